This is an optimization exercise on Yosys and OpenROAD, whose aim is small area, not a production implementation. At most, simulation tests tie the RTL to the original design; equivalence was not proved. Runs are listed by start time; runs that overlapped did not see each other's results, and the first one shown may already differ from the original design. The series may have gaps, and a smaller design here may also do less where the tests do not look. No functional check of the RTL was part of runs 5 to 9. Power figures rest on the tool's default switching activity, not on a simulated workload. The clock port is modelled as an ideal driver; clocking choices that lean on that would not hold on a real chip.

### design/flow/run.sh
#!/bin/bash
# synth_recipe.tcl (not shown) runs the flow's synth.tcl, then flattens the netlist and writes it again
# the make line also repeats each setting of config.mk as NAME=value (left out here)
make -C /OpenROAD-flow-scripts/flow DESIGN_CONFIG=/design/flow/config.mk WORK_HOME=/design/flow/orfs CLKGATE_MAP_FILE= SYNTH_SCRIPT=/design/flow/synth_recipe.tcl finish
### design/flow/config.mk
export PLATFORM = sky130hd
export DESIGN_NAME = max_pooling2x2
export DESIGN_NICKNAME = max_pooling2x2
export VERILOG_FILES = /design/flow/design.v
export SDC_FILE = /design/flow/constraint.sdc
export NUM_CORES = 8
export LEC_CHECK = 0
export CAP_MARGIN = 20
export CORE_MARGIN = 2
export CORE_UTILIZATION = 40
export SLEW_MARGIN = 20
### design/flow/constraint.sdc
create_clock -name core_clock -period 30.0 [get_ports {clk}]
set_input_delay 6.0000 -clock core_clock [delete_from_list [all_inputs] [get_ports {clk}]]
set_output_delay 6.0000 -clock core_clock [all_outputs]
set_load 0.01 [all_outputs]
### design/flow/design.v
module max_fp_2input #(parameter DATA_WIDTH = 32)(o_sel, i_data_0, i_data_1);
input 	[DATA_WIDTH-1:0] 	i_data_0;    
input 	[DATA_WIDTH-1:0] 	i_data_1;    
output 							o_sel;       
wire lt = (i_data_0[DATA_WIDTH-2:0] < i_data_1[DATA_WIDTH-2:0]);
assign o_sel = lt ? ~i_data_1[DATA_WIDTH-1] : i_data_0[DATA_WIDTH-1];
endmodule
module lines_buffer_maxpool
	#(	parameter IMAGE_WIDTH = 28)
	(	input      clk,
		input      rst_n,
		input      i_valid,
		output reg col_odd,
		output reg row_odd,
		output reg o_valid
	);
localparam NB = IMAGE_WIDTH/2;
reg [3:0] blk;       
always @(posedge clk or negedge rst_n) begin
	if (!rst_n) begin
		col_odd <= 1'b0;
		row_odd <= 1'b0;
		blk     <= 0;
		o_valid <= 1'b0;
	end else begin
		o_valid <= i_valid & col_odd & row_odd;
		if (i_valid) begin
			col_odd <= ~col_odd;
			if (col_odd) begin
				if (blk == NB-1) begin
					blk     <= 0;
					row_odd <= ~row_odd;
				end else
					blk <= blk + 1'b1;
			end
		end
	end
end
endmodule
module max_pooling2x2 
	#(	parameter DATA_WIDTH = 32,
		parameter IMAGE_WIDTH = 28)
	(	clk,
		rst_n,
		i_valid,
		i_data,
		o_data,
		o_valid
	);
input 							clk;
input 							rst_n;
input 							i_valid;
input 	[DATA_WIDTH-1:0] 	i_data;
output 	[DATA_WIDTH-1:0] 	o_data;
output 							o_valid;
localparam NB = IMAGE_WIDTH/2;
wire col_odd, row_odd;
lines_buffer_maxpool #(.IMAGE_WIDTH(IMAGE_WIDTH)) Position (
	.clk(clk), .rst_n(rst_n), .i_valid(i_valid),
	.col_odd(col_odd), .row_odd(row_odd), .o_valid(o_valid));
reg [DATA_WIDTH-1:0] R [0:NB-1];
wire sel_head, sel_tail;
max_fp_2input #(.DATA_WIDTH(DATA_WIDTH)) MaxHead (sel_head, R[0],    i_data);
max_fp_2input #(.DATA_WIDTH(DATA_WIDTH)) MaxTail (sel_tail, R[NB-1], i_data);
wire take_new = col_odd ? sel_head : (~row_odd | sel_tail);
always @(posedge clk) begin
	if (i_valid) begin
		if (col_odd) begin
			if (take_new) R[0] <= i_data;
		end else begin
			R[0] <= take_new ? i_data : R[NB-1];
		end
	end
end
genvar k;
generate
	for (k = 1; k < NB; k = k + 1) begin : chain
		always @(posedge clk)
			if (i_valid & ~col_odd) R[k] <= R[k-1];
	end
endgenerate
assign o_data = R[0];
endmodule
==> results of run 1 <==
## Yosys cell counts, drive strengths merged (2+ instances only)
cell type	instances
a211o	3
a211oi	2
a21o	12
a21oi	19
a221oi	2
and2	2
and4	3
buf	3
dfrtp	7
edfxtp	448
ha	60
inv	32
mux2	31
mux2i	2
nand2	11
nand2b	2
nand3	2
nand4	9
nor2	8
nor2b	2
o2111ai	2
o211ai	2
o21ai	11
or3	2
xnor2	2
## metrics by stage
| stage | worst slack, ps | hold WS [ps] |
|---|---|---|
| 3_5_place_dp | 18340 | 405 |
| 2_1_floorplan | 4910 | 400 |
| 5_1_grt | 18520 | 420 |
| 6_report | 19050 | 412 |
| 3_3_place_gp | 18580 | 400 |
| 4_1_cts | 18990 | 414 |
## cell type report
type                    instances  area [µm²]
clock buffers                  54        1200
clock inverters                27         210
fillers                      3229       20300
inverters                      32         120
multi-input cells             199        1940
flip-flops and latches        455       13600
well taps                     518         648
repair buffers                 74         723
## registers in the layout (all words and copies together) (netlist names)
signal	count
R	448
Position.o_valid	1
Position.col_odd	1
Position.row_odd	1
Position.blk	4
## worst max-delay path by stage
stage	end	cells past startpoint	slack, ps
finish	R[8][25]	6	19050
global route	R[11][28]	6	18520
CTS	R[10][25]	6	18990
detailed placement	R[7][24]	6	18340
global placement	R[7][24]	6	18580
floorplan	R[10][0]	1	4910
## power by group
group	leakage (nW)	internal, mW	switching, mW
registers	4.29	0.899	0.0540
logic	1.46	0.0742	0.118
clock network	0.687	0.311	0.226
## cell families after synthesis
family	count (synthesis)	synth area share, %
flip-flops	455	86.8
adder cells (fa/ha/maj)	60	4.78
AO/OA/AOI/OAI	59	2.49
AND/OR/NAND/NOR	44	1.66
buffers and inverters	36	1.00
multiplexers	33	3.09
XOR/XNOR	3	0.167
## metal layers
layer | global-route usage (%) | up-vias | wire [µm]
met4 | 3.91 | 0 | 606
met1 | 17.9 | 3223 | 11900
met2 | 16.3 | 132 | 10000
met3 | 2.97 | 47 | 1270
met5 | 0 | - | 0
li1 | - | 2980 | -
==> flow_metrics.env, run 1 <==
export IMPL_syn_cell_area_mm2=0.0157
export IMPL_viasPerCell=4.70
export IMPL_final_cell_mix="edfxtp_1 (448), clkdlybuf4s50_1 (67), ha_1 (60)"
export IMPL_nNetsFinal=902
export IMPL_slew_headroom_pct=29.0
export IMPL_fin_util_pct=47.7
export IMPL_final_common_cell="edfxtp_1"
export IMPL_synth_nets=785
export IMPL_period_needed_ps=10950
export IMPL_cts_htree_levels=2
export IMPL_clk_pin_slew_ps=60
export IMPL_worst_pin_slew_ps=1060
export IMPL_synth_edf_count=448
export IMPL_setup_viol=0
export IMPL_cts_num_sinks=455
export IMPL_maxCapViolCount=0
export IMPL_clock_root_buffer="clkbuf_16"
export IMPL_port_buffers=67
export IMPL_first_global_vias=6384
export IMPL_syn_mean_instance_area_um2=22.8
export IMPL_grt_pass1_wl_um=36300
export IMPL_cp_startpoint="i_valid"
export IMPL_period_share_pct=36.5
export IMPL_pin_count=68
export IMPL_crit_path_end_kind="flip-flop"
export IMPL_reg2reg_to="R[8][25]"
export IMPL_crit_buf_inv=5
export IMPL_cts_buffer_depth=3
export IMPL_max_clock_freq_mhz=91.3
export IMPL_cp_required_ps=30170
export IMPL_worst_hold_path_type="reg -> reg"
export IMPL_areaGrowthSynthToFinish_pct=17.7
export IMPL_drt_pass1_iterations=6
export IMPL_yosys_top_cells_area="edfxtp_1 (86%), ha_1 (4.8%), mux2_4 (2.9%)"
export IMPL_crit_family="buffers and inverters"
export IMPL_path_cells="clkdlybuf4s50_1, nor2b_4, buf_4, buf_4, buf_4, buf_4"
export IMPL_num_antenna_cells=0
export IMPL_cpMaxStageDelayCell="buf_4"
export IMPL_track_usage_pct=11.7
export IMPL_dpl_cell_area_mm2=0.0171
export IMPL_ir_drop_v=0.0000718
export IMPL_synth_seq_cells=455
export IMPL_reg2reg_depth=5
export IMPL_final_hold_viol_count=0
export IMPL_crit_path_max_incr_delay_ps=950
export IMPL_post_dp_hpwl_um=14000
export IMPL_grt_max_degree=88
export IMPL_antenna_found_initial=0
export IMPL_core_area_mm2=0.0387
export IMPL_drcViolationCount=0
export IMPL_slew_violations=0
export IMPL_finalPower_mw=1.68
export IMPL_dieArea_mm2=0.0408
export IMPL_worst_skew_pair_late_latency_ps=540
export IMPL_postCtsHoldBufs=0
export IMPL_start_kind="primary input"
export IMPL_worst_r2r_setup_slack_ps=24620
export IMPL_vias=6382
export IMPL_final_area_mm2=0.0185
export IMPL_cts_buffers=45
export IMPL_synth_largest_area_cell="edfxtp_1"
export IMPL_overflow=0
export IMPL_drive_gt1_share_pct=13.0
export IMPL_cts_tree="built"
export IMPL_ys_types=41
export IMPL_drtIter0Drc=434
export IMPL_globalplace_congestion=0.724
export IMPL_syn_inst=690
export IMPL_fin_skew_ps=17.5
export IMPL_wire_per_inst_um=17.5
export IMPL_postRouteAntennaNets=0
export IMPL_placed_cells=1278
export IMPL_fin_tns_setup_ps=0
export IMPL_post_cts_setup_buffer_count=0
export IMPL_core_rowCount=72
export IMPL_ys_flop_type="edfxtp_1"
export IMPL_wirelength_um=23800
export IMPL_status="timing/DRC/antenna clean"
export IMPL_start_util_pct=40.5
export IMPL_final_cells=1359
export IMPL_min_delay_path_depth=0
export IMPL_ctsResizeCount=0
export IMPL_rr_startpoint="Position.col_odd"
export IMPL_ys_warnings_count=4
export IMPL_fp_dieH_um=202
export IMPL_critPathKind="in -> reg"
export IMPL_rsz0062_at_grt="no"
export IMPL_power_leakage_nw=6.45
export IMPL_path_max_fanout=87
export IMPL_whs_endpoint="R[5][24]"
export IMPL_cp_data_arrival_time_ps=11120
export IMPL_die_x_um=202
export IMPL_crit_top_cell="buf_4"
export IMPL_synth_top_area_share_pct=85.7
export IMPL_power_density_mw_per_mm2=91.1
export IMPL_ys_async_sr_fraction_pct=1.54
export IMPL_ys_seq_area_share_pct=86.8
export IMPL_hp_start="R[4][24]"
==> run 2, diff against run 1 <==
--- a/design/flow/design.v
+++ b/design/flow/design.v
@@ -1,9 +1,23 @@
-module max_fp_2input #(parameter DATA_WIDTH = 32)(o_sel, i_data_0, i_data_1);
+module max_fp_2input #(parameter DATA_WIDTH = 32)(o_sel, i_data_0, i_sign_1, i_nmag_1);
 input 	[DATA_WIDTH-1:0] 	i_data_0;    
-input 	[DATA_WIDTH-1:0] 	i_data_1;    
-output 							o_sel;       
-wire lt = (i_data_0[DATA_WIDTH-2:0] < i_data_1[DATA_WIDTH-2:0]);
-assign o_sel = lt ? ~i_data_1[DATA_WIDTH-1] : i_data_0[DATA_WIDTH-1];
+input 							i_sign_1;    
+input 	[DATA_WIDTH-2:0] 	i_nmag_1;    
+output 							o_sel;
+wire [DATA_WIDTH-1:0] ge;
+assign ge[1] = i_data_0[0] | i_nmag_1[0];
+genvar i;
+generate
+	for (i = 1; i < DATA_WIDTH-1; i = i + 1) begin : chain
+		maj3_cell Carry (.a(i_data_0[i]), .b(i_nmag_1[i]), .c(ge[i]), .y(ge[i+1]));
+	end
+endgenerate
+assign o_sel = ge[DATA_WIDTH-1] ? i_data_0[DATA_WIDTH-1] : ~i_sign_1;
+endmodule
+module maj3_cell (input a, input b, input c, output y);
+assign y = (a & b) | (c & (a | b));
+endmodule
+module mux2_cell (input a0, input a1, input s, output y);
+assign y = s ? a1 : a0;
 endmodule
 module lines_buffer_maxpool
 	#(	parameter IMAGE_WIDTH = 28)
@@ -59,24 +73,26 @@
 	.clk(clk), .rst_n(rst_n), .i_valid(i_valid),
 	.col_odd(col_odd), .row_odd(row_odd), .o_valid(o_valid));
 reg [DATA_WIDTH-1:0] R [0:NB-1];
+wire [DATA_WIDTH-2:0] nmag = ~i_data[DATA_WIDTH-2:0];
 wire sel_head, sel_tail;
-max_fp_2input #(.DATA_WIDTH(DATA_WIDTH)) MaxHead (sel_head, R[0],    i_data);
-max_fp_2input #(.DATA_WIDTH(DATA_WIDTH)) MaxTail (sel_tail, R[NB-1], i_data);
-wire take_new = col_odd ? sel_head : (~row_odd | sel_tail);
-always @(posedge clk) begin
-	if (i_valid) begin
-		if (col_odd) begin
-			if (take_new) R[0] <= i_data;
-		end else begin
-			R[0] <= take_new ? i_data : R[NB-1];
-		end
+max_fp_2input #(.DATA_WIDTH(DATA_WIDTH)) MaxHead (sel_head, R[0],    i_data[DATA_WIDTH-1], nmag);
+max_fp_2input #(.DATA_WIDTH(DATA_WIDTH)) MaxTail (sel_tail, R[NB-1], i_data[DATA_WIDTH-1], nmag);
+wire pick_new = col_odd | ~row_odd | sel_tail;
+wire load0 = i_valid & (~col_odd | sel_head);
+wire shift = i_valid & ~col_odd;
+wire [DATA_WIDTH-1:0] next0;
+genvar k;
+generate
+	for (k = 0; k < DATA_WIDTH; k = k + 1) begin : in_mux
+		mux2_cell Sel (.a0(R[NB-1][k]), .a1(i_data[k]), .s(pick_new), .y(next0[k]));
 	end
-end
-genvar k;
+endgenerate
+always @(posedge clk)
+	if (load0) R[0] <= next0;
 generate
 	for (k = 1; k < NB; k = k + 1) begin : chain
 		always @(posedge clk)
-			if (i_valid & ~col_odd) R[k] <= R[k-1];
+			if (shift) R[k] <= R[k-1];
 	end
 endgenerate
 assign o_data = R[0];
--- a/design/flow/config.mk
+++ b/design/flow/config.mk
@@ -7,5 +7,10 @@
 export LEC_CHECK = 0
 export CAP_MARGIN = 20
 export CORE_MARGIN = 2
-export CORE_UTILIZATION = 40
+export CORE_UTILIZATION = 70
+export CTS_BUF_LIST = sky130_fd_sc_hd__clkbuf_8
+export CTS_CLUSTER_DIAMETER = 60
+export CTS_CLUSTER_SIZE = 16
 export SLEW_MARGIN = 20
+export SYNTH_HIERARCHICAL = 1
+export SYNTH_MINIMUM_KEEP_SIZE = 0
==> run 2 against run 1 <==
Against the previous run: still clean on timing, DRC and antenna; final cell count fell by 26%; sequential share of layout area is 7.4 points higher; clock skew increased by 5.6 ps; cell area decreased by 9.1%; fmax is 37% lower; clock power shrank 42%; highest routed layer is now met5.
==> flow_metrics.env, run 2 <==
export IMPL_power_density_mw_per_mm2=82.5
export IMPL_antenna_found_initial=1
export IMPL_worst_pin_slew_ps=1020
export IMPL_place_ws_ps=12170
export IMPL_die_x_um=151
export IMPL_rr_startpoint="R[13][0]"
export IMPL_syn_inst=605
export IMPL_cp_required_ps=30320
export IMPL_ir_drop_v=0.0000590
export IMPL_top_register="R"
export IMPL_yosysMostFrequentCell="edfxtp_1"
export IMPL_wire_per_inst_um=21.3
export IMPL_top_regs="R: 448 flops, Position.blk: 4 flops"
export IMPL_port_buffers=67
export IMPL_vias=5686
export IMPL_grt_pass1_wl_um=32400
export IMPL_nNetsFinal=751
export IMPL_path_max_fanout=32
export IMPL_postRouteAntennaNets=0
export IMPL_fin_tns_setup_ps=0
export IMPL_num_antenna_cells=0
export IMPL_viasPerCell=5.67
export IMPL_maxCapViolCount=0
export IMPL_ys_types=23
export IMPL_synth_top_area_share_pct=89.2
export IMPL_post_cts_setup_buffer_count=0
export IMPL_yosys_top_cells_area="edfxtp_1 (89%), maj3_2 (4.5%), mux2_4 (3.2%)"
export IMPL_synth_largest_area_cell="edfxtp_1"
export IMPL_dieArea_mm2=0.0227
export IMPL_min_delay_path_depth=0
export IMPL_final_common_cell="edfxtp_1"
export IMPL_core_area_mm2=0.0211
export IMPL_drtIter0Drc=441
export IMPL_slew_violations=0
export IMPL_drive_gt1_share_pct=20.2
export IMPL_ctsResizeCount=0
export IMPL_clock_root_buffer="clkbuf_8"
export IMPL_ys_async_sr_fraction_pct=1.54
export IMPL_power_leakage_nw=5.69
export IMPL_postCtsHoldBufs=0
export IMPL_cp_data_arrival_time_ps=17600
export IMPL_pin_count=68
export IMPL_cts_buffer_depth=3
export IMPL_rsz0062_at_grt="no"
export IMPL_syn_mean_instance_area_um2=24.9
export IMPL_core_rowCount=53
export IMPL_grt_max_degree=97
export IMPL_cts_tree="built"
export IMPL_post_dp_hpwl_um=12000
export IMPL_drt_pass1_iterations=5
export IMPL_ys_flop_type="edfxtp_1"
export IMPL_areaGrowthSynthToFinish_pct=11.3
export IMPL_cp_endpoint="R[0][1]"
export IMPL_ys_seq_area_share_pct=90.3
export IMPL_reg2reg_to="R[0][1]"
export IMPL_drcViolationCount=0
export IMPL_max_clock_freq_mhz=57.8
export IMPL_start_util_pct=71.5
export IMPL_final_hold_viol_count=0
export IMPL_synth_edf_count=448
export IMPL_overflow=0
export IMPL_syn_cell_area_mm2=0.0151
export IMPL_fp_dieH_um=151
export IMPL_setup_ws_ps=12710
export IMPL_ys_warnings_count=10
export IMPL_cts_buffers=35
export IMPL_crit_path_max_incr_delay_ps=480
export IMPL_synth_nets=640
export IMPL_clk_pin_slew_ps=100
export IMPL_first_global_vias=5824
export IMPL_worst_r2r_setup_slack_ps=18240
export IMPL_period_needed_ps=17290
export IMPL_globalplace_congestion=0.770
export IMPL_worst_skew_pair_late_latency_ps=560
export IMPL_fin_skew_ps=23.1
export IMPL_slew_headroom_pct=31.8
export IMPL_track_usage_pct=19.7
export IMPL_wirelength_um=21400
export IMPL_status="timing/DRC/antenna clean"
export IMPL_start_kind="primary input"
export IMPL_cts_num_sinks=455
export IMPL_cp_startpoint="i_data[0]"
export IMPL_worst_hold_path_type="reg -> reg"
export IMPL_setup_viol=0
export IMPL_cpMaxStageDelayCell="clkdlybuf4s50_1"
export IMPL_crit_path_end_kind="flip-flop"
export IMPL_largest_reg_flops=448
export IMPL_ys_top_cells_by_count="edfxtp_1 (448), maj3_2 (60), inv_1 (34)"
export IMPL_period_share_pct=57.6
export IMPL_critPathKind="in -> reg"
export IMPL_reg2reg_depth=35
export IMPL_crit_top_cell="maj3_2"
export IMPL_cts_htree_levels=2
export IMPL_final_cell_mix="edfxtp_1 (448), clkdlybuf4s50_1 (67), maj3_2 (60)"
export IMPL_synth_seq_cells=455
[run 2: worst min path at each step]
stage | startpoint | end
after global routing | R[12][10] | R[13][10]
after global placement | R[12][2] | R[13][2]
after detailed placement | R[11][13] | R[12][13]
final | R[12][10] | R[13][10]
after floorplan | R[9][0] | R[10][0]
after CTS | R[11][9] | R[12][9]
[run 2: per-stage QoR]
| stage | hold WS, ps | cell area, µm² | util, % | cells | total power [mW] |
|---|---|---|---|---|---|
| floorplan | 400 | 15100 | - | 605 | 1.04 |
| global placement | 401 | 16200 | 76.6 | 953 | 1.07 |
| detailed placement | 405 | 16200 | 76.6 | 953 | 1.09 |
| CTS | 419 | 16800 | 79.5 | 1002 | 1.40 |
| global route | 425 | 16800 | 79.7 | 1003 | 1.44 |
| finish | 415 | 16800 | 79.7 | 1003 | 1.39 |
[run 2: layer usage]
metal | wire length (µm) | GRT usage, % | vias to the layer above
met1 | 9330 | 28.4 | 2921
met3 | 1170 | 4.46 | 33
met5 | 7 | 0 | -
li1 | - | - | 2582
met4 | 363 | 6.26 | 2
met2 | 10500 | 31.0 | 148
[run 2: worst max-delay path, delay by kind of cell]
kind | cells | cell delay [ps]
fa+ha+maj | 30 | 9510
buf+inv | 3 | 870
simple gates | 2 | 670
mux | 2 | 500
[run 2: kinds of logic (layout without fill, tap and decap cells)]
logic type / after synthesis / after routing / share of synthesized area, %
mux: 34 / 34 / 3.32
fa+ha+maj: 60 / 60 / 4.48
flops: 455 / 455 / 90.3
simple gates: 13 / 13 / 0.605
xor+xnor: 3 / 3 / 0.174
compound gates: 6 / 6 / 0.249
buf+inv: 34 / 157 / 0.846
[run 2: report_power, final]
part	total, mW	switching [mW]	leakage (nW)	internal (mW)
Sequential	0.939	0.0518	4.30	0.887
Clock	0.312	0.183	0.327	0.129
Combinational	0.134	0.0862	1.06	0.0479
Total	1.39	0.321	5.69	1.06
[run 2: per-module statistics from Yosys (local to each module, per instance), a selection]
module	flops+latches	area, µm²	times used	cells
mux2_cell	0	15.0	32	1
maj3_cell	0	11.3	60	1
max_pooling2x2	448	13600	1	483
[run 2: area by class of cell]
| class | instances | area (µm²) |
|---|---|---|
| clock buffer | 36 | 495 |
| inverter | 34 | 128 |
| multi-input combinational | 116 | 1340 |
| tap | 275 | 344 |
| clock inverter | 13 | 120 |
| sequential | 455 | 13600 |
| fill | 988 | 4290 |
| timing repair buffer | 74 | 739 |
==> run 3, diff against run 2 <==
--- a/design/flow/config.mk
+++ b/design/flow/config.mk
@@ -8,9 +8,9 @@
 export CAP_MARGIN = 20
 export CORE_MARGIN = 2
 export CORE_UTILIZATION = 70
-export CTS_BUF_LIST = sky130_fd_sc_hd__clkbuf_8
-export CTS_CLUSTER_DIAMETER = 60
-export CTS_CLUSTER_SIZE = 16
+export CTS_BUF_LIST = sky130_fd_sc_hd__clkbuf_16
+export CTS_CLUSTER_DIAMETER = 100
+export CTS_CLUSTER_SIZE = 30
 export SLEW_MARGIN = 20
 export SYNTH_HIERARCHICAL = 1
 export SYNTH_MINIMUM_KEEP_SIZE = 0
==> run 3 against run 2 <==
Against the previous run: still clean on timing, DRC and antenna; flip-flop and latch count unchanged; non-clock buffer count unchanged; clock skew up 3.1 ps; fmax up 0.12%; die area unchanged; global-route usage down 1.1 points; wire length down 3.5%; critical path type unchanged; critical endpoint unchanged.
==> flow_metrics.env, run 3 <==
export IMPL_cts_htree_levels=1
export IMPL_post_dp_hpwl_um=12000
export IMPL_setup_viol=0
export IMPL_start_kind="primary input"
export IMPL_slew_headroom_pct=32.0
export IMPL_ys_async_sr_fraction_pct=1.54
export IMPL_crit_top_cell="maj3_2"
export IMPL_finalPower_mw=1.36
export IMPL_num_antenna_cells=0
export IMPL_post_cts_setup_buffer_count=0
export IMPL_dieArea_mm2=0.0227
export IMPL_drtIter0Drc=381
export IMPL_cp_required_ps=30290
export IMPL_ys_warnings_count=10
export IMPL_clock_root_buffer="clkbuf_16"
export IMPL_grt_max_degree=97
export IMPL_cts_buffers=19
export IMPL_maxCapViolCount=0
export IMPL_die_x_um=151
export IMPL_overflow=0
export IMPL_fin_tns_setup_ps=0
export IMPL_power_density_mw_per_mm2=81.5
export IMPL_postRouteAntennaNets=0
export IMPL_synth_edf_count=448
export IMPL_areaGrowthSynthToFinish_pct=10.8
export IMPL_globalplace_congestion=0.770
export IMPL_start_util_pct=71.5
export IMPL_grt_pass1_wl_um=31200
export IMPL_clk_pin_slew_ps=100
export IMPL_whs_ps=402
export IMPL_period_needed_ps=17270
export IMPL_slew_violations=0
export IMPL_final_cell_mix="edfxtp_1 (448), clkdlybuf4s50_1 (67), maj3_2 (60)"
export IMPL_ctsResizeCount=0
export IMPL_ys_seq_area_share_pct=90.3
export IMPL_final_common_cell="edfxtp_1"
export IMPL_largest_reg_flops=448
export IMPL_period_share_pct=57.6
export IMPL_hp_start="R[5][2]"
export IMPL_fin_skew_ps=26.2
export IMPL_power_leakage_nw=5.64
export IMPL_port_buffers=67
export IMPL_core_area_mm2=0.0211
export IMPL_nNetsFinal=735
export IMPL_rr_startpoint="R[13][0]"
export IMPL_top_register="R"
export IMPL_seq_area_mm2=0.0136
export IMPL_drcViolationCount=0
export IMPL_antenna_found_initial=0
export IMPL_synth_largest_area_cell="edfxtp_1"
export IMPL_vias=5561
export IMPL_cp_data_arrival_time_ps=17560
export IMPL_ys_types=23
export IMPL_synth_nets=640
export IMPL_yosys_top_cells_area="edfxtp_1 (89%), maj3_2 (4.5%), mux2_4 (3.2%)"
export IMPL_core_rowCount=53
export IMPL_top_regs="R: 448 flops, Position.blk: 4 flops"
export IMPL_status="timing/DRC/antenna clean"
export IMPL_synth_seq_cells=455
export IMPL_track_usage_pct=18.6
export IMPL_yosysMostFrequentCell="edfxtp_1"
export IMPL_fp_dieH_um=151
export IMPL_wirelength_um=20600
export IMPL_postCtsHoldBufs=0
export IMPL_synth_top_area_share_pct=89.2
export IMPL_cts_tree="built"
export IMPL_drive_gt1_share_pct=17.8
export IMPL_ys_top_cells_by_count="edfxtp_1 (448), maj3_2 (60), inv_1 (34)"
export IMPL_path_max_fanout=32
export IMPL_drt_pass1_iterations=4
export IMPL_final_hold_viol_count=0
export IMPL_cts_num_sinks=455
export IMPL_wire_per_inst_um=21.0
export IMPL_first_global_vias=5623
export IMPL_cpMaxStageDelayCell="clkdlybuf4s50_1"
export IMPL_ys_flop_type="edfxtp_1"
export IMPL_worst_pin_slew_ps=1020
export IMPL_syn_inst=605
export IMPL_rsz0062_at_grt="no"
export IMPL_ir_drop_v=0.0000576
export IMPL_worst_skew_pair_late_latency_ps=530
export IMPL_viasPerCell=5.67
export IMPL_crit_path_max_incr_delay_ps=480
export IMPL_cts_buffer_depth=3
export IMPL_crit_path_end_kind="flip-flop"
export IMPL_pin_count=68
export IMPL_worst_hold_path_type="reg -> reg"
export IMPL_critPathKind="in -> reg"
export IMPL_syn_cell_area_mm2=0.0151
export IMPL_multiInputGateArea_mm2=0.00134
export IMPL_fillerInstances=1007
export IMPL_syn_mean_instance_area_um2=24.9
export IMPL_max_clock_freq_mhz=57.9
export IMPL_cp_startpoint="i_data[0]"
-- run 3: path summary, 6_finish.rpt --
kind | slack [ps] | cells after the start | end
max | 12730 | 37 | R[0][1]
min | 400 | 0 | R[6][2]
max reg2reg | 18280 | 35 | R[0][1]
min reg2reg | 400 | 0 | R[6][2]
max in group asynchronous | 24070 | 1 | Position.col_odd
min in group asynchronous | 5710 | 1 | Position.blk[1]
-- run 3: critical path, delay by kind of cell --
family / cells / cell delay, ps
mux: 2 / 510
buf+inv: 3 / 870
fa+ha+maj: 30 / 9450
simple gates: 2 / 670
-- run 3: cell type report --
type,instances,share of cell area (%)
clock inverters,8,0.367
inverters,34,0.763
well taps,275,2.06
flip-flops and latches,455,81.5
repair buffers,74,4.42
clock buffers,19,2.84
multi-input cells,116,8.04
-- run 3: cell families after synthesis --
group           share of synthesized area (%)
buf+inv                                 0.846
fa+ha+maj                                4.48
simple gates                            0.605
compound gates                          0.249
mux                                      3.32
xor+xnor                                0.174
flops                                    90.3
-- run 3: metal layers --
metal | part of all wire [%] | global-route usage, % | wire, µm
met1 | 46 | 27.7 | 9460
met2 | 49 | 29.9 | 10100
met3 | 3.4 | 3.22 | 708
met4 | 1.9 | 4.30 | 393
met5 | 0 | 0 | 0
-- run 3: Yosys stat by module, one instance, submodules excluded, a selection --
module / area (µm²) / cells inside
maj3_cell: 11.3 / 1
max_pooling2x2: 13600 / 483
mux2_cell: 15.0 / 1
-- run 3: where the power goes --
group / internal (mW) / switching [mW] / leakage, nW
clock network: 0.119 / 0.173 / 0.282
logic: 0.0478 / 0.0856 / 1.06
registers: 0.887 / 0.0511 / 4.30
-- run 3: through the flow --
stage          area [µm²]  worst slack, ps  instances  util, %
2_1_floorplan       15100            11580        605        -
3_3_place_gp        16200            12290        953     76.6
3_5_place_dp        16200            12170        953     76.6
4_1_cts             16700            12710        980     79.2
5_1_grt             16700            12570        981     79.3
6_report            16700            12730        981     79.3
==> run 4, diff against run 3 <==
==> design/flow/flow/run.sh (new file) <==
#!/bin/bash
# Own layout flow: the standard synthesis, then every combinational cell
# set to its smallest drive strength (placement repair sizes up what needs
# it), then the standard layout with minimum-size port buffers and a
# clock tree built from fewer, larger clusters.
set -euo pipefail
LIB=$FLOW_HOME/platforms/$FLOW_PLATFORM/lib/sky130_fd_sc_hd__tt_025C_1v80.lib
RES=orfs/results/$FLOW_PLATFORM/max_pooling2x2/base

bash standard.sh synth > synth.log 2>&1
python3 flow/downsize.py "$LIB" $RES/1_2_yosys.v > downsize.log 2>&1

export BUFFER_PORTS_ARGS="-buffer_cell sky130_fd_sc_hd__buf_1"
export CTS_ARGS="-sink_clustering_enable -repair_clock_nets -sink_clustering_size 30 -sink_clustering_max_diameter 100 -buf_list sky130_fd_sc_hd__clkbuf_16"
bash standard.sh finish > layout.log 2>&1
==> design/flow/flow/downsize.py (new file) <==
#!/usr/bin/env python3
"""Set every combinational cell of a synthesised netlist to the smallest drive
strength of its kind (same function and pins); flip-flops are left as they
are. Placement's repair then sizes up what needs more drive.
usage: downsize.py LIBERTY NETLIST"""
import re, sys, collections

lib, net = sys.argv[1], sys.argv[2]
txt = open(lib).read()
area = {}
seq = set()
for m in re.finditer(r'\n\s*cell\s*\(\s*"?(\w+)"?\s*\)\s*\{', txt):
    name = m.group(1)
    end = txt.find('\n    cell (', m.end())
    body = txt[m.end(): end if end > 0 else len(txt)]
    a = re.search(r'area\s*:\s*([\d.]+)', body)
    if a:
        area[name] = float(a.group(1))
    if re.search(r'\b(ff|latch|statetable)\s*\(', body) or 'dont_use : true' in body:
        seq.add(name)
dont = ('lpflow', 'probe', 'clk', 'dly', 'buf', 'conb', 'tap', 'fill', 'decap', 'diode')
groups = collections.defaultdict(list)
for n in area:
    m = re.match(r'(sky130_fd_sc_hd__\w+?)_(\d+)$', n)
    if m and n not in seq and not any(d in n for d in dont):
        groups[m.group(1)].append(n)
best = {}
for base, ns in groups.items():
    small = min(ns, key=lambda n: (area[n], n))
    for n in ns:
        if n != small and area[n] > area[small]:
            best[n] = small

src = open(net).read()
count = collections.Counter()
def sub(m):
    c = m.group(1)
    if c in best:
        count[c + ' -> ' + best[c]] += 1
        return m.group(0).replace(c, best[c], 1)
    return m.group(0)
out = re.sub(r'^(\s*)(sky130_fd_sc_hd__\w+)(\s)', lambda m: m.group(1) + best.get(m.group(2), m.group(2)) + m.group(3), src, flags=re.M)
for m in re.finditer(r'^\s*(sky130_fd_sc_hd__\w+)\s', src, flags=re.M):
    if m.group(1) in best:
        count[m.group(1) + ' -> ' + best[m.group(1)]] += 1
open(net, 'w').write(out)
for k, v in sorted(count.items()):
    print(f'{v:5d} {k}')
==> design/flow/standard.sh (new file) <==
#!/bin/bash
# synth_recipe.tcl (not shown) runs the flow's synth.tcl, then flattens the netlist and writes it again
# the make line also repeats each setting of config.mk as NAME=value (left out here)
make -C /OpenROAD-flow-scripts/flow DESIGN_CONFIG=/design/flow/config.mk WORK_HOME=/design/flow/orfs CLKGATE_MAP_FILE= SYNTH_SCRIPT=/design/flow/synth_recipe.tcl "${@:-finish}"
--- a/design/flow/config.mk
+++ b/design/flow/config.mk
@@ -8,9 +8,6 @@
 export CAP_MARGIN = 20
 export CORE_MARGIN = 2
 export CORE_UTILIZATION = 70
-export CTS_BUF_LIST = sky130_fd_sc_hd__clkbuf_16
-export CTS_CLUSTER_DIAMETER = 100
-export CTS_CLUSTER_SIZE = 30
 export SLEW_MARGIN = 20
 export SYNTH_HIERARCHICAL = 1
 export SYNTH_MINIMUM_KEEP_SIZE = 0
removed: design/flow/run.sh
==> run 4 against run 3 <==
Against the previous run: still clean on timing, DRC and antenna; area after synthesis shrank 1.4%; combinational power is 19% lower; final cell count fell by 0.20%; total power shrank 1.8%; non-clock buffer count down 2; sequential power is essentially flat.
==> flow_metrics.env, run 4 <==
export IMPL_status="timing/DRC/antenna clean"
export IMPL_port_buffers=67
export IMPL_clk_pin_slew_ps=110
export IMPL_top_register="R"
export IMPL_finalPower_mw=1.34
export IMPL_postRouteAntennaNets=0
export IMPL_final_cells=979
export IMPL_cp_data_arrival_time_ps=19000
export IMPL_viasPerCell=5.62
export IMPL_syn_mean_instance_area_um2=24.6
export IMPL_final_area_mm2=0.0161
export IMPL_whs_ps=405
export IMPL_path_max_fanout=32
export IMPL_fp_dieH_um=150
export IMPL_dieArea_mm2=0.0224
export IMPL_max_clock_freq_mhz=53.4
export IMPL_wire_per_inst_um=20.5
export IMPL_ir_drop_v=0.0000567
export IMPL_clock_root_buffer="clkbuf_16"
export IMPL_top_regs="R: 448 flops, Position.blk: 4 flops"
export IMPL_core_rowCount=53
export IMPL_first_global_vias=5505
export IMPL_setup_viol=0
export IMPL_cts_htree_levels=1
export IMPL_largest_reg_flops=448
export IMPL_track_usage_pct=18.2
export IMPL_core_area_mm2=0.0210
export IMPL_crit_path_end_kind="flip-flop"
export IMPL_crit_top_cell="maj3_1"
export IMPL_worst_skew_pair_late_latency_ps=530
export IMPL_fillerInstances=1117
export IMPL_globalplace_congestion=0.808
export IMPL_start_kind="primary input"
export IMPL_cpMaxStageDelayCell="or3b_2"
export IMPL_start_util_pct=71.0
export IMPL_power_leakage_nw=5.20
export IMPL_worst_pin_slew_ps=1040
export IMPL_fin_tns_setup_ps=0
export IMPL_cts_tree="built"
export IMPL_overflow=0
export IMPL_period_needed_ps=18720
export IMPL_power_density_mw_per_mm2=83.3
export IMPL_slew_headroom_pct=30.9
export IMPL_nNetsFinal=733
export IMPL_grt_pass1_wl_um=30400
export IMPL_final_cell_mix="edfxtp_1 (448), buf_1 (67), maj3_1 (60)"
export IMPL_period_share_pct=62.4
export IMPL_rsz0062_at_grt="no"
export IMPL_vias=5505
export IMPL_cp_required_ps=30280
export IMPL_wirelength_um=20100
export IMPL_ctsResizeCount=0
export IMPL_antenna_found_initial=0
export IMPL_drcViolationCount=0
export IMPL_syn_inst=605
export IMPL_fin_util_pct=76.6
export IMPL_critPathKind="in -> reg"
export IMPL_postCtsHoldBufs=0
export IMPL_post_dp_hpwl_um=11600
export IMPL_final_hold_viol_count=0
export IMPL_fin_skew_ps=28.9
export IMPL_ys_warnings_count=10
export IMPL_drt_pass1_iterations=7
export IMPL_die_x_um=150
export IMPL_cts_buffer_depth=3
export IMPL_slew_violations=0
export IMPL_cts_buffers=19
export IMPL_num_antenna_cells=0
export IMPL_place_ws_ps=10740
export IMPL_setup_ws_ps=11280
export IMPL_final_common_cell="edfxtp_1"
export IMPL_cts_num_sinks=455
export IMPL_worst_hold_path_type="reg -> reg"
export IMPL_post_cts_setup_buffer_count=0
export IMPL_dpl_cell_area_mm2=0.0155
export IMPL_drtIter0Drc=385
export IMPL_placed_cells=952
export IMPL_crit_path_max_incr_delay_ps=810
export IMPL_grt_max_degree=96
export IMPL_areaGrowthSynthToFinish_pct=7.95
export IMPL_synth_nets=640
export IMPL_maxCapViolCount=0
export IMPL_drive_gt1_share_pct=3.98
export IMPL_syn_cell_area_mm2=0.0149
export IMPL_pin_count=68
## run 4: layout make-up
type	instances	area, µm²	area share (%)
well taps	275	344	2.14
inverters	34	128	0.795
multi-input cells	116	1140	7.07
repair buffers	72	293	1.82
clock inverters	8	56.3	0.351
flip-flops and latches	455	13600	84.9
clock buffers	19	475	2.96
## run 4: metal layers
metal  part of all wire [%]  routed length [µm]  global-route usage [%]  vias to the layer above
met2                     47                9390                    27.9                       83
met1                     47                9520                    28.5                     2849
met3                    3.8                 759                    2.84                       29
met5                      0                   0                       0                        -
met4                    2.0                 408                    4.91                        0
li1                       -                   -                       -                     2544
## run 4: final timing paths
check / startpoint / end / slack, ps / depth (start not counted)
min in group asynchronous: rst_n / Position.blk[1] / 5340 / 1
max: i_data[0] / R[0][4] / 11280 / 36
min: R[4][9] / R[5][9] / 400 / 0
max in group asynchronous: rst_n / Position.row_odd / 24390 / 1
min reg2reg: R[4][9] / R[5][9] / 400 / 0
max reg2reg: R[13][0] / R[0][4] / 16470 / 34
## run 4: critical path: cells and delay by family
kind	cells	cell delay [ps]
adders and majority gates	30	11200
buffers and inverters	2	160
muxes	2	580
and+or+nand+nor	2	1040
## run 4: report_power, final
group	switching, mW	leakage, nW	internal [mW]	total (mW)
Clock	0.174	0.283	0.118	0.292
Sequential	0.0504	4.30	0.887	0.938
Combinational	0.0823	0.620	0.0260	0.108
Total	0.307	5.20	1.03	1.34
==> run 5, diff against run 4 <==
--- a/design/flow/design.v
+++ b/design/flow/design.v
@@ -16,8 +16,8 @@
 module maj3_cell (input a, input b, input c, output y);
 assign y = (a & b) | (c & (a | b));
 endmodule
-module mux2_cell (input a0, input a1, input s, output y);
-assign y = s ? a1 : a0;
+module mux2_cell (input a0, input a1, input s0, input s1, output y);
+assign y = (s1 & a1) | (s0 & a0);
 endmodule
 module lines_buffer_maxpool
 	#(	parameter IMAGE_WIDTH = 28)
@@ -84,7 +84,7 @@
 genvar k;
 generate
 	for (k = 0; k < DATA_WIDTH; k = k + 1) begin : in_mux
-		mux2_cell Sel (.a0(R[NB-1][k]), .a1(i_data[k]), .s(pick_new), .y(next0[k]));
+		mux2_cell Sel (.a0(R[NB-1][k]), .a1(i_data[k]), .s0(~pick_new), .s1(pick_new), .y(next0[k]));
 	end
 endgenerate
 always @(posedge clk)
--- a/design/flow/flow/run.sh
+++ b/design/flow/flow/run.sh
@@ -11,5 +11,5 @@
 python3 flow/downsize.py "$LIB" $RES/1_2_yosys.v > downsize.log 2>&1
 
 export BUFFER_PORTS_ARGS="-buffer_cell sky130_fd_sc_hd__buf_1"
-export CTS_ARGS="-sink_clustering_enable -repair_clock_nets -sink_clustering_size 30 -sink_clustering_max_diameter 100 -buf_list sky130_fd_sc_hd__clkbuf_16"
+export CTS_ARGS="-sink_clustering_enable -repair_clock_nets -sink_clustering_size 30 -sink_clustering_max_diameter 100 -buf_list sky130_fd_sc_hd__clkbuf_16 -dont_use_dummy_load"
 bash standard.sh finish > layout.log 2>&1
==> run 5 against run 4 <==
Against the previous run: first-iteration DRC count shrank 12%; fmax decreased by 0.54%; cell area decreased by 0.41%; synthesized cell count is 0.17% higher; wire length down 1.8%; critical path depth is 2 higher; die area fell by 0.51%; area after synthesis is 0.52% lower; sequential power about the same; flip-flop and latch count unchanged; largest power group unchanged.
==> flow_metrics.env, run 5 <==
export IMPL_largest_reg_flops=448
export IMPL_antenna_found_initial=4
export IMPL_worst_pin_slew_ps=1060
export IMPL_viasPerCell=5.63
export IMPL_yosysMostFrequentCell="edfxtp_1"
export IMPL_path_max_fanout=33
export IMPL_overflow=0
export IMPL_ys_area_mm2=0.0149
export IMPL_rr_startpoint="R[13][0]"
export IMPL_ys_flop_type="edfxtp_1"
export IMPL_cts_buffers=19
export IMPL_synth_edf_count=448
export IMPL_slew_headroom_pct=29.5
export IMPL_whs_endpoint="R[7][9]"
export IMPL_final_hold_viol_count=0
export IMPL_drtIter0Drc=337
export IMPL_wirelength_um=19700
export IMPL_period_share_pct=62.8
export IMPL_postCtsHoldBufs=0
export IMPL_vias=5495
export IMPL_crit_top_cell="maj3_1"
export IMPL_cp_data_arrival_time_ps=19100
export IMPL_reg2reg_to="R[0][30]"
export IMPL_ys_warnings_count=10
export IMPL_post_cts_setup_buffer_count=0
export IMPL_track_usage_pct=18.0
export IMPL_worst_r2r_setup_slack_ps=16410
export IMPL_fin_skew_ps=59.7
export IMPL_worst_skew_pair_late_latency_ps=520
export IMPL_period_needed_ps=18830
export IMPL_drcViolationCount=0
export IMPL_die_x_um=149
export IMPL_critPathKind="in -> reg"
export IMPL_cts_htree_levels=1
export IMPL_dieArea_mm2=0.0223
export IMPL_nNetsFinal=736
export IMPL_cts_num_sinks=455
export IMPL_ys_seq_area_share_pct=91.5
export IMPL_top_register="R"
export IMPL_synth_seq_cells=455
export IMPL_drt_pass1_iterations=4
export IMPL_dpl_cell_area_mm2=0.0155
export IMPL_final_common_cell="edfxtp_1"
export IMPL_fin_tns_setup_ps=0
export IMPL_syn_inst=606
export IMPL_cts_buffer_depth=3
export IMPL_top_regs="R: 448 flops, Position.blk: 4 flops"
export IMPL_final_area_mm2=0.0160
export IMPL_start_kind="primary input"
export IMPL_worst_hold_path_type="reg -> reg"
export IMPL_power_density_mw_per_mm2=83.2
export IMPL_wire_per_inst_um=20.2
export IMPL_maxCapViolCount=0
export IMPL_fp_dieH_um=149
export IMPL_min_delay_path_depth=0
export IMPL_hp_start="R[6][9]"
export IMPL_areaGrowthSynthToFinish_pct=8.07
export IMPL_drive_gt1_share_pct=4.15
export IMPL_grt_pass1_wl_um=29700
export IMPL_crit_buf_inv=4
export IMPL_final_cell_mix="edfxtp_1 (448), buf_1 (67), maj3_1 (60)"
export IMPL_post_dp_hpwl_um=11800
export IMPL_postRouteAntennaNets=0
export IMPL_ys_top_cells_by_count="edfxtp_1 (448), maj3_2 (60), inv_1 (35)"
export IMPL_rsz0062_at_grt="no"
export IMPL_reg2reg_depth=36
export IMPL_setup_viol=0
export IMPL_clk_pin_slew_ps=100
export IMPL_yosys_top_cells_area="edfxtp_1 (90%), maj3_2 (4.5%), a22o_1 (1.9%)"
export IMPL_crit_path_max_incr_delay_ps=530
export IMPL_ir_drop_v=0.0000669
export IMPL_max_clock_freq_mhz=53.1
export IMPL_synth_largest_area_cell="edfxtp_1"
export IMPL_clock_root_buffer="clkbuf_16"
export IMPL_synth_top_area_share_pct=90.3
export IMPL_power_leakage_nw=5.15
export IMPL_globalplace_congestion=0.759
export IMPL_cts_tree="built"
export IMPL_crit_family="adder cells"
export IMPL_syn_mean_instance_area_um2=24.4
export IMPL_port_buffers=67
export IMPL_ys_async_sr_fraction_pct=1.54
export IMPL_core_area_mm2=0.0209
export IMPL_slew_violations=0
export IMPL_cp_required_ps=30270
export IMPL_syn_cell_area_mm2=0.0148
export IMPL_ys_types=22
export IMPL_crit_path_end_kind="flip-flop"
export IMPL_ctsResizeCount=0
export IMPL_grt_max_degree=98
export IMPL_pin_count=68
export IMPL_core_rowCount=53
export IMPL_cpMaxStageDelayCell="inv_1"
export IMPL_start_util_pct=70.9
export IMPL_synth_nets=641
export IMPL_first_global_vias=5387
export IMPL_status="timing/DRC/antenna clean"
-- run 5: cell types whose count changed in the layout (fill, tap and decap cells not counted) --
cell | previous run | this run
nor3b_2 | 0 | 1
or3b_2 | 1 | 0
clkinv_16 | 1 | 0
mux2_1 | 32 | 0
buf_4 | 4 | 3
buf_16 | 0 | 2
diode_2 | 0 | 2
inv_1 | 41 | 35
buf_6 | 1 | 2
a22o_1 | 0 | 32
-- run 5: Yosys stat by module, one instance, submodules excluded, excerpt --
module          cells  flip-flops and latches  copies in the design
max_pooling2x2    484                     448                     1
mux2_cell           1                       0                    32
maj3_cell           1                       0                    60
-- run 5: per-stage QoR --
stage          total power, mW  worst slack (ps)  hold slack [ps]  cells  util [%]
2_1_floorplan             1.06              9510              400    606         -
3_3_place_gp              1.05             10850              401    953      74.0
3_5_place_dp              1.07             10670              405    953      74.0
4_1_cts                   1.34             11200              365    972      76.3
5_1_grt                   1.38             10790              375    974      76.5
6_report                  1.33             11170              356    976      76.6
-- run 5: routing by layer --
| layer | share of wire, % | global-route usage (%) |
|---|---|---|
| met5 | 0.14 | 0 |
| met4 | 1.5 | 4.29 |
| met3 | 6.2 | 4.42 |
| met2 | 46 | 26.3 |
| met1 | 46 | 28.5 |
-- run 5: worst reg2reg max path: cells and delay by family (launching register included) --
| family | cells | cell delay (ps) |
|---|---|---|
| DFF | 1 | 400 |
| buffers and inverters | 2 | 880 |
| AOI/OAI and AO/OA | 1 | 440 |
| and+or+nand+nor | 2 | 370 |
| adders and majority gates | 30 | 11100 |
| muxes | 1 | 150 |
-- run 5: logic make-up (layout without fill, tap and decap cells) --
group / count (synthesis) / count (layout) / share of synthesized area, %
xor gates and xnor gates: 3 / 3 / 0.176
other: 0 / 2 / 0
and+or+nand+nor: 13 / 13 / 0.638
buffers and inverters: 35 / 128 / 0.882
AOI/OAI and AO/OA: 38 / 38 / 2.13
adders and majority gates: 60 / 60 / 4.54
muxes: 2 / 2 / 0.134
DFF: 455 / 455 / 91.5
-- run 5: how the worst max path moves through the flow --
stage / from / endpoint / slack, ps / depth (start not counted)
2_1_floorplan: i_data[0] / R[0][0] / 9510 / 36
3_3_place_gp: i_data[0] / R[0][26] / 10850 / 38
3_5_place_dp: i_data[0] / R[0][11] / 10670 / 38
4_1_cts: i_data[0] / R[0][29] / 11200 / 38
5_1_grt: i_data[0] / R[0][30] / 10790 / 38
6_report: i_data[0] / R[0][30] / 11170 / 38
-- run 5: cell type report --
| type | count | area [µm²] |
|---|---|---|
| fill | 1080 | 4890 |
| clock buffer | 19 | 475 |
| inverter | 35 | 131 |
| tap | 275 | 344 |
| antenna | 2 | 5.00 |
| sequential | 455 | 13600 |
| timing repair buffer | 74 | 352 |
| multi-input combinational | 116 | 1060 |
-- run 5: power by group --
group | leakage, nW | internal, mW | switching (mW)
Clock | 0.234 | 0.114 | 0.161
Sequential | 4.30 | 0.888 | 0.0509
Combinational | 0.618 | 0.0316 | 0.0846
==> run 6, diff against run 5 <==
--- a/design/flow/flow/run.sh
+++ b/design/flow/flow/run.sh
@@ -11,5 +11,5 @@
 python3 flow/downsize.py "$LIB" $RES/1_2_yosys.v > downsize.log 2>&1
 
 export BUFFER_PORTS_ARGS="-buffer_cell sky130_fd_sc_hd__buf_1"
-export CTS_ARGS="-sink_clustering_enable -repair_clock_nets -sink_clustering_size 30 -sink_clustering_max_diameter 100 -buf_list sky130_fd_sc_hd__clkbuf_16 -dont_use_dummy_load"
+export CTS_ARGS="-sink_clustering_enable -repair_clock_nets -sink_clustering_size 33 -sink_clustering_max_diameter 100 -buf_list sky130_fd_sc_hd__clkbuf_16 -sink_clustering_buffer sky130_fd_sc_hd__clkbuf_16 -tree_buf sky130_fd_sc_hd__clkbuf_4 -root_buf sky130_fd_sc_hd__clkbuf_4 -dont_use_dummy_load"
 bash standard.sh finish > layout.log 2>&1
==> run 6 against run 5 <==
Against the previous run: critical endpoint is now R[0][26]; largest power group unchanged; fmax rose by 0.89%; worst hold slack better by 1.2 ps; global-route usage grew 0.34 points; clock power decreased by 9.8%; count of clock-buffer cells in the layout is 2 lower; highest routed layer unchanged; critical path type unchanged; sequential share of layout area up 0.65 points; synthesized cell count did not move; still clean.
==> flow_metrics.env, run 6 <==
export IMPL_top_regs="R: 448 flops, Position.blk: 4 flops"
export IMPL_syn_mean_instance_area_um2=24.4
export IMPL_seq_area_mm2=0.0136
export IMPL_slew_violations=0
export IMPL_ys_area_mm2=0.0149
export IMPL_syn_inst=606
export IMPL_synth_largest_area_cell="edfxtp_1"
export IMPL_fin_tns_setup_ps=0
export IMPL_period_share_pct=62.2
export IMPL_ys_async_sr_fraction_pct=1.54
export IMPL_yosys_top_cells_area="edfxtp_1 (90%), maj3_2 (4.5%), a22o_1 (1.9%)"
export IMPL_areaGrowthSynthToFinish_pct=7.25
export IMPL_path_max_fanout=33
export IMPL_fillerInstances=1105
export IMPL_grt_use_met3_pct=4.05
export IMPL_start_util_pct=70.9
export IMPL_ys_seq_area_share_pct=91.5
export IMPL_dieArea_mm2=0.0223
export IMPL_viasPerCell=5.66
export IMPL_drive_gt1_share_pct=3.74
export IMPL_synth_nets=641
export IMPL_slew_headroom_pct=30.1
export IMPL_crit_buf_inv=4
export IMPL_synth_seq_cells=455
export IMPL_drt_pass1_iterations=5
export IMPL_worst_pin_slew_ps=1050
export IMPL_whs_ps=357
export IMPL_p_sw_share_pct=22.7
export IMPL_yosysMostFrequentCell="edfxtp_1"
export IMPL_cts_num_sinks=455
export IMPL_overflow=0
export IMPL_drcViolationCount=0
export IMPL_grt_busiest_layer="met1"
export IMPL_syn_cell_area_mm2=0.0148
export IMPL_synth_top_area_share_pct=90.3
export IMPL_cts_buffers=17
export IMPL_max_clock_freq_mhz=53.6
export IMPL_synth_edf_count=448
export IMPL_ir_drop_v=0.0000691
export IMPL_fin_skew_ps=99.1
export IMPL_met2_usage_pct=26.7
export IMPL_start_kind="primary input"
export IMPL_cts_htree_levels=1
export IMPL_power_leakage_nw=5.09
export IMPL_cts_tree="built"
export IMPL_worst_skew_pair_late_latency_ps=730
export IMPL_worst_hold_path_type="reg -> reg"
export IMPL_placed_cells=953
export IMPL_setup_viol=0
export IMPL_crit_family="adder cells"
export IMPL_cts_buffer_depth=3
export IMPL_period_needed_ps=18660
export IMPL_cp_data_arrival_time_ps=19060
export IMPL_vias=5522
export IMPL_track_usage_pct=18.3
export IMPL_first_global_vias=5373
export IMPL_cpMaxStageDelayCell="inv_1"
export IMPL_final_cell_mix="edfxtp_1 (448), buf_1 (67), maj3_1 (60)"
export IMPL_final_common_cell="edfxtp_1"
export IMPL_crit_top_cell="maj3_1"
export IMPL_final_hold_viol_count=0
export IMPL_ys_types=22
export IMPL_wire_per_inst_um=20.7
export IMPL_rsz0062_at_grt="no"
export IMPL_port_buffers=67
export IMPL_seq_power_share_pct=72.2
export IMPL_ys_warnings_count=10
export IMPL_status="timing/DRC/antenna clean"
export IMPL_cp_required_ps=30400
export IMPL_clkPwrFrac_pct=19.0
export IMPL_top_register="R"
export IMPL_critPathKind="in -> reg"
export IMPL_power_density_mw_per_mm2=82.0
export IMPL_multiInputGateArea_mm2=0.00106
export IMPL_ys_flop_type="edfxtp_1"
export IMPL_core_area_mm2=0.0209
export IMPL_crit_path_max_incr_delay_ps=530
export IMPL_crit_path_end_kind="flip-flop"
export IMPL_grt_max_degree=98
export IMPL_ys_top_cells_by_count="edfxtp_1 (448), maj3_2 (60), inv_1 (35)"
export IMPL_clk_pin_slew_ps=120
export IMPL_fp_dieH_um=149
export IMPL_grtUsageMet1_pct=29.9
export IMPL_ctsResizeCount=0
export IMPL_drtIter0Drc=406
export IMPL_post_dp_hpwl_um=11800
export IMPL_power_switching_uw=296
export IMPL_wirelength_um=20200
export IMPL_nNetsFinal=733
export IMPL_postCtsHoldBufs=0
export IMPL_pin_count=68
export IMPL_power_internal_mw=1.01
export IMPL_grt_pass1_wl_um=30100
export IMPL_clock_root_buffer="clkbuf_4"
export IMPL_final_cells=975
export IMPL_post_cts_setup_buffer_count=0
export IMPL_core_rowCount=53
export IMPL_largest_reg_flops=448
export IMPL_comb_power_share_pct=8.8
export IMPL_antenna_found_initial=5
export IMPL_maxCapViolCount=0
export IMPL_globalplace_congestion=0.759
export IMPL_die_x_um=149
export IMPL_postRouteAntennaNets=0
## run 6: cell count changes in the layout (fill, tap and decap cells not counted)
cell | previous run | this run
clkbuf_16 | 19 | 14
clkbuf_4 | 0 | 3
diode_2 | 2 | 4
buf_16 | 2 | 1
buf_4 | 3 | 2
buf_6 | 2 | 3
## run 6: stage by stage
| step | power [mW] | util, % | cell area (µm²) | setup slack, ps |
|---|---|---|---|---|
| final | 1.30 | 76.0 | 15900 | 11340 |
| after global placement | 1.05 | 74.0 | 15500 | 10850 |
| after floorplan | 1.06 | - | 14800 | 9510 |
| after detailed placement | 1.07 | 74.0 | 15500 | 10670 |
| after CTS | 1.31 | 75.8 | 15800 | 11370 |
| after global routing | 1.35 | 76.0 | 15900 | 10980 |
## run 6: Yosys stat by module, one instance, submodules excluded, excerpt
module          flops+latches  times used  cells  cell area, µm²
maj3_cell                   0          60      1            11.3
max_pooling2x2            448           1    484           13600
mux2_cell                   0          32      1            8.76
## run 6: layout make-up
type                    instances  area share, %
diodes                          4         0.0631
multi-input cells             116           6.68
flip-flops and latches        455           85.9
well taps                     275           2.17
clock buffers                  17           2.35
repair buffers                 73           2.07
inverters                      35          0.828
## run 6: worst paths after layout
path / startpoint / end / slack (ps) / cells after the start
min reg2reg: R[2][27] / R[3][27] / 360 / 0
max reg2reg: R[13][0] / R[0][26] / 16360 / 36
max in group asynchronous: rst_n / Position.row_odd / 24570 / 1
max: i_data[0] / R[0][26] / 11340 / 38
min in group asynchronous: rst_n / Position.o_valid / 5140 / 1
min: R[2][27] / R[3][27] / 360 / 0
## run 6: cells by family after synthesis
| group | share of synthesized area, % |
|---|---|
| flip-flops | 91.5 |
| AND/OR/NAND/NOR | 0.638 |
| buffers and inverters | 0.882 |
| AO/OA/AOI/OAI | 2.13 |
| multiplexers | 0.134 |
| XOR/XNOR | 0.176 |
| adder cells (fa/ha/maj) | 4.54 |
## run 6: layer usage
layer / wire, µm / share of wire [%]
met2: 9380 / 46
met4: 252 / 1.2
met3: 1160 / 5.8
met5: 27 / 0.13
met1: 9390 / 46
## run 6: worst reg2reg max path, delay by kind of cell (launching register included)
family | cells | cell delay, ps
flip-flops | 1 | 400
buffers and inverters | 2 | 900
multiplexers | 1 | 140
AND/OR/NAND/NOR | 2 | 370
adder cells (fa/ha/maj) | 30 | 11100
AO/OA/AOI/OAI | 1 | 430
## run 6: power by group through the flow
stage	clock (mW)	sequential, mW	combinational [mW]
finish	0.248	0.940	0.114
global route	0.272	0.955	0.127
CTS	0.255	0.945	0.113
detailed placement	0	0.954	0.113
global placement	0	0.947	0.108
floorplan	0	0.987	0.0752
==> run 7, diff against run 6 <==
--- a/design/flow/flow/run.sh
+++ b/design/flow/flow/run.sh
@@ -11,5 +11,5 @@
 python3 flow/downsize.py "$LIB" $RES/1_2_yosys.v > downsize.log 2>&1
 
 export BUFFER_PORTS_ARGS="-buffer_cell sky130_fd_sc_hd__buf_1"
-export CTS_ARGS="-sink_clustering_enable -repair_clock_nets -sink_clustering_size 33 -sink_clustering_max_diameter 100 -buf_list sky130_fd_sc_hd__clkbuf_16 -sink_clustering_buffer sky130_fd_sc_hd__clkbuf_16 -tree_buf sky130_fd_sc_hd__clkbuf_4 -root_buf sky130_fd_sc_hd__clkbuf_4 -dont_use_dummy_load"
+export CTS_ARGS="-sink_clustering_enable -repair_clock_nets -sink_clustering_size 30 -sink_clustering_max_diameter 100 -buf_list sky130_fd_sc_hd__clkbuf_16 -dont_use_dummy_load"
 bash standard.sh finish > layout.log 2>&1
--- a/design/flow/config.mk
+++ b/design/flow/config.mk
@@ -5,9 +5,9 @@
 export SDC_FILE = /design/flow/constraint.sdc
 export NUM_CORES = 8
 export LEC_CHECK = 0
-export CAP_MARGIN = 20
+export CAP_MARGIN = 0
 export CORE_MARGIN = 2
 export CORE_UTILIZATION = 70
-export SLEW_MARGIN = 20
+export SLEW_MARGIN = 0
 export SYNTH_HIERARCHICAL = 1
 export SYNTH_MINIMUM_KEEP_SIZE = 0
==> run 7 against run 6 <==
Against the previous run: critical endpoint is now R[0][30]; largest cell class unchanged; die area did not move; first-iteration DRC count fell by 22%; still clean; count of clock-buffer cells in the layout rose by 2; highest routed layer unchanged; sequential power barely moved; synthesized cell count did not move.
==> flow_metrics.env, run 7 <==
export IMPL_status="timing/DRC/antenna clean"
export IMPL_finalPower_mw=1.33
export IMPL_worst_pin_slew_ps=1160
export IMPL_setup_ws_ps=11230
export IMPL_synth_largest_area_cell="edfxtp_1"
export IMPL_areaGrowthSynthToFinish_pct=7.65
export IMPL_grt_pass1_wl_um=29700
export IMPL_port_buffers=67
export IMPL_final_area_mm2=0.0159
export IMPL_place_ws_ps=10670
export IMPL_postRouteAntennaNets=0
export IMPL_drtIter0Drc=317
export IMPL_met2_usage_pct=26.3
export IMPL_crit_path_end_kind="flip-flop"
export IMPL_slew_headroom_pct=22.4
export IMPL_crit_top_cell="maj3_1"
export IMPL_whs_ps=356
export IMPL_globalplace_congestion=0.759
export IMPL_cpMaxStageDelayCell="inv_1"
export IMPL_fin_util_pct=76.3
export IMPL_setup_viol=0
export IMPL_power_density_mw_per_mm2=83.3
export IMPL_ys_flop_type="edfxtp_1"
export IMPL_slew_violations=0
export IMPL_fillerInstances=1094
export IMPL_ys_types=22
export IMPL_crit_path_max_incr_delay_ps=520
export IMPL_drt_pass1_iterations=4
export IMPL_dieArea_mm2=0.0223
export IMPL_synthXorXnorAreaFrac_pct=0.176
export IMPL_core_area_mm2=0.0209
export IMPL_fin_tns_setup_ps=0
export IMPL_placed_cells=953
export IMPL_core_rowCount=53
export IMPL_first_global_vias=5387
export IMPL_track_usage_pct=18.0
export IMPL_dpl_cell_area_mm2=0.0155
export IMPL_yosys_top_cells_area="edfxtp_1 (90%), maj3_2 (4.5%), a22o_1 (1.9%)"
export IMPL_period_needed_ps=18770
export IMPL_worst_skew_pair_late_latency_ps=520
export IMPL_nNetsFinal=734
export IMPL_synth_top_area_share_pct=90.3
export IMPL_wirelength_um=19700
export IMPL_ctsResizeCount=0
export IMPL_post_cts_setup_buffer_count=0
export IMPL_clock_root_buffer="clkbuf_16"
export IMPL_final_cells=974
export IMPL_max_clock_freq_mhz=53.3
export IMPL_yosysMostFrequentCell="edfxtp_1"
export IMPL_fin_skew_ps=59.3
export IMPL_synth_compound_area_share_pct=2.13
export IMPL_crit_buf_inv=4
export IMPL_synthSimpleGateAreaFrac_pct=0.638
export IMPL_synth_nets=641
export IMPL_wire_per_inst_um=20.2
export IMPL_cts_tree="built"
export IMPL_syn_mean_instance_area_um2=24.4
export IMPL_power_leakage_nw=5.13
export IMPL_die_x_um=149
export IMPL_grt_max_degree=98
export IMPL_largest_reg_flops=448
export IMPL_final_hold_viol_count=0
export IMPL_ys_async_sr_fraction_pct=1.54
export IMPL_synth_seq_cells=455
export IMPL_grt_busiest_layer="met1"
export IMPL_vias=5479
export IMPL_start_kind="primary input"
export IMPL_rsz0062_at_grt="no"
export IMPL_synth_edf_count=448
export IMPL_fp_dieH_um=149
export IMPL_ys_seq_area_share_pct=91.5
export IMPL_drive_gt1_share_pct=3.87
export IMPL_synth_mux_area_share_pct=0.134
export IMPL_cts_buffers=19
export IMPL_syn_inst=606
export IMPL_grt_use_met3_pct=4.42
export IMPL_top_register="R"
export IMPL_post_dp_hpwl_um=11800
export IMPL_cts_num_sinks=455
export IMPL_drcViolationCount=0
export IMPL_period_share_pct=62.6
export IMPL_grtUsageMet1_pct=28.5
export IMPL_maxCapViolCount=0
export IMPL_cts_buffer_depth=3
export IMPL_overflow=0
export IMPL_antenna_found_initial=4
export IMPL_ir_drop_v=0.0000669
export IMPL_critPathKind="in -> reg"
export IMPL_syn_cell_area_mm2=0.0148
export IMPL_ys_warnings_count=10
export IMPL_cp_required_ps=30270
export IMPL_path_max_fanout=33
export IMPL_crit_family="adder cells"
export IMPL_start_util_pct=70.9
export IMPL_top_regs="R: 448 flops, Position.blk: 4 flops"
export IMPL_synth_top_family_by_area="adder cells"
export IMPL_viasPerCell=5.63
export IMPL_ys_area_mm2=0.0149
export IMPL_cts_htree_levels=1
export IMPL_synth_fa_ha_area_share_pct=4.54
export IMPL_pin_count=68
export IMPL_worst_hold_path_type="reg -> reg"
export IMPL_final_cell_mix="edfxtp_1 (448), buf_1 (67), maj3_1 (60)"
export IMPL_final_common_cell="edfxtp_1"
export IMPL_ys_top_cells_by_count="edfxtp_1 (448), maj3_2 (60), inv_1 (35)"
export IMPL_clk_pin_slew_ps=110
export IMPL_postCtsHoldBufs=0
export IMPL_cp_data_arrival_time_ps=19040
[run 7: where the power goes]
part	internal (mW)	switching, mW
combinational	0.0275	0.0836
sequential	0.890	0.0507
clock	0.114	0.161
total	1.03	0.295
[run 7: worst register-to-register path: cells and delay by family, from the launching register on]
| family | cells | cell delay, ps |
|---|---|---|
| fa+ha+maj | 30 | 11080 |
| simple gates | 2 | 370 |
| flops | 1 | 400 |
| mux | 1 | 140 |
| compound gates | 1 | 430 |
| buf+inv | 2 | 880 |
[run 7: final timing paths]
path                       depth (start not counted)                to  slack [ps]  startpoint
max                                               38          R[0][30]       11230   i_data[0]
min                                                0           R[7][9]         360     R[6][9]
max reg2reg                                       36          R[0][30]       16470    R[13][0]
min reg2reg                                        0           R[7][9]         360     R[6][9]
max in group asynchronous                          1  Position.row_odd       24350       rst_n
min in group asynchronous                          1  Position.o_valid        5370       rst_n
[run 7: cells by family (layout without fill, tap and decap cells)]
group                      Yosys count  after routing
other                                0              2
adders and majority gates           60             60
and+or+nand+nor                     13             13
DFF                                455            455
muxes                                2              2
buffers and inverters               35            126
xor gates and xnor gates             3              3
AOI/OAI and AO/OA                   38             38
[run 7: final cells by class]
cell class                 instances  area, µm²  area share (%)
sequential                       455      13600            85.5
multi-input combinational        116       1060            6.65
clock buffer                      19        475            2.98
tap                              275        344            2.16
timing repair buffer              72        289            1.81
inverter                          35        131           0.825
antenna                            2       5.00          0.0314
[run 7: Yosys stat by module (local to each module, per instance), excerpt]
module | area, µm² | flops+latches | cells inside | times used
max_pooling2x2 | 13600 | 448 | 484 | 1
mux2_cell | 8.76 | 0 | 1 | 32
maj3_cell | 11.3 | 0 | 1 | 60
[run 7: metal layers]
metal | up-vias | routed length [µm] | part of all wire (%)
met4 | 4 | 292 | 1.5
met5 | - | 27 | 0.14
li1 | 2573 | - | -
met2 | 108 | 9020 | 46
met1 | 2765 | 9210 | 47
met3 | 29 | 1140 | 5.8
==> run 8, diff against run 7 <==
--- a/design/flow/flow/run.sh
+++ b/design/flow/flow/run.sh
@@ -11,5 +11,5 @@
 python3 flow/downsize.py "$LIB" $RES/1_2_yosys.v > downsize.log 2>&1
 
 export BUFFER_PORTS_ARGS="-buffer_cell sky130_fd_sc_hd__buf_1"
-export CTS_ARGS="-sink_clustering_enable -repair_clock_nets -sink_clustering_size 30 -sink_clustering_max_diameter 100 -buf_list sky130_fd_sc_hd__clkbuf_16 -dont_use_dummy_load"
+export CTS_ARGS="-sink_clustering_enable -repair_clock_nets -sink_clustering_size 30 -sink_clustering_max_diameter 100 -buf_list sky130_fd_sc_hd__buf_12 -sink_clustering_buffer sky130_fd_sc_hd__buf_12 -tree_buf sky130_fd_sc_hd__clkbuf_4 -root_buf sky130_fd_sc_hd__clkbuf_4 -dont_use_dummy_load"
 bash standard.sh finish > layout.log 2>&1
==> run 8 against run 7 <==
Against the previous run: final cell count up 0.21%; non-clock buffer count is the same; count of clock-buffer cells in the layout stayed put; synthesized cell count unchanged; fmax increased by 0.97%; critical endpoint unchanged.
==> flow_metrics.env, run 8 <==
export IMPL_top_layer_used="met5"
export IMPL_worst_pin_slew_ps=1150
export IMPL_syn_inst=606
export IMPL_synth_nets=641
export IMPL_die_x_um=149
export IMPL_core_area_mm2=0.0209
export IMPL_slew_violations=0
export IMPL_ys_flop_type="edfxtp_1"
export IMPL_yosys_top_cells_area="edfxtp_1 (90%), maj3_2 (4.5%), a22o_1 (1.9%)"
export IMPL_wl_met1_um=9290
export IMPL_ys_warnings_count=10
export IMPL_cts_num_sinks=455
export IMPL_drt_pass1_iterations=4
export IMPL_top_register="R"
export IMPL_setup_ws_ps=11410
export IMPL_final_hold_viol_count=0
export IMPL_max_clock_freq_mhz=53.8
export IMPL_ys_area_mm2=0.0149
export IMPL_ys_top_cells_by_count="edfxtp_1 (448), maj3_2 (60), inv_1 (35)"
export IMPL_period_needed_ps=18590
export IMPL_final_common_cell="edfxtp_1"
export IMPL_finalPower_mw=1.30
export IMPL_place_ws_ps=10670
export IMPL_critPathKind="in -> reg"
export IMPL_grt_pass1_wl_um=29800
export IMPL_fillerInstances=1115
export IMPL_synth_top_area_share_pct=90.3
export IMPL_start_util_pct=70.9
export IMPL_synth_largest_area_cell="edfxtp_1"
export IMPL_wirelength_um=19700
export IMPL_clk_pin_slew_ps=110
export IMPL_seq_area_mm2=0.0136
export IMPL_ctsResizeCount=0
export IMPL_routed_wl_met2_um=9000
export IMPL_globalplace_congestion=0.759
export IMPL_nNetsFinal=734
export IMPL_maxCapViolCount=0
export IMPL_cts_buffer_depth=3
export IMPL_antenna_found_initial=5
export IMPL_worst_r2r_setup_slack_ps=16460
export IMPL_power_density_mw_per_mm2=82.4
export IMPL_ys_seq_area_share_pct=91.5
export IMPL_areaGrowthSynthToFinish_pct=6.79
export IMPL_pin_count=68
export IMPL_crit_path_max_incr_delay_ps=520
export IMPL_multiInputGateArea_mm2=0.00106
export IMPL_viasPerCell=5.64
export IMPL_slew_headroom_pct=23.0
export IMPL_first_global_vias=5372
export IMPL_core_rowCount=53
export IMPL_syn_cell_area_mm2=0.0148
export IMPL_wire_per_inst_um=20.2
export IMPL_dieArea_mm2=0.0223
export IMPL_overflow=0
export IMPL_drcViolationCount=0
export IMPL_cts_htree_levels=1
export IMPL_path_max_fanout=33
export IMPL_worst_skew_pair_late_latency_ps=720
export IMPL_cts_tree="built"
export IMPL_cts_buffers=19
export IMPL_grt_max_degree=98
export IMPL_postCtsHoldBufs=0
export IMPL_post_dp_hpwl_um=11800
export IMPL_drtIter0Drc=322
export IMPL_syn_mean_instance_area_um2=24.4
export IMPL_top_regs="R: 448 flops, Position.blk: 4 flops"
export IMPL_final_area_mm2=0.0158
export IMPL_ys_async_sr_fraction_pct=1.54
export IMPL_port_buffers=67
export IMPL_cpMaxStageDelayCell="inv_1"
export IMPL_start_kind="primary input"
export IMPL_vias=5500
export IMPL_fp_dieH_um=149
export IMPL_post_cts_setup_buffer_count=0
export IMPL_power_leakage_nw=5.06
export IMPL_whs_ps=356
export IMPL_final_cell_mix="edfxtp_1 (448), buf_1 (67), maj3_1 (60)"
export IMPL_largest_reg_flops=448
export IMPL_track_usage_pct=18.0
export IMPL_met3WireLength_um=1130
export IMPL_ys_types=22
export IMPL_rsz0062_at_grt="no"
export IMPL_clock_root_buffer="clkbuf_4"
export IMPL_final_cells=976
export IMPL_synth_seq_cells=455
export IMPL_cp_required_ps=30460
export IMPL_placed_cells=953
export IMPL_postRouteAntennaNets=0
export IMPL_ir_drop_v=0.0000645
export IMPL_drive_gt1_share_pct=3.87
export IMPL_dpl_cell_area_mm2=0.0155
export IMPL_yosysMostFrequentCell="edfxtp_1"
export IMPL_status="timing/DRC/antenna clean"
export IMPL_crit_top_cell="maj3_1"
export IMPL_period_share_pct=62.0
export IMPL_fin_tns_setup_ps=0
export IMPL_worst_hold_path_type="reg -> reg"
export IMPL_synth_edf_count=448
export IMPL_cp_data_arrival_time_ps=19050
export IMPL_setup_viol=0
export IMPL_fin_util_pct=75.7
export IMPL_fin_skew_ps=65.3
export IMPL_crit_path_end_kind="flip-flop"
run 8: kinds of logic (layout without fill, tap and decap cells):
family | Yosys count | count (layout) | synth area share (%)
flip-flops | 455 | 455 | 91.5
adder cells (fa/ha/maj) | 60 | 60 | 4.54
AO/OA/AOI/OAI | 38 | 38 | 2.13
buffers and inverters | 35 | 126 | 0.882
AND/OR/NAND/NOR | 13 | 13 | 0.638
XOR/XNOR | 3 | 3 | 0.176
multiplexers | 2 | 2 | 0.134
other | 0 | 4 | 0
run 8: power breakdown:
group,switching [mW],internal (mW)
Sequential,0.0508,0.890
Combinational,0.0835,0.0275
Clock,0.164,0.0864
run 8: final cells by class:
type	count	area share [%]
inverter	35	0.831
sequential	455	86.2
multi-input combinational	116	6.71
tap	275	2.18
timing repair buffer	72	1.83
clock buffer	19	2.17
antenna	4	0.0633
run 8: final timing paths:
kind                            startpoint                to  cells past startpoint
min in group asynchronous            rst_n  Position.o_valid                      1
worst max register to register    R[13][0]          R[0][30]                     36
worst max-delay path             i_data[0]          R[0][30]                     38
max in group asynchronous            rst_n  Position.row_odd                      1
worst min-delay path               R[6][9]           R[7][9]                      0
worst min register to register     R[6][9]           R[7][9]                      0
run 8: Yosys stat by module (local to each module, per instance), excerpt:
module | cells inside | flops+latches
maj3_cell | 1 | 0
max_pooling2x2 | 484 | 448
mux2_cell | 1 | 0
run 8: worst max-delay path, delay by kind of cell:
| kind | cells | cell delay (ps) |
|---|---|---|
| compound gates | 1 | 420 |
| fa+ha+maj | 30 | 11050 |
| buf+inv | 4 | 1010 |
| mux | 1 | 140 |
| simple gates | 2 | 370 |
run 8: routing by layer:
metal  track usage (%)  up-vias
met5                 0        -
met4              4.19        2
met3              4.51       28
met2              25.9       97
met1              28.9     2800
li1                  -     2573
==> run 9, diff against run 8 <==
--- a/design/flow/flow/run.sh
+++ b/design/flow/flow/run.sh
@@ -11,5 +11,5 @@
 python3 flow/downsize.py "$LIB" $RES/1_2_yosys.v > downsize.log 2>&1
 
 export BUFFER_PORTS_ARGS="-buffer_cell sky130_fd_sc_hd__buf_1"
-export CTS_ARGS="-sink_clustering_enable -repair_clock_nets -sink_clustering_size 30 -sink_clustering_max_diameter 100 -buf_list sky130_fd_sc_hd__buf_12 -sink_clustering_buffer sky130_fd_sc_hd__buf_12 -tree_buf sky130_fd_sc_hd__clkbuf_4 -root_buf sky130_fd_sc_hd__clkbuf_4 -dont_use_dummy_load"
+export CTS_ARGS="-sink_clustering_enable -repair_clock_nets -sink_clustering_size 30 -sink_clustering_max_diameter 100 -buf_list sky130_fd_sc_hd__clkbuf_16 -sink_clustering_buffer sky130_fd_sc_hd__clkbuf_16 -tree_buf sky130_fd_sc_hd__clkbuf_4 -root_buf sky130_fd_sc_hd__clkbuf_4 -dont_use_dummy_load"
 bash standard.sh finish > layout.log 2>&1
==> run 9 against run 8 <==
Against the previous run: count of clock-buffer cells in the layout stayed put; area after synthesis stayed put; critical path depth stayed put; sequential share of layout area is 0.42 points lower; still clean on timing, DRC and antenna.
==> flow_metrics.env, run 9 <==
export IMPL_top_register="R"
export IMPL_setup_viol=0
export IMPL_die_x_um=149
export IMPL_crit_buf_inv=4
export IMPL_ys_async_sr_fraction_pct=1.54
export IMPL_cts_buffer_depth=3
export IMPL_drtIter0Drc=279
export IMPL_worst_skew_pair_late_latency_ps=730
export IMPL_synth_largest_area_cell="edfxtp_1"
export IMPL_reg2reg_to="R[0][30]"
export IMPL_fin_skew_ps=62.9
export IMPL_synth_mux_area_share_pct=0.134
export IMPL_rsz0062_at_grt="no"
export IMPL_cp_required_ps=30470
export IMPL_crit_top_cell="maj3_1"
export IMPL_grt_max_degree=98
export IMPL_worst_hold_path_type="reg -> reg"
export IMPL_power_density_mw_per_mm2=82.5
export IMPL_slew_violations=0
export IMPL_postRouteAntennaNets=0
export IMPL_start_util_pct=70.9
export IMPL_synth_seq_cells=455
export IMPL_fp_dieH_um=149
export IMPL_nNetsFinal=734
export IMPL_crit_path_end_kind="flip-flop"
export IMPL_maxCapViolCount=0
export IMPL_cts_buffers=19
export IMPL_grtUsageMet1_pct=28.5
export IMPL_crit_path_max_incr_delay_ps=530
export IMPL_grt_busiest_layer="met1"
export IMPL_synth_top_area_share_pct=90.3
export IMPL_crit_family="adder cells"
export IMPL_synth_fa_ha_area_share_pct=4.54
export IMPL_whs_endpoint="R[7][9]"
export IMPL_postCtsHoldBufs=0
export IMPL_ys_seq_area_share_pct=91.5
export IMPL_largest_reg_flops=448
export IMPL_globalplace_congestion=0.759
export IMPL_fin_tns_setup_ps=0
export IMPL_yosysMostFrequentCell="edfxtp_1"
export IMPL_ys_warnings_count=10
export IMPL_post_cts_setup_buffer_count=0
export IMPL_synth_top_family_by_area="adder cells"
export IMPL_core_area_mm2=0.0209
export IMPL_hp_start="R[6][9]"
export IMPL_status="timing/DRC/antenna clean"
export IMPL_syn_inst=606
export IMPL_ys_types=22
export IMPL_cp_startpoint="i_data[0]"
export IMPL_drive_gt1_share_pct=3.87
export IMPL_antenna_found_initial=5
export IMPL_synthXorXnorAreaFrac_pct=0.176
export IMPL_synth_edf_count=448
export IMPL_setup_ws_ps=11450
export IMPL_grt_pass1_wl_um=29700
export IMPL_max_clock_freq_mhz=53.9
export IMPL_final_cell_mix="edfxtp_1 (448), buf_1 (67), maj3_1 (60)"
export IMPL_dieArea_mm2=0.0223
export IMPL_top_regs="R: 448 flops, Position.blk: 4 flops"
export IMPL_areaGrowthSynthToFinish_pct=7.31
export IMPL_min_delay_path_depth=0
export IMPL_wirelength_um=19700
export IMPL_period_share_pct=61.8
export IMPL_drt_pass1_iterations=4
export IMPL_viasPerCell=5.63
export IMPL_cts_tree="built"
export IMPL_cp_data_arrival_time_ps=19030
export IMPL_ys_flop_type="edfxtp_1"
export IMPL_slew_headroom_pct=23.0
export IMPL_ys_area_mm2=0.0149
export IMPL_power_leakage_nw=5.10
export IMPL_clock_root_buffer="clkbuf_4"
export IMPL_final_hold_viol_count=0
export IMPL_ir_drop_v=0.0000673
export IMPL_clk_pin_slew_ps=110
export IMPL_ys_top_cells_by_count="edfxtp_1 (448), maj3_2 (60), inv_1 (35)"
export IMPL_synth_compound_area_share_pct=2.13
export IMPL_final_common_cell="edfxtp_1"
export IMPL_fillerInstances=1099
export IMPL_critPathKind="in -> reg"
export IMPL_yosys_top_cells_area="edfxtp_1 (90%), maj3_2 (4.5%), a22o_1 (1.9%)"
export IMPL_synth_nets=641
export IMPL_cts_num_sinks=455
export IMPL_synthSimpleGateAreaFrac_pct=0.638
export IMPL_syn_cell_area_mm2=0.0148
export IMPL_path_max_fanout=33
export IMPL_post_dp_hpwl_um=11800
export IMPL_syn_mean_instance_area_um2=24.4
export IMPL_cts_htree_levels=1
export IMPL_wire_per_inst_um=20.2
export IMPL_met2_usage_pct=26.3
export IMPL_place_ws_ps=10670
export IMPL_period_needed_ps=18550
export IMPL_drcViolationCount=0
export IMPL_worst_pin_slew_ps=1150
export IMPL_overflow=0
export IMPL_start_kind="primary input"
export IMPL_track_usage_pct=18.0
export IMPL_ctsResizeCount=0
export IMPL_core_rowCount=53
export IMPL_worst_r2r_setup_slack_ps=16480
export IMPL_cpMaxStageDelayCell="inv_1"
export IMPL_rr_startpoint="R[13][0]"
export IMPL_reg2reg_depth=36
export IMPL_first_global_vias=5394
export IMPL_port_buffers=67
export IMPL_pin_count=68
export IMPL_vias=5492
export IMPL_grt_use_met3_pct=4.33
-- run 9: area by class of cell --
class / count / area (µm²) / share of cell area [%]
sequential: 455 / 13600 / 85.8
clock buffer: 19 / 423 / 2.66
multi-input combinational: 116 / 1060 / 6.67
tap: 275 / 344 / 2.17
antenna: 3 / 7.51 / 0.0473
timing repair buffer: 72 / 289 / 1.82
inverter: 35 / 131 / 0.827
-- run 9: stage by stage --
step | area (µm²) | cells | utilization, % | total power, mW | hold WS, ps
final | 15900 | 975 | 76.0 | 1.31 | 359
after global routing | 15900 | 973 | 76.0 | 1.36 | 375
after CTS | 15900 | 972 | 76.0 | 1.33 | 365
after detailed placement | 15500 | 953 | 74.0 | 1.07 | 405
after global placement | 15500 | 953 | 74.0 | 1.05 | 401
after floorplan | 14800 | 606 | - | 1.06 | 400
-- run 9: cell families after synthesis --
logic type               count (synthesis)
buffers and inverters                   35
XOR/XNOR                                 3
multiplexers                             2
AND/OR/NAND/NOR                         13
adder cells (fa/ha/maj)                 60
flip-flops                             455
AO/OA/AOI/OAI                           38
-- run 9: worst max path at each step --
| stage | end | depth (start not counted) |
|---|---|---|
| 6_report | R[0][30] | 38 |
| 3_5_place_dp | R[0][11] | 38 |
| 4_1_cts | R[0][29] | 38 |
| 2_1_floorplan | R[0][0] | 36 |
| 5_1_grt | R[0][30] | 38 |
| 3_3_place_gp | R[0][26] | 38 |
-- run 9: Yosys stat by module (local to each module, per instance), excerpt --
module / cell area, µm² / cells / times used / flip-flops and latches
maj3_cell: 11.3 / 1 / 60 / 0
max_pooling2x2: 13600 / 484 / 1 / 448
mux2_cell: 8.76 / 1 / 32 / 0
-- run 9: per-layer routing --
| metal | part of all wire, % | vias to the layer above |
|---|---|---|
| met4 | 1.7 | 2 |
| met2 | 46 | 103 |
| met5 | 0.066 | - |
| li1 | - | 2576 |
| met1 | 46 | 2782 |
| met3 | 6.1 | 29 |
-- run 9: worst reg2reg max path, delay by kind of cell, from the launching register on --
| kind | cells | cell delay (ps) |
|---|---|---|
| flops | 1 | 400 |
| mux | 1 | 140 |
| buf+inv | 2 | 890 |
| simple gates | 2 | 370 |
| fa+ha+maj | 30 | 11040 |
| compound gates | 1 | 440 |
-- run 9: power breakdown --
group / total, mW / internal, mW / switching [mW]
Sequential: 0.940 / 0.889 / 0.0508
Combinational: 0.111 / 0.0275 / 0.0834
Clock: 0.260 / 0.0987 / 0.161
Total: 1.31 / 1.02 / 0.295
==> run 10, diff against run 9 <==
--- a/design/flow/design.v
+++ b/design/flow/design.v
@@ -1,20 +1,31 @@
-module max_fp_2input #(parameter DATA_WIDTH = 32)(o_sel, i_data_0, i_sign_1, i_nmag_1);
-input 	[DATA_WIDTH-1:0] 	i_data_0;    
-input 							i_sign_1;    
-input 	[DATA_WIDTH-2:0] 	i_nmag_1;    
+module max_fp_2input #(parameter DATA_WIDTH = 32)(o_sel, i_data_a, i_data_b, i_sel_a, i_sel_b, i_data_1);
+input 	[DATA_WIDTH-1:0] 	i_data_a;
+input 	[DATA_WIDTH-1:0] 	i_data_b;
+input 							i_sel_a;
+input 							i_sel_b;
+input 	[DATA_WIDTH-1:0] 	i_data_1;    
 output 							o_sel;
-wire [DATA_WIDTH-1:0] ge;
-assign ge[1] = i_data_0[0] | i_nmag_1[0];
+wire [DATA_WIDTH-1:0] na;
 genvar i;
 generate
-	for (i = 1; i < DATA_WIDTH-1; i = i + 1) begin : chain
-		maj3_cell Carry (.a(i_data_0[i]), .b(i_nmag_1[i]), .c(ge[i]), .y(ge[i+1]));
+	for (i = 0; i < DATA_WIDTH; i = i + 1) begin : opsel
+		nmux2_cell Op (.a0(i_data_a[i]), .a1(i_data_b[i]), .s0(i_sel_a), .s1(i_sel_b), .y(na[i]));
 	end
 endgenerate
-assign o_sel = ge[DATA_WIDTH-1] ? i_data_0[DATA_WIDTH-1] : ~i_sign_1;
+wire [DATA_WIDTH-1:0] lt;
+assign lt[1] = na[0] & i_data_1[0];
+generate
+	for (i = 1; i < DATA_WIDTH-1; i = i + 1) begin : chain
+		maj3_cell Borrow (.a(na[i]), .b(i_data_1[i]), .c(lt[i]), .y(lt[i+1]));
+	end
+endgenerate
+assign o_sel = lt[DATA_WIDTH-1] ? ~i_data_1[DATA_WIDTH-1] : ~na[DATA_WIDTH-1];
 endmodule
 module maj3_cell (input a, input b, input c, output y);
 assign y = (a & b) | (c & (a | b));
+endmodule
+module nmux2_cell (input a0, input a1, input s0, input s1, output y);
+assign y = ~((s0 | a1) & (s1 | a0));
 endmodule
 module mux2_cell (input a0, input a1, input s0, input s1, output y);
 assign y = (s1 & a1) | (s0 & a0);
@@ -73,12 +84,10 @@
 	.clk(clk), .rst_n(rst_n), .i_valid(i_valid),
 	.col_odd(col_odd), .row_odd(row_odd), .o_valid(o_valid));
 reg [DATA_WIDTH-1:0] R [0:NB-1];
-wire [DATA_WIDTH-2:0] nmag = ~i_data[DATA_WIDTH-2:0];
-wire sel_head, sel_tail;
-max_fp_2input #(.DATA_WIDTH(DATA_WIDTH)) MaxHead (sel_head, R[0],    i_data[DATA_WIDTH-1], nmag);
-max_fp_2input #(.DATA_WIDTH(DATA_WIDTH)) MaxTail (sel_tail, R[NB-1], i_data[DATA_WIDTH-1], nmag);
-wire pick_new = col_odd | ~row_odd | sel_tail;
-wire load0 = i_valid & (~col_odd | sel_head);
+wire take;
+max_fp_2input #(.DATA_WIDTH(DATA_WIDTH)) Max (take, R[NB-1], R[0], ~col_odd, col_odd, i_data);
+wire pick_new = col_odd | ~row_odd | take;
+wire load0 = i_valid & (~col_odd | take);
 wire shift = i_valid & ~col_odd;
 wire [DATA_WIDTH-1:0] next0;
 genvar k;
--- a/design/flow/flow/run.sh
+++ b/design/flow/flow/run.sh
@@ -11,5 +11,5 @@
 python3 flow/downsize.py "$LIB" $RES/1_2_yosys.v > downsize.log 2>&1
 
 export BUFFER_PORTS_ARGS="-buffer_cell sky130_fd_sc_hd__buf_1"
-export CTS_ARGS="-sink_clustering_enable -repair_clock_nets -sink_clustering_size 30 -sink_clustering_max_diameter 100 -buf_list sky130_fd_sc_hd__clkbuf_16 -sink_clustering_buffer sky130_fd_sc_hd__clkbuf_16 -tree_buf sky130_fd_sc_hd__clkbuf_4 -root_buf sky130_fd_sc_hd__clkbuf_4 -dont_use_dummy_load"
+export CTS_ARGS="-sink_clustering_enable -repair_clock_nets -sink_clustering_size 30 -sink_clustering_max_diameter 100 -buf_list sky130_fd_sc_hd__buf_12 -sink_clustering_buffer sky130_fd_sc_hd__buf_12 -tree_buf sky130_fd_sc_hd__clkbuf_4 -root_buf sky130_fd_sc_hd__clkbuf_4 -dont_use_dummy_load"
 bash standard.sh finish > layout.log 2>&1
==> run 10 against run 9 <==
Against the previous run: critical path depth decreased by 2; fmax about the same; sequential share of layout area increased by 1.7 points; synthesized cell count decreased by 5.3%; flip-flop and latch count unchanged; non-clock buffer count decreased by 1; die area decreased by 1.6%; clock power decreased by 4%; total power increased by 3.1%; clock skew increased by 1.7 ps; area after synthesis decreased by 1.6%; highest routed layer unchanged.
==> flow_metrics.env, run 10 <==
export IMPL_status="timing/DRC/antenna clean"
export IMPL_seq_power_share_pct=70.1
export IMPL_crit_path_end_kind="flip-flop"
export IMPL_drive_gt1_share_pct=3.77
export IMPL_dpl_cell_area_mm2=0.0152
export IMPL_critPathKind="in -> reg"
export IMPL_power_switching_uw=327
export IMPL_clkPwrFrac_pct=18.4
export IMPL_setup_viol=0
export IMPL_antenna_found_initial=6
export IMPL_cts_buffers=19
export IMPL_synth_seq_cells=455
export IMPL_power_internal_mw=1.02
export IMPL_start_util_pct=71.7
export IMPL_die_x_um=148
export IMPL_final_area_mm2=0.0156
export IMPL_wire_per_inst_um=21.2
export IMPL_cp_data_arrival_time_ps=19020
export IMPL_top_regs="R: 448 flops, Position.blk: 4 flops"
export IMPL_fin_util_pct=76.7
export IMPL_top_register="R"
export IMPL_largest_reg_flops=448
export IMPL_areaGrowthSynthToFinish_pct=6.91
export IMPL_overflow=0
export IMPL_synth_top_area_share_pct=92.0
export IMPL_maxCapViolCount=0
export IMPL_rsz0062_at_grt="no"
export IMPL_period_needed_ps=18570
export IMPL_pin_count=68
export IMPL_post_dp_hpwl_um=11500
export IMPL_path_max_fanout=32
export IMPL_crit_path_max_incr_delay_ps=920
export IMPL_grt_max_degree=185
export IMPL_cts_buffer_depth=3
export IMPL_clk_pin_slew_ps=110
export IMPL_globalplace_congestion=0.781
export IMPL_final_common_cell="edfxtp_1"
export IMPL_fin_skew_ps=64.5
export IMPL_ys_warnings_count=10
export IMPL_core_area_mm2=0.0203
export IMPL_synth_nets=609
export IMPL_synth_largest_area_cell="edfxtp_1"
export IMPL_fp_dieH_um=148
export IMPL_fin_tns_setup_ps=0
export IMPL_cts_tree="built"
export IMPL_cpMaxStageDelayCell="nand3_1"
export IMPL_dieArea_mm2=0.0220
export IMPL_worst_pin_slew_ps=1330
export IMPL_p_sw_share_pct=24.2
export IMPL_worst_skew_pair_late_latency_ps=690
export IMPL_cts_htree_levels=1
export IMPL_period_share_pct=61.9
export IMPL_first_global_vias=5362
export IMPL_crit_top_cell="maj3_1"
export IMPL_track_usage_pct=18.4
export IMPL_drt_pass1_iterations=4
export IMPL_ys_area_mm2=0.0146
export IMPL_synth_edf_count=448
export IMPL_worst_hold_path_type="reg -> reg"
export IMPL_grt_pass1_wl_um=30200
export IMPL_ys_async_sr_fraction_pct=1.54
export IMPL_ys_types=24
export IMPL_slew_violations=0
export IMPL_wirelength_um=20000
export IMPL_yosysMostFrequentCell="edfxtp_1"
export IMPL_nNetsFinal=701
export IMPL_ys_flop_type="edfxtp_1"
export IMPL_final_cell_mix="edfxtp_1 (448), buf_1 (67), o22ai_1 (32), a22o_1 (32), maj3_1 (30)"
export IMPL_syn_inst=574
export IMPL_drcViolationCount=0
export IMPL_viasPerCell=5.91
export IMPL_start_kind="primary input"
export IMPL_slew_headroom_pct=11.3
export IMPL_port_buffers=67
export IMPL_ys_top_cells_by_count="edfxtp_1 (448), a22o_1 (32), o22ai_1 (32)"
export IMPL_power_density_mw_per_mm2=86.8
export IMPL_ctsResizeCount=0
export IMPL_vias=5563
export IMPL_ys_seq_area_share_pct=93.2
export IMPL_power_leakage_nw=4.86
export IMPL_postRouteAntennaNets=0
export IMPL_ir_drop_v=0.0000560
export IMPL_cts_num_sinks=455
export IMPL_post_cts_setup_buffer_count=0
export IMPL_clock_root_buffer="clkbuf_4"
export IMPL_comb_power_share_pct=11.5
export IMPL_final_hold_viol_count=0
export IMPL_max_clock_freq_mhz=53.8
export IMPL_postCtsHoldBufs=0
export IMPL_yosys_top_cells_area="edfxtp_1 (92%), maj3_2 (2.3%), a22o_1 (1.9%)"
export IMPL_cp_required_ps=30450
export IMPL_drtIter0Drc=511
export IMPL_syn_mean_instance_area_um2=25.4
export IMPL_syn_cell_area_mm2=0.0146
export IMPL_core_rowCount=52
==> run 10: cell count changes in the layout (fill, tap and decap cells not counted), sizes merged, moves of 2 or more <==
cell    delta
maj3      -30
inv       -33
or2        -2
o22ai     +32
diode      +4
buf       +15
clkbuf    -16
==> run 10: final timing paths <==
| path | from | to | slack (ps) | depth (start not counted) |
|---|---|---|---|---|
| setup / recovery | i_data[0] | R[0][14] | 11430 | 36 |
| hold / removal | R[3][10] | R[4][10] | 350 | 0 |
| setup reg to reg | Position.col_odd | R[0][14] | 15080 | 38 |
| hold reg to reg | R[3][10] | R[4][10] | 350 | 0 |
| max in group asynchronous | rst_n | Position.o_valid | 24580 | 1 |
| min in group asynchronous | rst_n | Position.row_odd | 5170 | 1 |
==> run 10: kinds of logic after synthesis <==
| logic type | share of synthesized area [%] |
|---|---|
| adder cells (fa/ha/maj) | 2.31 |
| buffers and inverters | 0.0514 |
| multiplexers | 0.0685 |
| XOR/XNOR | 0.180 |
| flip-flops | 93.2 |
| AND/OR/NAND/NOR | 0.599 |
| AO/OA/AOI/OAI | 3.54 |
==> run 10: Yosys stat by module, one instance, submodules excluded, a selection <==
module / cells / area, µm²
mux2_cell: 1 / 8.76
maj3_cell: 1 / 11.3
max_pooling2x2: 454 / 13500
nmux2_cell: 1 / 6.26
==> run 10: critical path, delay by kind of cell <==
kind,cells,cell delay (ps)
muxes,1,130
and+or+nand+nor,2,1060
buffers and inverters,2,220
adders and majority gates,30,10970
AOI/OAI and AO/OA,1,590
==> run 10: per-stage QoR <==
stage	total power, mW	setup WS (ps)	hold WS (ps)	std cells
2_1_floorplan	1.10	10210	400	574
3_3_place_gp	1.10	10910	401	915
3_5_place_dp	1.12	10770	405	915
4_1_cts	1.36	11470	345	934
5_1_grt	1.41	11020	342	935
6_report	1.35	11430	346	941
==> run 10: per-layer routing <==
metal | up-vias | share of wire (%) | GRT usage, %
li1 | 2555 | - | -
met1 | 2852 | 45 | 28.8
met3 | 23 | 5.2 | 4.02
met2 | 131 | 48 | 27.8
met4 | 2 | 2.1 | 4.48
met5 | - | 0.035 | 0
==> run 10: area by class of cell <==
cell class,instances,area [µm²]
sequential,455,13600
fill,1061,4730
multi-input combinational,117,942
clock buffer,19,343
tap,270,338
timing repair buffer,71,294
antenna,7,17.5
inverter,2,7.51
==> run 10: power groups by stage <==
stage	clock, mW	combinational (mW)	sequential, mW
after floorplan	0	0.0995	1.00
after global placement	0	0.150	0.951
after detailed placement	0	0.158	0.959
after CTS	0.256	0.156	0.950
after global routing	0.274	0.171	0.962
final	0.249	0.156	0.947
==> run 11, diff against run 10 <==
--- a/design/flow/flow/run.sh
+++ b/design/flow/flow/run.sh
@@ -11,5 +11,5 @@
 python3 flow/downsize.py "$LIB" $RES/1_2_yosys.v > downsize.log 2>&1
 
 export BUFFER_PORTS_ARGS="-buffer_cell sky130_fd_sc_hd__buf_1"
-export CTS_ARGS="-sink_clustering_enable -repair_clock_nets -sink_clustering_size 30 -sink_clustering_max_diameter 100 -buf_list sky130_fd_sc_hd__buf_12 -sink_clustering_buffer sky130_fd_sc_hd__buf_12 -tree_buf sky130_fd_sc_hd__clkbuf_4 -root_buf sky130_fd_sc_hd__clkbuf_4 -dont_use_dummy_load"
+export CTS_ARGS="-sink_clustering_enable -repair_clock_nets -sink_clustering_size 33 -sink_clustering_max_diameter 100 -buf_list sky130_fd_sc_hd__buf_12 -sink_clustering_buffer sky130_fd_sc_hd__buf_12 -tree_buf sky130_fd_sc_hd__clkbuf_4 -root_buf sky130_fd_sc_hd__clkbuf_4 -dont_use_dummy_load"
 bash standard.sh finish > layout.log 2>&1
==> run 11 against run 10 <==
Against the previous run: combinational power hardly changed; global-route usage is 0.12 points lower; critical path type unchanged; still clean on timing, DRC and antenna; largest cell class unchanged; clock power is 5% lower; worst hold slack better by 48 ps.
==> flow_metrics.env, run 11 <==
export IMPL_slew_violations=0
export IMPL_ys_flop_type="edfxtp_1"
export IMPL_yosysMostFrequentCell="edfxtp_1"
export IMPL_overflow=0
export IMPL_ys_top_cells_by_count="edfxtp_1 (448), a22o_1 (32), o22ai_1 (32)"
export IMPL_clock_root_buffer="clkbuf_4"
export IMPL_synth_seq_cells=455
export IMPL_top_regs="R: 448 flops, Position.blk: 4 flops"
export IMPL_dieArea_mm2=0.0220
export IMPL_grt_max_degree=185
export IMPL_fin_skew_ps=29.6
export IMPL_setup_ws_ps=11420
export IMPL_ys_seq_area_share_pct=93.2
export IMPL_drtIter0Drc=434
export IMPL_worst_pin_slew_ps=1330
export IMPL_reg2reg_depth=38
export IMPL_synth_nets=609
export IMPL_maxCapViolCount=0
export IMPL_path_depth=36
export IMPL_die_x_um=148
export IMPL_drt_pass1_iterations=4
export IMPL_start_kind="primary input"
export IMPL_dpl_cell_area_mm2=0.0152
export IMPL_postCtsHoldBufs=0
export IMPL_postRouteAntennaNets=0
export IMPL_final_cell_mix="edfxtp_1 (448), buf_1 (67), o22ai_1 (32), a22o_1 (32), maj3_1 (30)"
export IMPL_path_max_fanout=32
export IMPL_core_rowCount=52
export IMPL_drive_gt1_share_pct=3.47
export IMPL_areaGrowthSynthToFinish_pct=6.63
export IMPL_track_usage_pct=18.3
export IMPL_start_util_pct=71.7
export IMPL_crit_path_end_kind="flip-flop"
export IMPL_critPathKind="in -> reg"
export IMPL_place_ws_ps=10770
export IMPL_final_area_mm2=0.0155
export IMPL_hp_start="R[10][9]"
export IMPL_ys_async_sr_fraction_pct=1.54
export IMPL_cts_buffers=17
export IMPL_cts_num_sinks=455
export IMPL_power_leakage_nw=4.85
export IMPL_period_share_pct=61.9
export IMPL_reg2reg_to="R[0][10]"
export IMPL_vias=5486
export IMPL_crit_buf_inv=2
export IMPL_cts_htree_levels=1
export IMPL_worst_r2r_setup_slack_ps=15100
export IMPL_cp_startpoint="i_data[0]"
export IMPL_grt_pass1_wl_um=30000
export IMPL_worst_hold_path_type="reg -> reg"
export IMPL_ys_area_mm2=0.0146
export IMPL_cp_endpoint="R[0][10]"
export IMPL_synth_edf_count=448
export IMPL_largest_reg_flops=448
export IMPL_wirelength_um=19800
export IMPL_post_dp_hpwl_um=11500
export IMPL_crit_top_cell="maj3_1"
export IMPL_synth_top_area_share_pct=92.0
export IMPL_syn_inst=574
export IMPL_top_register="R"
export IMPL_wire_per_inst_um=21.1
export IMPL_clk_pin_slew_ps=120
export IMPL_antenna_found_initial=6
export IMPL_crit_path_max_incr_delay_ps=920
export IMPL_post_cts_setup_buffer_count=0
export IMPL_drcViolationCount=0
export IMPL_core_area_mm2=0.0203
export IMPL_slew_headroom_pct=11.2
export IMPL_final_common_cell="edfxtp_1"
export IMPL_syn_mean_instance_area_um2=25.4
export IMPL_cpMaxStageDelayCell="nand3_1"
export IMPL_ctsResizeCount=0
export IMPL_fin_tns_setup_ps=0
export IMPL_fp_dieH_um=148
export IMPL_period_needed_ps=18580
export IMPL_cp_data_arrival_time_ps=19010
export IMPL_nNetsFinal=699
export IMPL_status="timing/DRC/antenna clean"
export IMPL_pin_count=68
export IMPL_finalPower_mw=1.34
export IMPL_cts_buffer_depth=3
export IMPL_port_buffers=67
export IMPL_crit_family="adder cells"
export IMPL_cts_tree="built"
export IMPL_ir_drop_v=0.0000595
export IMPL_yosys_top_cells_area="edfxtp_1 (92%), maj3_2 (2.3%), a22o_1 (1.9%)"
export IMPL_final_hold_viol_count=0
export IMPL_rsz0062_at_grt="no"
export IMPL_max_clock_freq_mhz=53.8
export IMPL_ys_warnings_count=10
export IMPL_first_global_vias=5314
export IMPL_power_density_mw_per_mm2=86.2
export IMPL_setup_viol=0
export IMPL_viasPerCell=5.84
export IMPL_cp_required_ps=30430
export IMPL_syn_cell_area_mm2=0.0146
export IMPL_globalplace_congestion=0.781
export IMPL_synth_largest_area_cell="edfxtp_1"
export IMPL_rr_startpoint="Position.col_odd"
export IMPL_worst_skew_pair_late_latency_ps=680
export IMPL_ys_types=24
## run 11: layer usage
layer | up-vias | global-route usage [%] | wire length, µm | share of wire, %
met3 | 24 | 4.54 | 907 | 4.6
met1 | 2816 | 29.1 | 9390 | 47
met4 | 2 | 4.62 | 389 | 2.0
met2 | 101 | 26.7 | 9110 | 46
met5 | - | 0 | 13 | 0.066
li1 | 2543 | - | - | -
## run 11: cell families after synthesis
kind of cell | Yosys count | share of synthesized area (%)
xor+xnor | 3 | 0.180
fa+ha+maj | 30 | 2.31
simple gates | 13 | 0.599
buf+inv | 2 | 0.0514
mux | 1 | 0.0685
flops | 455 | 93.2
compound gates | 70 | 3.54
## run 11: final cells by class
cell class                      instances  area [µm²]
Inverter                                2        7.51
Clock buffer                           17         303
Multi-Input combinational cell        117         942
Fill cell                            1071        4770
Timing Repair Buffer                   71         294
Tap cell                              270         338
Antenna cell                            7        17.5
Sequential cell                       455       13600
## run 11: metrics by stage
| step | hold WS [ps] | std cells | utilization (%) |
|---|---|---|---|
| floorplan | 400 | 574 | - |
| detailed placement | 405 | 915 | 74.9 |
| CTS | 393 | 932 | 76.4 |
| global route | 411 | 933 | 76.4 |
| global placement | 401 | 915 | 74.9 |
| finish | 395 | 939 | 76.5 |
## run 11: worst reg2reg max path: cells and delay by family, from the launching register on
family	cells	cell delay (ps)
AOI/OAI and AO/OA	2	760
adders and majority gates	30	10980
buffers and inverters	3	1300
DFF	1	380
muxes	1	130
and+or+nand+nor	2	1120
## run 11: power by group
part / switching, mW / internal, mW / total, mW
Clock: 0.160 / 0.0766 / 0.236
Sequential: 0.0516 / 0.894 / 0.946
Combinational: 0.113 / 0.0430 / 0.156
Total: 0.325 / 1.01 / 1.34
## run 11: worst min path at each step
stage                     endpoint  slack (ps)  cells past startpoint
after global placement    R[2][26]         400                      0
after detailed placement  R[11][0]         400                      0
after floorplan           R[10][0]         400                      0
final                     R[11][9]         390                      0
after global routing      R[4][11]         410                      0
after CTS                 R[11][9]         390                      0
## run 11: modules after synthesis (local to each module, per instance), excerpt
| module | cells | times used | flip-flops and latches | area, µm² |
|---|---|---|---|---|
| max_pooling2x2 | 454 | 1 | 448 | 13500 |
| mux2_cell | 1 | 32 | 0 | 8.76 |
| nmux2_cell | 1 | 32 | 0 | 6.26 |
| maj3_cell | 1 | 30 | 0 | 11.3 |
==> run 12, diff against run 11 <==
--- a/design/flow/flow/run.sh
+++ b/design/flow/flow/run.sh
@@ -11,5 +11,5 @@
 python3 flow/downsize.py "$LIB" $RES/1_2_yosys.v > downsize.log 2>&1
 
 export BUFFER_PORTS_ARGS="-buffer_cell sky130_fd_sc_hd__buf_1"
-export CTS_ARGS="-sink_clustering_enable -repair_clock_nets -sink_clustering_size 33 -sink_clustering_max_diameter 100 -buf_list sky130_fd_sc_hd__buf_12 -sink_clustering_buffer sky130_fd_sc_hd__buf_12 -tree_buf sky130_fd_sc_hd__clkbuf_4 -root_buf sky130_fd_sc_hd__clkbuf_4 -dont_use_dummy_load"
+export CTS_ARGS="-sink_clustering_enable -repair_clock_nets -sink_clustering_size 34 -sink_clustering_max_diameter 50 -buf_list sky130_fd_sc_hd__buf_12 -sink_clustering_buffer sky130_fd_sc_hd__buf_12 -tree_buf sky130_fd_sc_hd__clkbuf_4 -root_buf sky130_fd_sc_hd__clkbuf_4 -dont_use_dummy_load"
 bash standard.sh finish > layout.log 2>&1
==> run 12 against run 11 <==
Against the previous run: still clean on timing, DRC and antenna; critical path depth unchanged; final cell count up 1.8%; first-iteration DRC count up 16%; wire length up 8.4%; via count up 4.0%; area after synthesis unchanged; critical endpoint is now R[0][20]; largest cell class unchanged; largest power group unchanged; highest routed layer unchanged.
==> flow_metrics.env, run 12 <==
export IMPL_status="timing/DRC/antenna clean"
export IMPL_placed_cells=915
export IMPL_vias=5703
export IMPL_antenna_found_initial=7
export IMPL_postCtsHoldBufs=0
export IMPL_setup_ws_ps=11350
export IMPL_setup_viol=0
export IMPL_synth_edf_count=448
export IMPL_worst_pin_slew_ps=1390
export IMPL_cp_data_arrival_time_ps=19080
export IMPL_ys_async_sr_fraction_pct=1.54
export IMPL_yosys_top_cells_area="edfxtp_1 (92%), maj3_2 (2.3%), a22o_1 (1.9%)"
export IMPL_critPathKind="in -> reg"
export IMPL_period_needed_ps=18650
export IMPL_core_rowCount=52
export IMPL_slew_headroom_pct=7.26
export IMPL_drcViolationCount=0
export IMPL_die_x_um=148
export IMPL_cp_required_ps=30430
export IMPL_areaGrowthSynthToFinish_pct=8.92
export IMPL_ys_area_mm2=0.0146
export IMPL_synth_largest_area_cell="edfxtp_1"
export IMPL_ctsResizeCount=0
export IMPL_overflow=0
export IMPL_synth_top_area_share_pct=92.0
export IMPL_ys_seq_area_share_pct=93.2
export IMPL_place_ws_ps=10770
export IMPL_power_leakage_nw=5.01
export IMPL_globalplace_congestion=0.781
export IMPL_final_hold_viol_count=0
export IMPL_worst_hold_path_type="reg -> reg"
export IMPL_post_cts_setup_buffer_count=0
export IMPL_clock_root_buffer="clkbuf_4"
export IMPL_synth_nets=609
export IMPL_ys_types=24
export IMPL_top_register="R"
export IMPL_pin_count=68
export IMPL_worst_skew_pair_late_latency_ps=710
export IMPL_largest_reg_flops=448
export IMPL_fin_skew_ps=39.2
export IMPL_syn_cell_area_mm2=0.0146
export IMPL_crit_path_max_incr_delay_ps=960
export IMPL_port_buffers=67
export IMPL_fillerInstances=1047
export IMPL_ys_top_cells_by_count="edfxtp_1 (448), a22o_1 (32), o22ai_1 (32)"
export IMPL_ys_warnings_count=10
export IMPL_max_clock_freq_mhz=53.6
export IMPL_wirelength_um=21500
export IMPL_first_global_vias=5545
export IMPL_drtIter0Drc=503
export IMPL_cts_tree="built"
export IMPL_seq_area_mm2=0.0136
export IMPL_syn_mean_instance_area_um2=25.4
export IMPL_post_dp_hpwl_um=11500
export IMPL_drt_pass1_iterations=4
export IMPL_start_kind="primary input"
export IMPL_syn_inst=574
export IMPL_maxCapViolCount=0
export IMPL_power_density_mw_per_mm2=91.9
export IMPL_postRouteAntennaNets=0
export IMPL_path_max_fanout=32
export IMPL_crit_path_end_kind="flip-flop"
export IMPL_top_regs="R: 448 flops, Position.blk: 4 flops"
export IMPL_cts_buffers=35
export IMPL_cpMaxStageDelayCell="nand3_1"
export IMPL_cts_buffer_depth=3
export IMPL_grt_pass1_wl_um=32500
export IMPL_slew_violations=0
export IMPL_core_area_mm2=0.0203
export IMPL_drive_gt1_share_pct=6.03
export IMPL_wire_per_inst_um=22.4
export IMPL_final_cells=956
export IMPL_track_usage_pct=20.4
export IMPL_synth_seq_cells=455
export IMPL_yosysMostFrequentCell="edfxtp_1"
export IMPL_fp_dieH_um=148
export IMPL_start_util_pct=71.7
export IMPL_cts_htree_levels=2
export IMPL_cts_num_sinks=455
export IMPL_period_share_pct=62.2
export IMPL_fin_tns_setup_ps=0
export IMPL_grt_max_degree=185
export IMPL_nNetsFinal=717
export IMPL_clk_pin_slew_ps=100
export IMPL_dieArea_mm2=0.0220
export IMPL_final_common_cell="edfxtp_1"
export IMPL_rsz0062_at_grt="no"
export IMPL_ys_flop_type="edfxtp_1"
export IMPL_viasPerCell=5.97
export IMPL_final_cell_mix="edfxtp_1 (448), buf_1 (67), o22ai_1 (32), a22o_1 (32), buf_12 (31)"
export IMPL_crit_top_cell="maj3_1"
export IMPL_ir_drop_v=0.0000564
export IMPL_multiInputGateArea_um2=942
run 12: area by class of cell:
type,count,area share (%)
sequential,455,85.9
multi-input combinational,117,5.94
inverter,2,0.0473
antenna,6,0.0947
timing repair buffer,71,1.85
clock buffer,35,4.02
tap,270,2.13
run 12: kinds of logic after synthesis:
kind of cell,share of synthesized area (%)
compound gates,3.54
xor+xnor,0.180
fa+ha+maj,2.31
buf+inv,0.0514
flops,93.2
mux,0.0685
simple gates,0.599
run 12: worst max-delay path, delay by kind of cell:
kind                     cells  cell delay, ps
AO/OA/AOI/OAI                1             610
adder cells (fa/ha/maj)     30           11000
buffers and inverters        2             220
multiplexers                 1             130
AND/OR/NAND/NOR              2            1100
run 12: where the power goes:
group          leakage [nW]  total, mW  internal, mW  switching [mW]
combinational         0.400      0.157        0.0431           0.114
sequential             4.30      0.951         0.897          0.0541
clock                 0.305      0.350         0.159           0.191
total                  5.01       1.46          1.10           0.358
run 12: metrics by stage:
| step | hold WS [ps] | total power [mW] | instance area (µm²) | utilization, % |
|---|---|---|---|---|
| 2_1_floorplan | 400 | 1.10 | 14600 | - |
| 3_3_place_gp | 401 | 1.10 | 15200 | 74.9 |
| 3_5_place_dp | 405 | 1.12 | 15200 | 74.9 |
| 4_1_cts | 383 | 1.47 | 15800 | 78.1 |
| 5_1_grt | 402 | 1.52 | 15900 | 78.1 |
| 6_report | 382 | 1.46 | 15900 | 78.1 |
run 12: worst paths after layout:
check / from / endpoint / slack (ps) / cells after the start
setup / recovery: i_data[0] / R[0][20] / 11350 / 36
hold / removal: R[8][19] / R[9][19] / 380 / 0
setup reg to reg: Position.col_odd / R[0][20] / 15020 / 38
hold reg to reg: R[8][19] / R[9][19] / 380 / 0
max in group asynchronous: rst_n / Position.o_valid / 24560 / 1
min in group asynchronous: rst_n / Position.blk[0] / 5180 / 1
run 12: per-layer routing:
metal  up-vias  global-route usage [%]  wire [µm]
met5         -                       0          7
met3        40                    4.91       1500
met1      2901                    33.0       9570
li1       2588                       -          -
met2       172                    28.8       9970
met4         2                    6.24        417
run 12: modules after synthesis (local to each module, per instance), excerpt:
module / times used / cells inside / flip-flops and latches
max_pooling2x2: 1 / 454 / 448
maj3_cell: 30 / 1 / 0
mux2_cell: 32 / 1 / 0
nmux2_cell: 32 / 1 / 0
==> run 13, diff against run 12 <==
--- a/design/flow/flow/run.sh
+++ b/design/flow/flow/run.sh
@@ -11,5 +11,5 @@
 python3 flow/downsize.py "$LIB" $RES/1_2_yosys.v > downsize.log 2>&1
 
 export BUFFER_PORTS_ARGS="-buffer_cell sky130_fd_sc_hd__buf_1"
-export CTS_ARGS="-sink_clustering_enable -repair_clock_nets -sink_clustering_size 34 -sink_clustering_max_diameter 50 -buf_list sky130_fd_sc_hd__buf_12 -sink_clustering_buffer sky130_fd_sc_hd__buf_12 -tree_buf sky130_fd_sc_hd__clkbuf_4 -root_buf sky130_fd_sc_hd__clkbuf_4 -dont_use_dummy_load"
+export CTS_ARGS="-sink_clustering_enable -repair_clock_nets -sink_clustering_size 40 -sink_clustering_max_diameter 60 -buf_list sky130_fd_sc_hd__buf_16 -sink_clustering_buffer sky130_fd_sc_hd__buf_16 -tree_buf sky130_fd_sc_hd__clkbuf_4 -root_buf sky130_fd_sc_hd__clkbuf_4 -dont_use_dummy_load"
 bash standard.sh finish > layout.log 2>&1
==> run 13 against run 12 <==
Against the previous run: flip-flop and latch count did not move; total power fell by 2.5%; global-route usage fell by 0.73 points; still clean on timing, DRC and antenna; sequential share of layout area rose by 0.67 points; clock power fell by about 10%; first-iteration DRC count rose by 8.7%; largest power group unchanged; wire length fell by 0.95%; fmax rose by 0.76%; critical endpoint unchanged; setup slack improved by 140 ps; highest routed layer unchanged.
==> flow_metrics.env, run 13 <==
export IMPL_status="timing/DRC/antenna clean"
export IMPL_areaGrowthSynthToFinish_pct=8.08
export IMPL_die_x_um=148
export IMPL_top_register="R"
export IMPL_period_share_pct=61.7
export IMPL_syn_cell_area_mm2=0.0146
export IMPL_drtIter0Drc=547
export IMPL_seq_area_mm2=0.0136
export IMPL_fin_skew_ps=95.6
export IMPL_cpMaxStageDelayCell="nand3_1"
export IMPL_wire_per_inst_um=22.6
export IMPL_synth_seq_cells=455
export IMPL_pin_count=68
export IMPL_worst_hold_path_type="reg -> reg"
export IMPL_cts_htree_levels=1
export IMPL_seq_power_share_pct=66.8
export IMPL_setup_viol=0
export IMPL_ys_warnings_count=10
export IMPL_worst_pin_slew_ps=1390
export IMPL_rsz0062_at_grt="no"
export IMPL_maxCapViolCount=0
export IMPL_clk_pin_slew_ps=110
export IMPL_viasPerCell=5.97
export IMPL_synth_largest_area_cell="edfxtp_1"
export IMPL_slew_violations=0
export IMPL_core_area_mm2=0.0203
export IMPL_postRouteAntennaNets=0
export IMPL_final_cell_mix="edfxtp_1 (448), buf_1 (67), o22ai_1 (32), a22o_1 (32), maj3_1 (30)"
export IMPL_drive_gt1_share_pct=4.05
export IMPL_path_max_fanout=32
export IMPL_synth_top_area_share_pct=92.0
export IMPL_min_delay_path_depth=0
export IMPL_final_common_cell="edfxtp_1"
export IMPL_nNetsFinal=703
export IMPL_synth_nets=609
export IMPL_clkPwrFrac_pct=22.2
export IMPL_core_rowCount=52
export IMPL_dieArea_mm2=0.0220
export IMPL_drt_pass1_iterations=5
export IMPL_fillerInstances=1032
export IMPL_clock_root_buffer="clkbuf_4"
export IMPL_multiInputGateArea_um2=942
export IMPL_ir_drop_v=0.0000566
export IMPL_ys_flop_type="edfxtp_1"
export IMPL_power_switching_uw=349
export IMPL_syn_inst=574
export IMPL_vias=5619
export IMPL_slew_headroom_pct=7.12
export IMPL_globalplace_congestion=0.781
export IMPL_p_sw_share_pct=24.6
export IMPL_whs_endpoint="R[11][24]"
export IMPL_critPathKind="in -> reg"
export IMPL_ys_async_sr_fraction_pct=1.54
export IMPL_port_buffers=67
export IMPL_first_global_vias=5378
export IMPL_hp_start="R[10][24]"
export IMPL_reg2reg_to="R[0][20]"
export IMPL_cp_required_ps=30540
export IMPL_fin_tns_setup_ps=0
export IMPL_fp_dieH_um=148
export IMPL_synth_edf_count=448
export IMPL_fin_util_pct=77.5
export IMPL_power_leakage_nw=4.94
export IMPL_yosysMostFrequentCell="edfxtp_1"
export IMPL_comb_power_share_pct=11.0
export IMPL_wirelength_um=21300
export IMPL_antenna_found_initial=6
export IMPL_top_regs="R: 448 flops, Position.blk: 4 flops"
export IMPL_worst_r2r_setup_slack_ps=14980
export IMPL_track_usage_pct=19.7
export IMPL_grt_max_degree=185
export IMPL_cp_data_arrival_time_ps=19040
export IMPL_syn_mean_instance_area_um2=25.4
export IMPL_cts_buffers=21
export IMPL_power_internal_mw=1.07
export IMPL_postCtsHoldBufs=0
export IMPL_overflow=0
export IMPL_crit_path_max_incr_delay_ps=960
export IMPL_ctsResizeCount=0
export IMPL_crit_top_cell="maj3_1"
export IMPL_period_needed_ps=18510
export IMPL_drcViolationCount=0
export IMPL_final_hold_viol_count=0
export IMPL_worst_skew_pair_late_latency_ps=860
export IMPL_start_kind="primary input"
export IMPL_ys_types=24
export IMPL_crit_path_end_kind="flip-flop"
export IMPL_ys_seq_area_share_pct=93.2
export IMPL_grt_pass1_wl_um=31700
export IMPL_post_cts_setup_buffer_count=0
export IMPL_ys_area_mm2=0.0146
export IMPL_cts_buffer_depth=3
export IMPL_reg2reg_depth=38
export IMPL_post_dp_hpwl_um=11500
export IMPL_cts_num_sinks=455
export IMPL_power_density_mw_per_mm2=90.3
export IMPL_largest_reg_flops=448
export IMPL_start_util_pct=71.7
export IMPL_max_clock_freq_mhz=54.0
export IMPL_cts_tree="built"
export IMPL_rr_startpoint="Position.col_odd"
export IMPL_ys_top_cells_by_count="edfxtp_1 (448), a22o_1 (32), o22ai_1 (32)"
export IMPL_yosys_top_cells_area="edfxtp_1 (92%), maj3_2 (2.3%), a22o_1 (1.9%)"
## run 13: how the worst max path moves through the flow
stage | slack [ps] | cells after the start | endpoint | from
after floorplan | 10210 | 34 | R[0][0] | i_data[0]
after global placement | 10910 | 36 | R[0][11] | i_data[0]
after detailed placement | 10770 | 36 | R[0][14] | i_data[0]
after CTS | 11570 | 36 | R[0][14] | i_data[0]
after global routing | 11190 | 36 | R[0][14] | i_data[0]
final | 11490 | 36 | R[0][20] | i_data[0]
## run 13: kinds of logic after synthesis
| group | count (synthesis) | share of synthesized area (%) |
|---|---|---|
| compound gates | 70 | 3.54 |
| xor+xnor | 3 | 0.180 |
| fa+ha+maj | 30 | 2.31 |
| buf+inv | 2 | 0.0514 |
| flops | 455 | 93.2 |
| mux | 1 | 0.0685 |
| simple gates | 13 | 0.599 |
## run 13: layer usage
metal | global-route usage (%) | vias to the layer above | wire (µm)
met5 | 0 | - | 13
met4 | 4.67 | 2 | 329
met3 | 3.99 | 23 | 1200
met2 | 29.0 | 157 | 9910
met1 | 31.8 | 2879 | 9800
li1 | - | 2558 | -
## run 13: per-module statistics from Yosys, one instance, submodules excluded, a selection
| module | cell area (µm²) | times used | flops+latches | cells inside |
|---|---|---|---|---|
| max_pooling2x2 | 13500 | 1 | 448 | 454 |
| maj3_cell | 11.3 | 30 | 0 | 1 |
| mux2_cell | 8.76 | 32 | 0 | 1 |
| nmux2_cell | 6.26 | 32 | 0 | 1 |
## run 13: layout make-up
cell class	count	area share [%]
flip-flops and latches	455	86.6
well taps	270	2.15
clock buffers	21	3.29
diodes	5	0.0795
repair buffers	71	1.87
multi-input cells	117	5.99
inverters	2	0.0477
## run 13: power groups by stage
| stage | sequential [mW] | combinational (mW) | clock, mW |
|---|---|---|---|
| final | 0.949 | 0.157 | 0.315 |
| after global routing | 0.964 | 0.171 | 0.344 |
| after CTS | 0.953 | 0.157 | 0.323 |
| after detailed placement | 0.959 | 0.158 | 0 |
| after global placement | 0.951 | 0.150 | 0 |
| after floorplan | 1.00 | 0.0995 | 0 |
## run 13: critical path: cells and delay by family
family / cells / cell delay, ps
AOI/OAI and AO/OA: 1 / 610
adders and majority gates: 30 / 10930
buffers and inverters: 2 / 220
muxes: 1 / 130
and+or+nand+nor: 2 / 1100
## run 13: through the flow
stage / area [µm²] / cells / worst slack [ps] / hold WS, ps / power [mW]
finish: 15700 / 941 / 11490 / 379 / 1.42
global route: 15700 / 937 / 11190 / 390 / 1.48
detailed placement: 15200 / 915 / 10770 / 405 / 1.12
CTS: 15700 / 936 / 11570 / 375 / 1.43
global placement: 15200 / 915 / 10910 / 401 / 1.10
floorplan: 14600 / 574 / 10210 / 400 / 1.10
==> run 14, diff against run 13 <==
--- a/design/flow/design.v
+++ b/design/flow/design.v
@@ -1,11 +1,13 @@
-module max_fp_2input #(parameter DATA_WIDTH = 32)(o_sel, i_data_a, i_data_b, i_sel_a, i_sel_b, i_data_1);
+module max_fp_2input #(parameter DATA_WIDTH = 32)(o_sel, i_data_a, i_data_b, i_sel_a, i_sel_b, i_data_1, o_na);
 input 	[DATA_WIDTH-1:0] 	i_data_a;
 input 	[DATA_WIDTH-1:0] 	i_data_b;
 input 							i_sel_a;
 input 							i_sel_b;
 input 	[DATA_WIDTH-1:0] 	i_data_1;    
 output 							o_sel;
+output 	[DATA_WIDTH-1:0] 	o_na;
 wire [DATA_WIDTH-1:0] na;
+assign o_na = na;
 genvar i;
 generate
 	for (i = 0; i < DATA_WIDTH; i = i + 1) begin : opsel
@@ -29,6 +31,9 @@
 endmodule
 module mux2_cell (input a0, input a1, input s0, input s1, output y);
 assign y = (s1 & a1) | (s0 & a0);
+endmodule
+module load_cell (input na, input d, input t1, input t2, output y);
+assign y = (d & t1) | (~na & ~t2);
 endmodule
 module lines_buffer_maxpool
 	#(	parameter IMAGE_WIDTH = 28)
@@ -83,25 +88,32 @@
 lines_buffer_maxpool #(.IMAGE_WIDTH(IMAGE_WIDTH)) Position (
 	.clk(clk), .rst_n(rst_n), .i_valid(i_valid),
 	.col_odd(col_odd), .row_odd(row_odd), .o_valid(o_valid));
-reg [DATA_WIDTH-1:0] R [0:NB-1];
-wire take;
-max_fp_2input #(.DATA_WIDTH(DATA_WIDTH)) Max (take, R[NB-1], R[0], ~col_odd, col_odd, i_data);
-wire pick_new = col_odd | ~row_odd | take;
-wire load0 = i_valid & (~col_odd | take);
-wire shift = i_valid & ~col_odd;
+reg  [DATA_WIDTH-1:0] R [0:NB-1];
+wire use_tail = i_valid & ~col_odd;
+wire [DATA_WIDTH-1:0] na;    
+wire take;                   
+max_fp_2input #(.DATA_WIDTH(DATA_WIDTH)) Max (take, R[0], R[NB-1], ~use_tail, use_tail, i_data, na);
+wire take_v = i_valid & (take | ~(col_odd | row_odd));
 wire [DATA_WIDTH-1:0] next0;
-genvar k;
+wire shift = use_tail;
+wire [DATA_WIDTH-1:0] next [1:NB-1];
+genvar k, j;
 generate
-	for (k = 0; k < DATA_WIDTH; k = k + 1) begin : in_mux
-		mux2_cell Sel (.a0(R[NB-1][k]), .a1(i_data[k]), .s0(~pick_new), .s1(pick_new), .y(next0[k]));
+	for (k = 0; k < DATA_WIDTH; k = k + 1) begin : in_sel
+		load_cell Sel (.na(na[k]), .d(i_data[k]), .t1(take_v), .t2(take_v), .y(next0[k]));
+	end
+	for (j = 1; j < NB; j = j + 1) begin : chain
+		for (k = 0; k < DATA_WIDTH; k = k + 1) begin : bits
+			mux2_cell Hold (.a0(R[j][k]), .a1(R[j-1][k]), .s0(~shift), .s1(shift), .y(next[j][k]));
+		end
 	end
 endgenerate
 always @(posedge clk)
-	if (load0) R[0] <= next0;
+	R[0] <= next0;
 generate
-	for (k = 1; k < NB; k = k + 1) begin : chain
+	for (j = 1; j < NB; j = j + 1) begin : regs
 		always @(posedge clk)
-			if (shift) R[k] <= R[k-1];
+			R[j] <= next[j];
 	end
 endgenerate
 assign o_data = R[0];
--- a/design/flow/flow/run.sh
+++ b/design/flow/flow/run.sh
@@ -11,5 +11,5 @@
 python3 flow/downsize.py "$LIB" $RES/1_2_yosys.v > downsize.log 2>&1
 
 export BUFFER_PORTS_ARGS="-buffer_cell sky130_fd_sc_hd__buf_1"
-export CTS_ARGS="-sink_clustering_enable -repair_clock_nets -sink_clustering_size 40 -sink_clustering_max_diameter 60 -buf_list sky130_fd_sc_hd__buf_16 -sink_clustering_buffer sky130_fd_sc_hd__buf_16 -tree_buf sky130_fd_sc_hd__clkbuf_4 -root_buf sky130_fd_sc_hd__clkbuf_4 -dont_use_dummy_load"
+export CTS_ARGS="-sink_clustering_enable -repair_clock_nets -sink_clustering_size 30 -sink_clustering_max_diameter 100 -buf_list sky130_fd_sc_hd__buf_12 -sink_clustering_buffer sky130_fd_sc_hd__buf_12 -tree_buf sky130_fd_sc_hd__clkbuf_4 -root_buf sky130_fd_sc_hd__clkbuf_4 -dont_use_dummy_load"
 bash standard.sh finish > layout.log 2>&1
==> run 14 against run 13 <==
Against the previous run: still clean; critical path depth is 2 higher; setup slack worse by 1300 ps; clock power is 19% lower; global-route usage is 0.84 points higher; flip-flop and latch count stayed put; utilization is 1.3 points lower; first-iteration DRC count is 2.6% higher; count of clock-buffer cells in the layout is 2 lower; sequential share of layout area is 25 points lower; non-clock buffer count is 5 higher; via count is 48% higher; synthesized cell count is 72% higher; critical endpoint is now R[0][9]; largest cell class unchanged; highest routed layer is now met4.
==> flow_metrics.env, run 14 <==
export IMPL_status="timing/DRC/antenna clean"
export IMPL_fin_tns_setup_ps=0
export IMPL_nNetsFinal=1121
export IMPL_clock_root_buffer="clkbuf_4"
export IMPL_cp_required_ps=30540
export IMPL_drcViolationCount=0
export IMPL_cp_data_arrival_time_ps=20350
export IMPL_first_global_vias=7461
export IMPL_period_share_pct=66.0
export IMPL_ctsResizeCount=0
export IMPL_top_register="R"
export IMPL_syn_mean_instance_area_um2=13.9
export IMPL_fillerInstances=1308
export IMPL_critPathKind="in -> reg"
export IMPL_ys_warnings_count=10
export IMPL_final_cell_mix="dfxtp_1 (448), a22o_1 (416), buf_1 (67)"
export IMPL_overflow=0
export IMPL_syn_cell_area_mm2=0.0137
export IMPL_worst_skew_pair_late_latency_ps=690
export IMPL_post_dp_hpwl_um=12600
export IMPL_crit_path_end_kind="flip-flop"
export IMPL_period_needed_ps=19810
export IMPL_post_cts_setup_buffer_count=0
export IMPL_vias=8339
export IMPL_rr_startpoint="Position.col_odd"
export IMPL_power_leakage_nw=5.86
export IMPL_cpMaxStageDelayCell="o21a_2"
export IMPL_start_kind="primary input"
export IMPL_slew_headroom_pct=19.4
export IMPL_power_density_mw_per_mm2=117
export IMPL_wire_per_inst_um=16.4
export IMPL_hp_start="R[5][10]"
export IMPL_synth_nets=1024
export IMPL_grt_pass1_wl_um=36100
export IMPL_globalplace_congestion=0.706
export IMPL_path_max_fanout=82
export IMPL_core_area_mm2=0.0193
export IMPL_die_x_um=144
export IMPL_viasPerCell=6.18
export IMPL_clk_pin_slew_ps=110
export IMPL_fp_dieH_um=144
export IMPL_worst_hold_path_type="reg -> reg"
export IMPL_whs_endpoint="R[6][10]"
export IMPL_seq_area_mm2=0.00914
export IMPL_rsz0062_at_grt="no"
export IMPL_postCtsHoldBufs=0
export IMPL_ir_drop_v=0.0000683
export IMPL_max_clock_freq_mhz=50.5
export IMPL_worst_r2r_setup_slack_ps=15150
export IMPL_cts_tree="built"
export IMPL_setup_viol=0
export IMPL_antenna_found_initial=1
export IMPL_slew_violations=0
export IMPL_drt_pass1_iterations=4
export IMPL_multiInputGateArea_mm2=0.00457
export IMPL_port_buffers=67
export IMPL_cts_htree_levels=1
export IMPL_min_delay_path_depth=1
export IMPL_areaGrowthSynthToFinish_pct=7.47
export IMPL_drtIter0Drc=561
export IMPL_crit_top_cell="maj3_1"
export IMPL_fin_skew_ps=65.1
export IMPL_drive_gt1_share_pct=2.86
export IMPL_final_hold_viol_count=0
export IMPL_reg2reg_to="R[0][9]"
export IMPL_fin_util_pct=76.2
export IMPL_crit_path_max_incr_delay_ps=940
export IMPL_syn_inst=989
export IMPL_top_regs="R: 448 flops, Position.blk: 4 flops"
export IMPL_maxCapViolCount=0
export IMPL_final_common_cell="dfxtp_1"
export IMPL_pin_count=68
export IMPL_postRouteAntennaNets=0
export IMPL_reg2reg_depth=37
export IMPL_core_rowCount=51
export IMPL_start_util_pct=70.9
export IMPL_largest_reg_flops=448
export IMPL_cts_buffer_depth=3
export IMPL_grt_max_degree=169
export IMPL_dieArea_mm2=0.0207
export IMPL_worst_pin_slew_ps=1210
export IMPL_cts_buffers=19
export IMPL_wirelength_um=22100
export IMPL_track_usage_pct=20.5
export IMPL_cts_num_sinks=455
[run 14: stage by stage]
stage | setup slack, ps | instances | instance area, µm² | hold slack, ps | power, mW
5_1_grt | 9660 | 1350 | 14700 | 433 | 1.83
2_1_floorplan | 2080 | 989 | 13700 | 440 | 1.36
6_report | 10190 | 1350 | 14700 | 418 | 1.72
4_1_cts | 10180 | 1349 | 14700 | 422 | 1.74
3_5_place_dp | 9440 | 1330 | 14400 | 453 | 1.48
3_3_place_gp | 9550 | 1330 | 14400 | 452 | 1.46
[run 14: final cells by class]
cell class	instances	share of cell area, %
tap	265	2.25
multi-input combinational	533	31.0
antenna	1	0.0170
inverter	1	0.0764
sequential	455	62.0
timing repair buffer	76	2.25
clock buffer	19	2.33
[run 14: layer usage]
layer	vias to the layer above	share of wire, %	routed length, µm	track usage [%]
li1	4209	-	-	-
met1	4018	53	11600	32.3
met2	89	43	9550	30.4
met3	23	2.6	564	2.67
met4	0	1.6	356	4.33
met5	-	0	0	0
[run 14: how the worst max path moves through the flow]
stage	start	to	slack [ps]
6_report	i_valid	R[0][9]	10190
5_1_grt	i_valid	R[0][20]	9660
4_1_cts	i_valid	R[0][26]	10180
3_5_place_dp	i_valid	R[0][26]	9440
3_3_place_gp	i_valid	R[0][13]	9550
2_1_floorplan	i_valid	R[0][0]	2080
[run 14: critical path, delay by kind of cell]
| family | cells | cell delay [ps] |
|---|---|---|
| adders and majority gates | 30 | 11120 |
| buffers and inverters | 2 | 950 |
| muxes | 1 | 150 |
| AOI/OAI and AO/OA | 3 | 1290 |
| and+or+nand+nor | 2 | 750 |
[run 14: where the power goes]
group	switching (mW)	leakage (nW)	total, mW	internal (mW)
clock	0.167	0.164	0.254	0.0865
sequential	0.152	3.78	1.02	0.871
combinational	0.212	1.92	0.445	0.233
total	0.531	5.86	1.72	1.19
==> run 15, diff against run 14 <==
--- a/design/flow/flow/run.sh
+++ b/design/flow/flow/run.sh
@@ -11,5 +11,5 @@
 python3 flow/downsize.py "$LIB" $RES/1_2_yosys.v > downsize.log 2>&1
 
 export BUFFER_PORTS_ARGS="-buffer_cell sky130_fd_sc_hd__buf_1"
-export CTS_ARGS="-sink_clustering_enable -repair_clock_nets -sink_clustering_size 30 -sink_clustering_max_diameter 100 -buf_list sky130_fd_sc_hd__buf_12 -sink_clustering_buffer sky130_fd_sc_hd__buf_12 -tree_buf sky130_fd_sc_hd__clkbuf_4 -root_buf sky130_fd_sc_hd__clkbuf_4 -dont_use_dummy_load"
+export CTS_ARGS="-sink_clustering_enable -repair_clock_nets -sink_clustering_max_diameter 100 -buf_list sky130_fd_sc_hd__buf_12 -sink_clustering_buffer sky130_fd_sc_hd__buf_12 -tree_buf sky130_fd_sc_hd__clkbuf_4 -root_buf sky130_fd_sc_hd__clkbuf_4 -dont_use_dummy_load -sink_clustering_size 32"
 bash standard.sh finish > layout.log 2>&1
==> run 15 against run 14 <==
Against the previous run: still clean on timing, DRC and antenna; first-iteration DRC count rose by 0.89%; flip-flop and latch count did not move; setup slack got worse by 37 ps; cell area fell by 0.14%; worst hold slack got worse by 9.6 ps; critical endpoint is now R[0][19].
==> flow_metrics.env, run 15 <==
export IMPL_status="timing/DRC/antenna clean"
export IMPL_largest_reg_flops=448
export IMPL_worst_r2r_setup_slack_ps=15090
export IMPL_crit_path_max_incr_delay_ps=950
export IMPL_viasPerCell=6.19
export IMPL_start_util_pct=70.9
export IMPL_met2_usage_pct=30.1
export IMPL_core_rowCount=51
export IMPL_cts_buffer_depth=3
export IMPL_reg2reg_depth=37
export IMPL_period_needed_ps=19850
export IMPL_globalplace_congestion=0.706
export IMPL_grt_max_degree=169
export IMPL_cts_buffers=18
export IMPL_core_area_mm2=0.0193
export IMPL_worst_skew_pair_late_latency_ps=710
export IMPL_power_density_mw_per_mm2=117
export IMPL_drt_pass1_iterations=5
export IMPL_clk_pin_slew_ps=110
export IMPL_cts_htree_levels=1
export IMPL_crit_top_cell="maj3_1"
export IMPL_pin_count=68
export IMPL_postRouteAntennaNets=0
export IMPL_first_global_vias=7411
export IMPL_final_cell_mix="dfxtp_1 (448), a22o_1 (416), buf_1 (67)"
export IMPL_wirelength_um=22400
export IMPL_max_clock_freq_mhz=50.4
export IMPL_period_share_pct=66.2
export IMPL_critPathKind="in -> reg"
export IMPL_cp_required_ps=30520
export IMPL_cts_tree="built"
export IMPL_ir_drop_v=0.0000684
export IMPL_slew_violations=0
export IMPL_whs_endpoint="R[9][11]"
export IMPL_fin_skew_ps=65.3
export IMPL_fp_dieH_um=144
export IMPL_port_buffers=67
export IMPL_overflow=0
export IMPL_grtUsageMet1_pct=33.0
export IMPL_placed_cells=1330
export IMPL_cts_num_sinks=455
export IMPL_top_register="R"
export IMPL_top_regs="R: 448 flops, Position.blk: 4 flops"
export IMPL_postCtsHoldBufs=0
export IMPL_power_leakage_nw=5.85
export IMPL_grt_busiest_layer="met1"
export IMPL_wire_per_inst_um=16.6
export IMPL_worst_pin_slew_ps=1220
export IMPL_grt_pass1_wl_um=36200
export IMPL_clock_root_buffer="clkbuf_4"
export IMPL_start_kind="primary input"
export IMPL_die_x_um=144
export IMPL_track_usage_pct=20.7
export IMPL_rr_startpoint="Position.col_odd"
export IMPL_syn_inst=989
export IMPL_drcViolationCount=0
export IMPL_place_ws_ps=9440
export IMPL_post_cts_setup_buffer_count=0
export IMPL_crit_path_end_kind="flip-flop"
export IMPL_drive_gt1_share_pct=2.77
export IMPL_path_max_fanout=82
export IMPL_maxCapViolCount=0
export IMPL_dieArea_mm2=0.0207
export IMPL_synth_nets=1024
export IMPL_min_delay_path_depth=1
export IMPL_antenna_found_initial=1
export IMPL_rsz0062_at_grt="no"
export IMPL_finalPower_mw=1.72
export IMPL_slew_headroom_pct=18.9
export IMPL_syn_cell_area_mm2=0.0137
export IMPL_ys_warnings_count=10
export IMPL_grt_use_met3_pct=2.80
export IMPL_reg2reg_to="R[0][19]"
export IMPL_vias=8345
export IMPL_cp_data_arrival_time_ps=20370
export IMPL_setup_viol=0
export IMPL_setup_ws_ps=10150
export IMPL_cpMaxStageDelayCell="o21a_2"
export IMPL_final_common_cell="dfxtp_1"
export IMPL_post_dp_hpwl_um=12600
export IMPL_final_cells=1349
export IMPL_nNetsFinal=1120
export IMPL_worst_hold_path_type="reg -> reg"
export IMPL_fin_util_pct=76.1
export IMPL_fin_tns_setup_ps=0
export IMPL_syn_mean_instance_area_um2=13.9
export IMPL_hp_start="R[8][11]"
export IMPL_areaGrowthSynthToFinish_pct=7.33
export IMPL_ctsResizeCount=0
export IMPL_final_hold_viol_count=0
export IMPL_drtIter0Drc=566
## run 15: power by group
part,internal (mW),switching [mW],leakage (nW)
combinational,0.233,0.212,1.92
clock,0.0816,0.168,0.155
sequential,0.870,0.152,3.78
## run 15: worst max-delay path by stage
stage               endpoint  slack [ps]    start
finish              R[0][19]       10150  i_valid
detailed placement  R[0][26]        9440  i_valid
CTS                 R[0][19]       10160  i_valid
global placement    R[0][13]        9550  i_valid
global route        R[0][20]        9600  i_valid
floorplan            R[0][0]        2080  i_valid
## run 15: critical path, delay by kind of cell
family                     cells  cell delay [ps]
buffers and inverters          2              940
AOI/OAI and AO/OA              3             1300
and+or+nand+nor                2              750
adders and majority gates     30            11090
muxes                          1              150
## run 15: area by class of cell
| cell class | count | area [µm²] |
|---|---|---|
| sequential | 455 | 9140 |
| fill | 1286 | 4620 |
| multi-input combinational | 533 | 4570 |
| timing repair buffer | 76 | 332 |
| tap | 265 | 332 |
| clock buffer | 18 | 323 |
| inverter | 1 | 11.3 |
| antenna | 1 | 2.50 |
## run 15: metal layers
layer / share of wire, % / routed length, µm
met1: 53 / 11800
met2: 43 / 9690
met3: 2.6 / 592
met4: 1.4 / 323
met5: 0 / 0
## run 15: through the flow
step           instance area [µm²]  hold WS [ps]
3_5_place_dp                 14400           453
4_1_cts                      14700           410
5_1_grt                      14700           427
6_report                     14700           408
3_3_place_gp                 14400           452
2_1_floorplan                13700           440
==> run 16, diff against run 15 <==
--- a/design/flow/flow/run.sh
+++ b/design/flow/flow/run.sh
@@ -11,5 +11,5 @@
 python3 flow/downsize.py "$LIB" $RES/1_2_yosys.v > downsize.log 2>&1
 
 export BUFFER_PORTS_ARGS="-buffer_cell sky130_fd_sc_hd__buf_1"
-export CTS_ARGS="-sink_clustering_enable -repair_clock_nets -sink_clustering_max_diameter 100 -buf_list sky130_fd_sc_hd__buf_12 -sink_clustering_buffer sky130_fd_sc_hd__buf_12 -tree_buf sky130_fd_sc_hd__clkbuf_4 -root_buf sky130_fd_sc_hd__clkbuf_4 -dont_use_dummy_load -sink_clustering_size 32"
+export CTS_ARGS="-sink_clustering_enable -repair_clock_nets -sink_clustering_max_diameter 100 -buf_list sky130_fd_sc_hd__buf_12 -sink_clustering_buffer sky130_fd_sc_hd__buf_12 -tree_buf sky130_fd_sc_hd__clkbuf_4 -root_buf sky130_fd_sc_hd__clkbuf_4 -dont_use_dummy_load -sink_clustering_size 30"
 bash standard.sh finish > layout.log 2>&1
--- a/design/flow/config.mk
+++ b/design/flow/config.mk
@@ -7,7 +7,7 @@
 export LEC_CHECK = 0
 export CAP_MARGIN = 0
 export CORE_MARGIN = 2
-export CORE_UTILIZATION = 70
+export CORE_UTILIZATION = 85
 export SLEW_MARGIN = 0
 export SYNTH_HIERARCHICAL = 1
 export SYNTH_MINIMUM_KEEP_SIZE = 0
==> run 16 against run 15 <==
Against the previous run: wire length up 64%; clock skew up 14 ps; utilization up 17 points; final cell count down 3.6%; largest cell class unchanged; synthesized cell count unchanged; critical path depth unchanged; non-clock buffer count unchanged; die area down 17%; global-route usage up 21 points.
==> flow_metrics.env, run 16 <==
export IMPL_start_util_pct=86.6
export IMPL_postCtsHoldBufs=0
export IMPL_track_usage_pct=42.0
export IMPL_cp_data_arrival_time_ps=21070
export IMPL_slew_headroom_pct=11.6
export IMPL_antenna_found_initial=1
export IMPL_final_hold_viol_count=0
export IMPL_top_register="R"
export IMPL_wirelength_um=36700
export IMPL_power_density_mw_per_mm2=127
export IMPL_grt_pass1_wl_um=55200
export IMPL_setup_ws_ps=9420
export IMPL_worst_hold_path_type="reg -> reg"
export IMPL_cts_tree="built"
export IMPL_grt_max_degree=190
export IMPL_largest_reg_flops=448
export IMPL_areaGrowthSynthToFinish_pct=7.03
export IMPL_cp_required_ps=30490
export IMPL_fin_util_pct=92.7
export IMPL_worst_pin_slew_ps=1330
export IMPL_syn_inst=989
export IMPL_drive_gt1_share_pct=2.86
export IMPL_wire_per_inst_um=28.2
export IMPL_status="timing/DRC/antenna clean"
export IMPL_cts_buffer_depth=3
export IMPL_fp_dieH_um=131
export IMPL_globalplace_congestion=0.698
export IMPL_clock_root_buffer="clkbuf_4"
export IMPL_pin_count=68
export IMPL_critPathKind="in -> reg"
export IMPL_crit_path_max_incr_delay_ps=1050
export IMPL_top_regs="R: 448 flops, Position.blk: 4 flops"
export IMPL_synth_nets=1024
export IMPL_port_buffers=67
export IMPL_first_global_vias=9496
export IMPL_crit_top_cell="maj3_1"
export IMPL_cts_buffers=19
export IMPL_worst_skew_pair_late_latency_ps=750
export IMPL_cts_num_sinks=455
export IMPL_dpl_cell_area_mm2=0.0143
export IMPL_max_clock_freq_mhz=48.6
export IMPL_power_leakage_nw=5.86
export IMPL_die_x_um=131
export IMPL_final_common_cell="dfxtp_1"
export IMPL_syn_mean_instance_area_um2=13.9
export IMPL_slew_violations=0
export IMPL_core_area_mm2=0.0158
export IMPL_rsz0062_at_grt="no"
export IMPL_cts_htree_levels=1
export IMPL_ys_warnings_count=10
export IMPL_maxCapViolCount=0
export IMPL_viasPerCell=7.61
export IMPL_postRouteAntennaNets=0
export IMPL_period_share_pct=68.6
export IMPL_fin_tns_setup_ps=0
export IMPL_ir_drop_v=0.000107
export IMPL_ctsResizeCount=0
export IMPL_core_rowCount=46
export IMPL_post_cts_setup_buffer_count=0
export IMPL_path_max_fanout=101
export IMPL_setup_viol=0
export IMPL_vias=9896
export IMPL_fin_skew_ps=79.5
export IMPL_post_dp_hpwl_um=18300
export IMPL_cpMaxStageDelayCell="o21a_2"
export IMPL_start_kind="primary input"
export IMPL_drcViolationCount=0
export IMPL_whs_ps=426
export IMPL_drtIter0Drc=1363
export IMPL_overflow=0
export IMPL_drt_pass1_iterations=8
export IMPL_crit_path_end_kind="flip-flop"
export IMPL_period_needed_ps=20580
export IMPL_nNetsFinal=1121
export IMPL_final_cell_mix="dfxtp_1 (448), a22o_1 (416), buf_1 (67)"
export IMPL_syn_cell_area_mm2=0.0137
export IMPL_dieArea_mm2=0.0172
export IMPL_clk_pin_slew_ps=120
export IMPL_final_area_mm2=0.0147
export IMPL_place_ws_ps=9260
[run 16: worst max-delay path: cells and delay by family]
| family | cells | cell delay [ps] |
|---|---|---|
| muxes | 1 | 180 |
| and+or+nand+nor | 2 | 670 |
| adders and majority gates | 30 | 11640 |
| buffers and inverters | 2 | 950 |
| AOI/OAI and AO/OA | 3 | 1520 |
[run 16: final cells by class]
cell class | instances | area, µm²
flip-flops and latches | 455 | 9140
clock buffers | 19 | 343
diodes | 1 | 2.50
multi-input cells | 533 | 4570
fillers | 422 | 1150
inverters | 1 | 11.3
well taps | 216 | 270
repair buffers | 76 | 332
[run 16: where the power goes]
group	switching, mW	leakage, nW	total, mW	internal, mW
combinational	0.284	1.91	0.521	0.237
sequential	0.210	3.78	1.08	0.871
clock	0.178	0.164	0.265	0.0867
total	0.672	5.86	1.87	1.19
[run 16: routing by layer]
layer / wire length [µm] / share of wire (%) / global-route usage, %
met5: 0 / 0 / 0
met1: 13500 / 37 / 52.9
met4: 1970 / 5.4 / 20.7
met3: 2810 / 7.7 / 6.60
met2: 18400 / 50 / 71.1
[run 16: final timing paths]
kind,slack (ps),to,cells past startpoint,start
min in group asynchronous,5140,Position.blk[1],1,rst_n
max reg2reg,14500,R[0][0],37,Position.col_odd
min,430,R[3][7],1,R[2][7]
max in group asynchronous,24510,Position.row_odd,1,rst_n
min reg2reg,430,R[3][7],1,R[2][7]
max,9420,R[0][0],38,i_valid
[run 16: per-stage QoR]
step,power [mW],instances
finish,1.87,1301
global route,1.92,1301
global placement,1.45,1281
floorplan,1.36,989
CTS,1.84,1300
detailed placement,1.53,1281
==> run 17, diff against run 16 <==
--- a/design/flow/config.mk
+++ b/design/flow/config.mk
@@ -7,7 +7,8 @@
 export LEC_CHECK = 0
 export CAP_MARGIN = 0
 export CORE_MARGIN = 2
-export CORE_UTILIZATION = 85
+export CORE_UTILIZATION = 70
+export PLACE_DENSITY = 0.85
 export SLEW_MARGIN = 0
 export SYNTH_HIERARCHICAL = 1
 export SYNTH_MINIMUM_KEEP_SIZE = 0
==> run 17 against run 16 <==
Against the previous run: still clean; clock skew shrank 16 ps; die area grew 21%; worst hold slack worse by 11 ps; via count is 14% lower; utilization decreased by 17 points; combinational power shrank 14%; clock power shrank 4%; synthesized cell count did not move; fmax is 7.3% higher; total power down 7.4%.
==> flow_metrics.env, run 17 <==
export IMPL_cts_htree_levels=1
export IMPL_track_usage_pct=21.8
export IMPL_grt_max_degree=167
export IMPL_fp_dieH_um=144
export IMPL_drcViolationCount=0
export IMPL_final_hold_viol_count=0
export IMPL_critPathKind="in -> reg"
export IMPL_die_x_um=144
export IMPL_path_max_fanout=105
export IMPL_crit_path_max_incr_delay_ps=530
export IMPL_ctsResizeCount=0
export IMPL_rr_startpoint="Position.col_odd"
export IMPL_crit_family="adder cells"
export IMPL_cts_tree="built"
export IMPL_clock_root_buffer="clkbuf_4"
export IMPL_cts_buffer_depth=3
export IMPL_drtIter0Drc=597
export IMPL_reg2reg_depth=38
export IMPL_fin_util_pct=76.2
export IMPL_viasPerCell=6.28
export IMPL_place_ws_ps=10050
export IMPL_slew_violations=0
export IMPL_overflow=0
export IMPL_ys_warnings_count=10
export IMPL_crit_buf_inv=3
export IMPL_ir_drop_v=0.0000734
export IMPL_cpMaxStageDelayCell="inv_8"
export IMPL_maxCapViolCount=0
export IMPL_areaGrowthSynthToFinish_pct=7.47
export IMPL_grt_pass1_wl_um=37700
export IMPL_core_area_mm2=0.0193
export IMPL_final_cell_mix="dfxtp_1 (448), a22o_1 (416), buf_1 (67)"
export IMPL_drt_pass1_iterations=5
export IMPL_rsz0062_at_grt="no"
export IMPL_reg2reg_to="R[0][2]"
export IMPL_setup_ws_ps=10830
export IMPL_postCtsHoldBufs=0
export IMPL_period_needed_ps=19170
export IMPL_postRouteAntennaNets=0
export IMPL_cp_required_ps=30520
export IMPL_post_cts_setup_buffer_count=0
export IMPL_top_register="R"
export IMPL_largest_reg_flops=448
export IMPL_syn_mean_instance_area_um2=13.9
export IMPL_whs_endpoint="R[4][1]"
export IMPL_worst_r2r_setup_slack_ps=15910
export IMPL_dieArea_mm2=0.0207
export IMPL_power_internal_mw=1.19
export IMPL_top_regs="R: 448 flops, Position.blk: 4 flops"
export IMPL_post_dp_hpwl_um=13400
export IMPL_hp_start="R[3][1]"
export IMPL_slew_headroom_pct=32.8
export IMPL_vias=8479
export IMPL_period_share_pct=63.9
export IMPL_worst_skew_pair_late_latency_ps=710
export IMPL_max_clock_freq_mhz=52.2
export IMPL_start_util_pct=70.9
export IMPL_min_delay_path_depth=1
export IMPL_crit_path_end_kind="flip-flop"
export IMPL_wirelength_um=23000
export IMPL_power_switching_uw=537
export IMPL_syn_inst=989
export IMPL_clkPwrFrac_pct=14.7
export IMPL_syn_cell_area_mm2=0.0137
export IMPL_worst_hold_path_type="reg -> reg"
export IMPL_wire_per_inst_um=17.0
export IMPL_nNetsFinal=1121
export IMPL_final_common_cell="dfxtp_1"
export IMPL_clk_pin_slew_ps=110
export IMPL_whs_ps=416
export IMPL_pin_count=68
export IMPL_crit_top_cell="maj3_1"
export IMPL_power_density_mw_per_mm2=117
export IMPL_power_leakage_nw=5.86
export IMPL_start_kind="primary input"
export IMPL_cts_num_sinks=455
export IMPL_status="timing/DRC/antenna clean"
export IMPL_synth_nets=1024
export IMPL_antenna_found_initial=1
export IMPL_cts_buffers=19
export IMPL_drive_gt1_share_pct=2.86
export IMPL_comb_power_share_pct=26.0
export IMPL_cp_startpoint="i_valid"
export IMPL_seq_power_share_pct=59.3
export IMPL_worst_pin_slew_ps=1010
export IMPL_core_rowCount=51
export IMPL_globalplace_congestion=0.733
export IMPL_cp_data_arrival_time_ps=19690
export IMPL_port_buffers=67
export IMPL_fin_tns_setup_ps=0
export IMPL_first_global_vias=7658
export IMPL_fin_skew_ps=63.6
export IMPL_p_sw_share_pct=31.1
export IMPL_setup_viol=0
==> run 17: routing by layer <==
metal	track usage, %	share of wire, %	wire length [µm]	vias up
met5	0	0	0	-
met4	5.83	2.4	551	0
met3	2.83	3.1	712	37
met2	32.8	45	10400	113
met1	33.3	49	11400	4120
li1	-	-	-	4209
==> run 17: worst register-to-register path: cells and delay by family (launching register included) <==
family                   cells  cell delay [ps]
adder cells (fa/ha/maj)     30            11150
buffers and inverters        2             1040
flip-flops                   1              480
AND/OR/NAND/NOR              2              570
AO/OA/AOI/OAI                3              500
multiplexers                 1              160
==> run 17: layout make-up <==
| type | count | area, µm² |
|---|---|---|
| antenna | 1 | 2.50 |
| clock buffer | 19 | 343 |
| fill | 1257 | 4600 |
| inverter | 1 | 11.3 |
| multi-input combinational | 533 | 4570 |
| sequential | 455 | 9140 |
| tap | 265 | 332 |
| timing repair buffer | 76 | 332 |
==> run 17: worst max path at each step <==
stage | to | slack (ps) | depth (start not counted)
final | R[0][2] | 10830 | 39
after global routing | R[0][2] | 10180 | 39
after CTS | R[0][2] | 10780 | 39
after floorplan | R[0][0] | 2080 | 37
after detailed placement | R[0][18] | 10050 | 39
after global placement | R[0][22] | 10290 | 39
==> run 17: power by group through the flow <==
stage          Clock (mW)  Sequential [mW]  Combinational, mW
3_3_place_gp            0             1.03              0.431
2_1_floorplan           0            0.999              0.359
5_1_grt             0.280             1.06              0.500
4_1_cts             0.261             1.02              0.454
3_5_place_dp            0             1.03              0.450
6_report            0.254             1.02              0.449
==> run 17: per-stage QoR <==
stage	instances	cell area (µm²)	total power [mW]
after global routing	1350	14700	1.84
after detailed placement	1330	14400	1.48
final	1350	14700	1.73
after floorplan	989	13700	1.36
after global placement	1330	14400	1.46
after CTS	1349	14700	1.74
==> run 18, diff against run 17 <==
--- a/design/flow/flow/run.sh
+++ b/design/flow/flow/run.sh
@@ -11,5 +11,5 @@
 python3 flow/downsize.py "$LIB" $RES/1_2_yosys.v > downsize.log 2>&1
 
 export BUFFER_PORTS_ARGS="-buffer_cell sky130_fd_sc_hd__buf_1"
-export CTS_ARGS="-sink_clustering_enable -repair_clock_nets -sink_clustering_max_diameter 100 -buf_list sky130_fd_sc_hd__buf_12 -sink_clustering_buffer sky130_fd_sc_hd__buf_12 -tree_buf sky130_fd_sc_hd__clkbuf_4 -root_buf sky130_fd_sc_hd__clkbuf_4 -dont_use_dummy_load -sink_clustering_size 30"
+export CTS_ARGS="-sink_clustering_enable -repair_clock_nets -sink_clustering_max_diameter 100 -buf_list sky130_fd_sc_hd__buf_12 -sink_clustering_buffer sky130_fd_sc_hd__buf_12 -tree_buf sky130_fd_sc_hd__clkbuf_4 -root_buf sky130_fd_sc_hd__clkbuf_4 -dont_use_dummy_load -sink_clustering_size 34"
 bash standard.sh finish > layout.log 2>&1
==> run 18 against run 17 <==
Against the previous run: still clean on timing, DRC and antenna; worst hold slack improved by 11 ps; clock power decreased by 6%; non-clock buffer count unchanged; global-route usage decreased by 0.13 points; area after synthesis unchanged; first-iteration DRC count decreased by 3.0%; utilization decreased by 0.21 points; setup slack got worse by 53 ps; register-to-register slack about the same; count of clock-buffer cells in the layout decreased by 2; final cell count decreased by 0.15%; critical path depth unchanged; critical endpoint unchanged.
==> flow_metrics.env, run 18 <==
export IMPL_dieArea_mm2=0.0207
export IMPL_core_area_mm2=0.0193
export IMPL_start_util_pct=70.9
export IMPL_crit_path_end_kind="flip-flop"
export IMPL_largest_reg_flops=448
export IMPL_nNetsFinal=1119
export IMPL_crit_top_cell="maj3_1"
export IMPL_maxCapViolCount=0
export IMPL_clkPwrFrac_pct=14.0
export IMPL_power_leakage_nw=5.84
export IMPL_cts_buffers=17
export IMPL_min_delay_path_depth=1
export IMPL_globalplace_congestion=0.733
export IMPL_core_rowCount=51
export IMPL_drtIter0Drc=579
export IMPL_cpMaxStageDelayCell="inv_8"
export IMPL_syn_mean_instance_area_um2=13.9
export IMPL_crit_path_max_incr_delay_ps=530
export IMPL_grt_max_degree=167
export IMPL_post_dp_hpwl_um=13400
export IMPL_fin_util_pct=76.0
export IMPL_slew_headroom_pct=32.0
export IMPL_cts_tree="built"
export IMPL_final_cells=1348
export IMPL_worst_hold_path_type="reg -> reg"
export IMPL_fp_dieH_um=144
export IMPL_final_hold_viol_count=0
export IMPL_viasPerCell=6.28
export IMPL_postCtsHoldBufs=0
export IMPL_critPathKind="in -> reg"
export IMPL_ys_warnings_count=10
export IMPL_cts_num_sinks=455
export IMPL_cp_data_arrival_time_ps=19710
export IMPL_fin_skew_ps=66.2
export IMPL_clock_root_buffer="clkbuf_4"
export IMPL_path_max_fanout=105
export IMPL_reg2reg_to="R[0][2]"
export IMPL_period_needed_ps=19230
export IMPL_worst_pin_slew_ps=1020
export IMPL_cp_required_ps=30490
export IMPL_wire_per_inst_um=16.9
export IMPL_slew_violations=0
export IMPL_p_sw_share_pct=31.1
export IMPL_overflow=0
export IMPL_rr_startpoint="Position.col_odd"
export IMPL_track_usage_pct=21.6
export IMPL_fin_tns_setup_ps=0
export IMPL_status="timing/DRC/antenna clean"
export IMPL_die_x_um=144
export IMPL_post_cts_setup_buffer_count=0
export IMPL_ctsResizeCount=0
export IMPL_power_switching_uw=533
export IMPL_antenna_found_initial=1
export IMPL_first_global_vias=7602
export IMPL_vias=8461
export IMPL_worst_skew_pair_late_latency_ps=680
export IMPL_drive_gt1_share_pct=2.68
export IMPL_start_kind="primary input"
export IMPL_pin_count=68
export IMPL_synth_nets=1024
export IMPL_wirelength_um=22800
export IMPL_ir_drop_v=0.0000650
export IMPL_port_buffers=67
export IMPL_final_cell_mix="dfxtp_1 (448), a22o_1 (416), buf_1 (67)"
export IMPL_areaGrowthSynthToFinish_pct=7.18
export IMPL_hp_start="R[3][1]"
export IMPL_whs_endpoint="R[4][1]"
export IMPL_worst_r2r_setup_slack_ps=15900
export IMPL_grt_pass1_wl_um=37400
export IMPL_period_share_pct=64.1
export IMPL_drt_pass1_iterations=5
export IMPL_setup_ws_ps=10770
export IMPL_syn_cell_area_mm2=0.0137
export IMPL_final_common_cell="dfxtp_1"
export IMPL_top_register="R"
export IMPL_setup_viol=0
export IMPL_cts_buffer_depth=3
export IMPL_postRouteAntennaNets=0
export IMPL_rsz0062_at_grt="no"
export IMPL_reg2reg_depth=38
export IMPL_drcViolationCount=0
export IMPL_placed_cells=1330
export IMPL_top_regs="R: 448 flops, Position.blk: 4 flops"
export IMPL_comb_power_share_pct=26.2
export IMPL_max_clock_freq_mhz=52.0
export IMPL_power_density_mw_per_mm2=117
export IMPL_syn_inst=989
export IMPL_power_internal_mw=1.18
export IMPL_cts_htree_levels=1
export IMPL_seq_power_share_pct=59.8
export IMPL_place_ws_ps=10050
export IMPL_clk_pin_slew_ps=120
run 18: worst max-delay path, delay by kind of cell:
kind            cells  cell delay (ps)
compound gates      3              450
fa+ha+maj          30            11160
buf+inv             3             1340
mux                 1              160
simple gates        2              530
run 18: area by class of cell:
cell class | instances | area [µm²]
Antenna cell | 1 | 2.50
Clock buffer | 17 | 303
Fill cell | 1265 | 4640
Inverter | 1 | 11.3
Multi-Input combinational cell | 533 | 4570
Sequential cell | 455 | 9140
Tap cell | 265 | 332
Timing Repair Buffer | 76 | 332
run 18: worst max path at each step:
stage                     cells after the start       end     from  slack [ps]
after global routing                         39   R[0][2]  i_valid       10160
final                                        39   R[0][2]  i_valid       10770
after global placement                       39  R[0][22]  i_valid       10290
after floorplan                              37   R[0][0]  i_valid        2080
after CTS                                    39   R[0][0]  i_valid       10760
after detailed placement                     39  R[0][18]  i_valid       10050
run 18: power groups by stage:
stage          combinational [mW]  sequential [mW]  clock [mW]
5_1_grt                     0.501             1.06       0.265
3_5_place_dp                0.450             1.03           0
4_1_cts                     0.454             1.02       0.247
3_3_place_gp                0.431             1.03           0
2_1_floorplan               0.359            0.999           0
6_report                    0.449             1.02       0.240
run 18: metrics by stage:
stage                     total power [mW]  hold slack (ps)  area [µm²]
after floorplan                       1.36              440       13700
final                                 1.71              426       14700
after global placement                1.46              452       14400
after global routing                  1.82              444       14700
after detailed placement              1.48              453       14400
after CTS                             1.72              429       14700
run 18: per-layer routing:
layer,GRT usage (%),up-vias,part of all wire [%]
met5,0,-,0
met4,5.47,0,2.3
met3,2.80,28,3.3
met2,33.0,116,45
met1,32.8,4113,50
li1,-,4204,-
==> run 19, diff against run 18 <==
--- a/design/flow/flow/run.sh
+++ b/design/flow/flow/run.sh
@@ -11,5 +11,5 @@
 python3 flow/downsize.py "$LIB" $RES/1_2_yosys.v > downsize.log 2>&1
 
 export BUFFER_PORTS_ARGS="-buffer_cell sky130_fd_sc_hd__buf_1"
-export CTS_ARGS="-sink_clustering_enable -repair_clock_nets -sink_clustering_max_diameter 100 -buf_list sky130_fd_sc_hd__buf_12 -sink_clustering_buffer sky130_fd_sc_hd__buf_12 -tree_buf sky130_fd_sc_hd__clkbuf_4 -root_buf sky130_fd_sc_hd__clkbuf_4 -dont_use_dummy_load -sink_clustering_size 34"
+export CTS_ARGS="-sink_clustering_enable -repair_clock_nets -sink_clustering_max_diameter 100 -tree_buf sky130_fd_sc_hd__clkbuf_4 -root_buf sky130_fd_sc_hd__clkbuf_4 -dont_use_dummy_load -buf_list sky130_fd_sc_hd__buf_8 -sink_clustering_buffer sky130_fd_sc_hd__buf_8 -sink_clustering_size 23"
 bash standard.sh finish > layout.log 2>&1
==> run 19 against run 18 <==
Against the previous run: critical endpoint is now R[0][6]; register-to-register slack hardly changed; cell area rose by 0.12%; still clean on timing, DRC and antenna; sequential share of layout area down 0.074 points.
==> flow_metrics.env, run 19 <==
export IMPL_first_global_vias=7605
export IMPL_dieArea_mm2=0.0207
export IMPL_post_dp_hpwl_um=13400
export IMPL_drcViolationCount=0
export IMPL_ir_drop_v=0.0000688
export IMPL_final_common_cell="dfxtp_1"
export IMPL_crit_path_max_incr_delay_ps=530
export IMPL_maxCapViolCount=0
export IMPL_final_hold_viol_count=0
export IMPL_num_antenna_cells=0
export IMPL_slew_violations=0
export IMPL_grt_max_degree=167
export IMPL_port_buffers=67
export IMPL_cts_num_sinks=455
export IMPL_globalplace_congestion=0.733
export IMPL_areaGrowthSynthToFinish_pct=7.31
export IMPL_wire_per_inst_um=17.1
export IMPL_max_clock_freq_mhz=52.3
export IMPL_start_util_pct=70.9
export IMPL_syn_mean_instance_area_um2=13.9
export IMPL_worst_pin_slew_ps=1010
export IMPL_placed_cells=1330
export IMPL_fin_tns_setup_ps=0
export IMPL_drive_gt1_share_pct=3.22
export IMPL_place_ws_ps=10050
export IMPL_clock_root_buffer="clkbuf_4"
export IMPL_wirelength_um=23100
export IMPL_ctsResizeCount=0
export IMPL_critPathKind="in -> reg"
export IMPL_synth_nets=1024
export IMPL_ys_warnings_count=10
export IMPL_slew_headroom_pct=32.5
export IMPL_crit_top_cell="maj3_1"
export IMPL_core_rowCount=51
export IMPL_cts_tree="built"
export IMPL_track_usage_pct=21.9
export IMPL_worst_hold_path_type="reg -> reg"
export IMPL_fp_dieH_um=144
export IMPL_drt_pass1_iterations=5
export IMPL_postRouteAntennaNets=0
export IMPL_cpMaxStageDelayCell="inv_8"
export IMPL_fillerInstances=1263
export IMPL_syn_inst=989
export IMPL_cp_required_ps=30580
export IMPL_multiInputGateArea_mm2=0.00457
export IMPL_cts_buffers=23
export IMPL_top_register="R"
export IMPL_cts_buffer_depth=3
export IMPL_postCtsHoldBufs=0
export IMPL_setup_ws_ps=10860
export IMPL_vias=8520
export IMPL_power_density_mw_per_mm2=117
export IMPL_fin_skew_ps=25.4
export IMPL_cts_htree_levels=1
export IMPL_top_regs="R: 448 flops, Position.blk: 4 flops"
export IMPL_viasPerCell=6.30
export IMPL_pin_count=68
export IMPL_rsz0062_at_grt="no"
export IMPL_status="timing/DRC/antenna clean"
export IMPL_nNetsFinal=1125
export IMPL_worst_skew_pair_late_latency_ps=730
export IMPL_clk_pin_slew_ps=110
export IMPL_power_leakage_nw=5.86
export IMPL_setup_viol=0
export IMPL_fin_util_pct=76.1
export IMPL_antenna_found_initial=0
export IMPL_grt_pass1_wl_um=37800
export IMPL_post_cts_setup_buffer_count=0
export IMPL_drtIter0Drc=625
export IMPL_seq_area_mm2=0.00914
export IMPL_period_share_pct=63.8
export IMPL_final_cells=1353
export IMPL_path_max_fanout=105
export IMPL_core_area_mm2=0.0193
export IMPL_die_x_um=144
export IMPL_crit_path_end_kind="flip-flop"
export IMPL_start_kind="primary input"
export IMPL_period_needed_ps=19140
export IMPL_final_cell_mix="dfxtp_1 (448), a22o_1 (416), buf_1 (67)"
export IMPL_largest_reg_flops=448
export IMPL_cp_data_arrival_time_ps=19720
export IMPL_syn_cell_area_mm2=0.0137
export IMPL_overflow=0
## run 19: metal layers
| metal | vias up | share of wire, % | track usage [%] | wire, µm |
|---|---|---|---|---|
| met3 | 38 | 3.3 | 3.03 | 762 |
| met1 | 4156 | 49 | 33.4 | 11400 |
| met5 | - | 0 | 0 | 0 |
| li1 | 4211 | - | - | - |
| met4 | 0 | 2.2 | 5.47 | 506 |
| met2 | 115 | 45 | 33.1 | 10400 |
## run 19: final timing paths
| check | startpoint | to | slack, ps | cells after the start |
|---|---|---|---|---|
| max | i_valid | R[0][6] | 10860 | 39 |
| min | R[8][8] | R[9][8] | 470 | 1 |
| max reg2reg | Position.col_odd | R[0][6] | 15910 | 38 |
| min reg2reg | R[8][8] | R[9][8] | 470 | 1 |
| max in group asynchronous | rst_n | Position.blk[2] | 24630 | 1 |
| min in group asynchronous | rst_n | Position.row_odd | 5120 | 1 |
## run 19: through the flow
stage | instance area, µm² | power [mW] | hold WS [ps]
final | 14700 | 1.72 | 466
after global routing | 14700 | 1.83 | 477
after CTS | 14700 | 1.73 | 469
after detailed placement | 14400 | 1.48 | 453
after global placement | 14400 | 1.46 | 452
after floorplan | 13700 | 1.36 | 440
## run 19: layout make-up
cell class / count / share of cell area [%]
inverters: 1 / 0.0765
repair buffers: 76 / 2.25
multi-input cells: 533 / 31.1
well taps: 265 / 2.25
flip-flops and latches: 455 / 62.1
clock buffers: 23 / 2.19
## run 19: power by group
group | switching (mW) | total [mW] | internal [mW] | leakage (nW)
Combinational | 0.216 | 0.449 | 0.234 | 1.92
Sequential | 0.154 | 1.02 | 0.870 | 3.78
Clock | 0.169 | 0.245 | 0.0760 | 0.162
Total | 0.540 | 1.72 | 1.18 | 5.86
## run 19: worst max-delay path: cells and delay by family
| kind | cells | cell delay [ps] |
|---|---|---|
| buffers and inverters | 3 | 1340 |
| and+or+nand+nor | 2 | 520 |
| muxes | 1 | 160 |
| adders and majority gates | 30 | 11160 |
| AOI/OAI and AO/OA | 3 | 460 |
==> run 20, diff against run 19 <==
--- a/design/flow/flow/run.sh
+++ b/design/flow/flow/run.sh
@@ -11,5 +11,5 @@
 python3 flow/downsize.py "$LIB" $RES/1_2_yosys.v > downsize.log 2>&1
 
 export BUFFER_PORTS_ARGS="-buffer_cell sky130_fd_sc_hd__buf_1"
-export CTS_ARGS="-sink_clustering_enable -repair_clock_nets -sink_clustering_max_diameter 100 -tree_buf sky130_fd_sc_hd__clkbuf_4 -root_buf sky130_fd_sc_hd__clkbuf_4 -dont_use_dummy_load -buf_list sky130_fd_sc_hd__buf_8 -sink_clustering_buffer sky130_fd_sc_hd__buf_8 -sink_clustering_size 23"
+export CTS_ARGS="-sink_clustering_enable -repair_clock_nets -tree_buf sky130_fd_sc_hd__clkbuf_4 -root_buf sky130_fd_sc_hd__clkbuf_4 -dont_use_dummy_load -buf_list sky130_fd_sc_hd__buf_12 -sink_clustering_buffer sky130_fd_sc_hd__buf_12 -sink_clustering_size 32 -sink_clustering_max_diameter 100"
 bash standard.sh finish > layout.log 2>&1
==> run 20 against run 19 <==
Against the previous run: still clean on timing, DRC and antenna; total power about the same; area after synthesis unchanged; clock skew increased by 70 ps; critical path type unchanged; critical endpoint is now R[0][2]; largest power group unchanged.
==> flow_metrics.env, run 20 <==
export IMPL_status="timing/DRC/antenna clean"
export IMPL_period_needed_ps=19190
export IMPL_synth_nets=1024
export IMPL_p_sw_share_pct=31.1
export IMPL_crit_path_max_incr_delay_ps=520
export IMPL_final_cell_mix="dfxtp_1 (448), a22o_1 (416), buf_1 (67)"
export IMPL_drt_pass1_iterations=5
export IMPL_period_share_pct=64.0
export IMPL_clk_pin_slew_ps=110
export IMPL_path_max_fanout=105
export IMPL_slew_violations=0
export IMPL_num_antenna_cells=0
export IMPL_pin_count=68
export IMPL_setup_viol=0
export IMPL_cp_startpoint="i_valid"
export IMPL_drive_gt1_share_pct=2.77
export IMPL_final_common_cell="dfxtp_1"
export IMPL_nNetsFinal=1120
export IMPL_worst_pin_slew_ps=1010
export IMPL_die_x_um=144
export IMPL_dieArea_mm2=0.0207
export IMPL_largest_reg_flops=448
export IMPL_drtIter0Drc=692
export IMPL_rr_startpoint="Position.col_odd"
export IMPL_top_regs="R: 448 flops, Position.blk: 4 flops"
export IMPL_ys_warnings_count=10
export IMPL_vias=8482
export IMPL_seq_power_share_pct=59.6
export IMPL_port_buffers=67
export IMPL_seq_area_mm2=0.00914
export IMPL_fin_tns_setup_ps=0
export IMPL_grt_max_degree=167
export IMPL_max_clock_freq_mhz=52.1
export IMPL_viasPerCell=6.29
export IMPL_crit_top_cell="maj3_1"
export IMPL_core_area_mm2=0.0193
export IMPL_ir_drop_v=0.0000655
export IMPL_cts_htree_levels=1
export IMPL_fillerInstances=1276
export IMPL_top_register="R"
export IMPL_start_kind="primary input"
export IMPL_cp_data_arrival_time_ps=19680
export IMPL_ctsResizeCount=0
export IMPL_wire_per_inst_um=17.0
export IMPL_globalplace_congestion=0.733
export IMPL_crit_path_end_kind="flip-flop"
export IMPL_power_leakage_nw=5.85
export IMPL_syn_mean_instance_area_um2=13.9
export IMPL_grt_pass1_wl_um=37600
export IMPL_syn_cell_area_mm2=0.0137
export IMPL_postRouteAntennaNets=0
export IMPL_fp_dieH_um=144
export IMPL_core_rowCount=51
export IMPL_drcViolationCount=0
export IMPL_antenna_found_initial=0
export IMPL_multiInputGateArea_mm2=0.00457
export IMPL_cts_buffer_depth=3
export IMPL_maxCapViolCount=0
export IMPL_areaGrowthSynthToFinish_pct=7.31
export IMPL_worst_hold_path_type="reg -> reg"
export IMPL_cts_buffers=18
export IMPL_wirelength_um=22900
export IMPL_power_switching_uw=535
export IMPL_track_usage_pct=21.7
export IMPL_power_internal_mw=1.19
export IMPL_fin_util_pct=76.1
export IMPL_post_dp_hpwl_um=13400
export IMPL_overflow=0
export IMPL_worst_skew_pair_late_latency_ps=720
export IMPL_start_util_pct=70.9
export IMPL_slew_headroom_pct=33.0
export IMPL_hp_start="R[3][1]"
export IMPL_syn_inst=989
export IMPL_fin_skew_ps=95.1
export IMPL_cp_required_ps=30490
export IMPL_first_global_vias=7605
export IMPL_cts_num_sinks=455
export IMPL_comb_power_share_pct=26.1
export IMPL_rsz0062_at_grt="no"
export IMPL_cpMaxStageDelayCell="inv_8"
export IMPL_clock_root_buffer="clkbuf_4"
export IMPL_power_density_mw_per_mm2=117
export IMPL_post_cts_setup_buffer_count=0
export IMPL_postCtsHoldBufs=0
export IMPL_cts_tree="built"
export IMPL_final_hold_viol_count=0
export IMPL_clkPwrFrac_pct=14.4
export IMPL_critPathKind="in -> reg"
-- run 20: stage by stage --
step | area (µm²) | instances | hold slack (ps) | worst slack (ps) | total power, mW
3_3_place_gp | 14400 | 1330 | 452 | 10290 | 1.46
4_1_cts | 14700 | 1348 | 417 | 10760 | 1.73
2_1_floorplan | 13700 | 989 | 440 | 2080 | 1.36
6_report | 14700 | 1348 | 412 | 10810 | 1.72
3_5_place_dp | 14400 | 1330 | 453 | 10050 | 1.48
5_1_grt | 14700 | 1348 | 427 | 10150 | 1.83
-- run 20: layout make-up --
type	instances	area share, %
clock buffers	18	2.19
inverters	1	0.0765
multi-input cells	533	31.1
flip-flops and latches	455	62.1
well taps	265	2.25
repair buffers	76	2.25
-- run 20: metal layers --
layer / track usage (%) / vias up / wire length (µm)
li1: - / 4200 / -
met1: 33.2 / 4160 / 11300
met2: 32.9 / 95 / 10500
met3: 2.90 / 27 / 714
met4: 4.95 / 0 / 405
met5: 0 / - / 0
-- run 20: worst paths after layout --
kind	to	cells after the start	slack (ps)
min reg2reg	R[4][1]	1	410
max in group asynchronous	Position.blk[2]	1	24570
min	R[4][1]	1	410
max	R[0][2]	39	10810
max reg2reg	R[0][2]	38	15920
min in group asynchronous	Position.row_odd	1	5170
-- run 20: power groups by stage --
stage	Clock, mW	Combinational (mW)	Sequential [mW]
4_1_cts	0.254	0.453	1.02
6_report	0.247	0.449	1.02
2_1_floorplan	0	0.359	0.999
3_3_place_gp	0	0.431	1.03
3_5_place_dp	0	0.450	1.03
5_1_grt	0.274	0.500	1.06
-- run 20: worst max-delay path, delay by kind of cell --
family,cells,cell delay (ps)
AOI/OAI and AO/OA,3,450
buffers and inverters,3,1330
adders and majority gates,30,11150
and+or+nand+nor,2,530
muxes,1,160
==> run 21, diff against run 20 <==
--- a/design/flow/flow/run.sh
+++ b/design/flow/flow/run.sh
@@ -11,5 +11,5 @@
 python3 flow/downsize.py "$LIB" $RES/1_2_yosys.v > downsize.log 2>&1
 
 export BUFFER_PORTS_ARGS="-buffer_cell sky130_fd_sc_hd__buf_1"
-export CTS_ARGS="-sink_clustering_enable -repair_clock_nets -tree_buf sky130_fd_sc_hd__clkbuf_4 -root_buf sky130_fd_sc_hd__clkbuf_4 -dont_use_dummy_load -buf_list sky130_fd_sc_hd__buf_12 -sink_clustering_buffer sky130_fd_sc_hd__buf_12 -sink_clustering_size 32 -sink_clustering_max_diameter 100"
+export CTS_ARGS="-sink_clustering_enable -repair_clock_nets -tree_buf sky130_fd_sc_hd__clkbuf_4 -root_buf sky130_fd_sc_hd__clkbuf_4 -dont_use_dummy_load -buf_list sky130_fd_sc_hd__buf_12 -sink_clustering_buffer sky130_fd_sc_hd__buf_12 -sink_clustering_size 32 -sink_clustering_max_diameter 70"
 bash standard.sh finish > layout.log 2>&1
==> run 21 against run 20 <==
Against the previous run: count of clock-buffer cells in the layout is the same; critical path type unchanged; first-iteration DRC count shrank 16%; cell area is the same; sequential share of layout area is the same; largest cell class unchanged; largest power group unchanged; via count is essentially flat; fmax is essentially flat; die area is the same; utilization is the same; combinational power is essentially flat.
==> flow_metrics.env, run 21 <==
export IMPL_top_register="R"
export IMPL_antenna_found_initial=0
export IMPL_core_rowCount=51
export IMPL_grt_busiest_layer="met1"
export IMPL_grt_max_degree=167
export IMPL_cts_buffer_depth=3
export IMPL_slew_headroom_pct=32.5
export IMPL_viasPerCell=6.29
export IMPL_drive_gt1_share_pct=2.77
export IMPL_largest_reg_flops=448
export IMPL_wirelength_um=22900
export IMPL_path_max_fanout=105
export IMPL_ctsResizeCount=0
export IMPL_drt_pass1_iterations=4
export IMPL_worst_pin_slew_ps=1010
export IMPL_overflow=0
export IMPL_status="timing/DRC/antenna clean"
export IMPL_worst_hold_path_type="reg -> reg"
export IMPL_cp_data_arrival_time_ps=19710
export IMPL_fin_skew_ps=57.6
export IMPL_grt_use_met3_pct=2.70
export IMPL_die_x_um=144
export IMPL_core_area_mm2=0.0193
export IMPL_clock_root_buffer="clkbuf_4"
export IMPL_fin_util_pct=76.1
export IMPL_final_cell_mix="dfxtp_1 (448), a22o_1 (416), buf_1 (67)"
export IMPL_synth_nets=1024
export IMPL_track_usage_pct=21.6
export IMPL_grtUsageMet1_pct=33.5
export IMPL_period_share_pct=64.0
export IMPL_ys_warnings_count=10
export IMPL_clk_pin_slew_ps=110
export IMPL_post_cts_setup_buffer_count=0
export IMPL_port_buffers=67
export IMPL_worst_skew_pair_late_latency_ps=700
export IMPL_cp_required_ps=30520
export IMPL_crit_top_cell="maj3_1"
export IMPL_fin_tns_setup_ps=0
export IMPL_cts_buffers=18
export IMPL_syn_mean_instance_area_um2=13.9
export IMPL_syn_cell_area_mm2=0.0137
export IMPL_drtIter0Drc=579
export IMPL_start_util_pct=70.9
export IMPL_vias=8474
export IMPL_drcViolationCount=0
export IMPL_slew_violations=0
export IMPL_rsz0062_at_grt="no"
export IMPL_setup_viol=0
export IMPL_power_leakage_nw=5.85
export IMPL_cpMaxStageDelayCell="inv_8"
export IMPL_max_clock_freq_mhz=52.1
export IMPL_start_kind="primary input"
export IMPL_critPathKind="in -> reg"
export IMPL_crit_path_end_kind="flip-flop"
export IMPL_wire_per_inst_um=17.0
export IMPL_globalplace_congestion=0.733
export IMPL_nNetsFinal=1120
export IMPL_syn_inst=989
export IMPL_maxCapViolCount=0
export IMPL_cts_htree_levels=1
export IMPL_num_antenna_cells=0
export IMPL_final_area_mm2=0.0147
export IMPL_dpl_cell_area_mm2=0.0144
export IMPL_fp_dieH_um=144
export IMPL_period_needed_ps=19190
export IMPL_post_dp_hpwl_um=13400
export IMPL_areaGrowthSynthToFinish_pct=7.31
export IMPL_final_common_cell="dfxtp_1"
export IMPL_met2_usage_pct=33.0
export IMPL_pin_count=68
export IMPL_final_hold_viol_count=0
export IMPL_first_global_vias=7560
export IMPL_dieArea_mm2=0.0207
export IMPL_crit_path_max_incr_delay_ps=540
export IMPL_top_regs="R: 448 flops, Position.blk: 4 flops"
export IMPL_cts_tree="built"
export IMPL_cts_num_sinks=455
export IMPL_grt_pass1_wl_um=37500
export IMPL_postCtsHoldBufs=0
export IMPL_ir_drop_v=0.0000828
export IMPL_postRouteAntennaNets=0
export IMPL_power_density_mw_per_mm2=117
-- run 21: power breakdown --
part | switching, mW | internal [mW] | leakage (nW)
Sequential | 0.154 | 0.871 | 3.78
Clock | 0.165 | 0.0817 | 0.155
Combinational | 0.216 | 0.234 | 1.92
-- run 21: through the flow --
stage | total power, mW | hold WS [ps] | std cells | setup slack (ps)
final | 1.72 | 450 | 1348 | 10810
after global placement | 1.46 | 452 | 1330 | 10290
after floorplan | 1.36 | 440 | 989 | 2080
after detailed placement | 1.48 | 453 | 1330 | 10050
after CTS | 1.73 | 459 | 1348 | 10780
after global routing | 1.83 | 469 | 1348 | 10220
-- run 21: worst paths after layout --
| kind | cells past startpoint | slack [ps] | startpoint | end |
|---|---|---|---|---|
| setup / recovery | 39 | 10810 | i_valid | R[0][6] |
| hold / removal | 1 | 450 | R[6][13] | R[7][13] |
| setup reg to reg | 38 | 15910 | Position.col_odd | R[0][6] |
| hold reg to reg | 1 | 450 | R[6][13] | R[7][13] |
| max in group asynchronous | 1 | 24580 | rst_n | Position.blk[2] |
| min in group asynchronous | 1 | 5170 | rst_n | Position.row_odd |
-- run 21: metal layers --
metal / up-vias / wire length [µm] / share of wire (%)
met3: 25 / 663 / 2.9
met1: 4140 / 11500 / 50
met2: 100 / 10400 / 45
met5: - / 0 / 0
met4: 0 / 333 / 1.5
li1: 4209 / - / -
-- run 21: worst max-delay path, delay by kind of cell --
kind | cells | cell delay (ps)
AND/OR/NAND/NOR | 2 | 520
AO/OA/AOI/OAI | 3 | 460
multiplexers | 1 | 160
adder cells (fa/ha/maj) | 30 | 11140
buffers and inverters | 3 | 1340
-- run 21: layout make-up --
| cell class | instances | area [µm²] |
|---|---|---|
| Tap cell | 265 | 332 |
| Clock buffer | 18 | 323 |
| Sequential cell | 455 | 9140 |
| Multi-Input combinational cell | 533 | 4570 |
| Fill cell | 1269 | 4620 |
| Inverter | 1 | 11.3 |
| Timing Repair Buffer | 76 | 332 |

-- what the ideal ports hide --
Ports are ideal in the flow. The routed layouts listed here were re-timed in OpenROAD.
Step 1: set_driving_cell puts a clkbuf_16 on clk and a buf_2 on each other input, an assumption about the parent block.
Step 2 moves the port delays by t, midway between the first and last clock arrival at a register: inputs arrive t later, outputs are due t later. That takes back most of the time a late clock gives input paths.
a / b / c = no drivers / after step 1 / after step 2; a / b = the first two.
run	t (ns)	setup WS [ns]	worst hold slack (ns)	cell pins on the clock port's net
run 1	0.589	19.046 / 19.077 / 18.488	0.412 / 0.412 / 0.412	1
run 2	0.593	12.713 / 12.730 / 12.137	0.415 / 0.415 / 0.415	1
run 3	0.564	12.734 / 12.754 / 12.190	0.402 / 0.402 / 0.402	1
run 4	0.558	11.275 / 11.301 / 10.743	0.405 / 0.405 / 0.405	1
run 5	0.541	11.174 / 11.174 / 10.633	0.356 / 0.356 / 0.356	1
run 6	0.721	11.341 / 11.334 / 10.613	0.357 / 0.357 / 0.357	1
run 7	0.539	11.229 / 11.229 / 10.690	0.356 / 0.356 / 0.356	1
run 8	0.728	11.409 / 11.397 / 10.669	0.356 / 0.356 / 0.356	1
run 9	0.739	11.446 / 11.434 / 10.695	0.359 / 0.359 / 0.359	1
run 10	0.701	11.429 / 11.407 / 10.706	0.346 / 0.346 / 0.346	1
run 11	0.714	11.423 / 11.419 / 10.705	0.395 / 0.395 / 0.395	1
run 12	0.738	11.351 / 11.346 / 10.608	0.382 / 0.382 / 0.382	1
run 13	0.861	11.492 / 11.485 / 10.624	0.379 / 0.379 / 0.379	1
run 14	0.707	10.186 / 10.208 / 9.501	0.418 / 0.418 / 0.418	1
run 15	0.720	10.149 / 10.170 / 9.450	0.408 / 0.408 / 0.408	1
run 16	0.756	9.420 / 9.432 / 8.677	0.426 / 0.426 / 0.426	1
run 17	0.721	10.825 / 10.840 / 10.119	0.416 / 0.416 / 0.416	1
run 18	0.691	10.773 / 10.787 / 10.097	0.426 / 0.426 / 0.426	1
run 19	0.758	10.864 / 10.878 / 10.120	0.466 / 0.466 / 0.466	1
run 20	0.708	10.808 / 10.822 / 10.115	0.412 / 0.412 / 0.412	1
run 21	0.709	10.807 / 10.820 / 10.111	0.450 / 0.450 / 0.450	1
After both steps setup and hold are still met in every run listed. For run 13, which loses most, drivers alone change the setup slack by -0.007 ns; drivers and shift together by -0.868 ns.
